Context: an optimization exercise on an open-source flow, tuned for small area. The choices shown serve that exercise and are no tape-out recipe. Only simulation tests tie the RTL to the original design; equivalence was not proved. Order is by start time. A run may have started before the one above it ended, and the first run may already hold edits. Some runs may be left out. An edit can pass the tests and still lose a function that they never use. Power figures rest on the tool's default switching activity, not on a simulated workload.

**flow/config.mk**
```make
export PLATFORM = sky130hd
export DESIGN_NAME = cpu_system
export DESIGN_NICKNAME = cpu_system
export VERILOG_FILES = /design/flow/design.v
export SDC_FILE = /design/flow/constraint.sdc
export NUM_CORES = 4
export LEC_CHECK = 0
export CAP_MARGIN = 20
export CORE_MARGIN = 2
export CORE_UTILIZATION = 40
export SLEW_MARGIN = 20
```
**flow/constraint.sdc**
```tcl
create_clock -name core_clock -period 18.0 [get_ports {clk}]
set_input_delay 3.6000 -clock core_clock [delete_from_list [all_inputs] [get_ports {clk}]]
set_output_delay 3.6000 -clock core_clock [all_outputs]
set_load 0.01 [all_outputs]
```
**flow/design.v**
```verilog
module alu(DATA1, DATA2, RESULT, SELECT, ZERO);
	input [7:0] DATA1, DATA2;
	input [2:0] SELECT;
	output reg [7:0] RESULT;
	output reg ZERO;
	wire [7:0] add_res, and_res, or_res, forward_res, mult_res, lshift_res, ashift_res, rot_res;
	ADD add1(DATA1, DATA2, add_res);
	AND and1(DATA1, DATA2, and_res);
	OR or1(DATA1, DATA2, or_res);
	FORWARD forward1(DATA1, DATA2, forward_res);
	MULTIPLY mult1(DATA1, DATA2, mult_res);
	L_SHIFT lshift1(DATA1, DATA2, lshift_res);
	A_SHIFT ashift1(DATA1, DATA2, ashift_res);
	ROTATE rotate1(DATA1, DATA2, rot_res);
	always @(*)
		begin
		ZERO = 0;				 
		RESULT = forward_res;
		if (SELECT == 3'b001) begin
			RESULT = add_res;			 
			if (add_res == 8'b00000000)
				ZERO = 1;
		end else if (SELECT == 3'b010) begin
			RESULT = and_res;			 
		end else if (SELECT == 3'b011) begin
			RESULT = or_res;			 
		end else if (SELECT == 3'b000) begin
			RESULT = forward_res;		 
		end else if (SELECT == 3'b100) begin
			RESULT = mult_res;			 
		end else if (SELECT == 3'b101) begin
			RESULT = lshift_res;		 
		end else if (SELECT == 3'b110) begin
			RESULT = ashift_res;		 
		end else if (SELECT == 3'b111) begin
			RESULT = rot_res;			 
		end
		end
endmodule
module ADD(DATA1, DATA2, RESULT);
	input [7:0] DATA1, DATA2;
	output reg [7:0] RESULT;
	always @(*) begin
		RESULT = DATA1 + DATA2;
	end
endmodule
module AND(DATA1, DATA2, RESULT);
	input [7:0] DATA1, DATA2;
	output reg [7:0] RESULT;
	always @(*) begin
		RESULT = DATA1 & DATA2;
	end
endmodule
module OR(DATA1, DATA2, RESULT);
	input [7:0] DATA1, DATA2;
	output reg [7:0] RESULT;
	always @(*) begin
		RESULT = DATA1 | DATA2;
	end
endmodule
module FORWARD(DATA1, DATA2, RESULT);
	input [7:0] DATA1, DATA2;
	output reg [7:0] RESULT;
	always @(*) begin
		RESULT = DATA2;
	end
endmodule
module MULTIPLY(DATA1, DATA2, RESULT);
	input [7:0] DATA1, DATA2;
	output [7:0] RESULT;
	wire C0 [5:0];
	wire C1 [4:0];
	wire C2 [3:0];
	wire C3 [2:0];
	wire C4 [1:0];
	wire C5;
	wire sum0 [5:0];
	wire sum1 [4:0];
	wire sum2 [3:0];
	wire sum3 [2:0];
	wire sum4 [1:0];
	wire sum5;
	wire dummy_carry0, dummy_carry1, dummy_carry2, dummy_carry3, dummy_carry4, dummy_carry5, dummy_carry6;
	wire [7:0] OUT;
	assign OUT[0] = DATA2[0] & DATA1[0];
	full_adder_module FA0_0(DATA2[0] & DATA1[1], DATA2[1] & DATA1[0], 1'b0, OUT[1], C0[0]);
	full_adder_module FA0_1(DATA2[0] & DATA1[2], DATA2[1] & DATA1[1], C0[0], sum0[0], C0[1]);
	full_adder_module FA0_2(DATA2[0] & DATA1[3], DATA2[1] & DATA1[2], C0[1], sum0[1], C0[2]);
	full_adder_module FA0_3(DATA2[0] & DATA1[4], DATA2[1] & DATA1[3], C0[2], sum0[2], C0[3]);
	full_adder_module FA0_4(DATA2[0] & DATA1[5], DATA2[1] & DATA1[4], C0[3], sum0[3], C0[4]);
	full_adder_module FA0_5(DATA2[0] & DATA1[6], DATA2[1] & DATA1[5], C0[4], sum0[4], C0[5]);
	full_adder_module FA0_6(DATA2[0] & DATA1[7], DATA2[1] & DATA1[6], C0[5], sum0[5], dummy_carry0);
	full_adder_module FA1_0(sum0[0], DATA2[2] & DATA1[0], 1'b0, OUT[2], C1[0]);
	full_adder_module FA1_1(sum0[1], DATA2[2] & DATA1[1], C1[0], sum1[0], C1[1]);
	full_adder_module FA1_2(sum0[2], DATA2[2] & DATA1[2], C1[1], sum1[1], C1[2]);
	full_adder_module FA1_3(sum0[3], DATA2[2] & DATA1[3], C1[2], sum1[2], C1[3]);
	full_adder_module FA1_4(sum0[4], DATA2[2] & DATA1[4], C1[3], sum1[3], C1[4]);
	full_adder_module FA1_5(sum0[5], DATA2[2] & DATA1[5], C1[4], sum1[4], dummy_carry1);
	full_adder_module FA2_0(sum1[0], DATA2[3] & DATA1[0], 1'b0, OUT[3], C2[0]);
	full_adder_module FA2_1(sum1[1], DATA2[3] & DATA1[1], C2[0], sum2[0], C2[1]);
	full_adder_module FA2_2(sum1[2], DATA2[3] & DATA1[2], C2[1], sum2[1], C2[2]);
	full_adder_module FA2_3(sum1[3], DATA2[3] & DATA1[3], C2[2], sum2[2], C2[3]);
	full_adder_module FA2_4(sum1[4], DATA2[3] & DATA1[4], C2[3], sum2[3], dummy_carry2);
	full_adder_module FA3_0(sum2[0], DATA2[4] & DATA1[0], 1'b0, OUT[4], C3[0]);
	full_adder_module FA3_1(sum2[1], DATA2[4] & DATA1[1], C3[0], sum3[0], C3[1]);
	full_adder_module FA3_2(sum2[2], DATA2[4] & DATA1[2], C3[1], sum3[1], C3[2]);
	full_adder_module FA3_3(sum2[3], DATA2[4] & DATA1[3], C3[2], sum3[2], dummy_carry3);
	full_adder_module FA4_0(sum3[0], DATA2[5] & DATA1[0], 1'b0, OUT[5], C4[0]);
	full_adder_module FA4_1(sum3[1], DATA2[5] & DATA1[1], C4[0], sum4[0], C4[1]);
	full_adder_module FA4_2(sum3[2], DATA2[5] & DATA1[2], C4[1], sum4[1], dummy_carry4);
	full_adder_module FA5_0(sum4[0], DATA2[6] & DATA1[0], 1'b0, OUT[6], C5);
	full_adder_module FA5_1(sum4[1], DATA2[6] & DATA1[1], C5, sum5, dummy_carry5);
	full_adder_module FA6_0(sum5, DATA2[7] & DATA1[0], 1'b0, OUT[7], dummy_carry6);
	assign RESULT = OUT;
endmodule
module L_SHIFT(DATA1, DATA2, RESULT);  
    input [7:0] DATA1, DATA2;
    output [7:0] RESULT;
    wire [2:0] shift = DATA2[2:0];   
    wire       dir   = DATA2[7];     
    wire [7:0] stage0, stage1, stage2;
    assign stage0 = (dir == 1) ?
                    (shift[0] ? {DATA1[6:0], 1'b0} : DATA1) :
                    (shift[0] ? {1'b0, DATA1[7:1]} : DATA1);
    assign stage1 = (dir == 1) ?
                    (shift[1] ? {stage0[5:0], 2'b00} : stage0) :
                    (shift[1] ? {2'b00, stage0[7:2]} : stage0);
    assign stage2 = (dir == 1) ?
                    (shift[2] ? {stage1[3:0], 4'b0000} : stage1) :
                    (shift[2] ? {4'b0000, stage1[7:4]} : stage1);
    assign RESULT = stage2;
endmodule
module A_SHIFT(DATA1, DATA2, RESULT);   
    input [7:0] DATA1, DATA2;
    output [7:0] RESULT;
    wire [2:0] shift = DATA2[2:0];   
    wire sign = DATA1[7];            
    wire [7:0] stage0, stage1, stage2;
    assign stage0 = (shift[0]) ? {sign, DATA1[7:1]} : DATA1;
    assign stage1 = (shift[1]) ? {{2{sign}}, stage0[7:2]} : stage0;
    assign stage2 = (shift[2]) ? {{4{sign}}, stage1[7:4]} : stage1;
    assign RESULT = stage2;
endmodule
module ROTATE(DATA1, DATA2, RESULT);
    input [7:0] DATA1, DATA2;
    output [7:0] RESULT;
    wire [2:0] rotate_amt = DATA2[2:0];
    wire [7:0] stage0, stage1, stage2;
    assign stage0 = (rotate_amt[0]) ? {DATA1[0], DATA1[7:1]} : DATA1;
    assign stage1 = (rotate_amt[1]) ? {stage0[1:0], stage0[7:2]} : stage0;
    assign stage2 = (rotate_amt[2]) ? {stage1[3:0], stage1[7:4]} : stage1;
    assign RESULT = stage2;
endmodule
module full_adder_module(A, B, C, SUM, CARRY);
	input A, B, C;
	output SUM, CARRY;
	assign SUM = (A ^ B ^ C);
	assign CARRY = (A & B) | (C & (A ^ B));
endmodule
module reg_file(IN,OUT1,OUT2,INADDRESS,OUT1ADDRESS,OUT2ADDRESS, WRITE, CLK, RESET);
	input [7:0] IN;
	input [2:0] OUT1ADDRESS, OUT2ADDRESS, INADDRESS;
	input WRITE, CLK, RESET;
	output reg [7:0] OUT1, OUT2;
	reg [7:0] registers[7:0];
	always @(posedge CLK)
		begin
		if (RESET == 1'b1)
			begin
			registers[0] <= 8'b0;
			registers[1] <= 8'b0;
			registers[2] <= 8'b0;
			registers[3] <= 8'b0;
			registers[4] <= 8'b0;
			registers[5] <= 8'b0;
			registers[6] <= 8'b0;
			registers[7] <= 8'b0;
			end
        	else if (WRITE == 1'b1)
			begin
			registers[INADDRESS] <= IN;
			end
		end
	always @(*)
		begin
		OUT1 = registers[OUT1ADDRESS];
		OUT2 = registers[OUT2ADDRESS];
		end
endmodule
module combinationalLogic(INSTRUCTION, WRITEREG, READREG1, READREG2, IMMEDIATE, OFFSET);
   	input [31:0] INSTRUCTION;
    	output [7:0] IMMEDIATE, OFFSET;
    	output [2:0] WRITEREG, READREG1, READREG2;
	assign WRITEREG = INSTRUCTION[18:16];
	assign READREG1 = INSTRUCTION[10:8];
	assign READREG2 = INSTRUCTION[2:0];
    assign IMMEDIATE = INSTRUCTION[7:0];
    assign OFFSET = INSTRUCTION[23:16];
endmodule
module twosComplement(ip_number,op_number);
    input [7:0] ip_number;
    output [7:0] op_number;
    assign op_number = ~ip_number + 8'b00000001;
endmodule
module controlUnit(INSTRUCTION, MUX1, MUX2, MUX4, ALUOP, WRITEENABLE, JUMP, BRANCH, WRITE, READ, BUSYWAIT);
    	input BUSYWAIT;
        input [31:0] INSTRUCTION;
    	reg [7:0] OPCODE;
    	output reg MUX1, MUX2, MUX4, WRITEENABLE, JUMP, BRANCH, WRITE, READ;
    	output reg [2:0] ALUOP;
    	always @(*)
    		begin
            OPCODE = INSTRUCTION[31:24];
            WRITEENABLE = 0;
            MUX1 = 0;
            MUX2 = 0;
            MUX4 = 0;
            ALUOP = 3'b000;
            JUMP = 0;
            BRANCH = 0;
            WRITE = 0;
            READ = 0;
            begin
                case(OPCODE)
                8'b00000000: 
                begin
                    WRITEENABLE = 1;   
                    MUX1 = 0;   	 
                    MUX2 = 0;   	 
                    ALUOP = 3'b000;  
                    JUMP = 0;		 
                    BRANCH = 0;		 
                    MUX4 = 0;        
                    WRITE = 0;       
                    READ = 0;        
                end
                8'b00000001:
                begin
                    WRITEENABLE = 1; 
                    MUX1 = 0;   	 
                    MUX2 = 1;   	 
                    ALUOP = 3'b000;	 
                    JUMP = 0;		 
                    BRANCH = 0;		 
                    MUX4 = 0;        
                    WRITE = 0;       
                    READ = 0;        
                end
                8'b00000010: 
                begin
                    WRITEENABLE = 1;   
                    MUX1 = 0;    	 
                    MUX2 = 1;   	 
                    ALUOP = 3'b001;  
                    JUMP = 0;		 
                    BRANCH = 0;		 
                    MUX4 = 0;        
                    WRITE = 0;       
                    READ = 0;        
                end
                8'b00000011: 
                begin
                    WRITEENABLE = 1;   
                    MUX1 = 1;   	 
                    MUX2 = 1;   	 
                    ALUOP = 3'b001;	 
                    JUMP = 0;		 
                    BRANCH = 0;		 
                    MUX4 = 0;        
                    WRITE = 0;       
                    READ = 0;        
                end
                8'b00000100: 
                begin
                    WRITEENABLE = 1;   
                    MUX1 = 0;   	 
                    MUX2 = 1;   	 
                    ALUOP = 3'b010;	 
                    JUMP = 0;		 
                    BRANCH = 0;		 
                    MUX4 = 0;        
                    WRITE = 0;       
                    READ = 0;        
                end
                8'b00000101: 
                begin
                    WRITEENABLE = 1;   
                    MUX1 = 0;    	 
                    MUX2 = 1;   	 
                    ALUOP = 3'b011;  
                    JUMP = 0;		 
                    BRANCH = 0;		 
                    MUX4 = 0;        
                    WRITE = 0;       
                    READ = 0;        
                end
                8'b00000110: 
                begin
                    WRITEENABLE = 0;   
                    MUX1 = 0;    	 
                    MUX2 = 1;   	 
                    ALUOP = 3'b000;  
                    JUMP = 1;		 
                    BRANCH = 0;		 
                    MUX4 = 0;        
                    WRITE = 0;       
                    READ = 0;        
                end
                8'b00000111: 
                begin
                    WRITEENABLE = 0;   
                    MUX1 = 1;    	 
                    MUX2 = 1;   	 
                    ALUOP = 3'b001;  
                    JUMP = 0;		 
                    BRANCH = 1;		 
                    MUX4 = 0;        
                    WRITE = 0;       
                    READ = 0;        
                end
                8'b00001000: 
                begin
                    WRITEENABLE = 1;   
                    MUX1 = 0;    	 
                    MUX2 = 1;   	 
                    ALUOP = 3'b100;  
                    JUMP = 0;		 
                    BRANCH = 0;		 
                    MUX4 = 0;        
                    WRITE = 0;       
                    READ = 0;        
                end
                8'b00001001: 
                begin
                    WRITEENABLE = 1;   
                    MUX1 = 0;    	 
                    MUX2 = 0;   	 
                    ALUOP = 3'b101;  
                    JUMP = 0;		 
                    BRANCH = 0;		 
                    MUX4 = 0;        
                    WRITE = 0;       
                    READ = 0;        
                end
                8'b00001010: 
                begin
                    WRITEENABLE = 1;   
                    MUX1 = 0;    	 
                    MUX2 = 0;   	 
                    ALUOP = 3'b110;  
                    JUMP = 0;		 
                    BRANCH = 0;		 
                    MUX4 = 0;        
                    WRITE = 0;       
                    READ = 0;        
                end
                8'b00001011: 
                begin
                    WRITEENABLE = 1;   
                    MUX1 = 0;    	 
                    MUX2 = 0;   	 
                    ALUOP = 3'b111;  
                    JUMP = 0;		 
                    BRANCH = 0;		 
                    MUX4 = 0;        
                    WRITE = 0;       
                    READ = 0;        
                end
                8'b00001100: 
                begin
                    WRITEENABLE = 0;   
                    MUX1 = 1;    	 
                    MUX2 = 1;   	 
                    ALUOP = 3'b001;  
                    JUMP = 1;		 
                    BRANCH = 1;		 
                    MUX4 = 0;        
                    WRITE = 0;       
                    READ = 0;        
                end
                8'b00001101: 
                begin
                    WRITEENABLE = 1;   
                    MUX1 = 0;    	 
                    MUX2 = 1;   	 
                    ALUOP = 3'b000;  
                    JUMP = 0;		 
                    BRANCH = 0;		 
                    MUX4 = 1;        
                    WRITE = 0;       
                    READ = 1;        
                end
                8'b00001110: 
                begin
                    WRITEENABLE = 1;   
                    MUX1 = 0;    	 
                    MUX2 = 0;   	 
                    ALUOP = 3'b000;  
                    JUMP = 0;		 
                    BRANCH = 0;		 
                    MUX4 = 1;        
                    WRITE = 0;       
                    READ = 1;        
                end
                8'b00001111: 
                begin
                    WRITEENABLE = 0;   
                    MUX1 = 0;    	 
                    MUX2 = 1;   	 
                    ALUOP = 3'b000;  
                    JUMP = 0;		 
                    BRANCH = 0;		 
                    MUX4 = 0;        
                    WRITE = 1;       
                    READ = 0;        
                end
                8'b00010000: 
                begin
                    WRITEENABLE = 0;   
                    MUX1 = 0;    	 
                    MUX2 = 0;   	 
                    ALUOP = 3'b000;  
                    JUMP = 0;		 
                    BRANCH = 0;		 
                    MUX4 = 0;        
                    WRITE = 1;       
                    READ = 0;        
                end
		endcase
            end
        end
endmodule
module mux(DATA1 , DATA2 , SELECT, OUTPUT);
	input [7:0] DATA1 , DATA2;  
	input SELECT;
	output reg [7:0] OUTPUT;
	always @(*)
		begin
		case(SELECT)
			1'b0 : OUTPUT = DATA1;  
			1'b1 : OUTPUT = DATA2;  
		endcase
	end
endmodule
module mux32(DATA1 , DATA2 , SELECT, OUTPUT);
    	input [31:0] DATA1 , DATA2;  
  		input SELECT;
    	output reg [31:0] OUTPUT;
    	always @(*)
    		begin
        	case(SELECT)
            	1'b0 : OUTPUT = DATA1;  
            	1'b1 : OUTPUT = DATA2;  
        	endcase
		end
endmodule
module mux6(DATA1 , DATA2 , SELECT, OUTPUT);
    	input [5:0] DATA1 , DATA2;  
  		input SELECT;
    	output reg [5:0] OUTPUT;
    	always @(*)
    		begin
        	case(SELECT)
            	1'b0 : OUTPUT = DATA1;  
            	1'b1 : OUTPUT = DATA2;  
        	endcase
		end
endmodule
module pc_adder(INPUT, BUSYWAIT, PC_OUTPUT);
	input BUSYWAIT;
	input [31:0] INPUT;
	output reg [31:0] PC_OUTPUT;  
	always @(*) begin
		if (BUSYWAIT == 1'b0)
			PC_OUTPUT = INPUT + 4;
		else
			PC_OUTPUT = INPUT;  
	end
endmodule
module offset_adder(PC_OUTPUT, OFFSET, OUTPUT);
	input [31:0] PC_OUTPUT;
	input [7:0] OFFSET;
	output [31:0] OUTPUT;
	wire [29:0] EXTENDED_OFFSET;
	wire [31:0] SHIFTED_OFFSET;
	assign EXTENDED_OFFSET = {{22{OFFSET[7]}}, OFFSET};
	assign SHIFTED_OFFSET = {EXTENDED_OFFSET, 2'b00};
	assign OUTPUT = PC_OUTPUT + SHIFTED_OFFSET;
endmodule
module cpu (
    PC,            
    INSTRUCTION,   
    CLK,           
    RESET,         
    READ_S,        
    WRITE_S,       
    ADDRESS,       
    WRITEDATA,     
    READDATA,      
    BUSYWAIT_D,     
	BUSYWAIT_I	   
);
    input [31:0] INSTRUCTION;     
    input CLK, RESET;      
    output reg [31:0] PC;
	input BUSYWAIT_D, BUSYWAIT_I;
	input [7:0] READDATA;
	output READ_S, WRITE_S;
	output reg [7:0] WRITEDATA, ADDRESS;
 	wire [7:0] ALURESULT;
    wire [2:0] ALUOP;             
	wire ZERO_OUT;	
   	wire [2:0] READREG1, READREG2, WRITEREG;  
    wire [7:0] REGOUT1, REGOUT2; 
    wire WRITEENABLE, WRITEENABLE_CU, WRITE_CU, READ_CU;
	wire BUSYWAIT;
	assign BUSYWAIT = BUSYWAIT_D | BUSYWAIT_I ;  
    wire [7:0] MUX1_OUT, NEGATIVE_NUM; 
    wire MUX1SELECT;
    wire [7:0] MUX2_OUT, IMMEDIATE; 
    wire MUX2SELECT;     
	wire JUMPSELECT, BRANCHSELECT;
	reg MUX3SELECT, INTERMEDIATE_AND1, INTERMEDIATE_AND2;
	wire [7:0] OFFSET;
	wire [31:0] MUX3_OUT, PC_OUT, OFFSET_COUNT;	
    wire [7:0] MUX4_OUT; 
    wire MUX4SELECT;     
    alu ALU(REGOUT1, MUX2_OUT, ALURESULT, ALUOP, ZERO_OUT);
	reg_file register(MUX4_OUT, REGOUT1, REGOUT2, WRITEREG, READREG1, READREG2, WRITEENABLE, CLK, RESET);
	combinationalLogic comLogic(INSTRUCTION, WRITEREG, READREG1, READREG2, IMMEDIATE, OFFSET);                      
  	controlUnit control(INSTRUCTION, MUX1SELECT, MUX2SELECT, MUX4SELECT, ALUOP, WRITEENABLE_CU, JUMPSELECT, BRANCHSELECT, WRITE_CU, READ_CU, BUSYWAIT_D);
	assign WRITEENABLE = WRITEENABLE_CU & ~BUSYWAIT;
	assign WRITE_S = WRITE_CU & ~BUSYWAIT_I;
	assign READ_S = READ_CU & ~BUSYWAIT_I;        
	twosComplement complement (REGOUT2, NEGATIVE_NUM);      
	mux mux1(REGOUT2, NEGATIVE_NUM, MUX1SELECT,MUX1_OUT);            
	mux mux2(IMMEDIATE, MUX1_OUT, MUX2SELECT, MUX2_OUT);
	mux32 mux3(PC_OUT, OFFSET_COUNT, MUX3SELECT, MUX3_OUT);
	mux mux4(ALURESULT, READDATA, MUX4SELECT, MUX4_OUT);
	pc_adder PCadder(PC, BUSYWAIT, PC_OUT);  
	offset_adder OffsetAdder(PC_OUT,OFFSET,OFFSET_COUNT); 
	always @(*)
	begin
		WRITEDATA = REGOUT1;
		ADDRESS = ALURESULT;	
		 INTERMEDIATE_AND1 = BRANCHSELECT & ZERO_OUT & ~JUMPSELECT;
		 INTERMEDIATE_AND2 = ~ZERO_OUT & JUMPSELECT;
		 MUX3SELECT = INTERMEDIATE_AND1 | INTERMEDIATE_AND2;
    end
    always @(posedge CLK)
    begin
		if(RESET == 1)
			begin
            	PC <= 0;
            end 
		else if (BUSYWAIT == 1'b0)
        PC <= MUX3_OUT;
    end
endmodule
module cacheControl (
    read,                    
    write,                   
    mem_read,                
    mem_write,               
    mem_busywait,            
    hit,                     
    dirty,                   
    address_select,          
    busywait,                
    clock,                   
    reset                    
);
    input read, write;
    input clock, reset, mem_busywait;
    input hit, dirty;
    output reg mem_read, mem_write;
    output reg busywait;
    output reg address_select;
    parameter IDLE = 3'b000, MEM_READ = 3'b001, MEM_WRITE = 3'b010;
    reg [2:0] state, next_state;
    always @(*)
    begin
        case (state)
            IDLE:
                if ((read || write) && !dirty && !hit)
                    next_state = MEM_READ;
                else if ((read || write) && dirty && !hit)
                    next_state = MEM_WRITE;
                else
                    next_state = IDLE;
            MEM_READ:
                if (!mem_busywait)
                    next_state = IDLE;
                else
                    next_state = MEM_READ;
            MEM_WRITE:
                if (!mem_busywait)
                    next_state = MEM_READ;
                else
                    next_state = MEM_WRITE;
            default:
                next_state = IDLE;
        endcase
    end
    always @(*)
    begin
        case(state)
            MEM_READ:
            begin
                mem_read = 1;            
                mem_write = 0;           
                address_select = 0;      
                busywait = 1;            
            end
            MEM_WRITE:
            begin
                mem_read = 0;            
                mem_write = 1;           
                address_select = 1;      
                busywait = 1;            
            end
            default:
            begin
                mem_read = 0;            
                mem_write = 0;           
                address_select = 0;      
                busywait = (read || write) && !hit;   
            end
        endcase
    end
    always @(posedge clock)
    begin
        if(reset)
            state <= IDLE;
        else
            state <= next_state;
    end
endmodule
module cache (
    CLOCK,            
    RESET,            
    READ_IN,          
    WRITE_IN,         
    ADDRESS_IN,       
    WRITEDATA_IN,     
    READDATA_OUT,     
    READDATA_IN,      
    WRITE_OUT,        
    READ_OUT,         
    ADDRESS_OUT,      
    WRITEDATA_OUT,    
    BUSYWAIT_OUT,     
    BUSYWAIT_IN       
);
input CLOCK;
input RESET;
input READ_IN;
input WRITE_IN;
input BUSYWAIT_IN;
input [7:0] ADDRESS_IN;
input [7:0] WRITEDATA_IN;
input [31:0] READDATA_IN;
output READ_OUT;
output WRITE_OUT;
output BUSYWAIT_OUT;
output [5:0] ADDRESS_OUT;
output reg [7:0] READDATA_OUT;
output [31:0] WRITEDATA_OUT;
reg [2:0] INDEX;
reg [2:0] TAG;
reg [1:0] BLOCK_OFFSET;
reg VALID_BIT;
reg DIRTY_BIT;
reg TAG_SIGNAL;
reg [2:0] CACHE_CURRENT_TAG;
reg [31:0] CACHE_CURRENT_DATA;
reg HIT;
wire ADDRESS_SELECT;
reg [5:0] BLOCK_ADDRESS;
reg [5:0] CACHE_CURRENT_BLOCK_ADDRESS;
reg WRITE_HIT;
reg [31:0] new_cache_data;
reg [36:0] cache_array [7:0];
always @(*) begin
    INDEX        = ADDRESS_IN[4:2];
    TAG          = ADDRESS_IN[7:5];
    BLOCK_OFFSET = ADDRESS_IN[1:0];
    BLOCK_ADDRESS = ADDRESS_IN[7:2] ;
end 
always @(*) begin
    VALID_BIT         = cache_array[INDEX][36];
    DIRTY_BIT         = cache_array[INDEX][35];
    CACHE_CURRENT_TAG = cache_array[INDEX][34:32];
    CACHE_CURRENT_DATA= cache_array[INDEX][31:0];
    CACHE_CURRENT_BLOCK_ADDRESS = {cache_array[INDEX][34:32], INDEX};
end
always @(*) begin
    TAG_SIGNAL = (TAG == CACHE_CURRENT_TAG) ? 1'b1 : 1'b0 ;
    HIT = TAG_SIGNAL & VALID_BIT;
end
always @(*) begin
    begin
        case (BLOCK_OFFSET)
            2'b00: READDATA_OUT = CACHE_CURRENT_DATA[7:0];      
            2'b01: READDATA_OUT = CACHE_CURRENT_DATA[15:8];     
            2'b10: READDATA_OUT = CACHE_CURRENT_DATA[23:16];    
            2'b11: READDATA_OUT = CACHE_CURRENT_DATA[31:24];    
        endcase
    end
end
always @(*) begin
    WRITE_HIT = WRITE_IN && HIT;
    new_cache_data = CACHE_CURRENT_DATA;  
    if (WRITE_HIT) begin
        case (BLOCK_OFFSET)
            2'b00: new_cache_data[7:0]   = WRITEDATA_IN;
            2'b01: new_cache_data[15:8]  = WRITEDATA_IN;
            2'b10: new_cache_data[23:16] = WRITEDATA_IN;
            2'b11: new_cache_data[31:24] = WRITEDATA_IN;
        endcase
    end
end
cacheControl cacheControl1 (
    READ_IN,             
    WRITE_IN,            
    READ_OUT,            
    WRITE_OUT,           
    BUSYWAIT_IN,         
    HIT,                 
    DIRTY_BIT,           
    ADDRESS_SELECT,      
    BUSYWAIT_OUT,        
    CLOCK,               
    RESET                
);
mux6 cachemux(BLOCK_ADDRESS, CACHE_CURRENT_BLOCK_ADDRESS, ADDRESS_SELECT, ADDRESS_OUT);
assign WRITEDATA_OUT = CACHE_CURRENT_DATA;
always @(posedge CLOCK) begin
    if (RESET) begin
    cache_array[0] <= 37'b0;
    cache_array[1] <= 37'b0;
    cache_array[2] <= 37'b0;
    cache_array[3] <= 37'b0;
    cache_array[4] <= 37'b0;
    cache_array[5] <= 37'b0;
    cache_array[6] <= 37'b0;
    cache_array[7] <= 37'b0;
    end else begin
    if (!BUSYWAIT_IN && READ_OUT) begin
        cache_array[INDEX][31:0]   <= READDATA_IN;   
        cache_array[INDEX][34:32]  <= TAG;              
        cache_array[INDEX][36]     <= 1'b1;             
        cache_array[INDEX][35]     <= 1'b0;             
    end
    if (!BUSYWAIT_IN && READ_OUT && WRITE_IN) begin
        case (BLOCK_OFFSET)
            2'b00: cache_array[INDEX][7:0]    <= WRITEDATA_IN;
            2'b01: cache_array[INDEX][15:8]   <= WRITEDATA_IN;
            2'b10: cache_array[INDEX][23:16]  <= WRITEDATA_IN;
            2'b11: cache_array[INDEX][31:24]  <= WRITEDATA_IN;
        endcase
        cache_array[INDEX][35] <= 1'b1;  
    end
    if (WRITE_HIT) begin
        cache_array[INDEX][31:0]  <= new_cache_data;    
        cache_array[INDEX][35]    <= 1'b1;                 
    end
    end
end
endmodule
module icacheControl (
    mem_read,                
    mem_busywait,            
    hit,                     
    busywait,                
    clock,                   
    reset                    
);
    input clock, reset, mem_busywait;
    input hit;
    output reg mem_read;
    output reg busywait;
    parameter IDLE = 3'b000, MEM_READ = 3'b001;
    reg [2:0] state, next_state;
    always @(*)
    begin
        case (state)
            IDLE:
                if (!hit)
                    next_state = MEM_READ;
                else
                    next_state = IDLE;
            MEM_READ:
                if (!mem_busywait)
                    next_state = IDLE;
                else
                    next_state = MEM_READ;
            default:
                next_state = IDLE;
        endcase
    end
    always @(*)
    begin
        case(state)
            MEM_READ:
            begin
                mem_read = 1;            
                busywait = 1;            
            end
            default:
            begin
                mem_read = 0;            
                busywait = !hit;         
            end
        endcase
    end
    always @(posedge clock)
    begin
        if(reset)
            state <= IDLE;
        else
            state <= next_state;
    end
endmodule
module icache (
    CLOCK,            
    RESET,            
    ADDRESS_IN,       
    READDATA_OUT,     
    READDATA_IN,      
    READ_OUT,         
    ADDRESS_OUT,      
    BUSYWAIT_OUT,     
    BUSYWAIT_IN       
);
input CLOCK;
input RESET;
input BUSYWAIT_IN;
input [31:0] ADDRESS_IN;
input [127:0] READDATA_IN;
output READ_OUT;
output BUSYWAIT_OUT;
output [5:0] ADDRESS_OUT;
output reg [31:0] READDATA_OUT;
reg [2:0] INDEX;
reg [2:0] TAG;
reg [1:0] BLOCK_OFFSET;
reg VALID_BIT;
reg TAG_SIGNAL;
reg [2:0] CACHE_CURRENT_TAG;
reg [127:0] CACHE_CURRENT_DATA;
reg HIT;
reg [5:0] BLOCK_ADDRESS;
reg [131:0] icache_array [7:0];
always @(*) begin
    INDEX        = ADDRESS_IN[6:4];
    TAG          = ADDRESS_IN[9:7];
    BLOCK_OFFSET = ADDRESS_IN[3:2];
    BLOCK_ADDRESS = ADDRESS_IN[9:4] ;
end 
always @(*) begin
    VALID_BIT         = icache_array[INDEX][131];
    CACHE_CURRENT_TAG = icache_array[INDEX][130:128];
    CACHE_CURRENT_DATA= icache_array[INDEX][127:0];
end
always @(*) begin
    TAG_SIGNAL = (TAG == CACHE_CURRENT_TAG) ? 1'b1 : 1'b0 ;
    HIT = TAG_SIGNAL & VALID_BIT;
end
always @(*) begin
    begin
        case (BLOCK_OFFSET)
            2'b00: READDATA_OUT = CACHE_CURRENT_DATA[31:0];      
            2'b01: READDATA_OUT = CACHE_CURRENT_DATA[63:32];     
            2'b10: READDATA_OUT = CACHE_CURRENT_DATA[95:64];    
            2'b11: READDATA_OUT = CACHE_CURRENT_DATA[127:96];    
        endcase
    end
end
icacheControl icacheControl1 (
    READ_OUT,            
    BUSYWAIT_IN,         
    HIT,                 
    BUSYWAIT_OUT,        
    CLOCK,               
    RESET                
);
assign ADDRESS_OUT = BLOCK_ADDRESS;
always @(posedge CLOCK) begin
    if (RESET) begin
    icache_array[0] <= 132'b0;
    icache_array[1] <= 132'b0;
    icache_array[2] <= 132'b0;
    icache_array[3] <= 132'b0;
    icache_array[4] <= 132'b0;
    icache_array[5] <= 132'b0;
    icache_array[6] <= 132'b0;
    icache_array[7] <= 132'b0;
    end else begin
    if (!BUSYWAIT_IN && READ_OUT) begin
        icache_array[INDEX][127:0]   <= READDATA_IN;       
        icache_array[INDEX][130:128]    <= TAG;               
        icache_array[INDEX][131]        <= 1'b1;              
    end
    end
end
endmodule
module cpu_system (
    input          clk,
    input          reset,           
    output [31:0]  pc,
    output         imem_read,
    output [5:0]   imem_addr,
    input  [127:0] imem_rdata,
    input          imem_busywait,
    output         dmem_read,
    output         dmem_write,
    output [5:0]   dmem_addr,
    output [31:0]  dmem_wdata,
    input  [31:0]  dmem_rdata,
    input          dmem_busywait
);
    wire [31:0] instruction;
    wire        ic_busywait, dc_busywait;
    wire        c_read, c_write;
    wire [7:0]  c_address, c_writedata, c_readdata;
    cpu mycpu (
        pc,              
        instruction,     
        clk,             
        reset,           
        c_read,          
        c_write,         
        c_address,       
        c_writedata,     
        c_readdata,      
        dc_busywait,     
        ic_busywait      
    );
    cache cache1 (
        clk,             
        reset,           
        c_read,          
        c_write,         
        c_address,       
        c_writedata,     
        c_readdata,      
        dmem_rdata,      
        dmem_write,      
        dmem_read,       
        dmem_addr,       
        dmem_wdata,      
        dc_busywait,     
        dmem_busywait    
    );
    icache icache1 (
        clk,             
        reset,           
        pc,              
        instruction,     
        imem_rdata,      
        imem_read,       
        imem_addr,       
        ic_busywait,     
        imem_busywait    
    );
endmodule
```
**flow/run.sh**
```bash
#!/bin/bash
# synth_recipe.tcl (not shown) runs the flow's synth.tcl, then flattens the netlist and writes it again
# the make line also repeats each setting of config.mk as NAME=value (left out here)
make -C /OpenROAD-flow-scripts/flow DESIGN_CONFIG=/design/flow/config.mk WORK_HOME=/design/flow/orfs CLKGATE_MAP_FILE= SYNTH_SCRIPT=/design/flow/synth_recipe.tcl finish
```
==> out/metrics.yaml, run 1 <==
floorplanning:
  dieArea_um2: 167800
  fp.dieW_um: 409.7
  io_pins: 243
  num_rows: 148
  core-area_um2: 163100
  initial_core_util_pct: 40.35
  die_h_um: 409.7
cts:
  cts_tree: "built"
  numCtsBuffers: 144
  holdBufCountCts: 0
  clock-root-buffer: "clkbuf_16"
  cts_resized: 0
  postCtsSetupRepairBufs: 0
  clk_pin_slew_ns: 0.06
  cts_sinks: 1292
  cts_max_path_buffers: 3
  clk_latency_ns: 0.79
  cts_max_level: 4
synthesis:
  yosys.area.top_type: "edfxtp_1"
  ys_async_sr_fraction_pct: 0
  synth_edf_count: 1240
  synth_common_cells: "1240 x edfxtp_1, 949 x and2_1, 367 x a21oi_1, 312 x mux2i_1, 294 x nand2_1"
  synth_cell_types: 99
  ys_seq_area_share_pct: 58.15
  ys.flop_type: "edfxtp_1"
  synth_warnings: 17
  yosysMostFrequentCell: "edfxtp_1"
  synth_top_area_share_pct: 56.57
  synth_area_per_cell_um2: 12.86
  synthCells: 5120
  synthTopCellsByArea: "edfxtp_1 57%, and2_1 9.0%, mux4_2 6.3%"
  ys_seq_elements: 1292
  syn_area_um2: 65830
sta:
  finalCritPeriodShare_pct: 94.23
  drv_slew: 0
  tns_ns: 0
  rsz0062_at_grt: "no"
  relSlewSlack_pct: 23.04
  hold_ws_ns: 0.4543
  fin_crit_ns: 16.96
  fmax_ghz: 0.05896
  hold_violations: 0
  finalClockSkew_ns: 0.04386
  setup_viol: 0
  worstMarginPinSlew_ns: 1.154
setup_path:
  crit_path_end_kind: "output port"
  cp.arrival_ns: 13.36
  critical_path_class: "flip-flop to output port"
  cpMostUsedCell: "fa_1"
  cp_slowest_stage_delay_ns: 0.65
  critical-path-slowest-cell: "clkdlybuf4s50_1"
  start_kind: "flip-flop"
  critPathRequiredTime_ns: 14.40
  worstPathMaxFanout: 25
detailed_routing:
  drt_iter0_drc: 4347
  routed_via_density: 5.767
  num_vias: 43650
  wl_per_cell_um: 26.13
  drc_errors: 0
  drtAntennaViolNets: 0
  drt-total-wl_mm: 197.7
  drtPass1Iterations: 6
global_routing:
  antenna_found_initial: 27
  grt_usage_pct: 23.32
  grt_overflow: 0
  grt_first_pass_wirelength_mm: 293.4
  grt_max_degree: 83
  grt_pass1_vias: 43980
finish:
  syn2layout_area_growth_pct: 13.99
  utilization_pct: 45.99
  drive_gt1_share_pct: 13.44
  nNetsFinal: 5514
min_path:
  hold_class: "flip-flop to flip-flop"
pwr:
  power_density_nw_per_um2: 101.5
  p_leak_nw: 27.20
  ir_worst_vdd_mv: 0.1036
placed_design:
  port_buffers: 220
  hpwl_mm: 116.8
  gp_congestion: 0.9029
job:
  maxCapViolCount: 0
outcome:
  outcome: "no timing/DRC/antenna violations"
==> flip-flops by register name, summed over array words and instances, names as in the netlist, named ones only <==
signal and cells:
cache1.cacheControl1.state 2, icache1.icache_array 896, icache1.icacheControl1.state 1, mycpu.PC 30
cache1.cache_array 296, mycpu.register.registers 64
==> metal layers <==
layer	GRT usage, %	part of all wire [%]
met2	38.09	48
met3	4.466	7.8
met4	6.351	2.3
met1	31.73	42
met5	0	0.11
==> stage by stage <==
stage / instances / setup WS, ns / instance area (um^2) / power, W
6_report: 7569 / 1.039 / 75030 / 0.007615
3_5_place_dp: 7294 / 0.8375 / 70380 / 0.004776
5_1_grt: 7562 / 0.06114 / 75020 / 0.007844
3_3_place_gp: 7294 / 0.8972 / 70370 / 0.004760
4_1_cts: 7560 / 0.6911 / 74990 / 0.007641
2_1_floorplan: 5121 / 2.263 / 65830 / 0.004266
==> cell families (layout without fill, tap and decap cells) <==
group           after synthesis  count (layout)  synth area share, %
mux                         599             599                12.82
flops                      1292            1292                58.15
fa+ha+maj                    84              84                1.779
buf+inv                     455             720                3.123
compound gates              849             849                8.234
simple gates               1762            1762                14.79
xor+xnor                     78              78                1.101
other cells                   1              10             0.005697
==> cells in the final DEF, fill, tap and decap left out, drive strengths merged, types with 68 or more instances in the layout <==
cell type and n:
a21oi 369, and2 949, buf 138, clkbuf 192, clkdlybuf4s50 219, edfxtp 1240, ha 68, inv 96
mux2 99, mux2i 316, mux4 184, nand2 294, nand3 80, nor2 192, nor3 72, o21ai 126
==> where the power goes <==
part	switching, W	internal [W]
sequential	0.0000278	0.00339
clock	0.00125	0.00163
combinational	0.000843	0.000473
==> path summary, 6_finish.rpt <==
kind,from,to,slack (ns),cells after the start
min reg2reg,icache1.icache_array[7][131],icache1.icache_array[7][131],0.45,1
max reg2reg,mycpu.PC[2],mycpu.PC[31],1.13,66
max,mycpu.PC[2],dmem_addr[5],1.04,43
min,icache1.icache_array[7][131],icache1.icache_array[7][131],0.45,1
==> layout make-up <==
class,instances,area [um^2]
inverters,97,369.1
diodes,8,20.02
flip-flops and latches,1292,38290
fillers,14490,88110
multi-input cells,3374,25780
clock buffers,192,3930
clock inverters,74,671.9
well taps,2175,2721
repair buffers,357,3254
==> worst max-delay path: cells and delay by family, from the launching register on <==
| kind | cells | cell delay [ns] |
|---|---|---|
| XOR/XNOR | 7 | 1.56 |
| multiplexers | 1 | 0.32 |
| AO/OA/AOI/OAI | 8 | 2.08 |
| AND/OR/NAND/NOR | 4 | 0.42 |
| adder cells (fa/ha/maj) | 13 | 5.28 |
| buffers and inverters | 10 | 2.38 |
| flip-flops | 1 | 0.50 |
==> run 2: changes to the inputs <==
==> flow/design.v (replaced) <==
module ienc (
    input  [31:0] i,
    output [15:0] e
);
    wire [7:0] op = i[31:24];
    wire       hi0 = (op[7:5] == 3'b000);
    wire       br  = hi0 & ~op[4] & ((op[3:0] == 4'h7) | (op[3:0] == 4'hc));
    wire       g1  = hi0 & ((op[4:0] == 5'h00) | (op[4:0] == 5'h06) |
                            (op[4:0] == 5'h0e) | (op[4:0] == 5'h10));
    wire       swi = hi0 & (op[4:0] == 5'h10);
    wire       jmp = hi0 & (op[4:0] == 5'h06);
    wire       g0v = hi0 & ~op[4] & ~br & ~g1;
    assign e[15]   = br;
    assign e[14]   = br ? op[3] : g1;
    assign e[2:0]  = i[2:0];
    assign e[5:3]  = g1 ? {op[4], op[3], op[1]} : i[10:8];
    assign e[8:6]  = swi ? i[10:8] : i[18:16];
    assign e[13:9] = (br | jmp) ? i[23:19] :
                     g1         ? i[7:3]   :
                     {i[7], g0v ? op[3:0] : 4'h0};
endmodule
module cpu_system (
    input          clk,
    input          reset,           
    output [31:0]  pc,
    output         imem_read,
    output [5:0]   imem_addr,
    input  [127:0] imem_rdata,
    input          imem_busywait,
    output         dmem_read,
    output         dmem_write,
    output [5:0]   dmem_addr,
    output [31:0]  dmem_wdata,
    input  [31:0]  dmem_rdata,
    input          dmem_busywait
);
    reg  [31:2] pc_q;
    assign pc = {pc_q, 2'b00};
    reg        ic_rd;                  
    reg  [7:0] ic_valid;
    reg  [2:0] ic_tag  [0:7];
    reg [63:0] ic_data [0:7];
    wire [2:0] ic_idx = pc_q[6:4];
    wire       ic_hit = ic_valid[ic_idx] & (ic_tag[ic_idx] == pc_q[9:7]);
    wire       ic_busy = ~ic_hit;
    wire       ic_fill = ic_rd & ~imem_busywait;
    assign imem_read = ic_rd;
    assign imem_addr = pc_q[9:4];
    wire [63:0] ic_wline;
    ienc enc0 (imem_rdata[31:0],   ic_wline[15:0]);
    ienc enc1 (imem_rdata[63:32],  ic_wline[31:16]);
    ienc enc2 (imem_rdata[95:64],  ic_wline[47:32]);
    ienc enc3 (imem_rdata[127:96], ic_wline[63:48]);
    wire [63:0] ic_line = ic_data[ic_idx];
    wire [15:0] e = ic_line[16*pc_q[3:2] +: 16];
    always @(posedge clk) begin
        if (reset)
            ic_rd <= 1'b0;
        else
            ic_rd <= ic_busy & ~ic_fill;
    end
    genvar gi;
    generate
        for (gi = 0; gi < 8; gi = gi + 1) begin : icl
            always @(posedge clk) begin
                if (reset)
                    ic_valid[gi] <= 1'b0;
                else if (ic_fill && ic_idx == gi)
                    ic_valid[gi] <= 1'b1;
            end
            always @(posedge clk) begin
                if (ic_fill && ic_idx == gi) begin
                    ic_tag[gi]  <= pc_q[9:7];
                    ic_data[gi] <= ic_wline;
                end
            end
        end
    endgenerate
    wire       br   = e[15];
    wire       g1   = ~e[15] & e[14];
    wire       g0   = ~e[15] & ~e[14];
    wire [3:0] sop  = e[12:9];
    wire op_loadi = g1 & ~e[3] & ~e[5];
    wire op_j     = g1 & e[3] & ~e[4];
    wire op_lwi   = g1 & e[4];
    wire op_swi   = g1 & e[5];
    wire op_mov   = g0 & (sop == 4'h1);
    wire op_add   = g0 & (sop == 4'h2);
    wire op_sub   = g0 & (sop == 4'h3);
    wire op_and   = g0 & (sop == 4'h4);
    wire op_or    = g0 & (sop == 4'h5);
    wire op_mult  = g0 & (sop == 4'h8);
    wire op_shl   = g0 & (sop == 4'h9);
    wire op_sra   = g0 & (sop == 4'ha);
    wire op_ror   = g0 & (sop == 4'hb);
    wire op_lwd   = g0 & (sop == 4'hd);
    wire op_swd   = g0 & (sop == 4'hf);
    wire [2:0] rd   = e[8:6];
    wire [2:0] rs1  = g1 ? e[8:6] : e[5:3];
    wire [2:0] rs2  = e[2:0];
    wire [7:0] imm  = {e[13:9], e[2:0]};
    wire [7:0] off  = e[13:6];
    reg  [7:0] regs [0:7];
    wire [7:0] a = regs[rs1];
    wire [7:0] b = regs[rs2];
    wire [7:0] addsub = a + (op_sub ? ~b : b) + {7'b0, op_sub};
    wire [7:0] prod   = a * b;
    wire [2:0] sh     = e[2:0];
    wire [7:0] srl    = a >> sh;
    wire [7:0] sll    = a << sh;
    wire [15:0] sraw  = {{8{a[7]}}, a} >> sh;
    wire [7:0] sra    = sraw[7:0];
    wire [15:0] rr    = {a, a} >> sh;
    reg [7:0] alu;
    always @(*) begin
        alu = b;                                     
        if (op_loadi)            alu = imm;
        if (op_add | op_sub)     alu = addsub;
        if (op_and)              alu = a & b;
        if (op_or)               alu = a | b;
        if (op_mult)             alu = prod;
        if (op_shl)              alu = e[13] ? sll : srl;
        if (op_sra)              alu = sra;
        if (op_ror)              alu = rr[7:0];
    end
    wire       is_load  = op_lwi | op_lwd;
    wire       is_store = op_swi | op_swd;
    wire [7:0] daddr    = g1 ? imm : b;
    wire       c_read   = is_load  & ic_hit;
    wire       c_write  = is_store & ic_hit;
    reg        dc_rd, dc_wr;               
    reg  [7:0] dc_valid, dc_dirty;
    reg  [2:0] dc_tag  [0:7];
    reg [31:0] dc_data [0:7];
    wire [2:0] d_idx   = daddr[4:2];
    wire [1:0] d_off   = daddr[1:0];
    wire       d_hit   = dc_valid[d_idx] & (dc_tag[d_idx] == daddr[7:5]);
    wire       d_dirty = dc_dirty[d_idx];
    wire       d_miss  = (c_read | c_write) & ~d_hit;
    wire       dc_busy = d_miss;
    wire       d_fill  = dc_rd & ~dmem_busywait;
    wire       d_whit  = c_write & d_hit;
    wire [31:0] d_line = dc_data[d_idx];
    wire [7:0]  d_byte = d_line[8*d_off +: 8];
    assign dmem_read  = dc_rd;
    assign dmem_write = dc_wr;
    assign dmem_addr  = {dc_wr ? dc_tag[d_idx] : daddr[7:5], d_idx};
    assign dmem_wdata = d_line;
    always @(posedge clk) begin
        if (reset) begin
            dc_rd <= 1'b0;
            dc_wr <= 1'b0;
        end else begin
            dc_rd <= d_miss & (dc_rd ? dmem_busywait : dc_wr ? ~dmem_busywait : ~d_dirty);
            dc_wr <= d_miss & (dc_wr ? dmem_busywait : ~dc_rd & d_dirty);
        end
    end
    wire [31:0] d_wdat = d_fill ? dmem_rdata : {4{a}};
    genvar gd, gb;
    generate
        for (gd = 0; gd < 8; gd = gd + 1) begin : dcl
            always @(posedge clk) begin
                if (reset) begin
                    dc_valid[gd] <= 1'b0;
                    dc_dirty[gd] <= 1'b0;
                end else if (d_idx == gd) begin
                    if (d_fill) begin
                        dc_valid[gd] <= 1'b1;
                        dc_dirty[gd] <= 1'b0;
                    end else if (d_whit) begin
                        dc_dirty[gd] <= 1'b1;
                    end
                end
            end
            always @(posedge clk) begin
                if (d_fill && d_idx == gd)
                    dc_tag[gd] <= daddr[7:5];
            end
            for (gb = 0; gb < 4; gb = gb + 1) begin : byt
                always @(posedge clk) begin
                    if (d_idx == gd && (d_fill || (d_whit && d_off == gb)))
                        dc_data[gd][8*gb +: 8] <= d_wdat[8*gb +: 8];
                end
            end
        end
    endgenerate
    wire busy = ic_busy | dc_busy;
    wire we   = (op_loadi | op_mov | op_add | op_sub | op_and | op_or | op_mult |
                 op_shl | op_sra | op_ror | is_load) & ~busy;
    wire [7:0] wd = (is_load ? d_byte : alu) & {8{~reset}};
    genvar gr;
    generate
        for (gr = 0; gr < 8; gr = gr + 1) begin : rf
            always @(posedge clk) begin
                if (reset || (we && rd == gr))
                    regs[gr] <= wd;
            end
        end
    endgenerate
    wire taken = op_j | (br & (e[14] ^ (a == b)));
    wire [29:0] pc_next = pc_q + {{22{taken & off[7]}}, taken ? off : 8'h00} + 30'd1;
    always @(posedge clk) begin
        if (reset)
            pc_q <= 30'd0;
        else if (!busy)
            pc_q <= pc_next;
    end
endmodule
--- a/flow/config.mk
+++ b/flow/config.mk
@@ -7,5 +7,6 @@
 export LEC_CHECK = 0
+export ABC_AREA = 1
 export CAP_MARGIN = 20
 export CORE_MARGIN = 2
-export CORE_UTILIZATION = 40
+export CORE_UTILIZATION = 50
 export SLEW_MARGIN = 20
==> run 2 against run 1 <==
Still clean on timing, DRC and antenna. Critical path depth is 14 lower. First-iteration DRC count shrank 25%. Final cell count decreased by 25%. Area after synthesis fell by 34%. Setup slack better by 5.1 ns. Via count shrank 27%. Utilization grew 12 points. Die area shrank 46%. Maximum frequency is 43% higher. Sequential share of layout area grew 3.8 points. Wire length down 36%. Flip-flop and latch count down 355.
==> out/metrics.yaml, run 2 <==
outcome:
  outcome: "no timing/DRC/antenna violations"
synthesis:
  synth_area_per_cell_um2: 10.44  # -19%
  ys.flop_type: "edfxtp_1"
  ys_seq_elements: 937  # -27%
  synth_top_area_share_pct: 60.44  # +3.9 points
  synth_edf_count: 880  # -29%
  syn_area_um2: 43720  # -34%
  synth_cell_types: 72  # -27%
  ys_async_sr_fraction_pct: 0  # unchanged
  synth_common_cells: "1249 x nand2_1, 880 x edfxtp_1, 349 x nor2_1, 272 x inv_1, 204 x nand3_1"
  synth_warnings: 6  # -11
  yosys.area.top_type: "edfxtp_1"
  yosysMostFrequentCell: "nand2_1"
  synthTopCellsByArea: "edfxtp_1 60%, nand2_1 11%, nor2_1 3.0%"
  synthCells: 4189  # -18%
  ys_seq_area_share_pct: 63.05  # +4.9 points
detailed_routing:
  drtPass1Iterations: 6  # unchanged
  routed_via_density: 5.629  # -2.4%
  num_vias: 31750  # -27%
  drt_iter0_drc: 3250  # -25%
  wl_per_cell_um: 22.58  # -14%
  drt-total-wl_mm: 127.3  # -36%
  drtAntennaViolNets: 0  # unchanged
  drc_errors: 0  # unchanged
sta:
  drv_slew: 0  # unchanged
  worstMarginPinSlew_ns: 1.198  # +0.04386 ns
  hold_violations: 0  # unchanged
  finalCritPeriodShare_pct: 65.87  # -28 points
  tns_ns: 0  # unchanged
  relSlewSlack_pct: 20.03  # -3.0 points
  finalClockSkew_ns: 0.06001  # +0.01615 ns
  fmax_ghz: 0.08434  # +43%
  hold_ws_ns: 0.4533  # -0.001046 ns
  rsz0062_at_grt: "no"
  setup_viol: 0  # unchanged
  fin_crit_ns: 11.86  # -5.104 ns
floorplanning:
  fp.dieW_um: 299.7  # -27%
  die_h_um: 299.7  # -27%
  num_rows: 108  # -27%
  core-area_um2: 86750  # -47%
  initial_core_util_pct: 50.40  # +10 points
  dieArea_um2: 89820  # -46%
  io_pins: 243  # unchanged
setup_path:
  critical-path-slowest-cell: "buf_4"
  cpMostUsedCell: "nand2_1"
  worstPathMaxFanout: 51  # +100%
  cp.arrival_ns: 8.26  # -5.10 ns
  critical_path_class: "flip-flop to output port"
  start_kind: "flip-flop"
  cp_slowest_stage_delay_ns: 0.66  # about the same
  crit_path_end_kind: "output port"
  critPathRequiredTime_ns: 14.40  # about the same
cts:
  clk_latency_ns: 0.68  # -0.11 ns
  clk_pin_slew_ns: 0.06  # about the same
  clock-root-buffer: "clkbuf_16"
  cts_sinks: 937  # -27%
  cts_max_level: 3  # -1
  cts_tree: "built"
  numCtsBuffers: 98  # -32%
  holdBufCountCts: 0  # unchanged
  postCtsSetupRepairBufs: 0  # unchanged
  cts_max_path_buffers: 3  # unchanged
  cts_resized: 0  # unchanged
finish:
  drive_gt1_share_pct: 8.252  # -5.2 points
  utilization_pct: 57.95  # +12 points
  syn2layout_area_growth_pct: 14.99
  final_cell_mix: "1249 x nand2_1, 880 x edfxtp_1, 338 x nor2_1"
  reg_top3: "ic_data x512, dc_data x256, regs x64"
  nNetsFinal: 4644  # -16%
  regMostFlops: "ic_data"
  layout_commonest_cell: "nand2_1"
  largest_register_ffs: 512  # -43%
  instances_no_fill: 5641  # -25%
global_routing:
  grt_first_pass_wirelength_mm: 190.6  # -35%
  grt_pass1_vias: 30830  # -30%
  grt_usage_pct: 28.29  # +5.0 points
  grt_overflow: 0  # unchanged
  grt_max_degree: 60  # -28%
  antenna_found_initial: 1  # -96%
placed_design:
  hpwl_mm: 79.99  # -31%
  dp.cells: 5452  # -25%
  gp_congestion: 0.9384  # +3.9%
  port_buffers: 220  # unchanged
min_path:
  hold_class: "flip-flop to flip-flop"
job:
  maxCapViolCount: 0  # unchanged
==> run 2: changes by cell type in the layout (fill, tap and decap cells not counted), sizes merged, moves of 184 or more <==
| cell | change |
|---|---|
| edfxtp | -360 |
| mux2i | -316 |
| nand2 | +997 |
| mux4 | -184 |
| and2 | -941 |
| nor2 | +198 |
| inv | +196 |
| a21oi | -213 |
==> run 2: path summary, 6_finish.rpt <==
path	from	to	slack (ns)	depth (start not counted)
min reg2reg	dc_dirty[6]	dc_dirty[6]	0.45	2
max reg2reg	pc_q[6]	pc_q[30]	6.71	54
min	dc_dirty[6]	dc_dirty[6]	0.45	2
max	pc_q[6]	dmem_wdata[14]	6.14	29
==> run 2: final cells by class <==
type / count / area (um^2)
Antenna cell: 2 / 5.005
Clock buffer: 121 / 2560
Clock inverter: 64 / 827.0
Fill cell: 7484 / 36480
Inverter: 293 / 1115
Multi-Input combinational cell: 2790 / 14110
Sequential cell: 937 / 27570
Tap cell: 1155 / 1445
Timing Repair Buffer: 279 / 2645
==> run 2: cell families after synthesis <==
kind of cell / share of synthesized area, %
compound gates: 7.985
other cells: 0.008577
mux: 0.07727
fa+ha+maj: 2.559
flops: 63.05
buf+inv: 4.951
simple gates: 20.49
xor+xnor: 0.8815
==> run 2: critical path, delay by kind of cell (launching register included) <==
| kind | cells | cell delay (ns) |
|---|---|---|
| flops | 1 | 0.31 |
| simple gates | 20 | 4.12 |
| compound gates | 1 | 0.20 |
| buf+inv | 8 | 2.82 |
==> run 2: layer usage <==
| layer | global-route usage (%) | share of wire, % | vias to the layer above |
|---|---|---|---|
| li1 | - | - | 14930 |
| met2 | 47.44 | 48 | 1311 |
| met4 | 11.12 | 3.9 | 0 |
| met3 | 3.577 | 6.9 | 287 |
| met1 | 37.69 | 42 | 15230 |
| met5 | 0 | 0 | - |
==> run 2: metrics by stage <==
stage	setup slack, ns	instance area (um^2)
3_3_place_gp	6.926	46840
4_1_cts	6.296	50240
6_report	6.143	50270
2_1_floorplan	10.52	43720
3_5_place_dp	6.932	46850
5_1_grt	5.687	50270
Power of run 2 is left out: the tool's default activity adds up to more than one toggle a clock period on the data nets, which glitch-free logic cannot reach.
==> run 3: changes to the inputs <==
--- a/flow/design.v
+++ b/flow/design.v
@@ -106,9 +106,12 @@
     wire [7:0] addsub = a + (op_sub ? ~b : b) + {7'b0, op_sub};
-    wire [7:0] prod   = a * b;
-    wire [2:0] sh     = e[2:0];
-    wire [7:0] srl    = a >> sh;
-    wire [7:0] sll    = a << sh;
-    wire [15:0] sraw  = {{8{a[7]}}, a} >> sh;
-    wire [7:0] sra    = sraw[7:0];
-    wire [15:0] rr    = {a, a} >> sh;
+    wire [7:0] prod;
+    mul8 mul0 (a, b, prod);
+    wire [2:0] sh    = e[2:0];
+    wire       left  = e[13] & ~e[10];           
+    wire [7:0] arev  = {a[0], a[1], a[2], a[3], a[4], a[5], a[6], a[7]};
+    wire [7:0] slo   = left ? arev : a;
+    wire [6:0] sfill = op_ror ? a[6:0] : {7{op_sra & a[7]}};
+    wire [14:0] sw   = {sfill, slo} >> sh;
+    wire [7:0] sr    = sw[7:0];
+    wire [7:0] shres = left ? {sr[0], sr[1], sr[2], sr[3], sr[4], sr[5], sr[6], sr[7]} : sr;
     reg [7:0] alu;
@@ -116,10 +119,8 @@
         alu = b;                                     
-        if (op_loadi)            alu = imm;
-        if (op_add | op_sub)     alu = addsub;
-        if (op_and)              alu = a & b;
-        if (op_or)               alu = a | b;
-        if (op_mult)             alu = prod;
-        if (op_shl)              alu = e[13] ? sll : srl;
-        if (op_sra)              alu = sra;
-        if (op_ror)              alu = rr[7:0];
+        if (op_loadi)                  alu = imm;
+        if (op_add | op_sub)           alu = addsub;
+        if (op_and)                    alu = a & b;
+        if (op_or)                     alu = a | b;
+        if (op_mult)                   alu = prod;
+        if (op_shl | op_sra | op_ror)  alu = shres;
     end
@@ -200,3 +201,16 @@
     wire taken = op_j | (br & (e[14] ^ (a == b)));
-    wire [29:0] pc_next = pc_q + {{22{taken & off[7]}}, taken ? off : 8'h00} + 30'd1;
+    wire [7:0]  toff = taken ? off : 8'h00;
+    wire [8:0]  lo_sum = {1'b0, pc_q[9:2]} + {1'b0, toff} + 9'd1;
+    wire        hi_inc = lo_sum[8] & ~toff[7];
+    wire        hi_dec = ~lo_sum[8] & toff[7];
+    wire [21:0] hi_x = pc_q[31:10] ^ {22{hi_dec}};
+    wire [21:0] hi_p;
+    assign hi_p[0] = hi_inc | hi_dec;
+    genvar gp;
+    generate
+        for (gp = 1; gp < 22; gp = gp + 1) begin : pcp
+            assign hi_p[gp] = hi_p[gp-1] & hi_x[gp-1];
+        end
+    endgenerate
+    wire [29:0] pc_next = {pc_q[31:10] ^ hi_p, lo_sum[7:0]};
     always @(posedge clk) begin
@@ -208 +222,28 @@
 endmodule
+module mul8 (
+    input  [7:0] x,
+    input  [7:0] y,
+    output [7:0] p
+);
+    wire [7:0] s [0:7];
+    wire [7:0] c [0:7];
+    genvar r, k;
+    generate
+        for (k = 0; k < 8; k = k + 1) begin : row0
+            assign s[0][k] = x[k] & y[0];
+        end
+        for (r = 1; r < 8; r = r + 1) begin : rows
+            for (k = 0; k < 8; k = k + 1) begin : col
+                if (k < r) begin : pass
+                    assign s[r][k] = s[r-1][k];
+                end else begin : add
+                    wire pp = x[k-r] & y[r];
+                    wire cin = (k == r) ? 1'b0 : c[r][k-1];
+                    assign s[r][k] = s[r-1][k] ^ pp ^ cin;
+                    assign c[r][k] = (s[r-1][k] & pp) | (cin & (s[r-1][k] ^ pp));
+                end
+            end
+        end
+    endgenerate
+    assign p = s[7];
+endmodule
==> flow/flow/run.sh (new file) <==
#!/bin/bash
# Own layout flow: the standard flow, with
#  - synthesis: abc maps the logic with an area-oriented script (flow/area.abc);
#  - port buffers: the smallest buffer (buf_1) instead of the flow's default choice;
#  - clock tree: small clock buffers and no dummy loads.
set -euo pipefail
W=$(pwd)
export AREA_ABC_SCRIPT=$W/flow/area.abc
export FLOW_SYNTH_TCL=$W/synth_recipe.tcl
bash standard.sh SYNTH_SCRIPT=$W/flow/synth.tcl synth > $W/synth.log 2>&1
bash standard.sh \
  "BUFFER_PORTS_ARGS=-buffer_cell sky130_fd_sc_hd__buf_1" \
  "CTS_ARGS=-sink_clustering_enable -repair_clock_nets -dont_use_dummy_load -buf_list {sky130_fd_sc_hd__clkbuf_4 sky130_fd_sc_hd__clkbuf_8}" \
  finish > $W/layout.log 2>&1
==> flow/flow/area.abc (new file) <==
strash
dc2
&get -n
&dch -f
&nf -R 1000
&put
strash
dch -f
&get -n
&nf -R 1000
&put
topo
==> flow/flow/synth.tcl (new file) <==
# The standard flow's synthesis (synth_recipe.tcl), with only the combinational mapping script of abc
# replaced by flow/area.abc. Registers, their names and cell types are untouched.
proc abc {args} {
  set i [lsearch $args -script]
  if { $i >= 0 } { lset args [expr {$i + 1}] $::env(AREA_ABC_SCRIPT) }
  yosys abc {*}$args
}
source $::env(FLOW_SYNTH_TCL)
==> flow/standard.sh (new file) <==
#!/bin/bash
# synth_recipe.tcl (not shown) runs the flow's synth.tcl, then flattens the netlist and writes it again
# the make line also repeats each setting of config.mk as NAME=value (left out here)
make -C /OpenROAD-flow-scripts/flow DESIGN_CONFIG=/design/flow/config.mk WORK_HOME=/design/flow/orfs CLKGATE_MAP_FILE= SYNTH_SCRIPT=/design/flow/synth_recipe.tcl "${@:-finish}"
--- a/flow/config.mk
+++ b/flow/config.mk
@@ -8,5 +8,6 @@
 export ABC_AREA = 1
-export CAP_MARGIN = 20
+export CAP_MARGIN = 0
 export CORE_MARGIN = 2
-export CORE_UTILIZATION = 50
-export SLEW_MARGIN = 20
+export CORE_UTILIZATION = 60
+export PLACE_DENSITY = 0.7
+export SLEW_MARGIN = 0
removed: flow/run.sh
==> run 3 against run 2 <==
Global-route usage rose by 3.8 points. Cell area fell by 14%. Critical path depth rose by 20. Synthesized cell count fell by 37%. First-iteration DRC count rose by 0.68%. Flip-flop and latch count did not move. Non-clock buffer count rose by 6. Clock-buffer cell count rose by 25. Sequential share of layout area rose by 9.3 points. Critical path type is now flip-flop to flip-flop. Critical endpoint is now pc_q[30].
==> out/metrics.yaml, run 3 <==
min_path:
  hold_class: "flip-flop to flip-flop"
setup_path:
  start_kind: "flip-flop"
  cpLargestDelayFamily: "compound AO/OA/AOI/OAI gates"
  critPathRequiredTime_ns: 18.66  # +4.26 ns
  critical_path_class: "flip-flop to flip-flop"
  cpMostUsedCell: "a21oi_1"
  crit_path_end_kind: "flip-flop"
  worstPathMaxFanout: 36  # -29%
  cp_slowest_stage_delay_ns: 0.86  # +0.20 ns
  critPathBufInv: 8  # unchanged
  cp.arrival_ns: 15.96  # +7.70 ns
  critical-path-slowest-cell: "dfxtp_1"
sta:
  worstMarginPinSlew_ns: 1.380  # +0.1816 ns
  tns_ns: 0  # unchanged
  rsz0062_at_grt: "no"
  finalCritPeriodShare_pct: 85.00  # +19 points
  fin_crit_ns: 15.30  # +3.443 ns
  relSlewSlack_pct: 7.304  # -13 points
  setup_viol: 0  # unchanged
  finalClockSkew_ns: 0.07214  # +0.01212 ns
  hold_violations: 0  # unchanged
  drv_slew: 0  # unchanged
  fmax_ghz: 0.06536  # -23%
synthesis:
  synth_edf_count: 880  # unchanged
  yosys.area.top_type: "edfxtp_1"
  synthCells: 2631  # -37%
  ys_seq_area_share_pct: 71.70  # +8.6 points
  synth_common_cells: "880 x edfxtp_1, 285 x a22oi_1, 212 x nor2_1, 183 x nand2_1, 129 x a21oi_1"
  synth_area_per_cell_um2: 14.61  # +40%
  yosysMostFrequentCell: "edfxtp_1"
  syn_area_um2: 38450  # -12%
  synth_top_area_share_pct: 68.73  # +8.3 points
  ys_seq_elements: 937  # unchanged
  ys.flop_type: "edfxtp_1"
  synth_warnings: 7  # +1
  synth_cell_types: 58  # -19%
  synthTopCellsByArea: "edfxtp_1 69%, a22oi_1 5.6%, dfxtp_1 3.0%"
  ys_async_sr_fraction_pct: 0  # unchanged
finish:
  drive_gt1_share_pct: 7.995  # -0.26 points
  fill_cells: 4416  # -41%
  regMostFlops: "ic_data"
  layout_commonest_cell: "edfxtp_1"
  reg_top3: "ic_data x512, dc_data x256, regs x64"
  nNetsFinal: 3272  # -30%
  largest_register_ffs: 512  # unchanged
  final_cell_mix: "880 x edfxtp_1, 285 x a22oi_1, 219 x buf_1"
  syn2layout_area_growth_pct: 11.86
detailed_routing:
  drt_iter0_drc: 3272  # +0.68%
  wl_per_cell_um: 27.39  # +21%
  drc_errors: 0  # unchanged
  drtPass1Iterations: 8  # +2
  drtAntennaViolNets: 0  # unchanged
  num_vias: 26290  # -17%
  drt-total-wl_mm: 106.8  # -16%
  routed_via_density: 6.743  # +20%
floorplanning:
  initial_core_util_pct: 60.84  # +10 points
  fp.dieW_um: 257.1  # -14%
  num_rows: 92  # -15%
  io_pins: 243  # unchanged
  die_h_um: 257.1  # -14%
  dieArea_um2: 66120  # -26%
  core-area_um2: 63200  # -27%
outcome:
  outcome: "no timing/DRC/antenna violations"
cts:
  holdBufCountCts: 0  # unchanged
  cts_tree: "built"
  clock-root-buffer: "clkbuf_8"
  clk_latency_ns: 0.81  # +0.13 ns
  cts_max_path_buffers: 3  # unchanged
  postCtsSetupRepairBufs: 0  # unchanged
  clk_pin_slew_ns: 0.06  # about the same
  cts_resized: 0  # unchanged
  cts_max_level: 4  # +1
  numCtsBuffers: 146  # +49%
  cts_sinks: 937  # unchanged
placed_design:
  port_buffers: 220  # unchanged
  hpwl_mm: 64.25  # -20%
  gp_congestion: 0.9646  # +2.8%
global_routing:
  grt_usage_pct: 32.10  # +3.8 points
  grt_pass1_vias: 25880  # -16%
  grt_max_degree: 68  # +13%
  grt_overflow: 0  # unchanged
  grt_first_pass_wirelength_mm: 158.2  # -17%
  antenna_found_initial: 3  # +2
job:
  maxCapViolCount: 0  # unchanged
## run 3: final cells by class
| type | instances | area (um^2) | area share (%) |
|---|---|---|---|
| Antenna cell | 1 | 2.502 | 0.005819 |
| Tap cell | 846 | 1059 | 2.461 |
| Sequential cell | 937 | 27570 | 64.11 |
| Inverter | 68 | 255.2 | 0.5935 |
| Multi-Input combinational cell | 1616 | 10750 | 24.99 |
| Clock buffer | 146 | 2009 | 4.673 |
| Timing Repair Buffer | 285 | 1365 | 3.174 |
## run 3: stage by stage
step	utilization (%)	hold WS, ns	cell area [um^2]	std cells	setup WS [ns]
floorplan	-	0.4349	38450	2632	3.304
global placement	64.87	0.4483	40990	3752	3.470
detailed placement	64.87	0.4459	40990	3752	3.094
CTS	68.05	0.4579	43000	3898	3.048
global route	68.05	0.4796	43010	3899	1.681
finish	68.05	0.4531	43010	3899	2.701
## run 3: layer usage
layer | GRT usage [%] | wire, um | vias to the layer above
li1 | - | - | 11480
met4 | 12.65 | 3523 | 2
met1 | 42.27 | 40270 | 12960
met2 | 52.99 | 52320 | 1605
met5 | 0 | 13 | -
met3 | 6.413 | 10670 | 248
## run 3: kinds of logic after synthesis
kind of cell    synth area share, %
xor+xnor                      1.253
flops                         71.70
other cells                0.009754
mux                           1.536
fa+ha+maj                     2.089
compound gates                15.39
simple gates                  7.147
buf+inv                      0.8787
## run 3: path summary, 6_finish.rpt
kind | startpoint | to | slack (ns) | cells past startpoint
hold / removal | pc_q[31] | pc_q[31] | 0.45 | 1
setup / recovery | pc_q[6] | pc_q[30] | 2.70 | 49
setup reg to reg | pc_q[6] | pc_q[30] | 2.70 | 49
hold reg to reg | pc_q[31] | pc_q[31] | 0.45 | 1
Power of run 3 is not shown: the default activity estimate is doubtful for this run.
==> run 4: changes to the inputs <==
==> flow/run.sh (new file) <==
#!/bin/bash
# synth_recipe.tcl (not shown) runs the flow's synth.tcl, then flattens the netlist and writes it again
# the make line also repeats each setting of config.mk as NAME=value (left out here)
make -C /OpenROAD-flow-scripts/flow DESIGN_CONFIG=/design/flow/config.mk WORK_HOME=/design/flow/orfs CLKGATE_MAP_FILE= SYNTH_SCRIPT=/design/flow/synth_recipe.tcl finish
--- a/flow/config.mk
+++ b/flow/config.mk
@@ -11,2 +11,3 @@
 export CORE_UTILIZATION = 60
+export CTS_BUF_LIST = sky130_fd_sc_hd__clkbuf_4 sky130_fd_sc_hd__clkbuf_8
 export PLACE_DENSITY = 0.7
removed: flow/flow/run.sh
removed: flow/flow/area.abc
removed: flow/flow/synth.tcl
removed: flow/standard.sh
==> run 4 against run 3 <==
Register-to-register slack improved by 2.7 ns. Via count rose by 20%. Sequential share of layout area fell by 7.7 points. Critical path depth fell by 26. Final cell count rose by 40%. Setup slack improved by 2.1 ns. First-iteration DRC count rose by 5.5%. Maximum frequency rose by 16%. Global-route usage rose by 0.25 points. Clock-buffer cell count rose by 46. Die area rose by 12%. Still clean.
==> out/metrics.yaml, run 4 <==
outcome:
  outcome: "no timing/DRC/antenna violations"
synthesis:
  synth_top_area_share_pct: 61.15  # -7.6 points
  yosysMostFrequentCell: "nand2_1"
  ys_seq_elements: 937  # unchanged
  synth_cell_types: 66  # +14%
  synth_warnings: 7  # unchanged
  ys_async_sr_fraction_pct: 0  # unchanged
  yosys.area.top_type: "edfxtp_1"
  ys_seq_area_share_pct: 63.79  # -7.9 points
  synthTopCellsByArea: "edfxtp_1 61%, nand2_1 12%, nand3_1 3.2%"
  synth_area_per_cell_um2: 10.40  # -29%
  ys.flop_type: "edfxtp_1"
  synth_edf_count: 880  # unchanged
  synth_common_cells: "1343 x nand2_1, 880 x edfxtp_1, 298 x nor2_1, 273 x nand3_1, 268 x inv_1"
  synthCells: 4156  # +58%
  syn_area_um2: 43220  # +12%
sta:
  finalClockSkew_ns: 0.04287  # -0.02926 ns
  worstMarginPinSlew_ns: 1.249  # -0.1307 ns
  fin_crit_ns: 13.22  # -2.079 ns
  tns_ns: 0  # unchanged
  finalCritPeriodShare_pct: 73.45  # -12 points
  relSlewSlack_pct: 15.84  # +8.5 points
  drv_slew: 0  # unchanged
  hold_violations: 0  # unchanged
  fmax_ghz: 0.07564  # +16%
  rsz0062_at_grt: "no"
  setup_viol: 0  # unchanged
setup_path:
  crit_chain: "nor2_8, nand2_4, buf_4, inv_1, a21oi_1, nand3_1, nand2_1, nand3_1, nand2_2, inv_2, nand3_1, nand2_1, nor2_1, nand2_1, nand2_2, nand2_1, nand2_2, nand2_1, nor2_2, inv_2, o21ai_0, inv_1, clkdlybuf4s50_1"
  critical_path_class: "flip-flop to output port"
  start_kind: "flip-flop"
  critPathRequiredTime_ns: 14.40  # -4.26 ns
  crit_path_end_kind: "output port"
  cp_slowest_stage_delay_ns: 0.95  # +0.09 ns
  critical-path-slowest-cell: "dfxtp_1"
  worstPathMaxFanout: 62  # +72%
  cp.arrival_ns: 9.62  # -6.34 ns
  cpMostUsedCell: "nand2_1"
global_routing:
  grt_overflow: 0  # unchanged
  antenna_found_initial: 2  # -1
  grt_first_pass_wirelength_mm: 179.0  # +13%
  grt_usage_pct: 32.36  # +0.25 points
  grt_pass1_vias: 29840  # +15%
  grt_max_degree: 63  # -7.4%
finish:
  fill_cells: 5462  # +24%
  layout_commonest_cell: "nand2_1"
  regMostFlops: "ic_data"
  reg_top3: "ic_data x512, dc_data x256, regs x64"
  final_cell_mix: "1343 x nand2_1, 880 x edfxtp_1, 291 x nor2_1"
  drive_gt1_share_pct: 9.183  # +1.2 points
  largest_register_ffs: 512  # unchanged
  nNetsFinal: 4624  # +41%
  syn2layout_area_growth_pct: 13.14
placed_design:
  port_buffers: 220  # unchanged
  gp_congestion: 1.028  # +6.6%
  hpwl_mm: 73.84  # +15%
floorplanning:
  core-area_um2: 71360  # +13%
  initial_core_util_pct: 60.56  # -0.28 points
  fp.dieW_um: 272.4  # +5.9%
  num_rows: 98  # +6.5%
  io_pins: 243  # unchanged
  die_h_um: 272.4  # +5.9%
  dieArea_um2: 74190  # +12%
cts:
  holdBufCountCts: 0  # unchanged
  cts_sinks: 937  # unchanged
  numCtsBuffers: 147  # +0.68%
  clock-root-buffer: "clkbuf_8"
  cts_resized: 0  # unchanged
  postCtsSetupRepairBufs: 0  # unchanged
  cts_tree: "built"
  cts_max_path_buffers: 3  # unchanged
  clk_latency_ns: 0.82  # about the same
  clk_pin_slew_ns: 0.06  # about the same
  cts_max_level: 4  # unchanged
detailed_routing:
  drtPass1Iterations: 8  # unchanged
  drtAntennaViolNets: 0  # unchanged
  drt_iter0_drc: 3452  # +5.5%
  routed_via_density: 5.776  # -14%
  drt-total-wl_mm: 119.6  # +12%
  drc_errors: 0  # unchanged
  num_vias: 31600  # +20%
  wl_per_cell_um: 21.86  # -20%
min_path:
  hold_class: "flip-flop to flip-flop"
job:
  maxCapViolCount: 0  # unchanged
[run 4: changes by cell type after synthesis, sizes merged, moves of 50 or more]
cell and change:
nand2 +1194, inv +287, nand3 +241, a22oi -222, nor2 +113, buf +111, o21ai +79, clkinv -60
clkbuf +50
[run 4: final cells by class]
| type | instances | area [um^2] | share of cell area, % |
|---|---|---|---|
| Timing Repair Buffer | 272 | 2592 | 5.302 |
| Sequential cell | 937 | 27570 | 56.38 |
| Inverter | 295 | 1115 | 2.280 |
| Tap cell | 950 | 1189 | 2.431 |
| Clock buffer | 192 | 2399 | 4.906 |
| Antenna cell | 2 | 5.005 | 0.01024 |
| Clock inverter | 70 | 483.0 | 0.9878 |
| Multi-Input combinational cell | 2753 | 13540 | 27.70 |
[run 4: worst paths after layout]
| path | start | end | slack [ns] | cells after the start |
|---|---|---|---|---|
| worst min-delay path | dc_dirty[5] | dc_dirty[5] | 0.45 | 2 |
| worst max-delay path | pc_q[4] | dmem_wdata[13] | 4.78 | 23 |
| worst max register to register | pc_q[5] | regs[0][7] | 5.39 | 51 |
| worst min register to register | dc_dirty[5] | dc_dirty[5] | 0.45 | 2 |
[run 4: critical path, delay by kind of cell, from the launching register on]
family / cells / cell delay [ns]
DFF: 1 / 0.95
AOI/OAI and AO/OA: 2 / 1.05
buffers and inverters: 6 / 3.09
and+or+nand+nor: 15 / 3.57
[run 4: cells by family (layout without fill, tap and decap cells)]
group | count (synthesis) | after routing | synth area share, %
xor gates and xnor gates | 58 | 58 | 1.175
and+or+nand+nor | 2147 | 2147 | 21.22
buffers and inverters | 467 | 829 | 5.049
AOI/OAI and AO/OA | 486 | 486 | 6.752
adders and majority gates | 54 | 54 | 1.859
muxes | 6 | 6 | 0.1505
other | 1 | 4 | 0.008677
DFF | 937 | 937 | 63.79
[run 4: stage by stage]
step	instances	hold WS (ns)	area (um^2)	setup WS (ns)	util (%)
6_report	5471	0.4506	48890	4.779	68.51
5_1_grt	5471	0.4696	48890	4.590	68.51
3_3_place_gp	5207	0.4355	46010	5.707	64.47
2_1_floorplan	4157	0.4284	43220	8.975	-
3_5_place_dp	5207	0.4410	46010	5.621	64.47
4_1_cts	5469	0.4510	48890	4.969	68.51
[run 4: layer usage]
| layer | vias up | track usage [%] | routed length, um |
|---|---|---|---|
| met5 | - | 0 | 0 |
| met2 | 1539 | 53.31 | 57370 |
| li1 | 14730 | - | - |
| met4 | 0 | 13.68 | 4868 |
| met1 | 15040 | 42.98 | 46950 |
| met3 | 288 | 5.201 | 10390 |
Power of run 4 is not shown: default switching activity piles up to over one toggle a cycle in this logic, so the estimate is an artifact.
==> run 5: changes to the inputs <==
--- a/flow/design.v
+++ b/flow/design.v
@@ -2,5 +2,7 @@
     input  [31:0] i,
-    output [15:0] e
+    output [14:0] e
 );
-    wire [7:0] op = i[31:24];
+    wire [7:0] op  = i[31:24];
+    wire [2:0] r1  = i[10:8];
+    wire [2:0] r2  = i[2:0];
     wire       hi0 = (op[7:5] == 3'b000);
@@ -9,13 +11,17 @@
                             (op[4:0] == 5'h0e) | (op[4:0] == 5'h10));
+    wire       jmp = hi0 & (op[4:0] == 5'h06);
     wire       swi = hi0 & (op[4:0] == 5'h10);
-    wire       jmp = hi0 & (op[4:0] == 5'h06);
     wire       g0v = hi0 & ~op[4] & ~br & ~g1;
-    assign e[15]   = br;
-    assign e[14]   = br ? op[3] : g1;
-    assign e[2:0]  = i[2:0];
-    assign e[5:3]  = g1 ? {op[4], op[3], op[1]} : i[10:8];
-    assign e[8:6]  = swi ? i[10:8] : i[18:16];
-    assign e[13:9] = (br | jmp) ? i[23:19] :
-                     g1         ? i[7:3]   :
-                     {i[7], g0v ? op[3:0] : 4'h0};
+    wire [2:0] d   = r1 ^ r2;
+    wire [1:0] xc;
+    assign xc[1] = d[2] ? (r1[2] ? r2[1] : r1[1]) : r1[2];
+    assign xc[0] = d[2] ? (r1[2] ? r2[0] : r1[0]) : d[1] ? (r1[1] ? r2[0] : r1[0]) : r1[1];
+    wire [1:0] sub1 = {op[4] | op[3], op[4] | (op[1] & ~op[3])};
+    wire [3:0] sop  = ~g0v ? 4'h0 : (op[3:0] == 4'h9 && i[7]) ? 4'hc : op[3:0];
+    assign e[14]    = br;
+    assign e[13]    = br ? op[3] : g1;
+    assign e[12:11] = br ? xc : g1 ? sub1 : sop[3:2];
+    assign e[10:8]  = swi ? r1 : i[18:16];
+    assign e[7:3]   = (br | jmp) ? i[23:19] : g1 ? i[7:3] : {sop[1:0], r1};
+    assign e[2:0]   = br ? d : r2;
 endmodule
@@ -41,3 +47,3 @@
     reg  [2:0] ic_tag  [0:7];
-    reg [63:0] ic_data [0:7];
+    reg [59:0] ic_data [0:7];
     wire [2:0] ic_idx = pc_q[6:4];
@@ -48,9 +54,9 @@
     assign imem_addr = pc_q[9:4];
-    wire [63:0] ic_wline;
-    ienc enc0 (imem_rdata[31:0],   ic_wline[15:0]);
-    ienc enc1 (imem_rdata[63:32],  ic_wline[31:16]);
-    ienc enc2 (imem_rdata[95:64],  ic_wline[47:32]);
-    ienc enc3 (imem_rdata[127:96], ic_wline[63:48]);
-    wire [63:0] ic_line = ic_data[ic_idx];
-    wire [15:0] e = ic_line[16*pc_q[3:2] +: 16];
+    wire [59:0] ic_wline;
+    ienc enc0 (imem_rdata[31:0],   ic_wline[14:0]);
+    ienc enc1 (imem_rdata[63:32],  ic_wline[29:15]);
+    ienc enc2 (imem_rdata[95:64],  ic_wline[44:30]);
+    ienc enc3 (imem_rdata[127:96], ic_wline[59:45]);
+    wire [59:0] ic_line = ic_data[ic_idx];
+    wire [14:0] e = ic_line[15*pc_q[3:2] +: 15];
     always @(posedge clk) begin
@@ -78,10 +84,10 @@
     endgenerate
-    wire       br   = e[15];
-    wire       g1   = ~e[15] & e[14];
-    wire       g0   = ~e[15] & ~e[14];
-    wire [3:0] sop  = e[12:9];
-    wire op_loadi = g1 & ~e[3] & ~e[5];
-    wire op_j     = g1 & e[3] & ~e[4];
-    wire op_lwi   = g1 & e[4];
-    wire op_swi   = g1 & e[5];
+    wire       br   = e[14];
+    wire       g1   = ~e[14] & e[13];
+    wire       g0   = ~e[14] & ~e[13];
+    wire [3:0] sop  = {e[12:11], e[7:6]};
+    wire op_loadi = g1 & (e[12:11] == 2'd0);
+    wire op_j     = g1 & (e[12:11] == 2'd1);
+    wire op_lwi   = g1 & (e[12:11] == 2'd2);
+    wire op_swi   = g1 & (e[12:11] == 2'd3);
     wire op_mov   = g0 & (sop == 4'h1);
@@ -92,3 +98,4 @@
     wire op_mult  = g0 & (sop == 4'h8);
-    wire op_shl   = g0 & (sop == 4'h9);
+    wire op_srl   = g0 & (sop == 4'h9);
+    wire op_sll   = g0 & (sop == 4'hc);
     wire op_sra   = g0 & (sop == 4'ha);
@@ -97,7 +104,10 @@
     wire op_swd   = g0 & (sop == 4'hf);
-    wire [2:0] rd   = e[8:6];
-    wire [2:0] rs1  = g1 ? e[8:6] : e[5:3];
-    wire [2:0] rs2  = e[2:0];
-    wire [7:0] imm  = {e[13:9], e[2:0]};
-    wire [7:0] off  = e[13:6];
+    wire [2:0] pd   = e[2:0];
+    wire [2:0] px   = pd[2] ? {1'b0, e[12:11]} : pd[1] ? {e[12], 1'b0, e[11]} : {e[12:11], 1'b0};
+    wire [2:0] py   = px ^ pd;
+    wire [2:0] rd   = e[10:8];
+    wire [2:0] rs1  = br ? px : g1 ? e[10:8] : e[5:3];
+    wire [2:0] rs2  = br ? py : e[2:0];
+    wire [7:0] imm  = e[7:0];
+    wire [7:0] off  = {e[7:3], e[10:8]};
     reg  [7:0] regs [0:7];
@@ -109,3 +119,3 @@
     wire [2:0] sh    = e[2:0];
-    wire       left  = e[13] & ~e[10];           
+    wire       left  = e[11];                    
     wire [7:0] arev  = {a[0], a[1], a[2], a[3], a[4], a[5], a[6], a[7]};
@@ -124,3 +134,3 @@
         if (op_mult)                   alu = prod;
-        if (op_shl | op_sra | op_ror)  alu = shres;
+        if (op_srl | op_sll | op_sra | op_ror)  alu = shres;
     end
@@ -189,3 +199,3 @@
     wire we   = (op_loadi | op_mov | op_add | op_sub | op_and | op_or | op_mult |
-                 op_shl | op_sra | op_ror | is_load) & ~busy;
+                 op_srl | op_sll | op_sra | op_ror | is_load) & ~busy;
     wire [7:0] wd = (is_load ? d_byte : alu) & {8{~reset}};
@@ -200,3 +210,3 @@
     endgenerate
-    wire taken = op_j | (br & (e[14] ^ (a == b)));
+    wire taken = op_j | (br & (e[13] ^ (a == b)));
     wire [7:0]  toff = taken ? off : 8'h00;
==> flow/flow/run.sh (new file) <==
#!/bin/bash
# Own layout flow: the standard flow, with
#  - synthesis: abc maps the logic with an area-oriented script (flow/area.abc);
#  - port buffers: the smallest buffer (buf_1) instead of the flow's default choice;
#  - clock tree: small clock buffers and no dummy loads.
set -euo pipefail
W=$(pwd)
export AREA_ABC_SCRIPT=$W/flow/area.abc
export FLOW_SYNTH_TCL=$W/synth_recipe.tcl
bash standard.sh SYNTH_SCRIPT=$W/flow/synth.tcl synth > $W/synth.log 2>&1
bash standard.sh \
  "BUFFER_PORTS_ARGS=-buffer_cell sky130_fd_sc_hd__buf_1" \
  "CTS_ARGS=-sink_clustering_enable -repair_clock_nets -dont_use_dummy_load -sink_clustering_size 20 -sink_clustering_max_diameter 60 -buf_list {sky130_fd_sc_hd__clkbuf_4 sky130_fd_sc_hd__clkbuf_8}" \
  finish > $W/layout.log 2>&1
==> flow/flow/area.abc (new file) <==
strash
&get -n
&deepsyn -T 60
&dch -f
&nf -R 1000
&put
topo
==> flow/flow/synth.tcl (new file) <==
# The standard flow's synthesis (synth_recipe.tcl), with only the combinational mapping script of abc
# replaced by flow/area.abc. Registers, their names and cell types are untouched.
proc abc {args} {
  set i [lsearch $args -script]
  if { $i >= 0 } { lset args [expr {$i + 1}] $::env(AREA_ABC_SCRIPT) }
  yosys abc {*}$args
}
source $::env(FLOW_SYNTH_TCL)
==> flow/standard.sh (new file) <==
#!/bin/bash
# synth_recipe.tcl (not shown) runs the flow's synth.tcl, then flattens the netlist and writes it again
# the make line also repeats each setting of config.mk as NAME=value (left out here)
make -C /OpenROAD-flow-scripts/flow DESIGN_CONFIG=/design/flow/config.mk WORK_HOME=/design/flow/orfs CLKGATE_MAP_FILE= SYNTH_SCRIPT=/design/flow/synth_recipe.tcl "${@:-finish}"
--- a/flow/config.mk
+++ b/flow/config.mk
@@ -11,3 +11,2 @@
 export CORE_UTILIZATION = 60
-export CTS_BUF_LIST = sky130_fd_sc_hd__clkbuf_4 sky130_fd_sc_hd__clkbuf_8
 export PLACE_DENSITY = 0.7
removed: flow/run.sh
==> run 5 against run 4 <==
Wire length down 7.6%. Critical endpoint is now pc_q[31]. Cell area down 17%. Sequential share of layout area up 8.9 points. Via count down 17%. Utilization down 2.6 points. Hold slack better by 0.031 ns. Highest routed layer unchanged.
==> out/metrics.yaml, run 5 <==
outcome:
  outcome: "no timing/DRC/antenna violations"
sta:
  finalCritPeriodShare_pct: 91.82  # +18 points
  worstMarginPinSlew_ns: 1.251  # +0.002181 ns
  fmax_ghz: 0.06051  # -20%
  tns_ns: 0  # unchanged
  rsz0062_at_grt: "no"
  fin_crit_ns: 16.53  # +3.306 ns
  drv_slew: 0  # unchanged
  hold_violations: 0  # unchanged
  setup_viol: 0  # unchanged
  relSlewSlack_pct: 16.21  # +0.37 points
  finalClockSkew_ns: 0.1048  # +0.06196 ns
finish:
  regMostFlops: "ic_data"
  final_area_um2: 40740  # -17%
  reg_top3: "ic_data x480, dc_data x256, regs x64"
  nNetsFinal: 3171  # -31%
  layout_commonest_cell: "edfxtp_1"
  final_cell_mix: "848 x edfxtp_1, 253 x nor2_1, 219 x buf_1"
  largest_register_ffs: 480  # -6.3%
  drive_gt1_share_pct: 5.151  # -4.0 points
  syn2layout_area_growth_pct: 8.508
synthesis:
  yosys.area.top_type: "edfxtp_1"
  synth_top_area_share_pct: 67.82  # +6.7 points
  syn_area_um2: 37540  # -13%
  yosysMostFrequentCell: "edfxtp_1"
  ys_async_sr_fraction_pct: 0  # unchanged
  synth_common_cells: "848 x edfxtp_1, 272 x nor2_1, 190 x nand2_1, 141 x a22oi_1, 114 x a222oi_1"
  synthCells: 2619  # -37%
  synth_cell_types: 58  # -12%
  synthTopCellsByArea: "edfxtp_1 68%, a222oi_1 3.0%, dfxtp_1 3.0%"
  ys.flop_type: "edfxtp_1"
  ys_seq_elements: 905  # -3.4%
  ys_seq_area_share_pct: 70.86  # +7.1 points
  synth_warnings: 7  # unchanged
  synth_edf_count: 848  # -3.6%
  synth_area_per_cell_um2: 14.34  # +38%
setup_path:
  cp_slowest_stage_delay_ns: 0.83  # -0.12 ns
  worstSetupEndpoint: "pc_q[31]"
  r2r-end: "pc_q[31]"
  cpLargestDelayFamily: "simple AND/OR/NAND/NOR gates"
  worstPathMaxFanout: 19  # -69%
  cp_num_cells: 65  # +180%
  rr_worst_depth: 65  # +27%
  critPathBufInv: 5  # -1
  crit_start: "pc_q[6]"
  start_kind: "flip-flop"
  critical_path_class: "flip-flop to flip-flop"
  cp.arrival_ns: 17.12  # +7.50 ns
  crit_path_end_kind: "flip-flop"
  cpMostUsedCell: "nand2_1"
  ff2ff_setup_slack_ns: 1.47  # -3.92 ns
  rr_startpoint: "pc_q[6]"
  critPathRequiredTime_ns: 18.59  # +4.19 ns
  critical-path-slowest-cell: "nor3_1"
placed_design:
  postPlaceCellArea_um2: 39980  # -13%
  gp_congestion: 0.9235  # -10%
  port_buffers: 220  # unchanged
  hpwl_mm: 70.91  # -4.0%
pwr:
  power_density_nw_per_um2: 103.0
  ir_worst_vdd_mv: 0.07032
  p_leak_nw: 12.66
cts:
  cts_tree: "built"
  numCtsBuffers: 55  # -63%
  clk_pin_slew_ns: 0.12  # +0.06 ns
  cts_max_path_buffers: 3  # unchanged
  cts_max_level: 2  # -2
  clk_latency_ns: 0.72  # -0.10 ns
  clock-root-buffer: "clkbuf_8"
  holdBufCountCts: 0  # unchanged
  postCtsSetupRepairBufs: 0  # unchanged
  cts_sinks: 905  # -3.4%
  cts_resized: 0  # unchanged
global_routing:
  grt_first_pass_wirelength_mm: 160.4  # -10%
  antenna_found_initial: 2  # unchanged
  grt_pass1_vias: 25280  # -15%
  grt_usage_pct: 34.11  # +1.8 points
  grt_max_degree: 65  # +3.2%
  grt_overflow: 0  # unchanged
detailed_routing:
  drtAntennaViolNets: 0  # unchanged
  drt_iter0_drc: 4152  # +20%
  drt-total-wl_mm: 110.5  # -7.6%
  routed_via_density: 6.949  # +20%
  drtPass1Iterations: 9  # +1
  drc_errors: 0  # unchanged
  wl_per_cell_um: 29.17  # +33%
  num_vias: 26330  # -17%
floorplanning:
  dieArea_um2: 64590  # -13%
  core-area_um2: 61830  # -13%
  die_h_um: 254.2  # -6.7%
  num_rows: 91  # -7.1%
  io_pins: 243  # unchanged
  initial_core_util_pct: 60.73  # +0.17 points
  fp.dieW_um: 254.2  # -6.7%
job:
  maxCapViolCount: 0  # unchanged
min_path:
  hold_class: "flip-flop to flip-flop"
## run 5: cell types whose count changed in the layout (fill, tap and decap cells not counted), sizes merged, moves of 136 or more
cell / delta
buf: +234
clkbuf: -136
clkdlybuf4s50: -220
inv: -295
nand2: -1187
nand3: -206
## run 5: how the worst min path moves through the flow
| stage | start | cells after the start | slack, ns | to |
|---|---|---|---|---|
| after detailed placement | ic_valid[5] | 2 | 0.46 | ic_valid[5] |
| after global placement | ic_valid[5] | 2 | 0.44 | ic_valid[5] |
| final | dc_valid[4] | 2 | 0.48 | dc_valid[4] |
| after floorplan | ic_valid[4] | 2 | 0.43 | ic_valid[4] |
| after global routing | ic_valid[5] | 2 | 0.50 | ic_valid[5] |
| after CTS | pc_q[31] | 1 | 0.48 | pc_q[31] |
## run 5: cell families (layout without fill, tap and decap cells)
| group | Yosys count | after routing | synth area share [%] |
|---|---|---|---|
| AO/OA/AOI/OAI | 752 | 752 | 15.10 |
| other | 1 | 3 | 0.009988 |
| buffers and inverters | 101 | 432 | 1.120 |
| multiplexers | 30 | 30 | 0.8564 |
| XOR/XNOR | 55 | 55 | 1.283 |
| flip-flops | 905 | 905 | 70.86 |
| adder cells (fa/ha/maj) | 54 | 54 | 2.139 |
| AND/OR/NAND/NOR | 721 | 721 | 8.625 |
## run 5: power breakdown
part           total (W)  switching (W)  internal, W
registers        0.00242      0.0000183      0.00240
clock network   0.000865       0.000591     0.000274
logic           0.000911       0.000637     0.000274
total            0.00419        0.00125      0.00295
## run 5: layout make-up
class                           count  area [um^2]
Antenna cell                        1        2.502
Clock buffer                       55        757.0
Fill cell                        4490        21090
Inverter                           90        337.8
Multi-Input combinational cell   1614        10660
Sequential cell                   905        26610
Tap cell                          837         1047
Timing Repair Buffer              287         1330
## run 5: worst register-to-register path, delay by kind of cell, from the launching register on
family,cells,cell delay [ns]
AOI/OAI and AO/OA,16,3.74
xor gates and xnor gates,1,0.18
adders and majority gates,4,1.51
buffers and inverters,5,1.37
DFF,1,0.33
muxes,8,1.80
and+or+nand+nor,31,7.45
## run 5: metrics by stage
stage          cells  total power (W)  utilization [%]  hold WS, ns  setup WS, ns
6_report        3789         0.004194            65.89       0.4815         1.473
5_1_grt         3789         0.004324            65.89       0.5021       0.08214
4_1_cts         3788         0.004173            65.89       0.4834         1.772
3_5_place_dp    3733         0.003346            64.67       0.4590         1.886
3_3_place_gp    3733         0.003321            64.67       0.4447         2.370
2_1_floorplan   2620         0.002993                -       0.4335         3.942
## run 5: metal layers
| metal | up-vias | share of wire, % | global-route usage (%) |
|---|---|---|---|
| met4 | 0 | 5.1 | 16.49 |
| met5 | - | 0 | 0 |
| met2 | 1738 | 48 | 56.42 |
| met3 | 271 | 10 | 4.787 |
| li1 | 11270 | - | - |
| met1 | 13050 | 37 | 45.06 |
==> run 6: changes to the inputs <==
--- a/flow/design.v
+++ b/flow/design.v
@@ -59,4 +59,10 @@
     ienc enc3 (imem_rdata[127:96], ic_wline[59:45]);
-    wire [59:0] ic_line = ic_data[ic_idx];
-    wire [14:0] e = ic_line[15*pc_q[3:2] +: 15];
+    wire [31:0] ic_wsel = 32'd1 << pc_q[6:2];
+    reg  [14:0] e;
+    integer wi;
+    always @(*) begin
+        e = 15'd0;
+        for (wi = 0; wi < 32; wi = wi + 1)
+            e = e | (ic_data[wi / 4][15*(wi % 4) +: 15] & {15{ic_wsel[wi]}});
+    end
     always @(posedge clk) begin
@@ -115,3 +121,14 @@
     wire [7:0] b = regs[rs2];
-    wire [7:0] addsub = a + (op_sub ? ~b : b) + {7'b0, op_sub};
+    wire [7:0] bb  = b ^ {8{op_sub}};
+    wire [7:0] ag  = a & bb;
+    wire [7:0] ap  = a ^ bb;
+    wire [8:0] cy;
+    assign cy[0] = op_sub;
+    genvar gk;
+    generate
+        for (gk = 0; gk < 8; gk = gk + 1) begin : addc
+            assign cy[gk+1] = ag[gk] | (ap[gk] & cy[gk]);
+        end
+    endgenerate
+    wire [7:0] addsub = ap ^ cy[7:0];
     wire [7:0] prod;
@@ -120,18 +137,16 @@
     wire       left  = e[11];                    
-    wire [7:0] arev  = {a[0], a[1], a[2], a[3], a[4], a[5], a[6], a[7]};
-    wire [7:0] slo   = left ? arev : a;
-    wire [6:0] sfill = op_ror ? a[6:0] : {7{op_sra & a[7]}};
-    wire [14:0] sw   = {sfill, slo} >> sh;
-    wire [7:0] sr    = sw[7:0];
-    wire [7:0] shres = left ? {sr[0], sr[1], sr[2], sr[3], sr[4], sr[5], sr[6], sr[7]} : sr;
-    reg [7:0] alu;
-    always @(*) begin
-        alu = b;                                     
-        if (op_loadi)                  alu = imm;
-        if (op_add | op_sub)           alu = addsub;
-        if (op_and)                    alu = a & b;
-        if (op_or)                     alu = a | b;
-        if (op_mult)                   alu = prod;
-        if (op_srl | op_sll | op_sra | op_ror)  alu = shres;
-    end
+    wire [2:0] rsh   = left ? (3'd0 - sh) : sh;
+    wire [7:0] ro1   = rsh[0] ? {a[0], a[7:1]} : a;
+    wire [7:0] ro2   = rsh[1] ? {ro1[1:0], ro1[7:2]} : ro1;
+    wire [7:0] ro3   = rsh[2] ? {ro2[3:0], ro2[7:4]} : ro2;
+    wire [7:0] topm  = ~(8'hff >> sh);
+    wire [7:0] botm  = ~(8'hff << sh);
+    wire [7:0] vac   = op_ror ? 8'h00 : left ? botm : topm;
+    wire       fill  = op_sra & a[7];
+    wire [7:0] shres = (ro3 & ~vac) | ({8{fill}} & vac);
+    wire is_sh  = op_srl | op_sll | op_sra | op_ror;
+    wire is_mov = ~(op_loadi | op_add | op_sub | op_and | op_or | op_mult | is_sh);
+    wire [7:0] alu = ({8{is_mov}} & b) | ({8{op_loadi}} & imm) | ({8{op_add | op_sub}} & addsub) |
+                     ({8{op_and}} & ag) | ({8{op_or}} & (ap | ag)) | ({8{op_mult}} & prod) |
+                     ({8{is_sh}} & shres);
     wire       is_load  = op_lwi | op_lwd;
--- a/flow/flow/run.sh
+++ b/flow/flow/run.sh
@@ -12,3 +12,3 @@
   "BUFFER_PORTS_ARGS=-buffer_cell sky130_fd_sc_hd__buf_1" \
-  "CTS_ARGS=-sink_clustering_enable -repair_clock_nets -dont_use_dummy_load -sink_clustering_size 20 -sink_clustering_max_diameter 60 -buf_list {sky130_fd_sc_hd__clkbuf_4 sky130_fd_sc_hd__clkbuf_8}" \
+  "CTS_ARGS=-sink_clustering_enable -repair_clock_nets -dont_use_dummy_load -sink_clustering_size 16 -sink_clustering_max_diameter 50 -buf_list {sky130_fd_sc_hd__clkbuf_8}" \
   finish > $W/layout.log 2>&1
==> run 6 against run 5 <==
Maximum frequency grew 3.9%. Utilization rose by 0.56 points. Largest cell class unchanged. Largest power group unchanged. Combinational power is 9.8% lower.
==> out/metrics.yaml, run 6 <==
outcome:
  outcome: "no timing/DRC/antenna violations"
sta:
  finalCritPeriodShare_pct: 88.39  # -3.4 points
  worstMarginPinSlew_ns: 1.309  # +0.05804 ns
  tns_ns: 0  # unchanged
  setup_viol: 0  # unchanged
  finalClockSkew_ns: 0.08668  # -0.01815 ns
  setup_ws_ns: 2.090  # +0.6166 ns
  relSlewSlack_pct: 12.18  # -4.0 points
  drv_slew: 0  # unchanged
  fin_crit_ns: 15.91  # -0.6166 ns
  rsz0062_at_grt: "no"
  fmax_ghz: 0.06285  # +3.9%
  hold_violations: 0  # unchanged
finish:
  reg_top3: "ic_data x480, dc_data x256, regs x64"
  multi_input_area_um2: 10430  # -2.1%
  drive_gt1_share_pct: 6.107  # +0.96 points
  regMostFlops: "ic_data"
  layout_commonest_cell: "edfxtp_1"
  final_cell_mix: "848 x edfxtp_1, 240 x nor2_1, 219 x buf_1"
  nNetsFinal: 3156  # -0.47%
  largest_register_ffs: 480  # unchanged
  fill_cells: 4328  # -3.6%
  instances_no_fill: 3771  # -0.48%
  syn2layout_area_growth_pct: 9.560
  final_area_um2: 40940  # +0.49%
  regArea_um2: 26610  # about the same
synthesis:
  ys_seq_elements: 905  # unchanged
  ys_seq_area_share_pct: 71.21  # +0.34 points
  syn_area_um2: 37360  # -0.48%
  synthTopCellsByArea: "edfxtp_1 68%, a222oi_1 3.4%, a22oi_1 3.1%"
  synth_cell_types: 60  # +3.4%
  ys_async_sr_fraction_pct: 0  # unchanged
  synth_area_per_cell_um2: 14.56  # +1.6%
  yosysMostFrequentCell: "edfxtp_1"
  ys.flop_type: "edfxtp_1"
  synth_warnings: 7  # unchanged
  yosys.area.top_type: "edfxtp_1"
  synth_edf_count: 848  # unchanged
  synth_common_cells: "848 x edfxtp_1, 256 x nor2_1, 195 x nand2_1, 153 x a22oi_1, 127 x a222oi_1"
  synthCells: 2566  # -2.0%
  synth_top_area_share_pct: 68.15  # +0.33 points
setup_path:
  critical_path_class: "flip-flop to flip-flop"
  critical-path-slowest-cell: "nor2_1"
  cpMostUsedCell: "nor2_1"
  r2r-end: "pc_q[31]"
  worstPathMaxFanout: 22  # +3
  cp.arrival_ns: 16.49  # -0.63 ns
  ff2ff_setup_slack_ns: 2.09  # +0.62 ns
  cp_slowest_stage_delay_ns: 0.89  # +0.06 ns
  rr_worst_depth: 61  # -6.2%
  crit_path_end_kind: "flip-flop"
  rr_startpoint: "pc_q[6]"
  critPathRequiredTime_ns: 18.58  # about the same
  start_kind: "flip-flop"
cts:
  clock-root-buffer: "clkbuf_8"
  numCtsBuffers: 77  # +40%
  cts_max_level: 3  # +1
  holdBufCountCts: 0  # unchanged
  clk_latency_ns: 0.72  # about the same
  clk_pin_slew_ns: 0.09  # -0.03 ns
  cts_resized: 0  # unchanged
  cts_max_path_buffers: 3  # unchanged
  cts_sinks: 905  # unchanged
  cts_tree: "built"
  postCtsSetupRepairBufs: 0  # unchanged
detailed_routing:
  drt-total-wl_mm: 115.3  # +4.3%
  drtPass1Iterations: 8  # -1
  drt_iter0_drc: 3958  # -4.7%
  top_layer: "met4"
  routed_via_density: 6.926  # -0.32%
  wl_met1_mm: 41.11  # +1.7%
  wl_met2_mm: 54.77  # +2.9%
  num_vias: 26120  # -0.79%
  route.met3.wl_mm: 13.54  # +21%
  wl_per_cell_um: 30.57  # +4.8%
  drtAntennaViolNets: 0  # unchanged
  drc_errors: 0  # unchanged
placed_design:
  dp.cells: 3691  # -1.1%
  gp_congestion: 0.9227  # about the same
  place_ws_ns: 2.348  # +0.4624 ns
  postPlaceCellArea_um2: 39870  # -0.28%
  hpwl_mm: 73.64  # +3.9%
  port_buffers: 220  # unchanged
floorplanning:
  core-area_um2: 61600  # -0.37%
  die_h_um: 253.6  # -0.24%
  num_rows: 91  # unchanged
  fp.dieW_um: 253.6  # -0.24%
  initial_core_util_pct: 60.66  # -0.068 points
  io_pins: 243  # unchanged
  dieArea_um2: 64290  # -0.47%
global_routing:
  grt_overflow: 0  # unchanged
  antenna_found_initial: 3  # +1
  grt_usage_pct: 35.71  # +1.6 points
  grt_pass1_vias: 24990  # -1.2%
  grt_first_pass_wirelength_mm: 165.2  # +2.9%
  grt_max_degree: 61  # -6.2%
job:
  maxCapViolCount: 0  # unchanged
pwr:
  power_w: 0.004228  # +0.79%
  ir_worst_vdd_mv: 0.08107  # +15%
  p_leak_nw: 13.05  # +3.1%
  power_density_nw_per_um2: 103.3  # +0.30%
min_path:
  hold_path_end: "pc_q[31]"
  hp-start: "pc_q[31]"
  hold_class: "flip-flop to flip-flop"
  min_path_cells: 1  # -1
[run 6: cell types whose count changed in the layout (fill, tap and decap cells not counted), moves of 8 or more]
cell      previous run  this run
o211ai_1            16         5
or4_1                1         9
buf_4               67        78
nand4_1             28        55
nor2b_1             15        26
a22oi_1            141       153
a221oi_1            70        49
clkinv_1            90       100
nor2_1             253       240
nand3_1             69        55
a222oi_1           114       127
a21oi_1             99        53
clkbuf_8            55        77
or2_0               15         7
[run 6: critical path, delay by kind of cell (launching register included)]
| family | cells | cell delay [ns] |
|---|---|---|
| AO/OA/AOI/OAI | 16 | 3.37 |
| XOR/XNOR | 1 | 0.10 |
| adder cells (fa/ha/maj) | 4 | 1.71 |
| buffers and inverters | 5 | 1.26 |
| flip-flops | 1 | 0.79 |
| multiplexers | 7 | 1.85 |
| AND/OR/NAND/NOR | 28 | 6.65 |
[run 6: how the worst max path moves through the flow]
stage                     slack [ns]        to  cells past startpoint     from
final                           2.09  pc_q[31]                     61  pc_q[6]
after global routing            0.67  pc_q[31]                     63  pc_q[4]
after CTS                       2.19  pc_q[31]                     63  pc_q[4]
after detailed placement        2.35  pc_q[31]                     63  pc_q[4]
after global placement          2.67  pc_q[31]                     61  pc_q[6]
after floorplan                 5.58  pc_q[31]                     62  pc_q[5]
[run 6: stage by stage]
stage          hold slack, ns  util [%]
3_3_place_gp           0.4499     64.73
3_5_place_dp           0.4481     64.73
2_1_floorplan          0.4349         -
5_1_grt                0.4866     66.45
4_1_cts                0.4579     66.45
6_report               0.4597     66.46
[run 6: report_power, final]
| group | internal, W | leakage, nW | switching, W | total [W] |
|---|---|---|---|---|
| clock | 0.000382 | 0.554 | 0.000620 | 0.00100 |
| sequential | 0.00239 | 8.29 | 0.0000153 | 0.00240 |
| combinational | 0.000242 | 4.21 | 0.000581 | 0.000822 |
[run 6: logic make-up (layout without fill, tap and decap cells)]
group | count (synthesis) | count (layout) | synth area share (%)
buffers and inverters | 111 | 475 | 1.226
DFF | 905 | 905 | 71.21
other | 1 | 5 | 0.01004
xor gates and xnor gates | 53 | 53 | 1.242
muxes | 32 | 32 | 0.9108
AOI/OAI and AO/OA | 666 | 666 | 13.80
and+or+nand+nor | 738 | 738 | 9.158
adders and majority gates | 60 | 60 | 2.444
[run 6: final cells by class]
| class | count | area share (%) |
|---|---|---|
| Sequential cell | 905 | 64.99 |
| Multi-Input combinational cell | 1551 | 25.48 |
| Antenna cell | 3 | 0.01834 |
| Clock buffer | 77 | 2.589 |
| Inverter | 100 | 0.9169 |
| Timing Repair Buffer | 298 | 3.451 |
| Tap cell | 837 | 2.558 |
[run 6: layer usage]
layer / up-vias / GRT usage, %
met5: - / 0
met4: 0 / 16.55
met3: 356 / 6.842
met2: 1856 / 58.29
met1: 12800 / 46.74
li1: 11110 / -
==> run 7: changes to the inputs <==
--- a/flow/flow/run.sh
+++ b/flow/flow/run.sh
@@ -12,3 +12,3 @@
   "BUFFER_PORTS_ARGS=-buffer_cell sky130_fd_sc_hd__buf_1" \
-  "CTS_ARGS=-sink_clustering_enable -repair_clock_nets -dont_use_dummy_load -sink_clustering_size 16 -sink_clustering_max_diameter 50 -buf_list {sky130_fd_sc_hd__clkbuf_8}" \
+  "CTS_ARGS=-sink_clustering_enable -repair_clock_nets -dont_use_dummy_load -sink_clustering_size 24 -sink_clustering_max_diameter 60 -buf_list {sky130_fd_sc_hd__clkbuf_8 sky130_fd_sc_hd__clkbuf_16}" \
   finish > $W/layout.log 2>&1
==> run 7 against run 6 <==
Now fails the layout checks on capacitance limit, slew limit. Area after synthesis unchanged. Utilization increased by 0.30 points. Clock-buffer cell count decreased by 27. Critical path depth increased by 2. Sequential power about the same. Setup slack got worse by 0.12 ns. Via count about the same. Combinational power about the same. Wire length decreased by 0.21%. Critical path type unchanged. Highest routed layer unchanged.
==> out/metrics.yaml, run 7 <==
global_routing:
  grt_max_degree: 61  # unchanged
  grt_pass1_vias: 24780  # -0.85%
  grt_usage_pct: 35.51  # -0.20 points
  grt_first_pass_wirelength_mm: 164.6  # -0.34%
  antenna_found_initial: 1  # -2
  grt_overflow: 0  # unchanged
synthesis:
  ys_seq_area_share_pct: 71.21  # unchanged
  ys_async_sr_fraction_pct: 0  # unchanged
  ys.flop_type: "edfxtp_1"
  synth_edf_count: 848  # unchanged
  synth_top_area_share_pct: 68.15  # unchanged
  yosys.area.top_type: "edfxtp_1"
  synth_warnings: 7  # unchanged
  synth_common_cells: "848 x edfxtp_1, 256 x nor2_1, 195 x nand2_1, 153 x a22oi_1, 127 x a222oi_1"
  ys_seq_elements: 905  # unchanged
  syn_area_um2: 37360  # unchanged
  synthTopCellsByArea: "edfxtp_1 68%, a222oi_1 3.4%, a22oi_1 3.1%"
  synthCells: 2566  # unchanged
  synth_cell_types: 60  # unchanged
  yosysMostFrequentCell: "edfxtp_1"
  synth_area_per_cell_um2: 14.56  # unchanged
setup_path:
  critical_path_class: "flip-flop to flip-flop"
  cp.arrival_ns: 16.54  # +0.05 ns
  critPathBufInv: 4  # -1
  crit_path_end_kind: "flip-flop"
  start_kind: "flip-flop"
  r2r-end: "pc_q[31]"
  rr_startpoint: "pc_q[4]"
  cpMostUsedCell: "nor2_1"
  rr_worst_depth: 63  # +3.3%
  critPathRequiredTime_ns: 18.50  # -0.08 ns
  worstPathMaxFanout: 20  # -9.1%
  ff2ff_setup_slack_ns: 1.97  # -0.12 ns
  critical-path-slowest-cell: "nor2_1"
  cp_slowest_stage_delay_ns: 0.94  # +0.05 ns
  cpLargestDelayFamily: "simple AND/OR/NAND/NOR gates"
detailed_routing:
  routed_via_density: 6.975  # +0.70%
  route.met3.wl_mm: 13.25  # -2.2%
  wl_per_cell_um: 30.74  # +0.56%
  drc_errors: 0  # unchanged
  drtPass1Iterations: 8  # unchanged
  wl_met1_mm: 41.06  # -0.12%
  num_vias: 26100  # -0.077%
  drt-total-wl_mm: 115.0  # -0.21%
  top_layer: "met4"
  drtAntennaViolNets: 0  # unchanged
  drt_iter0_drc: 3976  # +0.45%
  wl_met2_mm: 55.16  # +0.71%
cts:
  cts_tree: "built"
  postCtsSetupRepairBufs: 0  # unchanged
  cts_sinks: 905  # unchanged
  cts_max_path_buffers: 3  # unchanged
  cts_max_level: 2  # -1
  clk_pin_slew_ns: 0.09  # about the same
  clk_latency_ns: 0.65  # -0.07 ns
  cts_resized: 0  # unchanged
  clock-root-buffer: "clkbuf_16"
  holdBufCountCts: 0  # unchanged
  numCtsBuffers: 50  # -35%
sta:
  hold_violations: 0  # unchanged
  finalCritPeriodShare_pct: 89.08  # +0.69 points
  fin_crit_ns: 16.03  # +0.1238 ns
  tns_ns: 0  # unchanged
  drv_slew: 1  # +1
  finalClockSkew_ns: 0.08046  # -0.006220 ns
  relSlewSlack_pct: -0.2695  # -12 points
  setup_viol: 0  # unchanged
  rsz0062_at_grt: "no"
  fmax_ghz: 0.06237  # -0.77%
  worstMarginPinSlew_ns: 1.495  # +0.1857 ns
floorplanning:
  dieArea_um2: 64290  # unchanged
  core-area_um2: 61600  # unchanged
  io_pins: 243  # unchanged
  initial_core_util_pct: 60.66  # unchanged
  die_h_um: 253.6  # unchanged
  num_rows: 91  # unchanged
  fp.dieW_um: 253.6  # unchanged
finish:
  syn2layout_area_growth_pct: 10.06
  regMostFlops: "ic_data"
  reg_top3: "ic_data x480, dc_data x256, regs x64"
  drive_gt1_share_pct: 5.234  # -0.87 points
  final_area_um2: 41120  # +0.46%
  final_cell_mix: "848 x edfxtp_1, 240 x nor2_1, 219 x buf_1"
  layout_commonest_cell: "edfxtp_1"
  fill_cells: 4294  # -0.79%
  nNetsFinal: 3129  # -0.86%
  largest_register_ffs: 480  # unchanged
min_path:
  hold_class: "flip-flop to flip-flop"
  min_path_cells: 1  # unchanged
  hp-start: "pc_q[31]"
  hold_path_end: "pc_q[31]"
outcome:
  violations: "capacitance limit, slew limit"
  outcome: "failed layout checks"
pwr:
  ir_worst_vdd_mv: 0.07282  # -10%
  power_density_nw_per_um2: 105.5  # +2.1%
  p_leak_nw: 13.12  # +0.48%
placed_design:
  postPlaceCellArea_um2: 39870  # unchanged
  gp_congestion: 0.9227  # unchanged
  port_buffers: 220  # unchanged
  hpwl_mm: 73.64  # unchanged
job:
  maxCapViolCount: 1  # +1
-- run 7: area by class of cell --
class                   instances  area (um^2)  share of cell area, %
diodes                          1        2.502               0.006085
clock buffers                  50         1251                  3.043
inverters                     100        375.4                 0.9128
multi-input cells            1551        10430                  25.36
flip-flops and latches        905        26610                  64.70
well taps                     837         1047                  2.547
repair buffers                298         1413                  3.435
-- run 7: worst max-delay path by stage --
stage               startpoint  cells past startpoint       end  slack [ns]
detailed placement     pc_q[4]                     63  pc_q[31]        2.35
global placement       pc_q[6]                     61  pc_q[31]        2.67
global route           pc_q[4]                     63  pc_q[31]        0.63
CTS                    pc_q[4]                     63  pc_q[31]        2.14
floorplan              pc_q[5]                     62  pc_q[31]        5.58
finish                 pc_q[4]                     63  pc_q[31]        1.97
-- run 7: metrics by stage --
stage / power [W] / setup WS, ns / cells / hold WS [ns] / utilization [%]
floorplan: 0.002920 / 5.578 / 2567 / 0.4349 / -
global placement: 0.003223 / 2.673 / 3691 / 0.4499 / 64.73
detailed placement: 0.003247 / 2.348 / 3691 / 0.4481 / 64.73
CTS: 0.004315 / 2.141 / 3741 / 0.4720 / 66.76
global route: 0.004458 / 0.6319 / 3741 / 0.4858 / 66.76
finish: 0.004338 / 1.966 / 3742 / 0.4710 / 66.76
-- run 7: routing by layer --
layer	GRT usage, %	vias up
met2	58.19	1853
met3	6.555	324
met1	47.05	12860
met4	15.06	0
li1	-	11070
met5	0	-
-- run 7: logic make-up (layout without fill, tap and decap cells) --
group | after synthesis | in the layout | synth area share (%)
AO/OA/AOI/OAI | 666 | 666 | 13.80
XOR/XNOR | 53 | 53 | 1.242
adder cells (fa/ha/maj) | 60 | 60 | 2.444
buffers and inverters | 111 | 448 | 1.226
flip-flops | 905 | 905 | 71.21
multiplexers | 32 | 32 | 0.9108
other | 1 | 3 | 0.01004
AND/OR/NAND/NOR | 738 | 738 | 9.158
-- run 7: power breakdown --
part	total (W)	leakage [nW]	internal, W	switching, W
combinational	0.000824	4.21	0.000242	0.000582
sequential	0.00240	8.29	0.00239	0.0000152
clock	0.00111	0.616	0.000493	0.000619
==> run 8: changes to the inputs <==
--- a/flow/flow/run.sh
+++ b/flow/flow/run.sh
@@ -12,3 +12,3 @@
   "BUFFER_PORTS_ARGS=-buffer_cell sky130_fd_sc_hd__buf_1" \
-  "CTS_ARGS=-sink_clustering_enable -repair_clock_nets -dont_use_dummy_load -sink_clustering_size 24 -sink_clustering_max_diameter 60 -buf_list {sky130_fd_sc_hd__clkbuf_8 sky130_fd_sc_hd__clkbuf_16}" \
+  "CTS_ARGS=-sink_clustering_enable -repair_clock_nets -dont_use_dummy_load -sink_clustering_size 18 -sink_clustering_max_diameter 55 -buf_list {sky130_fd_sc_hd__clkbuf_8}" \
   finish > $W/layout.log 2>&1
==> flow/flow/area.abc (replaced) <==
strash
&get -n
&deepsyn -T 60
&dch -f
&nf -R 1000
&put
mfs3 -a
topo
--- a/flow/config.mk
+++ b/flow/config.mk
@@ -8,3 +8,3 @@
 export ABC_AREA = 1
-export CAP_MARGIN = 0
+export CAP_MARGIN = 10
 export CORE_MARGIN = 2
@@ -12,2 +12,2 @@
 export PLACE_DENSITY = 0.7
-export SLEW_MARGIN = 0
+export SLEW_MARGIN = 10
==> run 8 against run 7 <==
The run now finishes clean. Wire length is 2.2% lower. Area after synthesis decreased by 0.29%. Via count is 0.27% lower. Critical path depth rose by 4. Sequential share of layout area increased by 0.64 points. Sequential power about the same. Largest cell class unchanged. Highest routed layer unchanged.
==> out/metrics.yaml, run 8 <==
global_routing:
  grt_first_pass_wirelength_mm: 162.3  # -1.4%
  grt_usage_pct: 35.01  # -0.50 points
  grt_pass1_vias: 25010  # +0.94%
  grt_overflow: 0  # unchanged
  grt_max_degree: 62  # +1.6%
  antenna_found_initial: 1  # unchanged
finish:
  regArea_um2: 26610  # unchanged
  utilization_pct: 66.11  # -0.65 points
  syn2layout_area_growth_pct: 9.310
  fill_cells: 4444  # +3.5%
  final_cell_mix: "848 x edfxtp_1, 231 x nor2_1, 219 x buf_1"
  reg_top3: "ic_data x480, dc_data x256, regs x64"
  largest_register_ffs: 480  # unchanged
  layout_commonest_cell: "edfxtp_1"
  regMostFlops: "ic_data"
  multi_input_area_um2: 10370  # -0.59%
  nNetsFinal: 3131  # +0.064%
  drive_gt1_share_pct: 6.022  # +0.79 points
pwr:
  combPwrFrac_pct: 19.4  # +0.4 points
  p_sw_share_pct: 28.68  # +0.64 points
  p_leak_nw: 12.89  # -1.7%
  power_density_nw_per_um2: 101.7  # -3.6%
  seqPwrFrac_pct: 58.0  # +2.6 points
  p_switching_w: 0.001188  # -2.3%
  p_clk_share_pct: 22.6  # -3.0 points
  ir_worst_vdd_mv: 0.06389  # -12%
  internal_power_w: 0.002955  # -5.4%
cts:
  clk_pin_slew_ns: 0.11  # +0.02 ns
  cts_resized: 0  # unchanged
  numCtsBuffers: 66  # +32%
  clock-root-buffer: "clkbuf_8"
  cts_max_level: 3  # +1
  cts_tree: "built"
  cts_sinks: 905  # unchanged
  postCtsSetupRepairBufs: 0  # unchanged
  clk_latency_ns: 0.70  # +0.05 ns
  holdBufCountCts: 0  # unchanged
  cts_max_path_buffers: 3  # unchanged
floorplanning:
  die_h_um: 253.2  # -0.15%
  io_pins: 243  # unchanged
  num_rows: 91  # unchanged
  dieArea_um2: 64100  # -0.29%
  initial_core_util_pct: 60.48  # -0.18 points
  fp.dieW_um: 253.2  # -0.15%
  core-area_um2: 61600  # unchanged
synthesis:
  ys_async_sr_fraction_pct: 0  # unchanged
  ys_seq_area_share_pct: 71.42  # +0.21 points
  yosys.area.top_type: "edfxtp_1"
  ys_seq_elements: 905  # unchanged
  synth_warnings: 7  # unchanged
  synth_area_per_cell_um2: 14.59  # +0.21%
  ys.flop_type: "edfxtp_1"
  synthTopCellsByArea: "edfxtp_1 68%, a222oi_1 3.4%, a22oi_1 3.1%"
  syn_area_um2: 37250  # -0.29%
  synthCells: 2553  # -0.51%
  yosysMostFrequentCell: "edfxtp_1"
  synth_top_area_share_pct: 68.35  # +0.20 points
  synth_edf_count: 848  # unchanged
  synth_cell_types: 58  # -3.3%
  synth_common_cells: "848 x edfxtp_1, 253 x nor2_1, 198 x nand2_1, 153 x a22oi_1, 127 x a222oi_1"
min_path:
  hp-start: "dc_valid[2]"
  hold_class: "flip-flop to flip-flop"
detailed_routing:
  drt_iter0_drc: 3991  # +0.38%
  drtAntennaViolNets: 0  # unchanged
  drtPass1Iterations: 9  # +1
  drt-total-wl_mm: 112.5  # -2.2%
  routed_via_density: 6.952  # -0.32%
  num_vias: 26030  # -0.27%
  drc_errors: 0  # unchanged
  wl_per_cell_um: 30.03  # -2.3%
sta:
  setup_viol: 0  # unchanged
  fin_crit_ns: 15.74  # -0.2964 ns
  finalCritPeriodShare_pct: 87.43  # -1.6 points
  fmax_ghz: 0.06354  # +1.9%
  worstMarginPinSlew_ns: 1.327  # -0.1678 ns
  relSlewSlack_pct: 10.92  # +11 points
  tns_ns: 0  # unchanged
  hold_violations: 0  # unchanged
  finalClockSkew_ns: 0.1032  # +0.02275 ns
  drv_slew: 0  # -1
  rsz0062_at_grt: "no"
setup_path:
  cp.arrival_ns: 16.34  # -0.20 ns
  crit_start: "pc_q[4]"
  cp_slowest_stage_delay_ns: 0.63  # -0.31 ns
  worstPathMaxFanout: 18  # -10%
  start_kind: "flip-flop"
  crit_path_end_kind: "flip-flop"
  critical_path_class: "flip-flop to flip-flop"
  critPathRequiredTime_ns: 18.60  # +0.10 ns
  cpMostUsedCell: "nor2_1"
  rr_startpoint: "pc_q[4]"
  critical-path-slowest-cell: "or3_1"
placed_design:
  port_buffers: 220  # unchanged
  gp_congestion: 0.9741  # +5.6%
  hpwl_mm: 71.49  # -2.9%
outcome:
  outcome: "no timing/DRC/antenna violations"
job:
  maxCapViolCount: 0  # -1
-- run 8: cell types whose count changed after synthesis, sizes merged, moves of 4 or more --
cell   previous run  this run
or2               7        11
o21ai            74        79
nand3            55        51
nor3             40        34
o32ai             8         4
nor3b             8        12
-- run 8: layer usage --
metal	vias up	routed length [um]	global-route usage (%)
met2	1802	54360	57.92
met4	0	4900	14.39
met5	-	0	0
met3	301	12500	5.582
li1	11010	-	-
met1	12920	40700	46.74
-- run 8: power by group through the flow --
stage	Combinational, W	Sequential [W]	Clock [W]
after floorplan	0.000463	0.00244	0
final	0.000804	0.00240	0.000937
after CTS	0.000788	0.00240	0.000941
after global placement	0.000766	0.00245	0
after detailed placement	0.000783	0.00245	0
after global routing	0.000858	0.00240	0.00101
-- run 8: cell families (layout without fill, tap and decap cells) --
| group | count (synthesis) | count (layout) | share of synthesized area (%) |
|---|---|---|---|
| DFF | 905 | 905 | 71.42 |
| and+or+nand+nor | 725 | 725 | 8.984 |
| AOI/OAI and AO/OA | 661 | 661 | 13.67 |
| buffers and inverters | 114 | 466 | 1.259 |
| adders and majority gates | 60 | 60 | 2.452 |
| xor gates and xnor gates | 54 | 54 | 1.270 |
| muxes | 33 | 33 | 0.9404 |
| other | 1 | 3 | 0.01007 |
-- run 8: final cells by class --
type	count	area share (%)
antenna	1	0.006145
tap	837	2.572
clock buffer	66	2.231
timing repair buffer	297	3.450
sequential	905	65.33
multi-input combinational	1535	25.46
inverter	103	0.9494
-- run 8: final timing paths --
kind                      end  slack, ns  cells after the start
hold reg to reg   dc_valid[2]       0.48                      2
setup reg to reg     pc_q[31]       2.26                     67
hold / removal    dc_valid[2]       0.48                      2
setup / recovery     pc_q[31]       2.26                     67
-- run 8: worst max-delay path, delay by kind of cell (launching register included) --
kind	cells	cell delay (ns)
simple gates	34	7.43
flops	1	0.62
fa+ha+maj	4	1.60
xor+xnor	2	0.32
compound gates	17	3.42
buf+inv	4	1.02
mux	6	1.18
-- run 8: stage by stage --
stage | cell area, um^2 | cells | power [W] | setup WS, ns | hold slack [ns]
3_3_place_gp | 39810 | 3677 | 0.003213 | 3.165 | 0.4479
5_1_grt | 40720 | 3744 | 0.004270 | 1.125 | 0.5096
6_report | 40720 | 3744 | 0.004143 | 2.262 | 0.4756
3_5_place_dp | 39810 | 3677 | 0.003233 | 2.667 | 0.4575
2_1_floorplan | 37260 | 2554 | 0.002907 | 5.795 | 0.4349
4_1_cts | 40720 | 3743 | 0.004131 | 2.560 | 0.4728
==> run 9: changes to the inputs <==
--- a/flow/config.mk
+++ b/flow/config.mk
@@ -11,3 +11,3 @@
 export CORE_UTILIZATION = 60
-export PLACE_DENSITY = 0.7
+export PLACE_DENSITY = 0.78
 export SLEW_MARGIN = 10
==> run 9 against run 8 <==
Setup slack improved by 0.63 ns. Register-to-register slack gained 0.63 ns. Area after synthesis is the same. Sequential power about the same. Synthesized cell count stayed put. Combinational power decreased by 0.5%. Utilization about the same. Clock power is 0.4% lower. Total power is 0.17% lower. Critical path depth shrank 1. Non-clock buffer count is 1 lower.
==> out/metrics.yaml, run 9 <==
cts:
  cts_max_path_buffers: 3  # unchanged
  clk_pin_slew_ns: 0.11  # about the same
  cts_max_level: 3  # unchanged
  postCtsSetupRepairBufs: 0  # unchanged
  clock-root-buffer: "clkbuf_8"
  clk_latency_ns: 0.71  # about the same
  cts_resized: 0  # unchanged
  numCtsBuffers: 66  # unchanged
  cts_tree: "built"
  holdBufCountCts: 0  # unchanged
  cts_sinks: 905  # unchanged
floorplanning:
  core-area_um2: 61600  # unchanged
  die_h_um: 253.2  # unchanged
  fp.dieW_um: 253.2  # unchanged
  dieArea_um2: 64100  # unchanged
  io_pins: 243  # unchanged
  num_rows: 91  # unchanged
  initial_core_util_pct: 60.48  # unchanged
min_path:
  hp-start: "pc_q[31]"
  hold_path_end: "pc_q[31]"
  min_path_cells: 1  # -1
  hold_class: "flip-flop to flip-flop"
synthesis:
  syn_area_um2: 37250  # unchanged
  synth_edf_count: 848  # unchanged
  synthTopCellsByArea: "edfxtp_1 68%, a222oi_1 3.4%, a22oi_1 3.1%"
  synth_common_cells: "848 x edfxtp_1, 253 x nor2_1, 198 x nand2_1, 153 x a22oi_1, 127 x a222oi_1"
  yosysMostFrequentCell: "edfxtp_1"
  synth_warnings: 7  # unchanged
  synth_area_per_cell_um2: 14.59  # unchanged
  ys_async_sr_fraction_pct: 0  # unchanged
  synth_cell_types: 58  # unchanged
  ys_seq_elements: 905  # unchanged
  synth_top_area_share_pct: 68.35  # unchanged
  ys_seq_area_share_pct: 71.42  # unchanged
  yosys.area.top_type: "edfxtp_1"
  ys.flop_type: "edfxtp_1"
  synthCells: 2553  # unchanged
setup_path:
  cp.arrival_ns: 15.68  # -0.66 ns
  rr_startpoint: "pc_q[4]"
  rr_worst_depth: 66  # -1.5%
  critical_path_class: "flip-flop to flip-flop"
  ff2ff_setup_slack_ns: 2.89  # +0.63 ns
  critical-path-slowest-cell: "or4_1"
  r2r-end: "pc_q[31]"
  critPathRequiredTime_ns: 18.58  # -0.02 ns
  cp_slowest_stage_delay_ns: 0.78  # +0.15 ns
  cpMostUsedCell: "nor2_1"
  start_kind: "flip-flop"
  crit_path_end_kind: "flip-flop"
  worstPathMaxFanout: 18  # unchanged
pwr:
  p_leak_nw: 12.90  # about the same
  power_density_nw_per_um2: 101.6  # -0.15%
  ir_worst_vdd_mv: 0.05679  # -11%
finish:
  nNetsFinal: 3130  # -0.032%
  multi_input_area_um2: 10370  # about the same
  diodes: 0  # -1
  regMostFlops: "ic_data"
  syn2layout_area_growth_pct: 9.290  # about the same
  regArea_um2: 26610  # unchanged
  final_cell_mix: "848 x edfxtp_1, 237 x nor2_1, 219 x buf_1"
  largest_register_ffs: 480  # unchanged
  drive_gt1_share_pct: 5.955  # -0.067 points
  reg_top3: "ic_data x480, dc_data x256, regs x64"
  fill_cells: 4291  # -3.4%
  layout_commonest_cell: "edfxtp_1"
detailed_routing:
  drtPass1Iterations: 7  # -2
  drt_iter0_drc: 4285  # +7.4%
  num_vias: 26140  # +0.44%
  routed_via_density: 6.986  # +0.49%
  drc_errors: 0  # unchanged
  drtAntennaViolNets: 0  # unchanged
  drt-total-wl_mm: 111.0  # -1.3%
  wl_per_cell_um: 29.66  # -1.2%
global_routing:
  antenna_found_initial: 0  # -1
  grt_max_degree: 65  # +4.8%
  grt_usage_pct: 34.58  # -0.43 points
  grt_overflow: 0  # unchanged
  grt_pass1_vias: 25410  # +1.6%
  grt_first_pass_wirelength_mm: 161.6  # -0.45%
sta:
  setup_viol: 0  # unchanged
  rsz0062_at_grt: "no"
  fmax_ghz: 0.06619  # +4.2%
  hold_ws_ns: 0.4787  # +0.003093 ns
  tns_ns: 0  # unchanged
  finalCritPeriodShare_pct: 83.94  # -3.5 points
  hold_violations: 0  # unchanged
  fin_crit_ns: 15.11  # -0.6294 ns
  worstMarginPinSlew_ns: 1.219  # -0.1083 ns
  finalClockSkew_ns: 0.1246  # +0.02137 ns
  drv_slew: 0  # unchanged
  relSlewSlack_pct: 18.15  # +7.2 points
outcome:
  outcome: "no timing/DRC/antenna violations"
job:
  maxCapViolCount: 0  # unchanged
placed_design:
  port_buffers: 220  # unchanged
  hpwl_mm: 70.07  # -2.0%
  gp_congestion: 0.9664  # -0.79%
-- run 9: metrics by stage --
| step | setup WS, ns | cell area, um^2 | instances | total power (W) | util [%] |
|---|---|---|---|---|---|
| finish | 2.892 | 40720 | 3742 | 0.004136 | 66.10 |
| global route | 1.335 | 40720 | 3742 | 0.004254 | 66.10 |
| CTS | 2.877 | 40690 | 3742 | 0.004106 | 66.05 |
| detailed placement | 2.978 | 39780 | 3676 | 0.003217 | 64.58 |
| global placement | 3.521 | 39780 | 3676 | 0.003196 | 64.58 |
| floorplan | 5.795 | 37260 | 2554 | 0.002907 | - |
-- run 9: worst max path at each step --
stage / from / end / slack (ns) / cells after the start
finish: pc_q[4] / pc_q[31] / 2.89 / 66
global route: pc_q[4] / pc_q[31] / 1.34 / 67
CTS: pc_q[4] / pc_q[31] / 2.88 / 64
detailed placement: pc_q[4] / pc_q[31] / 2.98 / 64
global placement: pc_q[4] / pc_q[31] / 3.52 / 64
floorplan: pc_q[4] / pc_q[31] / 5.80 / 63
-- run 9: cell type report --
cell class	instances	share of cell area, %
flip-flops and latches	905	65.35
multi-input cells	1535	25.47
repair buffers	296	3.433
well taps	837	2.572
clock buffers	66	2.231
inverters	103	0.9496
-- run 9: critical path: cells and delay by family (launching register included) --
family | cells | cell delay [ns]
muxes | 6 | 1.14
buffers and inverters | 6 | 1.38
AOI/OAI and AO/OA | 17 | 3.35
xor gates and xnor gates | 1 | 0.11
and+or+nand+nor | 32 | 6.86
adders and majority gates | 4 | 1.58
DFF | 1 | 0.58
-- run 9: routing by layer --
| metal | GRT usage (%) | share of wire, % |
|---|---|---|
| met1 | 44.98 | 34 |
| met2 | 56.96 | 48 |
| met3 | 6.507 | 13 |
| met4 | 15.89 | 4.9 |
| met5 | 0 | 0 |
-- run 9: kinds of logic after synthesis --
family          count (synthesis)  synth area share [%]
simple gates                  725                 8.984
flops                         905                 71.42
xor+xnor                       54                 1.270
compound gates                661                 13.67
fa+ha+maj                      60                 2.452
mux                            33                0.9404
buf+inv                       114                 1.259
other cells                     1               0.01007
-- run 9: power breakdown --
part / leakage [nW] / total, W / switching, W / internal, W
Sequential: 8.29 / 0.00240 / 0.0000161 / 0.00239
Clock: 0.475 / 0.000933 / 0.000602 / 0.000331
Combinational: 4.13 / 0.000800 / 0.000565 / 0.000235
==> run 10: changes to the inputs <==
--- a/flow/flow/run.sh
+++ b/flow/flow/run.sh
@@ -12,3 +12,3 @@
   "BUFFER_PORTS_ARGS=-buffer_cell sky130_fd_sc_hd__buf_1" \
-  "CTS_ARGS=-sink_clustering_enable -repair_clock_nets -dont_use_dummy_load -sink_clustering_size 18 -sink_clustering_max_diameter 55 -buf_list {sky130_fd_sc_hd__clkbuf_8}" \
+  "CTS_ARGS=-sink_clustering_enable -repair_clock_nets -dont_use_dummy_load -sink_clustering_size 10 -sink_clustering_max_diameter 40 -buf_list {sky130_fd_sc_hd__clkbuf_4 sky130_fd_sc_hd__clkbuf_8}" \
   finish > $W/layout.log 2>&1
--- a/flow/config.mk
+++ b/flow/config.mk
@@ -11,3 +11,3 @@
 export CORE_UTILIZATION = 60
-export PLACE_DENSITY = 0.78
+export PLACE_DENSITY = 0.7
 export SLEW_MARGIN = 10
==> run 10 against run 9 <==
Sequential power about the same. Total power increased by 6.7%. Largest cell class unchanged. Area after synthesis unchanged. Die area unchanged.
==> out/metrics.yaml, run 10 <==
detailed_routing:
  drt_iter0_drc: 3972  # -7.3%
  routed_via_density: 6.894  # -1.3%
  drc_errors: 0  # unchanged
  drtAntennaViolNets: 0  # unchanged
  num_vias: 26140  # -0.023%
  drtPass1Iterations: 12  # +5
  drt-total-wl_mm: 113.2  # +2.0%
  wl_per_cell_um: 29.86  # +0.67%
setup_path:
  cp.arrival_ns: 16.31  # +0.63 ns
  start_kind: "flip-flop"
  worstPathMaxFanout: 18  # unchanged
  critPathRequiredTime_ns: 18.64  # +0.06 ns
  cpMostUsedCell: "nor2_1"
  crit_path_end_kind: "flip-flop"
  critical-path-slowest-cell: "or3_1"
  critical_path_class: "flip-flop to flip-flop"
  cp_slowest_stage_delay_ns: 0.63  # -0.15 ns
pwr:
  seqPwrFrac_pct: 54.5  # -3.6 points
  combPwrFrac_pct: 18.3  # -1.0 points
  p_leak_nw: 13.22  # +2.5%
  p_sw_share_pct: 28.06  # -0.54 points
  p_clk_share_pct: 27.2  # +4.6 points
  ir_worst_vdd_mv: 0.07594  # +34%
  p_switching_w: 0.001238  # +4.6%
  power_density_nw_per_um2: 106.7  # +5.0%
  internal_power_w: 0.003174  # +7.5%
  power_w: 0.004412  # +6.7%
synthesis:
  synth_area_per_cell_um2: 14.59  # unchanged
  synth_common_cells: "848 x edfxtp_1, 253 x nor2_1, 198 x nand2_1, 153 x a22oi_1, 127 x a222oi_1"
  synth_edf_count: 848  # unchanged
  synth_compound_area_share_pct: 13.67  # unchanged
  synthCells: 2553  # unchanged
  ys.flop_type: "edfxtp_1"
  synth_cell_types: 58  # unchanged
  synth_warnings: 7  # unchanged
  ys_seq_area_share_pct: 71.42  # unchanged
  synthAdderAreaFrac_pct: 2.452  # unchanged
  synth.area.mux_share_pct: 0.9404  # unchanged
  synth-xor-area-share_pct: 1.270  # unchanged
  ys_seq_elements: 905  # unchanged
  yosysMostFrequentCell: "edfxtp_1"
  synth_top_area_share_pct: 68.35  # unchanged
  synthSimpleGateAreaFrac_pct: 8.984  # unchanged
  synthTopCellsByArea: "edfxtp_1 68%, a222oi_1 3.4%, a22oi_1 3.1%"
  syn_area_um2: 37250  # unchanged
  ys_async_sr_fraction_pct: 0  # unchanged
  synth_top_family_by_area: "compound AO/OA/AOI/OAI gates"
  yosys.area.top_type: "edfxtp_1"
sta:
  fin_crit_ns: 15.67  # +0.5642 ns
  rsz0062_at_grt: "no"
  relSlewSlack_pct: 13.13  # -5.0 points
  setup_viol: 0  # unchanged
  finalClockSkew_ns: 0.1258  # +0.001181 ns
  tns_ns: 0  # unchanged
  hold_violations: 0  # unchanged
  fmax_ghz: 0.06381  # -3.6%
  worstMarginPinSlew_ns: 1.294  # +0.07531 ns
  finalCritPeriodShare_pct: 87.07  # +3.1 points
  drv_slew: 0  # unchanged
finish:
  utilization_pct: 67.14  # +1.0 points
  reg_top3: "ic_data x480, dc_data x256, regs x64"
  instances_no_fill: 3791  # +1.3%
  nNetsFinal: 3177  # +1.5%
  fill_cells: 4362  # +1.7%
  largest_register_ffs: 480  # unchanged
  drive_gt1_share_pct: 7.486  # +1.5 points
  layout_commonest_cell: "edfxtp_1"
  regMostFlops: "ic_data"
  syn2layout_area_growth_pct: 11.02
  final_cell_mix: "848 x edfxtp_1, 231 x nor2_1, 219 x buf_1"
floorplanning:
  fp.dieW_um: 253.2  # unchanged
  core-area_um2: 61600  # unchanged
  io_pins: 243  # unchanged
  initial_core_util_pct: 60.48  # unchanged
  dieArea_um2: 64100  # unchanged
  die_h_um: 253.2  # unchanged
  num_rows: 91  # unchanged
placed_design:
  gp_congestion: 0.9741  # +0.80%
  dp.cells: 3677  # +0.027%
  hpwl_mm: 71.49  # +2.0%
  port_buffers: 220  # unchanged
global_routing:
  grt_usage_pct: 35.25  # +0.67 points
  antenna_found_initial: 1  # +1
  grt_overflow: 0  # unchanged
  grt_max_degree: 62  # -4.6%
  grt_pass1_vias: 25420  # +0.067%
  grt_first_pass_wirelength_mm: 163.4  # +1.1%
cts:
  holdBufCountCts: 0  # unchanged
  cts_max_level: 3  # unchanged
  clock-root-buffer: "clkbuf_8"
  clk_latency_ns: 0.75  # +0.04 ns
  cts_tree: "built"
  cts_max_path_buffers: 3  # unchanged
  numCtsBuffers: 112  # +70%
  cts_resized: 0  # unchanged
  clk_pin_slew_ns: 0.07  # -0.04 ns
  postCtsSetupRepairBufs: 0  # unchanged
  cts_sinks: 905  # unchanged
job:
  maxCapViolCount: 0  # unchanged
outcome:
  outcome: "no timing/DRC/antenna violations"
min_path:
  hold_class: "flip-flop to flip-flop"
-- run 10: cell counts after synthesis --
Identical to the previous run, type by type.
-- run 10: final timing paths --
check	startpoint	to	slack, ns	depth (start not counted)
setup / recovery	pc_q[4]	pc_q[31]	2.33	67
hold / removal	dc_valid[2]	dc_valid[2]	0.47	2
setup reg to reg	pc_q[4]	pc_q[31]	2.33	67
hold reg to reg	dc_valid[2]	dc_valid[2]	0.47	2
-- run 10: kinds of logic after synthesis --
logic type	count (synthesis)
buffers and inverters	114
flip-flops	905
AO/OA/AOI/OAI	661
multiplexers	33
AND/OR/NAND/NOR	725
adder cells (fa/ha/maj)	60
other	1
XOR/XNOR	54
-- run 10: layout make-up --
class | instances | area, um^2 | share of cell area (%)
flip-flops and latches | 905 | 26610 | 64.33
multi-input cells | 1535 | 10370 | 25.07
clock buffers | 112 | 1541 | 3.727
repair buffers | 297 | 1405 | 3.397
well taps | 837 | 1047 | 2.532
inverters | 103 | 386.6 | 0.9348
diodes | 2 | 5.005 | 0.01210
-- run 10: per-layer routing --
layer	vias to the layer above	GRT usage, %	part of all wire [%]
met4	0	15.28	4.3
li1	11100	-	-
met1	12890	46.98	36
met3	269	5.458	11
met2	1877	58.15	48
met5	-	0	0
-- run 10: power by group through the flow --
stage	logic (W)	clock network, W	registers (W)
6_report	0.000805	0.00120	0.00241
5_1_grt	0.000857	0.00129	0.00241
4_1_cts	0.000787	0.00121	0.00240
3_5_place_dp	0.000783	0	0.00245
3_3_place_gp	0.000766	0	0.00245
2_1_floorplan	0.000463	0	0.00244
-- run 10: stage by stage --
step / worst slack [ns] / area [um^2] / hold WS (ns)
after global routing: 1.182 / 41360 / 0.5059
final: 2.327 / 41360 / 0.4701
after CTS: 2.625 / 41350 / 0.4692
after detailed placement: 2.667 / 39810 / 0.4575
after floorplan: 5.795 / 37260 / 0.4349
after global placement: 3.165 / 39810 / 0.4479
-- run 10: critical path, delay by kind of cell, from the launching register on --
| kind | cells | cell delay, ns |
|---|---|---|
| buf+inv | 4 | 1.03 |
| simple gates | 34 | 7.37 |
| xor+xnor | 2 | 0.32 |
| fa+ha+maj | 4 | 1.62 |
| mux | 6 | 1.18 |
| compound gates | 17 | 3.43 |
| flops | 1 | 0.60 |
==> run 11: changes to the inputs <==
--- a/flow/design.v
+++ b/flow/design.v
@@ -121,3 +121,4 @@
     wire [7:0] b = regs[rs2];
-    wire [7:0] bb  = b ^ {8{op_sub}};
+    wire       inv = op_sub | br;               
+    wire [7:0] bb  = b ^ {8{inv}};
     wire [7:0] ag  = a & bb;
@@ -125,3 +126,3 @@
     wire [8:0] cy;
-    assign cy[0] = op_sub;
+    assign cy[0] = inv;
     genvar gk;
@@ -225,3 +226,3 @@
     endgenerate
-    wire taken = op_j | (br & (e[13] ^ (a == b)));
+    wire taken = op_j | (br & (e[13] ^ (&ap)));      
     wire [7:0]  toff = taken ? off : 8'h00;
--- a/flow/flow/run.sh
+++ b/flow/flow/run.sh
@@ -12,3 +12,3 @@
   "BUFFER_PORTS_ARGS=-buffer_cell sky130_fd_sc_hd__buf_1" \
-  "CTS_ARGS=-sink_clustering_enable -repair_clock_nets -dont_use_dummy_load -sink_clustering_size 10 -sink_clustering_max_diameter 40 -buf_list {sky130_fd_sc_hd__clkbuf_4 sky130_fd_sc_hd__clkbuf_8}" \
+  "CTS_ARGS=-sink_clustering_enable -repair_clock_nets -dont_use_dummy_load -sink_clustering_size 18 -sink_clustering_max_diameter 55 -buf_list {sky130_fd_sc_hd__clkbuf_8}" \
   finish > $W/layout.log 2>&1
==> run 11 against run 10 <==
Global-route usage down 0.23 points. Sequential power is essentially flat. Highest routed layer unchanged. Non-clock buffer count is 4 lower. Hold slack gained 0.013 ns. Final cell count is 1.6% lower. Cell area shrank 1.7%. Clock power is 22% lower. Utilization fell by 1.2 points. Synthesized cell count is 0.43% lower. Total power shrank 6.1%.
==> out/metrics.yaml, run 11 <==
outcome:
  outcome: "no timing/DRC/antenna violations"
synthesis:
  yosysMostFrequentCell: "edfxtp_1"
  synth_area_per_cell_um2: 14.67  # +0.53%
  yosys.area.top_type: "edfxtp_1"
  ys_async_sr_fraction_pct: 0  # unchanged
  synthCells: 2542  # -0.43%
  synth_top_area_share_pct: 68.29  # about the same
  synth_cell_types: 57  # -1.7%
  synth_common_cells: "848 x edfxtp_1, 260 x nor2_1, 163 x a22oi_1, 159 x nand2_1, 113 x a222oi_1"
  syn_area_um2: 37290  # about the same
  ys_seq_elements: 905  # unchanged
  synthTopCellsByArea: "edfxtp_1 68%, a22oi_1 3.3%, dfxtp_1 3.1%"
  ys_seq_area_share_pct: 71.35  # about the same
  synth_warnings: 7  # unchanged
  ys.flop_type: "edfxtp_1"
  synth_edf_count: 848  # unchanged
global_routing:
  grt_max_degree: 72  # +16%
  grt_pass1_vias: 24920  # -2.0%
  grt_first_pass_wirelength_mm: 161.7  # -1.1%
  grt_usage_pct: 35.02  # -0.23 points
  antenna_found_initial: 1  # unchanged
  grt_overflow: 0  # unchanged
setup_path:
  critical_path_class: "flip-flop to flip-flop"
  cpMostUsedCell: "nor2_1"
  crit_path_end_kind: "flip-flop"
  r2r-end: "pc_q[31]"
  start_kind: "flip-flop"
  critPathRequiredTime_ns: 18.54  # -0.10 ns
  critical-path-slowest-cell: "nor3_1"
  cp_slowest_stage_delay_ns: 1.00  # +0.37 ns
  worstPathMaxFanout: 18  # unchanged
  ff2ff_setup_slack_ns: 3.70  # +1.37 ns
  rr_startpoint: "pc_q[5]"
  cp.arrival_ns: 14.84  # -1.47 ns
  rr_worst_depth: 59  # -12%
sta:
  drv_slew: 0  # unchanged
  setup_viol: 0  # unchanged
  fin_crit_ns: 14.30  # -1.368 ns
  hold_violations: 0  # unchanged
  finalClockSkew_ns: 0.08617  # -0.03959 ns
  worstMarginPinSlew_ns: 1.335  # +0.04054 ns
  finalCritPeriodShare_pct: 79.47  # -7.6 points
  fmax_ghz: 0.06991  # +9.6%
  rsz0062_at_grt: "no"
  tns_ns: 0  # unchanged
  hold_ws_ns: 0.4834  # +0.01330 ns
  relSlewSlack_pct: 10.79  # -2.3 points
finish:
  reg_top3: "ic_data x480, dc_data x256, regs x64"
  regArea_um2: 26610  # unchanged
  syn2layout_area_growth_pct: 9.002
  multi_input_area_um2: 10300  # -0.68%
  fill_cells: 4367  # +0.11%
  final_cell_mix: "848 x edfxtp_1, 244 x nor2_1, 219 x buf_1"
  nNetsFinal: 3116  # -1.9%
  largest_register_ffs: 480  # unchanged
  regMostFlops: "ic_data"
  layout_commonest_cell: "edfxtp_1"
  drive_gt1_share_pct: 5.533  # -2.0 points
floorplanning:
  initial_core_util_pct: 60.54  # about the same
  dieArea_um2: 64160  # about the same
  core-area_um2: 61600  # unchanged
  io_pins: 243  # unchanged
  fp.dieW_um: 253.3  # about the same
  num_rows: 91  # unchanged
  die_h_um: 253.3  # about the same
detailed_routing:
  drc_errors: 0  # unchanged
  num_vias: 25770  # -1.4%
  drtPass1Iterations: 8  # -4
  drt_iter0_drc: 3805  # -4.2%
  wl_per_cell_um: 30.18  # +1.1%
  drtAntennaViolNets: 0  # unchanged
  routed_via_density: 6.908  # +0.19%
  drt-total-wl_mm: 112.6  # -0.56%
cts:
  cts_max_level: 3  # unchanged
  clk_pin_slew_ns: 0.10  # +0.03 ns
  clk_latency_ns: 0.70  # -0.05 ns
  cts_sinks: 905  # unchanged
  holdBufCountCts: 0  # unchanged
  cts_tree: "built"
  postCtsSetupRepairBufs: 0  # unchanged
  cts_resized: 0  # unchanged
  clock-root-buffer: "clkbuf_8"
  cts_max_path_buffers: 3  # unchanged
  numCtsBuffers: 67  # -40%
min_path:
  hold_path_end: "dc_dirty[6]"
  hp-start: "dc_dirty[6]"
  hold_class: "flip-flop to flip-flop"
  min_path_cells: 2  # unchanged
pwr:
  ir_worst_vdd_mv: 0.06041  # -20%
  power_w: 0.004141  # -6.1%
  power_density_nw_per_um2: 101.9  # -4.5%
  p_leak_nw: 12.92  # -2.3%
placed_design:
  hpwl_mm: 71.42  # -0.11%
  port_buffers: 220  # unchanged
  gp_congestion: 0.9339  # -4.1%
job:
  maxCapViolCount: 0  # unchanged
run 11: routing by layer:
layer  GRT usage, %  up-vias  part of all wire, %
li1               -    10960                    -
met1          46.10    12600                   35
met2          56.74     1878                   47
met3          6.445      331                   12
met4          16.89        0                  5.2
met5              0        -                    0
run 11: how the worst max path moves through the flow:
stage                to    start
3_3_place_gp   pc_q[31]  pc_q[5]
2_1_floorplan  pc_q[31]  pc_q[6]
5_1_grt        pc_q[31]  pc_q[5]
3_5_place_dp   pc_q[31]  pc_q[5]
4_1_cts        pc_q[31]  pc_q[5]
6_report       pc_q[31]  pc_q[5]
run 11: stage by stage:
stage                     instances  setup WS (ns)  area [um^2]  utilization, %
after global placement         3662          4.705        39720           64.48
after detailed placement       3662          4.075        39720           64.48
after CTS                      3729          4.003        40640           65.98
after floorplan                2543          7.080        37290               -
after global routing           3730          2.461        40650           65.99
final                          3730          3.695        40650           65.99
run 11: critical path: cells and delay by family (launching register included):
| family | cells | cell delay, ns |
|---|---|---|
| buffers and inverters | 5 | 0.86 |
| xor gates and xnor gates | 3 | 1.07 |
| and+or+nand+nor | 29 | 6.58 |
| adders and majority gates | 4 | 1.65 |
| muxes | 3 | 0.79 |
| DFF | 1 | 0.69 |
| AOI/OAI and AO/OA | 15 | 2.51 |
run 11: final cells by class:
| class | instances | area share, % |
|---|---|---|
| timing repair buffer | 293 | 3.383 |
| clock buffer | 67 | 2.269 |
| multi-input combinational | 1521 | 25.33 |
| antenna | 1 | 0.006156 |
| inverter | 106 | 0.9789 |
| sequential | 905 | 65.45 |
| tap | 837 | 2.576 |
run 11: where the power goes:
part | switching (W) | internal, W
sequential | 0.0000153 | 0.00239
combinational | 0.000564 | 0.000237
clock | 0.000603 | 0.000336
total | 0.00118 | 0.00296
run 11: cell families (layout without fill, tap and decap cells):
| group | after synthesis | count (layout) | share of synthesized area (%) |
|---|---|---|---|
| flip-flops | 905 | 905 | 71.35 |
| buffers and inverters | 117 | 466 | 1.288 |
| XOR/XNOR | 57 | 57 | 1.339 |
| adder cells (fa/ha/maj) | 61 | 61 | 2.469 |
| other | 1 | 3 | 0.01006 |
| multiplexers | 24 | 24 | 0.7381 |
| AND/OR/NAND/NOR | 691 | 691 | 8.596 |
| AO/OA/AOI/OAI | 686 | 686 | 14.21 |
==> run 12: changes to the inputs <==
--- a/flow/flow/run.sh
+++ b/flow/flow/run.sh
@@ -12,3 +12,3 @@
   "BUFFER_PORTS_ARGS=-buffer_cell sky130_fd_sc_hd__buf_1" \
-  "CTS_ARGS=-sink_clustering_enable -repair_clock_nets -dont_use_dummy_load -sink_clustering_size 18 -sink_clustering_max_diameter 55 -buf_list {sky130_fd_sc_hd__clkbuf_8}" \
+  "CTS_ARGS=-sink_clustering_enable -repair_clock_nets -dont_use_dummy_load -sink_clustering_size 20 -sink_clustering_max_diameter 58 -buf_list {sky130_fd_sc_hd__clkbuf_8}" \
   finish > $W/layout.log 2>&1
==> run 12 against run 11 <==
Still clean. Non-clock buffer count up 1. Clock-buffer cell count is 11 lower. Total power fell by 1.7%. Setup slack better by 0.17 ns. Clock power is 7.6% lower. Clock skew up 0.022 ns. Sequential power barely moved. Combinational power hardly changed. Hold slack better by 0.0019 ns.
==> out/metrics.yaml, run 12 <==
outcome:
  outcome: "no timing/DRC/antenna violations"
cts:
  cts_resized: 0  # unchanged
  cts_max_level: 2  # -1
  cts_sinks: 905  # unchanged
  numCtsBuffers: 56  # -16%
  clk_pin_slew_ns: 0.12  # +0.02 ns
  clk_latency_ns: 0.75  # +0.05 ns
  holdBufCountCts: 0  # unchanged
  cts_max_path_buffers: 3  # unchanged
  clock-root-buffer: "clkbuf_8"
  cts_tree: "built"
  postCtsSetupRepairBufs: 0  # unchanged
finish:
  reg_top3: "ic_data x480, dc_data x256, regs x64"
  nNetsFinal: 3106  # -0.32%
  drive_gt1_share_pct: 5.170  # -0.36 points
  layout_commonest_cell: "edfxtp_1"
  final_area_um2: 40500  # -0.37%
  final_cell_mix: "848 x edfxtp_1, 244 x nor2_1, 219 x buf_1"
  largest_register_ffs: 480  # unchanged
  instances_no_fill: 3720  # -0.27%
  syn2layout_area_growth_pct: 8.596
  regMostFlops: "ic_data"
detailed_routing:
  drc_errors: 0  # unchanged
  drtPass1Iterations: 8  # unchanged
  routed_via_density: 6.912  # about the same
  num_vias: 25710  # -0.21%
  drtAntennaViolNets: 0  # unchanged
  wl_per_cell_um: 30.19  # about the same
  drt_iter0_drc: 3802  # -0.079%
  drt-total-wl_mm: 112.3  # -0.21%
synthesis:
  syn_area_um2: 37290  # unchanged
  synth_cell_types: 57  # unchanged
  ys_async_sr_fraction_pct: 0  # unchanged
  synth_area_per_cell_um2: 14.67  # unchanged
  synth_top_area_share_pct: 68.29  # unchanged
  ys_seq_elements: 905  # unchanged
  synth_warnings: 7  # unchanged
  synth_common_cells: "848 x edfxtp_1, 260 x nor2_1, 163 x a22oi_1, 159 x nand2_1, 113 x a222oi_1"
  synthCells: 2542  # unchanged
  ys.flop_type: "edfxtp_1"
  synthTopCellsByArea: "edfxtp_1 68%, a22oi_1 3.3%, dfxtp_1 3.1%"
  synth_edf_count: 848  # unchanged
  yosys.area.top_type: "edfxtp_1"
  yosysMostFrequentCell: "edfxtp_1"
  ys_seq_area_share_pct: 71.35  # unchanged
pwr:
  power_density_nw_per_um2: 100.5  # -1.4%
  ir_worst_vdd_mv: 0.06955  # +15%
  p_leak_nw: 12.84  # -0.59%
  power_w: 0.004070  # -1.7%
floorplanning:
  num_rows: 91  # unchanged
  dieArea_um2: 64160  # unchanged
  core-area_um2: 61600  # unchanged
  initial_core_util_pct: 60.54  # unchanged
  io_pins: 243  # unchanged
  fp.dieW_um: 253.3  # unchanged
  die_h_um: 253.3  # unchanged
global_routing:
  grt_use_met2_pct: 56.72  # about the same
  globalRouteMet3Util_pct: 6.384  # -0.062 points
  grt_usage_pct: 34.89  # -0.14 points
  antenna_found_initial: 1  # unchanged
  grt_overflow: 0  # unchanged
  grt_pass1_vias: 24860  # -0.26%
  gr-usage-met1_pct: 46.13  # about the same
  grt-busiest-layer: "met2"
  grt_first_pass_wirelength_mm: 161.4  # -0.19%
  grt_max_degree: 72  # unchanged
min_path:
  hold_class: "flip-flop to flip-flop"
  hp-start: "ic_valid[6]"
  min_path_cells: 2  # unchanged
  hold_path_end: "ic_valid[6]"
sta:
  tns_ns: 0  # unchanged
  finalClockSkew_ns: 0.1084  # +0.02222 ns
  fmax_ghz: 0.07074  # +1.2%
  finalCritPeriodShare_pct: 78.54  # -0.93 points
  worstMarginPinSlew_ns: 1.335  # +0.0004650 ns
  setup_viol: 0  # unchanged
  rsz0062_at_grt: "no"
  drv_slew: 0  # unchanged
  fin_crit_ns: 14.14  # -0.1678 ns
  hold_violations: 0  # unchanged
  relSlewSlack_pct: 10.76  # -0.031 points
setup_path:
  ff2ff_setup_slack_ns: 3.86  # +0.17 ns
  cp.arrival_ns: 14.76  # -0.08 ns
  cpMostUsedCell: "nor2_1"
  critPathRequiredTime_ns: 18.62  # +0.08 ns
  critical-path-slowest-cell: "nor3_1"
  r2r-end: "pc_q[31]"
  rr_startpoint: "pc_q[5]"
  cp_slowest_stage_delay_ns: 0.99  # about the same
  start_kind: "flip-flop"
  crit_path_end_kind: "flip-flop"
  crit_start: "pc_q[5]"
  worstPathMaxFanout: 18  # unchanged
  critical_path_class: "flip-flop to flip-flop"
  rr_worst_depth: 59  # unchanged
placed_design:
  postPlaceCellArea_um2: 39720  # unchanged
  dp.cells: 3662  # unchanged
  hpwl_mm: 71.42  # unchanged
  gp_congestion: 0.9339  # unchanged
  port_buffers: 220  # unchanged
job:
  maxCapViolCount: 0  # unchanged
==> run 12: changes by cell type in the layout (fill, tap and decap cells not counted) <==
cell | before | now
nor3_2 | 1 | 0
clkbuf_2 | 1 | 2
nor3_1 | 30 | 31
clkbuf_8 | 67 | 56
==> run 12: critical path: cells and delay by family, from the launching register on <==
family	cells	cell delay, ns
buf+inv	5	0.85
compound gates	15	2.52
simple gates	29	6.54
fa+ha+maj	4	1.64
xor+xnor	3	0.96
flops	1	0.70
mux	3	0.77
==> run 12: logic make-up (layout without fill, tap and decap cells) <==
group,count (synthesis),in the layout,share of synthesized area (%)
flops,905,905,71.35
xor+xnor,57,57,1.339
other cells,1,3,0.01006
fa+ha+maj,61,61,2.469
compound gates,686,686,14.21
buf+inv,117,456,1.288
mux,24,24,0.7381
simple gates,691,691,8.596
==> run 12: worst max path at each step <==
| stage | to | slack (ns) | cells past startpoint |
|---|---|---|---|
| after floorplan | pc_q[31] | 7.08 | 51 |
| after global placement | pc_q[31] | 4.71 | 59 |
| after detailed placement | pc_q[31] | 4.07 | 59 |
| after CTS | pc_q[31] | 4.03 | 59 |
| after global routing | pc_q[31] | 2.53 | 59 |
| final | pc_q[31] | 3.86 | 59 |
==> run 12: final cells by class <==
cell class,instances,area (um^2)
flip-flops and latches,905,26610
fillers,4379,21100
multi-input cells,1521,10290
repair buffers,294,1380
well taps,837,1047
clock buffers,56,770.7
inverters,106,397.9
diodes,1,2.502
==> run 12: through the flow <==
stage | hold slack (ns) | worst slack [ns] | utilization [%]
floorplan | 0.4349 | 7.080 | -
global placement | 0.4514 | 4.705 | 64.48
detailed placement | 0.4605 | 4.075 | 64.48
CTS | 0.4844 | 4.029 | 65.73
global route | 0.5031 | 2.526 | 65.74
finish | 0.4853 | 3.863 | 65.74
==> run 12: per-layer routing <==
layer	vias to the layer above	share of wire [%]
li1	10950	-
met1	12640	36
met2	1809	48
met3	308	12
met4	0	5.0
met5	-	0
==> run 12: where the power goes <==
part / internal [W] / switching (W)
Combinational: 0.000238 / 0.000563
Clock: 0.000279 / 0.000590
Sequential: 0.00239 / 0.0000151
Total: 0.00290 / 0.00117
==> run 13: changes to the inputs <==
--- a/flow/config.mk
+++ b/flow/config.mk
@@ -8,3 +8,3 @@
 export ABC_AREA = 1
-export CAP_MARGIN = 10
+export CAP_MARGIN = 5
 export CORE_MARGIN = 2
@@ -12,2 +12,2 @@
 export PLACE_DENSITY = 0.7
-export SLEW_MARGIN = 10
+export SLEW_MARGIN = 5
==> run 13 against run 12 <==
Clock power hardly changed. Cell area hardly changed. Still clean. Combinational power hardly changed. Global-route usage stayed put. Setup slack worse by 0.023 ns. Largest power group unchanged. Hold slack worse by 0.0035 ns. Final cell count hardly changed. First-iteration DRC count is 0.58% lower. Die area stayed put. Sequential share of layout area hardly changed.
==> out/metrics.yaml, run 13 <==
floorplanning:
  die_h_um: 253.3  # unchanged
  io_pins: 243  # unchanged
  fp.dieW_um: 253.3  # unchanged
  initial_core_util_pct: 60.54  # unchanged
  dieArea_um2: 64160  # unchanged
  num_rows: 91  # unchanged
  core-area_um2: 61600  # unchanged
min_path:
  hp-start: "ic_valid[6]"
  hold_class: "flip-flop to flip-flop"
cts:
  clk_latency_ns: 0.75  # about the same
  postCtsSetupRepairBufs: 0  # unchanged
  cts_sinks: 905  # unchanged
  holdBufCountCts: 0  # unchanged
  clock-root-buffer: "clkbuf_8"
  numCtsBuffers: 56  # unchanged
  cts_max_level: 2  # unchanged
  cts_max_path_buffers: 3  # unchanged
  clk_pin_slew_ns: 0.11  # about the same
  cts_tree: "built"
  cts_resized: 0  # unchanged
synthesis:
  synth_area_per_cell_um2: 14.67  # unchanged
  ys_seq_elements: 905  # unchanged
  synth_top_area_share_pct: 68.29  # unchanged
  synth_warnings: 7  # unchanged
  ys_async_sr_fraction_pct: 0  # unchanged
  yosys.area.top_type: "edfxtp_1"
  ys.flop_type: "edfxtp_1"
  synthTopCellsByArea: "edfxtp_1 68%, a22oi_1 3.3%, dfxtp_1 3.1%"
  synth_common_cells: "848 x edfxtp_1, 260 x nor2_1, 163 x a22oi_1, 159 x nand2_1, 113 x a222oi_1"
  synthCells: 2542  # unchanged
  yosysMostFrequentCell: "edfxtp_1"
  syn_area_um2: 37290  # unchanged
  synth_cell_types: 57  # unchanged
  ys_seq_area_share_pct: 71.35  # unchanged
  synth_edf_count: 848  # unchanged
finish:
  nNetsFinal: 3105  # -0.032%
  regMostFlops: "ic_data"
  final_area_um2: 40490  # about the same
  drive_gt1_share_pct: 5.137  # -0.033 points
  final_cell_mix: "848 x edfxtp_1, 244 x nor2_1, 219 x buf_1"
  utilization_pct: 65.74  # about the same
  layout_commonest_cell: "edfxtp_1"
  syn2layout_area_growth_pct: 8.583  # about the same
  fill_cells: 4378  # -0.023%
  reg_top3: "ic_data x480, dc_data x256, regs x64"
  largest_register_ffs: 480  # unchanged
global_routing:
  grt_usage_pct: 34.89  # unchanged
  grt_first_pass_wirelength_mm: 161.4  # unchanged
  antenna_found_initial: 1  # unchanged
  grt_max_degree: 72  # unchanged
  grt_overflow: 0  # unchanged
  grt_pass1_vias: 24860  # unchanged
sta:
  finalClockSkew_ns: 0.1093  # +0.0008590 ns
  rsz0062_at_grt: "no"
  fmax_ghz: 0.07062  # -0.16%
  relSlewSlack_pct: 10.11  # -0.65 points
  setup_ws_ns: 3.840  # -0.02256 ns
  finalCritPeriodShare_pct: 78.66  # +0.13 points
  drv_slew: 0  # unchanged
  worstMarginPinSlew_ns: 1.345  # +0.009733 ns
  fin_crit_ns: 14.16  # +0.02256 ns
  hold_violations: 0  # unchanged
  tns_ns: 0  # unchanged
  setup_viol: 0  # unchanged
pwr:
  power_w: 0.004070  # about the same
  power_density_nw_per_um2: 100.5  # about the same
  p_leak_nw: 12.84  # about the same
  ir_worst_vdd_mv: 0.06989  # +0.49%
setup_path:
  rr_startpoint: "pc_q[5]"
  crit_path_end_kind: "flip-flop"
  crit_start: "pc_q[5]"
  critPathRequiredTime_ns: 18.62  # about the same
  cp_slowest_stage_delay_ns: 1.00  # about the same
  worstPathMaxFanout: 18  # unchanged
  critical-path-slowest-cell: "nor3_1"
  start_kind: "flip-flop"
  cpMostUsedCell: "nor2_1"
  cp.arrival_ns: 14.78  # +0.02 ns
  critical_path_class: "flip-flop to flip-flop"
placed_design:
  port_buffers: 220  # unchanged
  hpwl_mm: 71.42  # unchanged
  place_ws_ns: 4.075  # unchanged
  gp_congestion: 0.9339  # unchanged
  postPlaceCellArea_um2: 39720  # unchanged
detailed_routing:
  wl_per_cell_um: 30.20  # about the same
  drtAntennaViolNets: 0  # unchanged
  num_vias: 25730  # +0.078%
  drt_iter0_drc: 3780  # -0.58%
  drtPass1Iterations: 8  # unchanged
  routed_via_density: 6.919  # +0.10%
  drt-total-wl_mm: 112.3  # about the same
  drc_errors: 0  # unchanged
outcome:
  outcome: "no timing/DRC/antenna violations"
job:
  maxCapViolCount: 0  # unchanged
run 13: critical path: cells and delay by family (launching register included):
family / cells / cell delay (ns)
flops: 1 / 0.70
xor+xnor: 3 / 0.97
fa+ha+maj: 4 / 1.64
compound gates: 15 / 2.52
mux: 3 / 0.77
buf+inv: 5 / 0.85
simple gates: 29 / 6.55
run 13: routing by layer:
layer | wire (um) | track usage (%)
met3 | 13020 | 6.384
met2 | 53410 | 56.72
met4 | 5613 | 15.98
met1 | 40250 | 46.13
met5 | 0 | 0
run 13: logic make-up after synthesis:
| group | synth area share (%) |
|---|---|
| adder cells (fa/ha/maj) | 2.469 |
| other | 0.01006 |
| XOR/XNOR | 1.339 |
| AO/OA/AOI/OAI | 14.21 |
| AND/OR/NAND/NOR | 8.596 |
| multiplexers | 0.7381 |
| buffers and inverters | 1.288 |
| flip-flops | 71.35 |
run 13: area by class of cell:
class	count	area (um^2)	share of cell area, %
clock buffers	56	770.7	1.903
multi-input cells	1521	10290	25.42
diodes	1	2.502	0.006180
flip-flops and latches	905	26610	65.71
inverters	106	397.9	0.9826
well taps	837	1047	2.586
repair buffers	293	1375	3.396
run 13: final timing paths:
kind / end / slack (ns) / cells after the start
setup / recovery: pc_q[31] / 3.84 / 59
hold / removal: ic_valid[6] / 0.48 / 2
setup reg to reg: pc_q[31] / 3.84 / 59
hold reg to reg: ic_valid[6] / 0.48 / 2
run 13: through the flow:
step           instances  hold slack (ns)
3_5_place_dp        3662           0.4605
2_1_floorplan       2543           0.4349
4_1_cts             3718           0.4844
5_1_grt             3719           0.5031
6_report            3719           0.4818
3_3_place_gp        3662           0.4514
run 13: power breakdown:
part	internal (W)	total [W]	leakage, nW	switching (W)
Sequential	0.00239	0.00240	8.28	0.0000151
Clock	0.000279	0.000869	0.403	0.000591
Combinational	0.000237	0.000801	4.16	0.000563
Total	0.00290	0.00407	12.8	0.00117
==> run 14: changes to the inputs <==
--- a/flow/config.mk
+++ b/flow/config.mk
@@ -8,6 +8,6 @@
 export ABC_AREA = 1
-export CAP_MARGIN = 5
+export CAP_MARGIN = 10
 export CORE_MARGIN = 2
-export CORE_UTILIZATION = 60
-export PLACE_DENSITY = 0.7
-export SLEW_MARGIN = 5
+export CORE_UTILIZATION = 64
+export PLACE_DENSITY = 0.74
+export SLEW_MARGIN = 10
==> run 14 against run 13 <==
Still clean on timing, DRC and antenna. Cell area shrank 0.32%. Maximum frequency shrank 1.2%. Clock power is essentially flat. Area after synthesis is the same. Utilization grew 4.2 points. Clock-buffer cell count is the same. Wire length shrank 1.3%. Hold slack lost 0.0022 ns. Highest routed layer unchanged.
==> out/metrics.yaml, run 14 <==
finish:
  final_area_um2: 40360  # -0.32%
  final_cell_mix: "848 x edfxtp_1, 244 x nor2_1, 219 x buf_1"
  nNetsFinal: 3098  # -0.23%
  regMostFlops: "ic_data"
  fill_cells: 3940  # -10%
  syn2layout_area_growth_pct: 8.237
  multi_input_area_um2: 10310  # +0.13%
  regArea_um2: 26610  # unchanged
  largest_register_ffs: 480  # unchanged
  drive_gt1_share_pct: 5.010  # -0.13 points
  utilization_pct: 69.96  # +4.2 points
  layout_commonest_cell: "edfxtp_1"
  reg_top3: "ic_data x480, dc_data x256, regs x64"
setup_path:
  critPathRequiredTime_ns: 18.64  # +0.02 ns
  critical_path_class: "flip-flop to flip-flop"
  cpMostUsedCell: "nor2_1"
  cp.arrival_ns: 14.97  # +0.19 ns
  r2r-end: "pc_q[31]"
  worstPathMaxFanout: 18  # unchanged
  ff2ff_setup_slack_ns: 3.67  # -0.17 ns
  cp_slowest_stage_delay_ns: 0.97  # -0.03 ns
  rr_startpoint: "pc_q[6]"
  critical-path-slowest-cell: "nor3_1"
  rr_worst_depth: 56  # -5.1%
  start_kind: "flip-flop"
  crit_path_end_kind: "flip-flop"
detailed_routing:
  drt_iter0_drc: 4080  # +7.9%
  wl_per_cell_um: 30.46  # +0.87%
  drtPass1Iterations: 6  # -2
  num_vias: 25790  # +0.24%
  routed_via_density: 7.086  # +2.4%
  drc_errors: 0  # unchanged
  drt-total-wl_mm: 110.9  # -1.3%
  drtAntennaViolNets: 0  # unchanged
cts:
  cts_tree: "built"
  cts_sinks: 905  # unchanged
  clock-root-buffer: "clkbuf_8"
  cts_resized: 0  # unchanged
  cts_max_path_buffers: 3  # unchanged
  clk_pin_slew_ns: 0.12  # about the same
  numCtsBuffers: 56  # unchanged
  clk_latency_ns: 0.74  # about the same
  cts_max_level: 2  # unchanged
  holdBufCountCts: 0  # unchanged
  postCtsSetupRepairBufs: 0  # unchanged
synthesis:
  yosysMostFrequentCell: "edfxtp_1"
  yosys.area.top_type: "edfxtp_1"
  synth_top_area_share_pct: 68.29  # unchanged
  ys_async_sr_fraction_pct: 0  # unchanged
  ys_seq_area_share_pct: 71.35  # unchanged
  synthTopCellsByArea: "edfxtp_1 68%, a22oi_1 3.3%, dfxtp_1 3.1%"
  synthCells: 2542  # unchanged
  ys.flop_type: "edfxtp_1"
  synth_area_per_cell_um2: 14.67  # unchanged
  synth_edf_count: 848  # unchanged
  synth_cell_types: 57  # unchanged
  syn_area_um2: 37290  # unchanged
  ys_seq_elements: 905  # unchanged
  synth_warnings: 7  # unchanged
  synth_common_cells: "848 x edfxtp_1, 260 x nor2_1, 163 x a22oi_1, 159 x nand2_1, 113 x a222oi_1"
sta:
  tns_ns: 0  # unchanged
  drv_slew: 0  # unchanged
  fmax_ghz: 0.06978  # -1.2%
  hold_violations: 0  # unchanged
  finalCritPeriodShare_pct: 79.61  # +0.95 points
  rsz0062_at_grt: "no"
  fin_crit_ns: 14.33  # +0.1705 ns
  setup_viol: 0  # unchanged
  worstMarginPinSlew_ns: 1.230  # -0.1149 ns
  relSlewSlack_pct: 17.36  # +7.3 points
  finalClockSkew_ns: 0.1044  # -0.004890 ns
min_path:
  hold_path_end: "pc_q[31]"
  hp-start: "pc_q[31]"
  min_path_cells: 1  # -1
  hold_class: "flip-flop to flip-flop"
pwr:
  p_leak_nw: 12.81  # -0.23%
  p_sw_share_pct: 28.74  # about the same
  p_switching_w: 0.001171  # +0.16%
  p_clk_share_pct: 21.3  # about the same
  seqPwrFrac_pct: 58.9  # about the same
  ir_worst_vdd_mv: 0.1016  # +45%
  combPwrFrac_pct: 19.8  # about the same
  internal_power_w: 0.002903  # about the same
  power_density_nw_per_um2: 100.9  # +0.40%
placed_design:
  gp_congestion: 0.9403  # +0.69%
  port_buffers: 220  # unchanged
  hpwl_mm: 70.59  # -1.2%
  postPlaceCellArea_um2: 39570  # -0.36%
global_routing:
  grt_max_degree: 64  # -11%
  antenna_found_initial: 1  # unchanged
  grt_overflow: 0  # unchanged
  grt_first_pass_wirelength_mm: 161.5  # about the same
  grt_usage_pct: 36.76  # +1.9 points
  grt_pass1_vias: 24790  # -0.25%
floorplanning:
  io_pins: 243  # unchanged
  fp.dieW_um: 245.4  # -3.1%
  dieArea_um2: 60210  # -6.2%
  num_rows: 88  # -3.3%
  core-area_um2: 57700  # -6.3%
  die_h_um: 245.4  # -3.1%
  initial_core_util_pct: 64.63  # +4.1 points
job:
  maxCapViolCount: 0  # unchanged
outcome:
  outcome: "no timing/DRC/antenna violations"
[run 14: cell counts after synthesis]
Identical to the previous run, type by type.
[run 14: through the flow]
| step | hold slack, ns | power (W) | setup WS (ns) | std cells |
|---|---|---|---|---|
| 2_1_floorplan | 0.4349 | 0.002899 | 7.080 | 2543 |
| 5_1_grt | 0.5010 | 0.004202 | 2.496 | 3640 |
| 4_1_cts | 0.4857 | 0.004054 | 3.997 | 3639 |
| 3_5_place_dp | 0.4654 | 0.003229 | 4.060 | 3583 |
| 6_report | 0.4796 | 0.004074 | 3.670 | 3640 |
| 3_3_place_gp | 0.4506 | 0.003208 | 4.381 | 3583 |
[run 14: worst max-delay path by stage]
stage / startpoint / to / slack (ns) / depth (start not counted)
floorplan: pc_q[6] / pc_q[31] / 7.08 / 51
global placement: pc_q[6] / pc_q[31] / 4.38 / 58
detailed placement: pc_q[6] / pc_q[31] / 4.06 / 55
CTS: pc_q[6] / pc_q[31] / 4.00 / 56
global route: pc_q[5] / pc_q[31] / 2.50 / 55
finish: pc_q[6] / pc_q[31] / 3.67 / 56
[run 14: power groups by stage]
stage               registers, W  clock network [W]  logic [W]
floorplan                0.00244                  0   0.000457
global placement         0.00244                  0   0.000763
detailed placement       0.00245                  0   0.000782
CTS                      0.00240           0.000867   0.000788
global route             0.00240           0.000939   0.000861
finish                   0.00240           0.000867   0.000807
[run 14: metal layers]
metal  global-route usage, %  wire length (um)  up-vias
met5                       0                 0        -
met4                   16.58              5725        0
met3                   7.257             15190      324
met2                   58.67             51890     2082
met1                   49.61             38070    12460
li1                        -                 -    10930
[run 14: worst max-delay path: cells and delay by family, from the launching register on]
family                     cells  cell delay (ns)
AOI/OAI and AO/OA             13             2.82
xor gates and xnor gates       3             0.76
adders and majority gates      3             0.83
buffers and inverters          4             0.98
DFF                            1             0.58
muxes                          3             0.75
and+or+nand+nor               30             7.50
[run 14: kinds of logic after synthesis]
group	Yosys count	synth area share [%]
buffers and inverters	117	1.288
muxes	24	0.7381
xor gates and xnor gates	57	1.339
AOI/OAI and AO/OA	686	14.21
adders and majority gates	61	2.469
DFF	905	71.35
and+or+nand+nor	691	8.596
other	1	0.01006
[run 14: cell type report]
cell class	count	area share, %
sequential	905	65.92
multi-input combinational	1521	25.53
timing repair buffer	286	3.277
tap	765	2.371
clock buffer	56	1.910
inverter	106	0.9858
antenna	1	0.006200

==> what the ideal ports hide <==
The results above use ideal ports. As a check the final layouts listed here were re-extracted and re-timed, cells and wires unchanged.
Step 1, drivers: a clkbuf_16 drives clk and a buf_2 each remaining input, both assumed.
Step 2 adds t to the input delays and takes it off the output delays; t is the mean of the earliest and latest rising clock arrival at the registers after step 1. Input paths then give back, and output paths get back, about the clock's delay inside the block.
a / b / c = no drivers / after step 1 / after step 2; a / b = the first two.
run | t (ns) | setup WS [ns] | worst register clock-pin slew, ns
run 1 | 0.850 | 1.039 / 0.959 / 1.128 | 0.07 / 0.07
run 2 | 0.722 | 6.143 / 6.075 / 6.711 | 0.07 / 0.07
run 3 | 0.834 | 2.701 / 2.701 / 2.701 | 0.06 / 0.06
run 4 | 0.863 | 4.779 / 4.712 / 5.393 | 0.08 / 0.08
run 5 | 0.729 | 1.473 / 1.473 / 1.473 | 0.12 / 0.12
run 6 | 0.742 | 2.090 / 2.090 / 2.090 | 0.10 / 0.10
run 7 | 0.675 | 1.966 / 1.966 / 1.966 | 0.09 / 0.09
run 8 | 0.716 | 2.262 / 2.262 / 2.262 | 0.11 / 0.11
run 9 | 0.707 | 2.892 / 2.892 / 2.892 | 0.12 / 0.12
run 10 | 0.752 | 2.327 / 2.327 / 2.327 | 0.07 / 0.07
run 11 | 0.723 | 3.695 / 3.695 / 3.695 | 0.11 / 0.11
run 12 | 0.754 | 3.863 / 3.863 / 3.863 | 0.12 / 0.12
run 13 | 0.754 | 3.840 / 3.840 / 3.840 | 0.12 / 0.12
run 14 | 0.752 | 3.670 / 3.670 / 3.670 | 0.12 / 0.12
